What follows belongs to an exercise in optimizing a design on an open flow for small area; a production flow would make more cautious choices.
Where RTL was checked, it was by simulation tests only, not by an equivalence proof against the original.
Order is by start time. A run may have started before the one above it ended, and the first run may already hold edits.
The series may have gaps, and a smaller design here may also do less where the tests do not look.
Only the layout flow was run in run 10; the RTL was not checked for function there.

===== design/flow/design.v =====
module game_vga(
	clk,
	reset,
	board1,board2,
	p1_win,p2_win,draw,
	end_of_active_frame,
	end_of_frame,divcntr,
	vga_blank,					 
	vga_c_sync,					 
	vga_h_sync,					 
	vga_v_sync,					 
	vga_data_enable,			 
	vga_red,						 
	vga_green,	 				 
	vga_blue	   			 
);
parameter CW								= 7;
parameter H_ACTIVE 						= 640;
parameter H_FRONT_PORCH					=  16;
parameter H_SYNC							=  96;
parameter H_BACK_PORCH 					=  48;
parameter H_TOTAL 						= 800;
parameter V_ACTIVE 						= 480;
parameter V_FRONT_PORCH					=  10;
parameter V_SYNC							=   2;
parameter V_BACK_PORCH 					=  33;
parameter V_TOTAL							= 525;
parameter PW								= 10;			 
parameter PIXEL_COUNTER_INCREMENT	= 10'h001;
parameter LW								= 10;			 
parameter LINE_COUNTER_INCREMENT		= 10'h001;
parameter [2500:0] o_pic = {
{50'b00000000000000000000000000000000000000000000000000},
{50'b00000000000000000000000000000000000000000000000000},
{50'b00000000000000000000000000000000000000000000000000},
{50'b00000000000000000000000000000000000000000000000000},
{50'b00000000000000000000000000000000000000000000000000},
{50'b00000000000000000000000000000000000000000000000000},
{50'b00000000000000000000000000000000000000000000000000},
{50'b00000000000000000001111111111100000000000000000000},
{50'b00000000000000001111111111111111100000000000000000},
{50'b00000000000000011111111111111111110000000000000000},
{50'b00000000000001111110000000000011111100000000000000},
{50'b00000000000011111000000000000000111110000000000000},
{50'b00000000000111100000000000000000001111000000000000},
{50'b00000000001111000000000000000000000111100000000000},
{50'b00000000001110000000000000000000000011100000000000},
{50'b00000000011100000000000000000000000001110000000000},
{50'b00000000111100000000000000000000000001111000000000},
{50'b00000000111000000000000000000000000000111000000000},
{50'b00000000111000000000000000000000000000111000000000},
{50'b00000001110000000000000000000000000000011100000000},
{50'b00000001110000000000000000000000000000011100000000},
{50'b00000001110000000000000000000000000000011100000000},
{50'b00000001110000000000000000000000000000011100000000},
{50'b00000001110000000000000000000000000000011100000000},
{50'b00000001110000000000000000000000000000011100000000},
{50'b00000001110000000000000000000000000000011100000000},
{50'b00000001110000000000000000000000000000011100000000},
{50'b00000001110000000000000000000000000000011100000000},
{50'b00000001110000000000000000000000000000011100000000},
{50'b00000001110000000000000000000000000000011100000000},
{50'b00000000111000000000000000000000000000111000000000},
{50'b00000000111000000000000000000000000000111000000000},
{50'b00000000111100000000000000000000000001111000000000},
{50'b00000000011100000000000000000000000001110000000000},
{50'b00000000001110000000000000000000000011100000000000},
{50'b00000000001111000000000000000000000111100000000000},
{50'b00000000000111100000000000000000001111000000000000},
{50'b00000000000011111000000000000000111110000000000000},
{50'b00000000000001111110000000000011111100000000000000},
{50'b00000000000000011111111111111111110000000000000000},
{50'b00000000000000001111111111111111100000000000000000},
{50'b00000000000000000001111111111100000000000000000000},
{50'b00000000000000000000000000000000000000000000000000},
{50'b00000000000000000000000000000000000000000000000000},
{50'b00000000000000000000000000000000000000000000000000},
{50'b00000000000000000000000000000000000000000000000000},
{50'b00000000000000000000000000000000000000000000000000},
{50'b00000000000000000000000000000000000000000000000000},
{50'b00000000000000000000000000000000000000000000000000},
{50'b00000000000000000000000000000000000000000000000000}
};
parameter [2500:0] x_pic = {
{50'b00000000000000000000000000000000000000000000000000},
{50'b01110000000000000000000000000000000000000000000111},
{50'b00111000000000000000000000000000000000000000001110},
{50'b00011100000000000000000000000000000000000000011100},
{50'b00001110000000000000000000000000000000000000111000},
{50'b00000111000000000000000000000000000000000001110000},
{50'b00000011100000000000000000000000000000000011100000},
{50'b00000001110000000000000000000000000000000111000000},
{50'b00000000111000000000000000000000000000001110000000},
{50'b00000000011100000000000000000000000000011100000000},
{50'b00000000001110000000000000000000000000111000000000},
{50'b00000000000111000000000000000000000001110000000000},
{50'b00000000000011100000000000000000000011100000000000},
{50'b00000000000001110000000000000000000111000000000000},
{50'b00000000000000111000000000000000001110000000000000},
{50'b00000000000000011100000000000000011100000000000000},
{50'b00000000000000001110000000000000111000000000000000},
{50'b00000000000000000111000000000001110000000000000000},
{50'b00000000000000000011100000000011100000000000000000},
{50'b00000000000000000001110000000111000000000000000000},
{50'b00000000000000000000111000001110000000000000000000},
{50'b00000000000000000000011100011100000000000000000000},
{50'b00000000000000000000001110111000000000000000000000},
{50'b00000000000000000000000111110000000000000000000000},
{50'b00000000000000000000000011100000000000000000000000},
{50'b00000000000000000000000111110000000000000000000000},
{50'b00000000000000000000001110111000000000000000000000},
{50'b00000000000000000000011100011100000000000000000000},
{50'b00000000000000000000111000001110000000000000000000},
{50'b00000000000000000001110000000111000000000000000000},
{50'b00000000000000000011100000000011100000000000000000},
{50'b00000000000000000111000000000001110000000000000000},
{50'b00000000000000001110000000000000111000000000000000},
{50'b00000000000000011100000000000000011100000000000000},
{50'b00000000000000111000000000000000001110000000000000},
{50'b00000000000001110000000000000000000111000000000000},
{50'b00000000000011100000000000000000000011100000000000},
{50'b00000000000111000000000000000000000001110000000000},
{50'b00000000001110000000000000000000000000111000000000},
{50'b00000000011100000000000000000000000000011100000000},
{50'b00000000111000000000000000000000000000001110000000},
{50'b00000001110000000000000000000000000000000111000000},
{50'b00000011100000000000000000000000000000000011100000},
{50'b00000111000000000000000000000000000000000001110000},
{50'b00001110000000000000000000000000000000000000111000},
{50'b00011100000000000000000000000000000000000000011100},
{50'b00111000000000000000000000000000000000000000001110},
{50'b01110000000000000000000000000000000000000000000111},
{50'b01100000000000000000000000000000000000000000000011},
{50'b01000000000000000000000000000000000000000000000001}
};
input						clk;
input						reset;
input [9:1]board1,board2;
input p1_win,p2_win,draw;
output reg           divcntr;
output reg				end_of_active_frame;
output reg				end_of_frame;
output reg				vga_blank;			 
output reg				vga_c_sync;			 
output reg				vga_h_sync;			 
output reg				vga_v_sync;			 
output reg				vga_data_enable;	 
output reg	[CW: 0]	vga_red;				 
output reg	[CW: 0]	vga_green;			 
output reg	[CW: 0]	vga_blue;  	 		 
reg			[PW:1]	pixel_counter;
reg			[LW:1]	line_counter;
reg						early_hsync_pulse;
reg						early_vsync_pulse;
reg						hsync_pulse;
reg						vsync_pulse;
reg						csync_pulse;
reg						hblanking_pulse;
reg						vblanking_pulse;
reg						blanking_pulse;
reg [11:0] m11,m12,m13,m14,m15,m16,m17,m18,m19;
reg [11:0] m21,m22,m23,m24,m25,m26,m27,m28,m29;
always @(posedge clk)
begin
if(reset) divcntr <= 1'b0;
 else
 divcntr <= ~divcntr;
 end
always @ (posedge clk)
begin
	if (reset)
	begin
		vga_c_sync			<= 1'b1;
		vga_blank			<= 1'b1;
		vga_h_sync			<= 1'b1;
		vga_v_sync			<= 1'b1;
		vga_red				<= {(CW + 1){1'b0}};
		vga_green			<= {(CW + 1){1'b0}};
		vga_blue				<= {(CW + 1){1'b0}};
		vga_data_enable	<= 1'b0;
		m11<=2500;m12<=2500;m13<=2500;m14<=2500;m15<=2500;m16<=2500;m17<=2500;m18<=2500;m19<=2500;
		m21<=2500;m22<=2500;m23<=2500;m24<=2500;m25<=2500;m26<=2500;m27<=2500;m28<=2500;m29<=2500;
	end
	else if (divcntr)
	begin
		vga_blank			<= ~blanking_pulse;
		vga_c_sync			<= ~csync_pulse;
		vga_h_sync			<= ~hsync_pulse;
		vga_v_sync			<= ~vsync_pulse;
		vga_data_enable	<= ~blanking_pulse;
		if (blanking_pulse)
		begin
			vga_red			<= {(CW + 1){1'b0}};
			vga_green		<= {(CW + 1){1'b0}};
			vga_blue			<= {(CW + 1){1'b0}};
		end
		else
		begin
		if((pixel_counter >= 10'd211 && pixel_counter <= 10'd215) ||
			          (pixel_counter >= 10'd424 && pixel_counter <= 10'd428) ||
						 (line_counter >= 10'd158 && line_counter <= 10'd162) ||
						 (line_counter >= 10'd318 && line_counter <= 10'd322))			
		begin
			vga_red<= 8'd255;
			vga_blue<= 8'd255;
			vga_green<= 8'd255;
		end
		else
		begin
			vga_red<= 8'd0;
			vga_blue<= 8'd0;
			vga_green<= 8'd0;
		end
				if(board1 != 9'h0) begin
				if(board1[1]==1'b1)
				begin
					if((pixel_counter >= 10'd0 && pixel_counter <= 10'd210)  && (line_counter >= 10'd0 && line_counter <= 10'd157)) 
					begin
						if((pixel_counter > 10'd60 && pixel_counter <= 10'd110)  && (line_counter > 10'd40 && line_counter <= 10'd90))
						begin
							if(m11==1)
							begin
							vga_red<= 8'd255;
							vga_blue<= 8'd255;
							vga_green<= 8'd255;
							m11<=2500;
							end
						else if(x_pic[m11])
							begin
							vga_red<= 8'd255;
							vga_blue<= 8'd255;
							vga_green<= 8'd255;
							m11<=m11-1'b1;
							end
						else
							begin
							vga_red<= 8'd25;
							vga_blue<= 8'd25;
							vga_green<= 8'd25;
							m11<=m11-1'b1;
							end
						end
					else
					begin
					vga_red<= 8'd25;
					vga_blue<= 8'd25;
					vga_green<= 8'd25;
					end
					end
				end
			if(board1[2]==1'b1)
				begin
				if((pixel_counter > 10'd216 && pixel_counter <= 10'd423)  && (line_counter >= 10'd0 && line_counter <= 10'd157)) begin
				if((pixel_counter > 10'd300 && pixel_counter <= 10'd350)  && (line_counter > 10'd40 && line_counter <= 10'd90))
					begin
						if(m12==1)
						begin
						vga_red<= 8'd255;
						vga_blue<= 8'd255;
						vga_green<= 8'd255;
						m12<=2500;
						end
					else if(x_pic[m12])
						begin
						vga_red<= 8'd255;
						vga_blue<= 8'd255;
						vga_green<= 8'd255;
						m12<=m12-1'b1;
						end
					else
						begin
						vga_red<= 8'd25;
						vga_blue<= 8'd25;
						vga_green<= 8'd25;
						m12<=m12-1'b1;
					end
					end
					else
					begin
					vga_red<= 8'd25;
					vga_blue<= 8'd25;
					vga_green<= 8'd25;
					end
				end
				end
			if(board1[3]==1'b1)
			begin
				if((pixel_counter > 10'd429 && pixel_counter <= 10'd640)  && (line_counter >= 10'd0 && line_counter <= 10'd157)) begin
				if((pixel_counter > 10'd550 && pixel_counter <= 10'd600)  && (line_counter > 10'd40 && line_counter <= 10'd90))
					begin
						if(m13==1)
						begin
						vga_red<= 8'd255;
						vga_blue<= 8'd255;
						vga_green<= 8'd255;
						m13<=2500;
						end
					else if(x_pic[m13])
						begin
						vga_red<= 8'd255;
						vga_blue<= 8'd255;
						vga_green<= 8'd255;
						m13<=m13-1'b1;
						end
					else
						begin
						vga_red<= 8'd25;
						vga_blue<= 8'd25;
						vga_green<= 8'd25;
						m13<=m13-1'b1;
					end
					end
					else
					begin
					vga_red<= 8'd25;
					vga_blue<= 8'd25;
					vga_green<= 8'd25;
					end
				end
				end
			if(board1[4]==1'b1)
			begin
				if((pixel_counter > 10'd0 && pixel_counter <= 10'd210)  && (line_counter > 10'd163 && line_counter <= 10'd317)) begin
				if((pixel_counter > 10'd60 && pixel_counter <= 10'd110)  && (line_counter > 10'd220 && line_counter <= 10'd270))
					begin
						if(m14==1)
						begin
						vga_red<= 8'd255;
						vga_blue<= 8'd255;
						vga_green<= 8'd255;
						m14<=2500;
						end
					else if(x_pic[m14])
						begin
						vga_red<= 8'd255;
						vga_blue<= 8'd255;
						vga_green<= 8'd255;
						m14<=m14-1'b1;
						end
					else
						begin
						vga_red<= 8'd25;
						vga_blue<= 8'd25;
						vga_green<= 8'd25;
						m14<=m14-1'b1;
					end
					end
					else
					begin
					vga_red<= 8'd25;
					vga_blue<= 8'd25;
					vga_green<= 8'd25;
					end
				end		
				end
			if(board1[5]==1'b1)
			begin
				if((pixel_counter > 10'd216 && pixel_counter <= 10'd423)  && (line_counter > 10'd163 && line_counter <= 10'd317)) begin
				if((pixel_counter > 10'd300 && pixel_counter <= 10'd350)  && (line_counter > 10'd220 && line_counter <= 10'd270))
					begin
						if(m15==1)
						begin
						vga_red<= 8'd255;
						vga_blue<= 8'd255;
						vga_green<= 8'd255;
						m15<=2500;
						end
					else if(x_pic[m15])
						begin
						vga_red<= 8'd255;
						vga_blue<= 8'd255;
						vga_green<= 8'd255;
						m15<=m15-1'b1;
						end
					else
						begin
						vga_red<= 8'd25;
						vga_blue<= 8'd25;
						vga_green<= 8'd25;
						m15<=m15-1'b1;
					end
					end
					else
					begin
					vga_red<= 8'd25;
					vga_blue<= 8'd25;
					vga_green<= 8'd25;
					end
				end
				end	
			if(board1[6]==1'b1)
				begin
				if((pixel_counter > 10'd429 && pixel_counter <= 10'd640)  && (line_counter > 10'd163 && line_counter <= 10'd317)) begin
				if((pixel_counter > 10'd550 && pixel_counter <= 10'd600)  && (line_counter > 10'd220 && line_counter <= 10'd270))
					begin
						if(m16==1)
						begin
						vga_red<= 8'd255;
						vga_blue<= 8'd255;
						vga_green<= 8'd255;
						m16<=2500;
						end
					else if(x_pic[m16])
						begin
						vga_red<= 8'd255;
						vga_blue<= 8'd255;
						vga_green<= 8'd255;
						m16<=m16-1'b1;
						end
					else
						begin
						vga_red<= 8'd25;
						vga_blue<= 8'd25;
						vga_green<= 8'd25;
						m16<=m16-1'b1;
					end
					end
					else
					begin
					vga_red<= 8'd25;
					vga_blue<= 8'd25;
					vga_green<= 8'd25;
					end
				end
				end
			if(board1[7]==1'b1)
				begin
				if((pixel_counter > 10'd0 && pixel_counter <= 10'd210)  && (line_counter > 10'd323 && line_counter <= 10'd480)) begin
				if((pixel_counter > 10'd60 && pixel_counter <= 10'd110)  && (line_counter > 10'd380 && line_counter <= 10'd430))
					begin
						if(m17==1)
						begin
						vga_red<= 8'd255;
						vga_blue<= 8'd255;
						vga_green<= 8'd255;
						m17<=2500;
						end
					else if(x_pic[m17])
						begin
						vga_red<= 8'd255;
						vga_blue<= 8'd255;
						vga_green<= 8'd255;
						m17<=m17-1'b1;
						end
					else
						begin
						vga_red<= 8'd25;
						vga_blue<= 8'd25;
						vga_green<= 8'd25;
						m17<=m17-1'b1;
					end
					end
					else
					begin
					vga_red<= 8'd25;
					vga_blue<= 8'd25;
					vga_green<= 8'd25;
					end
					end
				end	
			if(board1[8]==1'b1)
				begin
				if((pixel_counter > 10'd216 && pixel_counter <= 10'd423)  && (line_counter > 10'd323 && line_counter <= 10'd480)) begin
				if((pixel_counter > 10'd300 && pixel_counter <= 10'd350)  && (line_counter > 10'd380 && line_counter <= 10'd430))
					begin
						if(m18==1)
						begin
						vga_red<= 8'd255;
						vga_blue<= 8'd255;
						vga_green<= 8'd255;
						m18<=2500;
						end
					else if(x_pic[m18])
						begin
						vga_red<= 8'd255;
						vga_blue<= 8'd255;
						vga_green<= 8'd255;
						m18<=m18-1'b1;
						end
					else
						begin
						vga_red<= 8'd25;
						vga_blue<= 8'd25;
						vga_green<= 8'd25;
						m18<=m18-1'b1;
					end
					end
					else
					begin
					vga_red<= 8'd25;
					vga_blue<= 8'd25;
					vga_green<= 8'd25;
					end
					end
				end
			if(board1[9]==1'b1)
				begin
				if((pixel_counter > 10'd429 && pixel_counter <= 10'd640)  && (line_counter > 10'd323 && line_counter <= 10'd480)) begin
				if((pixel_counter > 10'd550 && pixel_counter <= 10'd600)  && (line_counter > 10'd380 && line_counter <= 10'd430))
					begin
						if(m19==1)
						begin
						vga_red<= 8'd255;
						vga_blue<= 8'd255;
						vga_green<= 8'd255;
						m19<=2500;
						end
					else if(x_pic[m19])
						begin
						vga_red<= 8'd255;
						vga_blue<= 8'd255;
						vga_green<= 8'd255;
						m19<=m19-1'b1;
						end
					else
						begin
						vga_red<= 8'd25;
						vga_blue<= 8'd25;
						vga_green<= 8'd25;
						m19<=m19-1'b1;
					end
					end
					else
					begin
					vga_red<= 8'd25;
					vga_blue<= 8'd25;
					vga_green<= 8'd25;
					end
					end
				end
				end
			if(board2 !=9'h0) begin
			if(board2[1]==1'b1)
				begin
				if((pixel_counter >= 10'd0 && pixel_counter <= 10'd210)  && (line_counter > 10'd0 && line_counter <= 10'd157)) begin
					if((pixel_counter > 10'd60 && pixel_counter <= 10'd110)  && (line_counter > 10'd40 && line_counter <= 10'd90))
					begin
						if(m21==1)
						begin
						vga_red<= 8'd255;
						vga_blue<= 8'd255;
						vga_green<= 8'd255;
						m21<=2500;
						end
						else if(o_pic[m21])
							begin
							vga_red<= 8'd255;
							vga_blue<= 8'd255;
							vga_green<= 8'd255;
							m21<=m21-1'b1;
							end
						else
							begin
							vga_red<= 8'd25;
							vga_blue<= 8'd25;
							vga_green<= 8'd25;
							m21<=m21-1'b1;
						end
					end
					else
					begin
					vga_red<= 8'd25;
					vga_blue<= 8'd25;
					vga_green<= 8'd25;
					end
				end
			end	
			if(board2[2]==1'b1)
				begin
				if((pixel_counter > 10'd216 && pixel_counter <= 10'd423)  && (line_counter > 10'd0 && line_counter <= 10'd157)) begin
				if((pixel_counter > 10'd300 && pixel_counter <= 10'd350)  && (line_counter > 10'd40 && line_counter <= 10'd90))
					begin
						if(m22==1)
						begin
						vga_red<= 8'd255;
						vga_blue<= 8'd255;
						vga_green<= 8'd255;
						m22<=2500;
						end
					else if(o_pic[m22])
						begin
						vga_red<= 8'd255;
						vga_blue<= 8'd255;
						vga_green<= 8'd255;
						m22<=m22-1'b1;
						end
					else
						begin
						vga_red<= 8'd25;
						vga_blue<= 8'd25;
						vga_green<= 8'd25;
						m22<=m22-1'b1;
					end
					end
					else
					begin
					vga_red<= 8'd25;
					vga_blue<= 8'd25;
					vga_green<= 8'd25;
					end
				end
				end
			if(board2[3]==1'b1)
				begin
				if((pixel_counter > 10'd429 && pixel_counter <= 10'd640)  && (line_counter > 10'd0 && line_counter <= 10'd157)) begin
				if((pixel_counter > 10'd550 && pixel_counter <= 10'd600)  && (line_counter > 10'd40 && line_counter <= 10'd90))
					begin
						if(m23==1)
						begin
						vga_red<= 8'd255;
						vga_blue<= 8'd255;
						vga_green<= 8'd255;
						m23<=2500;
						end
					else if(o_pic[m23])
						begin
						vga_red<= 8'd255;
						vga_blue<= 8'd255;
						vga_green<= 8'd255;
						m23<=m23-1'b1;
						end
					else
						begin
						vga_red<= 8'd25;
						vga_blue<= 8'd25;
						vga_green<= 8'd25;
						m23<=m23-1'b1;
					end
					end
					else
					begin
					vga_red<= 8'd25;
					vga_blue<= 8'd25;
					vga_green<= 8'd25;
					end
					end
				end
			if(board2[4]==1'b1)
				begin
				if((pixel_counter > 10'd0 && pixel_counter <= 10'd210)  && (line_counter > 10'd163 && line_counter <= 10'd317)) begin
				if((pixel_counter > 10'd60 && pixel_counter <= 10'd110)  && (line_counter > 10'd220 && line_counter <= 10'd270))
					begin
						if(m24==1)
						begin
						vga_red<= 8'd255;
						vga_blue<= 8'd255;
						vga_green<= 8'd255;
						m24<=2500;
						end
					else if(o_pic[m24])
						begin
						vga_red<= 8'd255;
						vga_blue<= 8'd255;
						vga_green<= 8'd255;
						m24<=m24-1'b1;
						end
					else
						begin
						vga_red<= 8'd25;
						vga_blue<= 8'd25;
						vga_green<= 8'd25;
						m24<=m24-1'b1;
					end
					end
					else
					begin
					vga_red<= 8'd25;
					vga_blue<= 8'd25;
					vga_green<= 8'd25;
					end
					end
				end			 
			if(board2[5]==1'b1)
				begin
				if((pixel_counter > 10'd216 && pixel_counter <= 10'd423)  && (line_counter > 10'd163 && line_counter <= 10'd317)) begin
				if((pixel_counter > 10'd300 && pixel_counter <= 10'd350)  && (line_counter > 10'd220 && line_counter <= 10'd270))
					begin
						if(m25==1)
						begin
						vga_red<= 8'd255;
						vga_blue<= 8'd255;
						vga_green<= 8'd255;
						m25<=2500;
						end
					else if(o_pic[m25])
						begin
						vga_red<= 8'd255;
						vga_blue<= 8'd255;
						vga_green<= 8'd255;
						m25<=m25-1'b1;
						end
					else
						begin
						vga_red<= 8'd25;
						vga_blue<= 8'd25;
						vga_green<= 8'd25;
						m25<=m25-1'b1;
					end
					end
					else
					begin
					vga_red<= 8'd25;
					vga_blue<= 8'd25;
					vga_green<= 8'd25;
					end
					end
				end	
			if(board2[6]==1'b1)
				begin
				if((pixel_counter > 10'd429 && pixel_counter <= 10'd640)  && (line_counter > 10'd163 && line_counter <= 10'd317)) begin
				if((pixel_counter > 10'd550 && pixel_counter <= 10'd600)  && (line_counter > 10'd220 && line_counter <= 10'd270))
					begin
						if(m26==1)
						begin
						vga_red<= 8'd255;
						vga_blue<= 8'd255;
						vga_green<= 8'd255;
						m26<=2500;
						end
					else if(o_pic[m26])
						begin
						vga_red<= 8'd255;
						vga_blue<= 8'd255;
						vga_green<= 8'd255;
						m26<=m26-1'b1;
						end
					else
						begin
						vga_red<= 8'd25;
						vga_blue<= 8'd25;
						vga_green<= 8'd25;
						m26<=m26-1'b1;
					end
					end
					else
					begin
					vga_red<= 8'd25;
					vga_blue<= 8'd25;
					vga_green<= 8'd25;
					end
					end
				end	
			if(board2[7]==1'b1)
				begin
				if((pixel_counter > 10'd0 && pixel_counter <= 10'd210)  && (line_counter > 10'd323 && line_counter <= 10'd480)) begin
				if((pixel_counter > 10'd60 && pixel_counter <= 10'd110)  && (line_counter > 10'd380 && line_counter <= 10'd430))
					begin
						if(m27==1)
						begin
						vga_red<= 8'd255;
						vga_blue<= 8'd255;
						vga_green<= 8'd255;
						m27<=2500;
						end
					else if(o_pic[m27])
						begin
						vga_red<= 8'd255;
						vga_blue<= 8'd255;
						vga_green<= 8'd255;
						m27<=m27-1'b1;
						end
					else
						begin
						vga_red<= 8'd25;
						vga_blue<= 8'd25;
						vga_green<= 8'd25;
						m27<=m27-1'b1;
					end
					end
					else
					begin
					vga_red<= 8'd25;
					vga_blue<= 8'd25;
					vga_green<= 8'd25;
					end
					end
				end	
			if(board2[8]==1'b1)
				begin
				if((pixel_counter > 10'd216 && pixel_counter <= 10'd423)  && (line_counter > 10'd323 && line_counter <= 10'd480)) begin
				if((pixel_counter > 10'd300 && pixel_counter <= 10'd350)  && (line_counter > 10'd380 && line_counter <= 10'd430))
					begin
						if(m28==1)
						begin
						vga_red<= 8'd255;
						vga_blue<= 8'd255;
						vga_green<= 8'd255;
						m28<=2500;
						end
					else if(o_pic[m28])
						begin
						vga_red<= 8'd255;
						vga_blue<= 8'd255;
						vga_green<= 8'd255;
						m28<=m28-1'b1;
						end
					else
						begin
						vga_red<= 8'd25;
						vga_blue<= 8'd25;
						vga_green<= 8'd25;
						m28<=m28-1'b1;
					end
					end
					else
					begin
					vga_red<= 8'd25;
					vga_blue<= 8'd25;
					vga_green<= 8'd25;
					end
					end
				end		
			if(board2[9]==1'b1)
				begin
				if((pixel_counter >= 10'd429 && pixel_counter <= 10'd640)  && (line_counter > 10'd323 && line_counter <= 10'd480)) begin
				if((pixel_counter > 10'd550 && pixel_counter <= 10'd600)  && (line_counter > 10'd380 && line_counter <= 10'd430))
					begin
						if(m29==1)
						begin
						vga_red<= 8'd255;
						vga_blue<= 8'd255;
						vga_green<= 8'd255;
						m29<=2500;
						end
					else if(o_pic[m29])
						begin
						vga_red<= 8'd255;
						vga_blue<= 8'd255;
						vga_green<= 8'd255;
						m29<=m29-1'b1;
						end
					else
						begin
						vga_red<= 8'd25;
						vga_blue<= 8'd25;
						vga_green<= 8'd25;
						m29<=m29-1'b1;
					end
					end
					else
					begin
					vga_red<= 8'd25;
					vga_blue<= 8'd25;
					vga_green<= 8'd25;
					end
					end
				end
		if(p1_win==1'b1)
	   begin
			if((pixel_counter > 10'd300 && pixel_counter <= 10'd350)  && (line_counter > 10'd220 && line_counter <= 10'd270))
					begin
						if(m15==1)
						begin
						vga_red<= 8'd255;
						vga_blue<= 8'd255;
						vga_green<= 8'd255;
						m15<=2500;
						end
					else if(x_pic[m15])
						begin
						vga_red<= 8'd255;
						vga_blue<= 8'd255;
						vga_green<= 8'd255;
						m15<=m15-1'b1;
						end
					else
						begin
						vga_red<= 8'd25;
						vga_blue<= 8'd25;
						vga_green<= 8'd25;
						m15<=m15-1'b1;
					end
					end
			 else
			 begin
				vga_red<= 8'd25;
				vga_blue<= 8'd25;
				vga_green<= 8'd25;
			 end
	   end
	   else if(p2_win==1'b1)
	   begin
			if((pixel_counter > 10'd300 && pixel_counter <= 10'd350)  && (line_counter > 10'd220 && line_counter <= 10'd270))
					begin
						if(m25==1)
						begin
						vga_red<= 8'd255;
						vga_blue<= 8'd255;
						vga_green<= 8'd255;
						m25<=2500;
						end
					else if(o_pic[m25])
						begin
						vga_red<= 8'd255;
						vga_blue<= 8'd255;
						vga_green<= 8'd255;
						m25<=m25-1'b1;
						end
					else
						begin
						vga_red<= 8'd25;
						vga_blue<= 8'd25;
						vga_green<= 8'd25;
						m25<=m25-1'b1;
					end
					end
			 else
			 begin
				vga_red<= 8'd25;
				vga_blue<= 8'd25;
				vga_green<= 8'd25;
			 end
	   end
	   else if(draw)
	   begin
			vga_red<= 8'd255;
			vga_blue<= 8'd255;
			vga_green<= 8'd255;
	   end	
		end
	end
end
end
always @ (posedge clk)
begin
	if (reset)
	begin
		pixel_counter	<= H_TOTAL - 20; 
		line_counter	<= V_TOTAL - 1; 
	end
	else if (!divcntr)
	begin
		if (pixel_counter == (H_TOTAL - 1))
		begin
			pixel_counter <= {PW{1'b0}};
			if (line_counter == (V_TOTAL - 1))
				line_counter <= {LW{1'b0}};
			else
				line_counter <= line_counter + LINE_COUNTER_INCREMENT;
		end
		else 
			pixel_counter <= pixel_counter + PIXEL_COUNTER_INCREMENT;  
	end
end
always @ (posedge clk)
begin
	if (reset)
	begin
		end_of_active_frame <= 1'b0;
		end_of_frame		<= 1'b0;
	end
	else if (!divcntr)
	begin
		if ((line_counter == (V_ACTIVE - 1)) &&
			(pixel_counter == (H_ACTIVE - 2)))
			end_of_active_frame <= 1'b1;
		else
			end_of_active_frame <= 1'b0;
		if ((line_counter == (V_TOTAL - 1)) && 
			(pixel_counter == (H_TOTAL - 2)))
			end_of_frame <= 1'b1;
		else
			end_of_frame <= 1'b0;
	end
end
always @ (posedge clk)
begin
	if (reset)
	begin
		early_hsync_pulse <= 1'b0;
		early_vsync_pulse <= 1'b0;
		hsync_pulse <= 1'b0;
		vsync_pulse <= 1'b0;
		csync_pulse	<= 1'b0;
	end
	else if (!divcntr)
	begin
		if (pixel_counter == (H_ACTIVE + H_FRONT_PORCH - 2))
			early_hsync_pulse <= 1'b1;	
		else if (pixel_counter == (H_TOTAL - H_BACK_PORCH - 2))
			early_hsync_pulse <= 1'b0;	
		if ((line_counter == (V_ACTIVE + V_FRONT_PORCH - 1)) && 
				(pixel_counter == (H_TOTAL - 2)))
			early_vsync_pulse <= 1'b1;
		else if ((line_counter == (V_TOTAL - V_BACK_PORCH - 1)) && 
				(pixel_counter == (H_TOTAL - 2)))
			early_vsync_pulse <= 1'b0;
		hsync_pulse <= early_hsync_pulse;
		vsync_pulse <= early_vsync_pulse;
		csync_pulse <= early_hsync_pulse ^ early_vsync_pulse;
	end
end
always @ (posedge clk)
begin
	if (reset)
	begin
		hblanking_pulse	<= 1'b1;
		vblanking_pulse	<= 1'b1;
		blanking_pulse	<= 1'b1;
	end
	else if (!divcntr)
	begin
		if (pixel_counter == (H_ACTIVE - 2))
			hblanking_pulse	<= 1'b1;
		else if (pixel_counter == (H_TOTAL - 2))
			hblanking_pulse	<= 1'b0;
		if ((line_counter == (V_ACTIVE - 1)) &&
				(pixel_counter == (H_TOTAL - 2))) 
			vblanking_pulse	<= 1'b1;
		else if ((line_counter == (V_TOTAL - 1)) &&
				(pixel_counter == (H_TOTAL - 2))) 
			vblanking_pulse	<= 1'b0;
		blanking_pulse		<= hblanking_pulse | vblanking_pulse;
	end
end
endmodule

===== design/flow/run.sh =====
#!/bin/bash
# synth_recipe.tcl (not shown) runs the flow's synth.tcl, then flattens the netlist and writes it again
# the make line also repeats each setting of config.mk as NAME=value (left out here)
make -C /OpenROAD-flow-scripts/flow DESIGN_CONFIG=/design/flow/config.mk WORK_HOME=/design/flow/orfs CLKGATE_MAP_FILE= SYNTH_SCRIPT=/design/flow/synth_recipe.tcl finish

===== design/flow/config.mk =====
export PLATFORM = sky130hd
export DESIGN_NAME = game_vga
export DESIGN_NICKNAME = game_vga
export VERILOG_FILES = /design/flow/design.v
export SDC_FILE = /design/flow/constraint.sdc
export NUM_CORES = 4
export LEC_CHECK = 0
export CAP_MARGIN = 20
export CORE_MARGIN = 2
export CORE_UTILIZATION = 40
export SLEW_MARGIN = 20

===== design/flow/constraint.sdc =====
create_clock -name core_clock -period 10.0 [get_ports {clk}]
set_input_delay 2.0000 -clock core_clock [delete_from_list [all_inputs] [get_ports {clk}]]
set_output_delay 2.0000 -clock core_clock [all_outputs]
set_load 0.01 [all_outputs]

==> impl_results.md, run 1 <==
* Worst flop-to-flop path startpoint: m13[1]
* Clk_skew at 14.4 ps
* Met2 usage at 0.375
* WP data required at roughly 10000 ps
* Syn Std Cell Area at 35700 µm²
* Busiest layer in global routing: met2
* Final setup fails at 0
* Die height at 303 µm
* Worst EP arrival at 5390 ps
* Final Non-Filler Cells at 6129
* Cts bufs inserted at 31
* Worst path bufs/invs at 1
* Post-CTS Setup Inserts at 0
* R2r setup slk at 5030 ps
* Clk root buf: clkbuf_16
* Placed insts at 6068
* Top_reg_cell synth: dfxtp_1
* Number of flops mapped to enable cells by yosys at 0
* Netlist cell types at 108
* Worst Max-Slew Pin Slew at 1300 ps
* Post-synthesis cell count at 5300
* Crit path kind: reg2reg
* CTS H-Tree Depth at 1
* RSZ-0062 raised after global routing: no
* CTS tree: yes
* Fmax at 201 MHz
* IO buf count at 54
* Setup TNS Final at 0 ps
* Worst min path class: reg2reg
* Max-Cap Viols at 0
* Area grow syn2layout at 4.26%
* Slowest-stage cell, CP: nor4_1
* FP Rows at 109
* Worst setup SP type: register
* Met1 Use GR at 0.355
* First-pass GRT wire length at 196000 µm
* Post-route DRC at 0
* Outcome: finished clean
* I/O pins at 55
* Wire per inst at 20.0 µm
* Met3 GRT Util at 0.0574
* Routed vias/inst at 6.65
* Hold_ws at between 400 and 500 ps
* Detailed placer's ending HPWL at between 80000 and 90000 µm
* Syn Area/Cell at between 6 and 7 µm²
* Period utilization at 0.497
* CTS clk-pin slew, worst paths at roughly 60 ps
* Clock buffer depth at 3
* Post-DRT Antenna Nets at 0
* Final hold violation count at 0
* Yosys Warn Count at 1
* CTS hold repair buffers at 0
* Routability Congestion at 1.03
* Worst-case reg-to-reg path depth at 13
* Share of cells above drive strength 1 at 0.0566
* Tmin final at approximately 5000 ps
* Layout Nets at 5102
* Vias in the first global route at 35600
* Initial antenna violation count at 6
* Routed WL at roughly 120000 µm
* Worst min-delay path startpoint: hblanking_pulse
* GRT Residual Overflow at 0
* Worst-Skew Late Latency at 610 ps
* Final worst slack at 5030 ps
* Slew headroom at 0.127
* RR Endpoint: vga_blue[6]
* Max incr delay on CP at 910 ps
* Die width at 303 µm
* Largest net degree at the start of global routing at 68
* Drt pass-1 iters at 9
* Dpl ws at 4730 ps
* CP cell instances: inv_1, ha_1, mux2i_1, o21ai_0, and3_1, nor4b_1, a211oi_1, o2111ai_1, nand4_1, nor4_1, a2111oi_0, nor3_1, o211ai_1
* DR iter-0 viols at between 6000 and 7000
* Via count at 40700
* CP top delay family: simple AND/OR/NAND/NOR gates
* Die area at approximately 90000 µm²
* All-Layer GR Usage at 0.252
* WHS Path Cells at 1
* Flops & latches, synth at 254
* Hold path endpoint: hblanking_pulse
* Sequential fraction of the synthesis area at 0.143
* Critical path endpoint category: register
* Starting Density at 0.404
* Max Slew Vio Count at 0
* Clk sinks at 254
* Number of gates resized after cts at 0
* Core region area at about 88000 µm²
* FFs w/ async S/R, synth at 0
* Crit Path Max Fanout at 22
-- synthesized netlist by cell type (all sizes together), types with 51 or more instances --
| master | count | area (µm²) |
|---|---|---|
| a31oi | 114 | 713 |
| ha | 143 | 1790 |
| dfxtp | 254 | 5080 |
| nor3 | 189 | 978 |
| a211oi | 77 | 588 |
| nor3b | 51 | 388 |
| nand2b | 124 | 776 |
| nor2b | 160 | 1000 |
| xor2 | 65 | 569 |
| and3 | 57 | 362 |
| o31ai | 52 | 390 |
| or2 | 52 | 325 |
| a21oi | 289 | 1450 |
| o211ai | 89 | 668 |
| o22ai | 70 | 438 |
| o21ai | 297 | 1490 |
| clkbuf | 348 | 1310 |
| nor2 | 510 | 1920 |
| inv | 175 | 657 |
| xnor2 | 143 | 1250 |
| nand2 | 497 | 1870 |
| nand3 | 197 | 996 |
| buf | 180 | 896 |
| nand4 | 74 | 463 |
| nor4 | 102 | 666 |
-- worst max-delay path by stage --
stage,start,endpoint,slack (ps),depth (start not counted)
2_1_floorplan,board1[7],m12[11],5950,11
3_3_place_gp,board2[5],m15[11],4830,10
3_5_place_dp,board1[4],m11[11],4730,10
4_1_cts,m13[1],vga_blue[6],5340,13
5_1_grt,m13[1],vga_blue[6],4760,13
6_report,m13[1],vga_blue[6],5030,13
-- cell usage in the layout (no fill, tap or decap), types with 78 or more instances in the layout --
| cell | netlist | routed |
|---|---|---|
| ha_1 | 143 | 143 |
| nor2b_1 | 160 | 160 |
| nor3_1 | 185 | 183 |
| dfxtp_1 | 254 | 254 |
| xnor2_1 | 143 | 143 |
| a21oi_1 | 288 | 288 |
| o211ai_1 | 89 | 89 |
| buf_4 | 26 | 78 |
| o21ai_0 | 297 | 297 |
| nand2b_1 | 124 | 124 |
| nor4_1 | 99 | 99 |
| nand3_1 | 195 | 195 |
| nor2_1 | 508 | 508 |
| inv_1 | 173 | 173 |
| nand2_1 | 496 | 496 |
| a31oi_1 | 114 | 114 |
-- worst reg2reg max path, delay by kind of cell (launching register included) --
kind | cells | cell delay, ps
AO/OA/AOI/OAI | 5 | 830
adder cells (fa/ha/maj) | 1 | 410
AND/OR/NAND/NOR | 5 | 1880
flip-flops | 1 | 810
buffers and inverters | 1 | 290
multiplexers | 1 | 590
-- logic make-up (layout without fill, tap and decap cells) --
| group | Yosys count | after routing | share of synthesized area |
|---|---|---|---|
| adder cells (fa/ha/maj) | 147 | 147 | 0.0513 |
| flip-flops | 254 | 254 | 0.143 |
| AND/OR/NAND/NOR | 2249 | 2249 | 0.326 |
| buffers and inverters | 727 | 388 | 0.0826 |
| AO/OA/AOI/OAI | 1633 | 1633 | 0.320 |
| other | 0 | 3 | 0 |
| XOR/XNOR | 208 | 208 | 0.0511 |
| multiplexers | 82 | 82 | 0.0267 |
-- cell type report --
class	count	area, µm²
fillers	9177	51200
clock inverters	20	278
multi-input cells	4319	27700
diodes	3	7.51
inverters	199	747
well taps	1165	1460
repair buffers	131	1120
clock buffers	38	852
flip-flops and latches	254	5080
-- sequential cells by signal, summed over array words and instances, names as in the netlist, 2 cells and up --
register       count
m11               12
m26               12
m22               12
m19               12
m16               12
m23               12
pixel_counter     10
m29               12
line_counter      10
m12               12
m27               12
m15               12
m17               12
m21               12
m24               12
m14               12
m28               12
m25               12
m13               12
vga_blue           2
m18               12
-- metal layers --
layer | routed length [µm] | part of all wire | up-vias
li1 | - | - | 19100
met1 | 51800 | 0.42 | 18700
met2 | 52400 | 0.43 | 2562
met3 | 14200 | 0.12 | 387
met4 | 4200 | 0.034 | 6
met5 | 145 | 0.0012 | -
-- through the flow --
step,util,area [µm²]
finish,0.421,37200
global route,0.421,37200
CTS,0.421,37200
detailed placement,0.408,36100
global placement,0.408,36100
floorplan,-,35700
Power of run 1 is not shown: the default activity estimate is doubtful for this run.
==> inputs of run 2 (changes only) <==
==> design/flow/design.v (replaced) <==
module game_vga(
	clk,
	reset,
	board1,board2,
	p1_win,p2_win,draw,
	end_of_active_frame,
	end_of_frame,divcntr,
	vga_blank,
	vga_c_sync,
	vga_h_sync,
	vga_v_sync,
	vga_data_enable,
	vga_red,
	vga_green,
	vga_blue
);
input			clk;
input			reset;
input	[9:1]	board1,board2;
input			p1_win,p2_win,draw;
output			divcntr;
output			end_of_active_frame;
output			end_of_frame;
output			vga_blank;
output			vga_c_sync;
output			vga_h_sync;
output			vga_v_sync;
output			vga_data_enable;
output	[7:0]	vga_red;
output	[7:0]	vga_green;
output	[7:0]	vga_blue;
wire [9:0] px, ln;
wire dv;
vga_timing tim(.clk(clk), .reset(reset), .px(px), .ln(ln), .dv(dv),
	.end_of_active_frame(end_of_active_frame), .end_of_frame(end_of_frame),
	.vga_blank(vga_blank), .vga_c_sync(vga_c_sync), .vga_h_sync(vga_h_sync),
	.vga_v_sync(vga_v_sync), .vga_data_enable(vga_data_enable));
assign divcntr = dv;
wire active, in_pic, grid;
wire [9:1] pic, in1, in2;
board_regions reg_i(.px(px), .ln(ln), .active(active), .pic(pic), .in_pic(in_pic),
	.in1(in1), .in2(in2), .grid(grid));
wire b2any = |board2;
wire [9:1] enx = {9{dv}} & pic & (board1 | {4'b0, p1_win & b2any, 4'b0});
wire [9:1] eno = {9{dv}} & pic & (board2 | {4'b0, p2_win & ~p1_win & b2any, 4'b0});
wire bitx, bito;
x_counters xc_i(.clk(clk), .reset(reset), .sel(pic), .en(enx), .bit_out(bitx));
o_counters oc_i(.clk(clk), .reset(reset), .sel(pic), .en(eno), .bit_out(bito));
wire hit1 = |(board1 & in1);
wire hit2 = |(board2 & in2);
reg cw, cg;
always @(posedge clk) begin
	if (reset) begin
		cw <= 1'b0;
		cg <= 1'b0;
	end else if (dv) begin
		if (!active) begin
			cw <= 1'b0;
			cg <= 1'b0;
		end else if (p1_win & b2any) begin
			cw <= pic[5] & bitx;
			cg <= 1'b1;
		end else if (p2_win & b2any) begin
			cw <= pic[5] & bito;
			cg <= 1'b1;
		end else if (draw & b2any) begin
			cw <= 1'b1;
			cg <= 1'b1;
		end else if (hit2) begin
			cw <= in_pic & bito;
			cg <= 1'b1;
		end else if (hit1) begin
			cw <= in_pic & bitx;
			cg <= 1'b1;
		end else begin
			cw <= grid;
			cg <= grid;
		end
	end
end
wire [7:0] col = {cw, cw, cw, cg, cg, cw, cw, cg};
assign vga_red   = col;
assign vga_green = col;
assign vga_blue  = col;
endmodule
module vga_timing(
	input clk, input reset,
	output reg [9:0] px, output reg [9:0] ln, output reg dv,
	output end_of_active_frame, output end_of_frame,
	output vga_blank, output vga_c_sync, output vga_h_sync, output vga_v_sync,
	output vga_data_enable
);
reg pr;		 
wire px_last = px[9] & px[8] & (&px[4:0]);
wire ln_last = ln[9] & ln[3] & ln[2];
always @(posedge clk) begin
	if (reset) begin
		dv <= 1'b0;
		px <= 10'd780;
		ln <= 10'd524;
		pr <= 1'b1;
	end else begin
		dv <= ~dv;
		if (dv) pr <= 1'b0;
		if (!dv) begin
			if (px_last) begin
				px <= 10'd0;
				ln <= ln_last ? 10'd0 : ln + 10'd1;
			end else
				px <= px + 10'd1;
		end
	end
end
assign end_of_frame        = ln_last & px_last;
assign end_of_active_frame = (ln == 10'd479) & (px == 10'd639);
wire hs = (px >= 10'd657 && px <= 10'd751) | (px == 10'd656 && !dv) | (px == 10'd752 && dv);
wire vs = (dv && px == 10'd0) ? (ln >= 10'd491 && ln <= 10'd492) : (ln >= 10'd490 && ln <= 10'd491);
wire den = (ln < 10'd480) & (dv ? (px >= 10'd1 && px <= 10'd640) : (px < 10'd640));
assign vga_h_sync = ~hs;
assign vga_v_sync = ~vs;
assign vga_c_sync = ~(hs ^ vs);
assign vga_data_enable = den;
assign vga_blank = den | pr;
endmodule
module board_regions(
	input [9:0] px, input [9:0] ln,
	output active, output [9:1] pic, output in_pic,
	output [9:1] in1, output [9:1] in2, output grid
);
assign active = (px < 10'd640) & (ln < 10'd480);
wire cA = px >= 10'd61  && px <= 10'd110;
wire cB = px >= 10'd301 && px <= 10'd350;
wire cC = px >= 10'd551 && px <= 10'd600;
wire rA = ln >= 10'd41  && ln <= 10'd90;
wire rB = ln >= 10'd221 && ln <= 10'd270;
wire rC = ln >= 10'd381 && ln <= 10'd430;
assign pic = {rC & cC, rC & cB, rC & cA, rB & cC, rB & cB, rB & cA, rA & cC, rA & cB, rA & cA};
assign in_pic = (cA | cB | cC) & (rA | rB | rC);
wire oc0  = px <= 10'd210;
wire oc0n = px >= 10'd1 && px <= 10'd210;
wire oc1  = px >= 10'd217 && px <= 10'd423;
wire oc2  = px >= 10'd430;
wire oc2b = px >= 10'd429;
wire or0  = ln <= 10'd157;
wire or0n = ln >= 10'd1 && ln <= 10'd157;
wire or1  = ln >= 10'd164 && ln <= 10'd317;
wire or2  = ln >= 10'd324;
assign grid = (px >= 10'd211 && px <= 10'd215) || (px >= 10'd424 && px <= 10'd428) ||
              (ln >= 10'd158 && ln <= 10'd162) || (ln >= 10'd318 && ln <= 10'd322);
assign in1 = {or2 & oc2, or2 & oc1, or2 & oc0n, or1 & oc2, or1 & oc1, or1 & oc0n, or0 & oc2, or0 & oc1, or0 & oc0};
assign in2 = {or2 & oc2b, or2 & oc1, or2 & oc0n, or1 & oc2, or1 & oc1, or1 & oc0n, or0n & oc2, or0n & oc1, or0n & oc0};
endmodule
module x_counters(
	input clk, input reset, input [9:1] sel, input [9:1] en, output bit_out
);
reg [5:0] r [1:9];
reg [5:0] c [1:9];
reg [5:0] sr, sc;
integer i;
always @* begin
	sr = 6'd0; sc = 6'd0;
	for (i = 1; i <= 9; i = i + 1) begin
		sr = sr | (r[i] & {6{sel[i]}});
		sc = sc | (c[i] & {6{sel[i]}});
	end
end
wire rl = sr[5] & sr[4] & sr[0];	 
wire cl = sc[5] & sc[4] & sc[0];
reg [6:0] d, s;
reg b;
always @* begin
	d = {1'b0, sc} - {1'b0, sr};
	s = {1'b0, sc} + {1'b0, sr};
	if (rl)
		b = (sc == 6'd1) | (sc == 6'd48);
	else
		b = (sr != 6'd0) & (sc != 6'd0) & ((d <= 7'd2) | (s >= 7'd48 && s <= 7'd50));
end
assign bit_out = b;
wire [5:0] nc = reset ? 6'd49 : (cl ? 6'd0 : sc + 6'd1);
wire [5:0] nr = reset ? 6'd49 : (cl ? (rl ? 6'd0 : sr + 6'd1) : sr);
genvar k;
generate
for (k = 1; k <= 9; k = k + 1) begin : cnt
	always @(posedge clk)
		if (reset | en[k]) begin
			r[k] <= nr;
			c[k] <= nc;
		end
end
endgenerate
endmodule
module o_counters(
	input clk, input reset, input [9:1] sel, input [9:1] en, output bit_out
);
reg [5:0] r [1:9];
reg [5:0] c [1:9];
reg [5:0] sr, sc;
integer i;
always @* begin
	sr = 6'd0; sc = 6'd0;
	for (i = 1; i <= 9; i = i + 1) begin
		sr = sr | (r[i] & {6{sel[i]}});
		sc = sc | (c[i] & {6{sel[i]}});
	end
end
function oring(input [4:0] a, input [4:0] b);
	begin
		case (a)
		5'd0, 5'd1, 5'd2, 5'd3, 5'd4, 5'd5: oring = b >= 15 && b <= 17;
		5'd6, 5'd7:  oring = b >= 14 && b <= 16;
		5'd8:  oring = b >= 13 && b <= 16;
		5'd9:  oring = b >= 13 && b <= 15;
		5'd10: oring = b >= 12 && b <= 14;
		5'd11: oring = b >= 11 && b <= 14;
		5'd12: oring = b >= 10 && b <= 13;
		5'd13: oring = b >= 8 && b <= 12;
		5'd14: oring = b >= 6 && b <= 11;
		5'd15: oring = b <= 9;
		5'd16: oring = b <= 8;
		5'd17: oring = b <= 5;
		default: oring = 1'b0;
		endcase
	end
endfunction
wire rl = ~sr[5] & sr[4] & sr[3] & sr[0];	 
wire cl = ~sc[5] & sc[4] & sc[3] & sc[0];
assign bit_out = oring(sr[4:0], sc[4:0]) | (rl & ~sc[5] & sc[4] & sc[3] & ~sc[0]);
function [5:0] fstep(input [5:0] v);
	begin
		if (v[5])
			fstep = (v[4:1] == 4'd0) ? 6'd0 : {1'b1, v[4:0] - 5'd1};
		else
			fstep = (v[4] & v[3] & v[0]) ? {1'b1, 5'd24} : {1'b0, v[4:0] + 5'd1};
	end
endfunction
wire [5:0] nc = reset ? 6'd25 : fstep(sc);
wire [5:0] nr = reset ? 6'd25 : (cl ? fstep(sr) : sr);
genvar k;
generate
for (k = 1; k <= 9; k = k + 1) begin : cnt
	always @(posedge clk)
		if (reset | en[k]) begin
			r[k] <= nr;
			c[k] <= nc;
		end
end
endgenerate
endmodule
==> run 2 against run 1 <==
Against the previous run: still clean; via count shrank 76%; utilization is 3.4 points higher; worst setup slack got worse by 1000 ps; largest cell class is now flip-flops and latches; critical path depth rose by 5; cell count shrank 75%; clock-buffer cell count is 9 lower; clock skew up 1.6 ps; wire length decreased by 70%; first-iteration DRC count shrank 80%; sequential cell count down 14; sequential share of layout area is 35 points higher.
==> impl_results.md, run 2 <==
* Share of cells above drive strength 1 at 0.0792 (+0.0225)
* Sequential fraction of the synthesis area at 0.551 (+0.409)
* Hold path endpoint: tim.pr
* Slowest-stage cell, CP: a221o_1
* Syn Std Cell Area at 12600 µm² (-65%)
* Top cells by area, synth: edfxtp_1, dfxtp_1, ha_1
* Crit Path Max Fanout at 37 (+68%)
* Max incr delay on CP at 650 ps (-260 ps)
* Hold_ws at 456 ps (-13.1 ps)
* Worst path bufs/invs at 3 (+2)
* Area grow syn2layout at 12.7%
* CTS tree: yes
* Worst Max-Slew Pin Slew at 1100 ps (-205 ps)
* GRT Residual Overflow at 0 (unchanged)
* RR Endpoint: cw
* Compound-Gate Fraction of Synth Area at 0.191 (-0.129)
* First-pass GRT wire length at 56300 µm (-71%)
* Die area at 33000 µm² (-64%)
* Period utilization at 0.599 (+0.102)
* Via count at 9760 (-76%)
* Fmax at 167 MHz (-17%)
* Mux share of post-synthesis cell area at 0.00574 (-0.0209)
* Starting Density at 0.404 (about the same)
* Worst-Skew Late Latency at 550 ps (-60 ps)
* Metal-1 WL at 15900 µm (-69%)
* Worst setup SP type: register
* Placed insts at 1491 (-75%)
* Max layer used: met4
* Wire per inst at 23.9 µm (+20%)
* CP cell instances: inv_1, ha_1, nand2b_1, a221o_1, and2_2, buf_4, a222oi_1, nor2_1, nor3_2, inv_1, ha_1, nor2_1, nor2_1, o311ai_0, a211oi_1, or4b_1, o41ai_2, o21ai_1
* WP data required at 10420 ps (about the same)
* Synth Area in Adders at 0.0388 (-0.0124)
* Post-CTS Setup Inserts at 0 (unchanged)
* Die width at 182 µm (-40%)
* Core region area at 31300 µm² (-65%)
* Most frequent cell after synthesis: edfxtp_1
* Syn Area/Cell at 11.3 µm² (+68%)
* Post-synth top area cell: edfxtp_1
* Crit path kind: reg2reg
* Clock buffer depth at 3 (unchanged)
* Worst-case reg-to-reg path depth at 18 (+5)
* FP Rows at 65 (-40%)
* CP top delay family: compound AO/OA/AOI/OAI gates
* Routed vias/inst at 6.34 (-4.6%)
* Final hold violation count at 0 (unchanged)
* Inserted Diodes at 0 (-3)
* Final Util at 0.455 (+0.0339)
* DR iter-0 viols at 1256 (-80%)
* Crit path launch: tim.ln[1]
* Initial antenna violation count at 0 (-6)
* Worst EP arrival at 6410 ps (+1020 ps)
* Cts bufs inserted at 26 (-16%)
* IO buf count at 54 (unchanged)
* CTS hold repair buffers at 0 (unchanged)
* CTS H-Tree Depth at 1 (unchanged)
* Die height at 182 µm (-40%)
* Slew headroom at 0.259 (+0.132)
* Yosys top cell area share at 0.513 (+0.371)
* Number of flops mapped to enable cells by yosys at 216 (+216)
* R2r setup slk at 4010 ps (-1020 ps)
* Post-Synth XOR/XNOR Area at 0.0153 (-0.0358)
* Crit path depth at 18 (+5)
* Setup TNS Final at 0 ps (unchanged)
* Drt pass-1 iters at 8 (-1)
* Synth Area in Simple Gates at 0.144 (-0.181)
* Routed WL at 36800 µm (-70%)
* Post-DRT Antenna Nets at 0 (unchanged)
* Post-synthesis cell count at 1120 (-79%)
* Most frequent cells in the layout: edfxtp_1, nor2_1, nand2_1
* Routability Congestion at 0.903 (-12%)
* Met2 routed WL at 17000 µm (-68%)
* Yosys Warn Count at 8 (+7)
* Detailed placer's ending HPWL at 23200 µm (-73%)
* Number of gates resized after cts at 0 (unchanged)
* Clk sinks at 240 (-5.5%)
* Flops & latches, synth at 240 (-5.5%)
* FFs w/ async S/R, synth at 0 (unchanged)
* Post-route DRC at 0 (unchanged)
* I/O pins at 55 (unchanged)
* Tmin final at 5990 ps (+1020 ps)
* WHS Path Cells at 1 (unchanged)
* Max-Cap Viols at 0 (unchanged)
* Largest net degree at the start of global routing at 58 (-15%)
* All-Layer GR Usage at 0.220 (-0.0324)
* Final setup fails at 0 (unchanged)
* Netlist cell types at 79 (-27%)
* Vias in the first global route at 9308 (-74%)
* Max Slew Vio Count at 0 (unchanged)
* Layout Nets at 1178 (-77%)
* Clk root buf: clkbuf_16
* Top_reg_cell synth: edfxtp_1
* Worst min-delay path startpoint: tim.pr
* Cell repeated most along the worst path: nor2_1
* RSZ-0062 raised after global routing: no
* Worst flop-to-flop path startpoint: tim.ln[1]
* Final Non-Filler Cells at 1539 (-75%)
* Worst min path class: reg2reg
* Synth top cells by count: edfxtp_1, nor2_1, nand2_1
* Clk_skew at 16.1 ps (+1.64 ps)
* CTS clk-pin slew, worst paths at 60 ps (about the same)
* Main combinational cell family by area after synthesis: compound AO/OA/AOI/OAI gates
* Outcome: finished clean
* Met3 wire length at 2850 µm (-80%)
* Most common cell after layout, fill and taps aside: edfxtp_1
* Critical path endpoint category: register
==> run 2: how the worst max path moves through the flow <==
stage | to | slack [ps]
3_3_place_gp | cw | 4190
2_1_floorplan | cw | 4730
5_1_grt | cw | 3430
3_5_place_dp | cw | 4120
4_1_cts | cw | 4040
6_report | cw | 4010
==> run 2: through the flow <==
| step | worst slack (ps) | instance area, µm² |
|---|---|---|
| after floorplan | 4730 | 12600 |
| after global placement | 4190 | 13300 |
| after detailed placement | 4120 | 13300 |
| after CTS | 4040 | 14200 |
| after global routing | 3430 | 14200 |
| final | 4010 | 14200 |
==> run 2: layout make-up <==
type / instances / area [µm²]
repair buffers: 75 / 698
clock buffers: 29 / 662
clock inverters: 19 / 279
well taps: 402 / 503
fillers: 2810 / 17100
flip-flops and latches: 240 / 6970
multi-input cells: 744 / 5020
inverters: 30 / 113
==> run 2: logic make-up after synthesis <==
family,after synthesis
AND/OR/NAND/NOR,360
AO/OA/AOI/OAI,317
flip-flops,240
buffers and inverters,136
adder cells (fa/ha/maj),38
XOR/XNOR,22
multiplexers,7
==> run 2: layer usage <==
metal,global-route usage,vias up
li1,-,4395
met1,0.306,4819
met2,0.357,478
met3,0.0277,68
met4,0.0751,0
met5,0,-
==> run 2: worst reg2reg max path, delay by kind of cell, from the launching register on <==
family	cells	cell delay, ps
compound gates	6	2070
simple gates	7	2010
buf+inv	3	640
flops	1	570
fa+ha+maj	2	540
Power of run 2 is not shown: the default activity estimate is doubtful for this run.
==> inputs of run 3 (changes only) <==
--- a/design/flow/config.mk
+++ b/design/flow/config.mk
@@ -7,5 +7,5 @@
 export LEC_CHECK = 0
 export CAP_MARGIN = 20
 export CORE_MARGIN = 2
-export CORE_UTILIZATION = 40
+export CORE_UTILIZATION = 70
 export SLEW_MARGIN = 20
==> run 3 against run 2 <==
Against the previous run: still clean; first-iteration DRC count rose by 27%; non-clock buffer count down 1; clock skew increased by 12 ps; synthesized cell count unchanged; wire length fell by 9.4%; cell count is 12% lower; fmax rose by 1.7%; design area is 3.0% lower; clock-buffer cell count increased by 2; hold slack about the same; via count increased by 1.2%; critical path type unchanged; highest routed layer is now met5.
==> impl_results.md, run 3 <==
* Outcome: finished clean
* Layout Nets at 1175 (-0.25%)
* Worst min path class: reg2reg
* Worst-case reg-to-reg path depth at 21 (+3)
* Synth top cells by count: edfxtp_1, nor2_1, nand2_1
* Vias in the first global route at 9090 (-2.3%)
* Clock buffer depth at 3 (unchanged)
* Cell Area, Placed at 13100 µm² (-1.6%)
* Worst EP arrival at 6290 ps (-120 ps)
* Clk_skew at 27.7 ps (+11.6 ps)
* Number of gates resized after cts at 0 (unchanged)
* Drt pass-1 iters at 6 (-2)
* Clk sinks at 240 (unchanged)
* Post-synthesis cell count at 1120 (unchanged)
* Worst Max-Slew Pin Slew at 1020 ps (-76.0 ps)
* Starting Density at 0.708 (+0.305)
* Initial antenna violation count at 1 (+1)
* Yosys top cell area share at 0.513 (unchanged)
* WHS Path Cells at 1 (unchanged)
* Routed vias/inst at 7.26 (+14%)
* Die area at 19100 µm² (-42%)
* Worst-Skew Late Latency at 540 ps (about the same)
* Routed WL at 33400 µm (-9.4%)
* Die height at 138 µm (-24%)
* Final hold violation count at 0 (unchanged)
* Setup TNS Final at 0 ps (unchanged)
* Fin area at 13800 µm² (-3.0%)
* WP data required at 10400 ps (-20 ps)
* Post-route DRC at 0 (unchanged)
* Max Slew Vio Count at 0 (unchanged)
* RR Endpoint: cw
* Post-CTS Setup Inserts at 0 (unchanged)
* RSZ-0062 raised after global routing: no
* Final setup fails at 0 (unchanged)
* Slew headroom at 0.316 (+0.0569)
* R2r setup slk at 4110 ps (+100 ps)
* CTS H-Tree Depth at 1 (unchanged)
* CTS clk-pin slew, worst paths at 70 ps (about the same)
* Hold path endpoint: tim.pr
* IO buf count at 54 (unchanged)
* Top_reg_cell synth: edfxtp_1
* Most frequent cell after synthesis: edfxtp_1
* All-Layer GR Usage at 0.341 (+0.121)
* Post-DRT Antenna Nets at 0 (unchanged)
* Detailed placer's ending HPWL at 21100 µm (-9.1%)
* Cts bufs inserted at 24 (-7.7%)
* Number of flops mapped to enable cells by yosys at 216 (unchanged)
* Syn Area/Cell at 11.3 µm² (unchanged)
* I/O pins at 55 (unchanged)
* Core region area at 17800 µm² (-43%)
* Worst min-delay path startpoint: tim.pr
* DR iter-0 viols at 1593 (+27%)
* GRT Residual Overflow at 0 (unchanged)
* Fmax at 170 MHz (+1.7%)
* CTS tree: yes
* Top cells by area, synth: edfxtp_1, dfxtp_1, ha_1
* Worst setup SP type: register
* Netlist cell types at 79 (unchanged)
* FFs w/ async S/R, synth at 0 (unchanged)
* Wire per inst at 24.5 µm (+2.5%)
* Worst flop-to-flop path startpoint: tim.ln[1]
* Inserted Diodes at 0 (unchanged)
* Yosys Warn Count at 8 (unchanged)
* Post-synth top area cell: edfxtp_1
* Tmin final at 5890 ps (-102 ps)
* Period utilization at 0.589 (-0.0102)
* Clk root buf: clkbuf_16
* Flops & latches, synth at 240 (unchanged)
* FILL cells at 1131 (-60%)
* Crit Path Max Fanout at 36 (-2.7%)
* Area grow syn2layout at 9.40%
* Via count at 9875 (+1.2%)
* Syn Std Cell Area at 12600 µm² (unchanged)
* Most common cell after layout, fill and taps aside: edfxtp_1
* Die width at 138 µm (-24%)
* Routability Congestion at 0.931 (+3.2%)
* Sequential fraction of the synthesis area at 0.551 (unchanged)
* FP Rows at 49 (-25%)
* Most frequent cells in the layout: edfxtp_1, nor2_1, nand2_1
* Critical path endpoint category: register
* Crit path kind: reg2reg
* First-pass GRT wire length at 51400 µm (-8.8%)
* CTS hold repair buffers at 0 (unchanged)
* Max-Cap Viols at 0 (unchanged)
* Largest net degree at the start of global routing at 69 (+19%)
* Share of cells above drive strength 1 at 0.0725 (-0.00665)
run 3: cell counts after synthesis:
No cell type changed its count.
run 3: worst max-delay path, stage by stage (launching register included):
cell      delay (ps)
dfxtp_1          590
inv_1            120
ha_1             250
nand2b_1         200
a221o_1          590
and2_2           440
buf_4            320
a222oi_1         280
o22ai_1          120
nor2_1           340
inv_1            190
ha_1             330
a21o_1           160
a21oi_1          230
mux2_2           200
o21ai_0           60
and4_1           150
a41oi_1          170
a31oi_1           70
a31o_2           310
a311oi_1         470
o21ai_1          130
run 3: how the worst max path moves through the flow:
stage	startpoint	end	slack (ps)	cells after the start
final	tim.ln[1]	cw	4110	21
after global routing	tim.ln[1]	cw	3720	21
after CTS	tim.ln[1]	cw	4180	21
after detailed placement	tim.ln[2]	cw	4250	19
after global placement	tim.ln[1]	cw	4330	21
after floorplan	tim.ln[0]	cw	4730	28
run 3: metrics by stage:
step | std cells | hold slack (ps) | worst slack [ps] | util
after global routing | 1360 | 488 | 3720 | 0.775
after CTS | 1360 | 452 | 4180 | 0.774
after floorplan | 1120 | 423 | 4730 | -
final | 1360 | 456 | 4110 | 0.775
after detailed placement | 1317 | 438 | 4250 | 0.733
after global placement | 1317 | 431 | 4330 | 0.733
run 3: final cells by class:
type                    count  area (µm²)  share of cell area
flip-flops and latches    240        6970               0.504
multi-input cells         744        5040               0.365
repair buffers             74         691              0.0500
clock buffers              31         627              0.0454
well taps                 229         287              0.0207
inverters                  30         113             0.00815
clock inverters            12         100             0.00724
run 3: logic make-up (layout without fill, tap and decap cells):
logic type,count (synthesis),after routing,synth area share
XOR/XNOR,22,22,0.0153
buffers and inverters,136,147,0.0537
flip-flops,240,240,0.551
multiplexers,7,7,0.00574
adder cells (fa/ha/maj),38,38,0.0388
AND/OR/NAND/NOR,360,360,0.144
AO/OA/AOI/OAI,317,317,0.191
run 3: per-layer routing:
layer  vias up  global-route usage  part of all wire
met2       716               0.512              0.45
met3        93              0.0658              0.12
met5         -                   0           0.00039
met4         2               0.135             0.036
li1       4376                   -                 -
met1      4688               0.499              0.39
Power of run 3 is not shown: the default activity estimate is doubtful for this run.
==> inputs of run 4 (changes only) <==
--- a/design/flow/config.mk
+++ b/design/flow/config.mk
@@ -5,7 +5,9 @@
 export SDC_FILE = /design/flow/constraint.sdc
 export NUM_CORES = 4
 export LEC_CHECK = 0
-export CAP_MARGIN = 20
+export CAP_MARGIN = 0
 export CORE_MARGIN = 2
 export CORE_UTILIZATION = 70
-export SLEW_MARGIN = 20
+export CTS_BUF_LIST = sky130_fd_sc_hd__clkbuf_8
+export CTS_CLUSTER_SIZE = 30
+export SLEW_MARGIN = 0
==> run 4 against run 3 <==
Against the previous run: utilization about the same; synthesized cell count did not move; die area is the same; wire length is 0.46% lower; synthesized area unchanged; critical path depth decreased by 2; via count rose by 0.24%; largest cell class unchanged.
==> impl_results.md, run 4 <==
* RSZ-0062 raised after global routing: no
* Yosys Warn Count at 8 (unchanged)
* Starting Density at 0.708 (unchanged)
* Routed WL at 33200 µm (-0.46%)
* RR Endpoint: cw
* Vias in the first global route at 9096 (+0.066%)
* Worst-Skew Late Latency at 560 ps (+20 ps)
* CTS clk-pin slew, worst paths at 60 ps (about the same)
* Met2 routed WL at 15100 µm (+0.15%)
* Post-Synth XOR/XNOR Area at 0.0153 (unchanged)
* CTS H-Tree Depth at 2 (+1)
* Worst-case reg-to-reg path depth at 19 (-9.5%)
* Post-route DRC at 0 (unchanged)
* Hold path endpoint: tim.pr
* Clock buffer depth at 3 (unchanged)
* Syn Area/Cell at 11.3 µm² (unchanged)
* Share of cells above drive strength 1 at 0.0849 (+0.0124)
* Post-DRT Antenna Nets at 0 (unchanged)
* Top cells by area, synth: edfxtp_1, dfxtp_1, ha_1
* Worst setup SP type: register
* CTS hold repair buffers at 0 (unchanged)
* Routed vias/inst at 7.16 (-1.4%)
* Drt pass-1 iters at 9 (+3)
* Met3 wire length at 3860 µm (-5.2%)
* Final setup fails at 0 (unchanged)
* First-pass GRT wire length at 50900 µm (-0.83%)
* Critical path endpoint category: register
* Fmax at 170 MHz (+0.19%)
* WHS Path Cells at 1 (unchanged)
* Final hold violation count at 0 (unchanged)
* CTS tree: yes
* Top_reg_cell synth: edfxtp_1
* Tmin final at 5880 ps (-11.3 ps)
* Number of gates resized after cts at 0 (unchanged)
* Metal-1 WL at 13200 µm (+1.6%)
* Largest net degree at the start of global routing at 69 (unchanged)
* Layout Nets at 1190 (+1.3%)
* DR iter-0 viols at 1594 (+0.063%)
* All-Layer GR Usage at 0.339 (-0.00212)
* Crit path kind: reg2reg
* Crit Path Max Fanout at 57 (+58%)
* Syn Std Cell Area at 12600 µm² (unchanged)
* Period utilization at 0.588 (-0.00113)
* Worst EP arrival at 6280 ps (about the same)
* Worst Max-Slew Pin Slew at 1220 ps (+192 ps)
* Initial antenna violation count at 0 (-1)
* Clk sinks at 240 (unchanged)
* Post-CTS Setup Inserts at 0 (unchanged)
* Post-synth top area cell: edfxtp_1
* Synth top cells by count: edfxtp_1, nor2_1, nand2_1
* Max layer used: met4
* Most frequent cell after synthesis: edfxtp_1
* Clk_skew at 29.1 ps (+1.41 ps)
* FFs w/ async S/R, synth at 0 (unchanged)
* Setup TNS Final at 0 ps (unchanged)
* FP Rows at 49 (unchanged)
* Die height at 138 µm (unchanged)
* Clk root buf: clkbuf_8
* Area grow syn2layout at 9.45% (about the same)
* Yosys top cell area share at 0.513 (unchanged)
* Flops & latches, synth at 240 (unchanged)
* Netlist cell types at 79 (unchanged)
* Synth Area in Adders at 0.0388 (unchanged)
* Core region area at 17800 µm² (unchanged)
* Worst flop-to-flop path startpoint: tim.ln[2]
* Main combinational cell family by area after synthesis: compound AO/OA/AOI/OAI gates
* Synth Area in Simple Gates at 0.144 (unchanged)
* Worst min-delay path startpoint: tim.pr
* Most frequent cells in the layout: edfxtp_1, nor2_1, nand2_1
* WP data required at 10410 ps (about the same)
* Most common cell after layout, fill and taps aside: edfxtp_1
* Outcome: finished clean
* IO buf count at 54 (unchanged)
* Wire per inst at 24.0 µm (-2.1%)
* Inserted Diodes at 0 (unchanged)
* Max Slew Vio Count at 0 (unchanged)
* Die width at 138 µm (unchanged)
* Compound-Gate Fraction of Synth Area at 0.191 (unchanged)
* Slew headroom at 0.184 (-0.132)
* Routability Congestion at 0.931 (unchanged)
* Mux share of post-synthesis cell area at 0.00574 (unchanged)
* Detailed placer's ending HPWL at 21100 µm (unchanged)
* I/O pins at 55 (unchanged)
* Die area at 19100 µm² (unchanged)
* GRT Residual Overflow at 0 (unchanged)
* Worst min path class: reg2reg
* Number of flops mapped to enable cells by yosys at 216 (unchanged)
* Max-Cap Viols at 0 (unchanged)
* R2r setup slk at 4120 ps (about the same)
* Cts bufs inserted at 39 (+63%)
* Via count at 9899 (+0.24%)
* Post-synthesis cell count at 1120 (unchanged)
* Sequential fraction of the synthesis area at 0.551 (unchanged)
-- run 4: critical path: stages, from the launching register on --
cell      delay, ps
dfxtp_1         620
nand4_1         590
o211ai_1        610
a21oi_4          90
buf_4           340
a222oi_1        370
nor2_1           80
a211oi_1        410
inv_1           280
ha_1            370
a21o_1          160
a21oi_1         230
mux2_2          200
o21ai_0          60
and4_1          150
a41oi_1         170
a31oi_1          70
a31o_2          310
a311oi_1        450
o21ai_1         120
-- run 4: cells by family after synthesis --
logic type	after synthesis
AO/OA/AOI/OAI	317
XOR/XNOR	22
adder cells (fa/ha/maj)	38
AND/OR/NAND/NOR	360
multiplexers	7
flip-flops	240
buffers and inverters	136
-- run 4: cell type report --
cell class | count | area (µm²)
sequential | 240 | 6970
clock buffer | 40 | 551
fill | 1149 | 4010
inverter | 30 | 113
timing repair buffer | 74 | 691
multi-input combinational | 744 | 5030
tap | 229 | 287
clock inverter | 26 | 193
-- run 4: through the flow --
| step | setup slack, ps | util | std cells | area, µm² | hold WS [ps] |
|---|---|---|---|---|---|
| 2_1_floorplan | 4730 | - | 1120 | 12600 | 423 |
| 3_3_place_gp | 4330 | 0.733 | 1317 | 13100 | 431 |
| 3_5_place_dp | 4250 | 0.733 | 1317 | 13100 | 438 |
| 4_1_cts | 4170 | 0.775 | 1383 | 13800 | 452 |
| 5_1_grt | 3700 | 0.775 | 1383 | 13800 | 489 |
| 6_report | 4120 | 0.775 | 1383 | 13800 | 456 |
-- run 4: per-layer routing --
metal  track usage  up-vias
met3        0.0658       77
met5             0        -
li1              -     4415
met1         0.496     4742
met2         0.509      665
met4         0.134        0
-- run 4: worst max path at each step --
stage | start | to
3_5_place_dp | tim.ln[2] | cw
6_report | tim.ln[2] | cw
3_3_place_gp | tim.ln[1] | cw
2_1_floorplan | tim.ln[0] | cw
5_1_grt | tim.ln[1] | cw
4_1_cts | tim.ln[1] | cw
Power of run 4 is not shown: the default activity estimate is doubtful for this run.
==> inputs of run 5 (changes only) <==
--- a/design/flow/config.mk
+++ b/design/flow/config.mk
@@ -8,6 +8,5 @@
 export CAP_MARGIN = 0
 export CORE_MARGIN = 2
 export CORE_UTILIZATION = 70
-export CTS_BUF_LIST = sky130_fd_sc_hd__clkbuf_8
-export CTS_CLUSTER_SIZE = 30
+export CTS_BUF_LIST = sky130_fd_sc_hd__clkbuf_4
 export SLEW_MARGIN = 0
==> run 5 against run 4 <==
Against the previous run: cell count increased by 3.2%; register-to-register slack got worse by 60 ps; non-clock buffer count unchanged; worst setup slack got worse by 64 ps; critical endpoint unchanged; highest routed layer unchanged.
==> impl_results.md, run 5 <==
* Top_reg_cell synth: edfxtp_1
* Most frequent cell after synthesis: edfxtp_1
* Detailed placer's ending HPWL at 21100 µm (unchanged)
* Flops & latches, synth at 240 (unchanged)
* Most frequent cells in the layout: edfxtp_1, nor2_1, clkbuf_4
* Cts bufs inserted at 59 (+51%)
* Post-route DRC at 0 (unchanged)
* Share of cells above drive strength 1 at 0.114 (+0.0295)
* Die area at 19100 µm² (unchanged)
* Worst EP arrival at 6480 ps (+200 ps)
* Final hold violation count at 0 (unchanged)
* WP data required at 10540 ps (+130 ps)
* Clk_skew at 57.3 ps (+28.2 ps)
* Routability Congestion at 0.931 (unchanged)
* Top cells by area, synth: edfxtp_1, dfxtp_1, ha_1
* Syn Std Cell Area at 12600 µm² (unchanged)
* Core region area at 17800 µm² (unchanged)
* Number of flops mapped to enable cells by yosys at 216 (unchanged)
* Area grow syn2layout at 9.69%
* Worst setup SP type: register
* Worst min path class: reg2reg
* Die width at 138 µm (unchanged)
* Slew headroom at 0.101 (-0.0839)
* Crit path kind: reg2reg
* Most common cell after layout, fill and taps aside: edfxtp_1
* All-Layer GR Usage at 0.338 (-0.00119)
* Met3 wire length at 3790 µm (-1.8%)
* Critical path endpoint category: register
* Max Slew Vio Count at 0 (unchanged)
* Worst Max-Slew Pin Slew at 1340 ps (+123 ps)
* Met2 routed WL at 15200 µm (+0.38%)
* Wire per inst at 23.2 µm (-3.5%)
* I/O pins at 55 (unchanged)
* Post-synthesis cell count at 1120 (unchanged)
* Sequential fraction of the synthesis area at 0.551 (unchanged)
* Starting Density at 0.708 (unchanged)
* Clk sinks at 240 (unchanged)
* First-pass GRT wire length at 50900 µm (about the same)
* Clock buffer depth at 3 (unchanged)
* CTS hold repair buffers at 0 (unchanged)
* Tmin final at 5940 ps (+64.5 ps)
* Layout Nets at 1210 (+1.7%)
* Die height at 138 µm (unchanged)
* Yosys top cell area share at 0.513 (unchanged)
* CTS tree: yes
* RSZ-0062 raised after global routing: no
* Fmax at 168 MHz (-1.1%)
* Synth top cells by count: edfxtp_1, nor2_1, nand2_1
* Metal-1 WL at 13200 µm (about the same)
* DR iter-0 viols at 1653 (+3.7%)
* Clk root buf: clkbuf_4
* Netlist cell types at 79 (unchanged)
* Crit Path Max Fanout at 57 (unchanged)
* FFs w/ async S/R, synth at 0 (unchanged)
* Worst-Skew Late Latency at 710 ps (+150 ps)
* Post-DRT Antenna Nets at 0 (unchanged)
* Drt pass-1 iters at 9 (unchanged)
* FP Rows at 49 (unchanged)
* Routed vias/inst at 7.05 (-1.4%)
* Setup TNS Final at 0 ps (unchanged)
* CTS H-Tree Depth at 2 (unchanged)
* Post-synth top area cell: edfxtp_1
* Post-CTS Setup Inserts at 0 (unchanged)
* Vias in the first global route at 9279 (+2.0%)
* GRT Residual Overflow at 0 (unchanged)
* Max-Cap Viols at 0 (unchanged)
* Syn Area/Cell at 11.3 µm² (unchanged)
* Period utilization at 0.594 (+0.00645)
* Via count at 10100 (+1.7%)
* CTS clk-pin slew, worst paths at 70 ps (about the same)
* IO buf count at 54 (unchanged)
* Routed WL at 33100 µm (-0.48%)
* Outcome: finished clean
* Final setup fails at 0 (unchanged)
* Largest net degree at the start of global routing at 69 (unchanged)
* Initial antenna violation count at 1 (+1)
* Yosys Warn Count at 8 (unchanged)
* Number of gates resized after cts at 0 (unchanged)
* Max layer used: met4
-- run 5: worst max-delay path: stages, from the launching register on --
cell      delay, ps
dfxtp_1         630
nand4_1         590
o211ai_1        610
a21oi_4          90
buf_4           340
a222oi_1        360
nor2_1           80
a211oi_1        440
inv_1           290
ha_1            370
a21o_1          160
a21oi_1         230
mux2_2          190
o21ai_0          60
and4_1          150
a41oi_1         180
a31oi_1          70
a31o_2          300
a311oi_1        460
o21ai_1         130
-- run 5: final cells by class --
type / instances / area (µm²)
timing repair buffer: 74 / 691
multi-input combinational: 744 / 5030
antenna: 1 / 2.50
fill: 1161 / 3980
clock buffer: 83 / 623
clock inverter: 26 / 149
tap: 229 / 287
inverter: 30 / 113
sequential: 240 / 6970
-- run 5: per-stage QoR --
| stage | hold slack [ps] | instance area [µm²] | utilization | setup slack, ps | std cells |
|---|---|---|---|---|---|
| floorplan | 423 | 12600 | - | 4730 | 1120 |
| global placement | 431 | 13100 | 0.733 | 4330 | 1317 |
| detailed placement | 438 | 13100 | 0.733 | 4250 | 1317 |
| CTS | 453 | 13900 | 0.777 | 4150 | 1426 |
| global route | 489 | 13900 | 0.777 | 3690 | 1427 |
| finish | 453 | 13900 | 0.777 | 4060 | 1427 |
-- run 5: final timing paths --
path / from / endpoint / slack (ps) / cells after the start
min: tim.pr / tim.pr / 450 / 1
max: tim.ln[2] / cw / 4060 / 19
max reg2reg: tim.ln[2] / cw / 4060 / 19
min reg2reg: tim.pr / tim.pr / 450 / 1
-- run 5: per-layer routing --
layer,GRT usage,up-vias
met3,0.0727,73
met4,0.128,0
met5,0,-
li1,-,4511
met1,0.487,4781
met2,0.513,701
-- run 5: logic make-up after synthesis --
kind of cell             share of synthesized area
AND/OR/NAND/NOR                              0.144
AO/OA/AOI/OAI                                0.191
flip-flops                                   0.551
buffers and inverters                       0.0537
adder cells (fa/ha/maj)                     0.0388
XOR/XNOR                                    0.0153
multiplexers                               0.00574
Power of run 5 is not shown: the default activity estimate is doubtful for this run.
==> inputs of run 6 (changes only) <==
==> design/flow/design.v (replaced) <==
module game_vga(
	clk,
	reset,
	board1,board2,
	p1_win,p2_win,draw,
	end_of_active_frame,
	end_of_frame,divcntr,
	vga_blank,
	vga_c_sync,
	vga_h_sync,
	vga_v_sync,
	vga_data_enable,
	vga_red,
	vga_green,
	vga_blue
);
input			clk;
input			reset;
input	[9:1]	board1,board2;
input			p1_win,p2_win,draw;
output			divcntr;
output			end_of_active_frame;
output			end_of_frame;
output			vga_blank;
output			vga_c_sync;
output			vga_h_sync;
output			vga_v_sync;
output			vga_data_enable;
output	[7:0]	vga_red;
output	[7:0]	vga_green;
output	[7:0]	vga_blue;
wire [9:0] px, ln;
wire dv;
vga_timing tim(.clk(clk), .reset(reset), .px(px), .ln(ln), .dv(dv),
	.end_of_active_frame(end_of_active_frame), .end_of_frame(end_of_frame),
	.vga_blank(vga_blank), .vga_c_sync(vga_c_sync), .vga_h_sync(vga_h_sync),
	.vga_v_sync(vga_v_sync), .vga_data_enable(vga_data_enable));
assign divcntr = dv;
wire act_h = px < 10'd640;
wire act_v = ln < 10'd480;
wire col0 = px < 10'd212;
wire col2 = px >= 10'd429;
wire row0 = ln < 10'd160;
wire row2 = ln >= 10'd320;
wire col1 = ~col0 & ~col2;
wire row1 = ~row0 & ~row2;
wire [9:1] cs = {row2 & col2, row2 & col1, row2 & col0, row1 & col2, row1 & col1, row1 & col0,
                   row0 & col2, row0 & col1, row0 & col0};
wire pic_h = (px >= 10'd61 && px <= 10'd110) | (px >= 10'd301 && px <= 10'd350) | (px >= 10'd551 && px <= 10'd600);
wire pic_v = (ln >= 10'd41 && ln <= 10'd90) | (ln >= 10'd221 && ln <= 10'd270) | (ln >= 10'd381 && ln <= 10'd430);
wire in_pic = pic_h & pic_v;
wire sep_h = (px >= 10'd211 && px <= 10'd216) | (px >= 10'd424 && px <= 10'd429);
wire sep_v = (ln >= 10'd158 && ln <= 10'd163) | (ln >= 10'd318 && ln <= 10'd323);
wire grid = (px >= 10'd211 && px <= 10'd215) | (px >= 10'd424 && px <= 10'd428) |
            (ln >= 10'd158 && ln <= 10'd162) | (ln >= 10'd318 && ln <= 10'd322);
wire px0 = px == 10'd0;
wire ln0 = ln == 10'd0;
wire in1 = ~sep_h & ~sep_v & ~(px0 & ~row0);
wire in2 = ~sep_v & (~sep_h | (px == 10'd429 & row2)) & ~(px0 & ~row0) & ~ln0;
wire b1 = |(board1 & cs);
wire b2 = |(board2 & cs);
wire b2any = |board2;
wire p1 = p1_win & b2any;
wire p2 = p2_win & ~p1_win & b2any;
wire [9:1] enx = {9{dv & in_pic}} & cs & (board1 | {4'b0, p1, 4'b0});
wire [9:1] eno = {9{dv & in_pic}} & cs & (board2 | {4'b0, p2, 4'b0});
wire bitx, bito;
x_counters xc_i(.clk(clk), .reset(reset), .sel(cs), .en(enx), .bit_out(bitx));
o_counters oc_i(.clk(clk), .reset(reset), .sel(cs), .en(eno), .bit_out(bito));
reg cw, cg;
always @(posedge clk) begin
	if (reset) begin
		cw <= 1'b0;
		cg <= 1'b0;
	end else if (dv) begin
		if (!(act_h & act_v)) begin
			cw <= 1'b0;
			cg <= 1'b0;
		end else if (b2any & (p1_win | p2_win | draw)) begin
			cw <= p1_win ? (cs[5] & in_pic & bitx) : p2_win ? (cs[5] & in_pic & bito) : 1'b1;
			cg <= 1'b1;
		end else if (b2 & in2) begin
			cw <= in_pic & bito;
			cg <= 1'b1;
		end else if (b1 & in1) begin
			cw <= in_pic & bitx;
			cg <= 1'b1;
		end else begin
			cw <= grid;
			cg <= grid;
		end
	end
end
wire [7:0] col = {cw, cw, cw, cg, cg, cw, cw, cg};
assign vga_red   = col;
assign vga_green = col;
assign vga_blue  = col;
endmodule
module vga_timing(
	input clk, input reset,
	output [9:0] px, output reg [9:0] ln, output dv,
	output end_of_active_frame, output end_of_frame,
	output vga_blank, output vga_c_sync, output vga_h_sync, output vga_v_sync,
	output vga_data_enable
);
reg [10:0] h;
reg pr;		 
wire h_last  = h[10] & h[9] & (&h[5:0]);
wire ln_last = ln[9] & ln[3] & ln[2];
always @(posedge clk) begin
	if (reset)
		h <= 11'd1561;
	else
		h <= h_last ? 11'd0 : h + 11'd1;
	if (reset | h_last)
		ln <= reset ? 10'd524 : ln_last ? 10'd0 : ln + 10'd1;
	pr <= reset | (pr & h[0]);
end
assign px = h[10:1];
assign dv = ~h[0];
assign end_of_frame        = ln_last & (h[10:1] == 10'd799);
assign end_of_active_frame = (ln == 10'd479) & (h[10:1] == 10'd639);
wire hs = h >= 11'd1313 && h <= 11'd1504;
wire vs = (h == 11'd0) ? (ln >= 10'd491 && ln <= 10'd492) : (ln >= 10'd490 && ln <= 10'd491);
wire den = (ln < 10'd480) & (h >= 11'd1) & (h <= 11'd1280);
assign vga_h_sync = ~hs;
assign vga_v_sync = ~vs;
assign vga_c_sync = ~(hs ^ vs);
assign vga_data_enable = den;
assign vga_blank = den | pr;
endmodule
module x_counters(
	input clk, input reset, input [9:1] sel, input [9:1] en, output bit_out
);
reg [11:0] q [1:9];
reg [11:0] s;
integer i;
always @* begin
	s = 12'd0;
	for (i = 1; i <= 9; i = i + 1)
		s = s | (q[i] & {12{sel[i]}});
end
wire [5:0] sr = s[11:6];
wire [5:0] sc = s[5:0];
wire rl = sr[5] & sr[4] & sr[0];	 
wire cl = sc[5] & sc[4] & sc[0];
wire [6:0] d = {1'b0, sc} - {1'b0, sr};
wire [6:0] t = {1'b0, sc} + {1'b0, sr};
assign bit_out = rl ? ((sc == 6'd1) | (sc == 6'd48)) :
	((sr != 6'd0) & (sc != 6'd0) & ((d <= 7'd2) | (t >= 7'd48 && t <= 7'd50)));
wire [5:0] nc = cl ? 6'd0 : sc + 6'd1;
wire [5:0] nr = cl ? (rl ? 6'd0 : sr + 6'd1) : sr;
wire [11:0] nq = reset ? {6'd49, 6'd49} : {nr, nc};
genvar k;
generate
for (k = 1; k <= 9; k = k + 1) begin : cnt
	always @(posedge clk)
		if (reset | en[k]) q[k] <= nq;
end
endgenerate
endmodule
module o_counters(
	input clk, input reset, input [9:1] sel, input [9:1] en, output bit_out
);
reg [11:0] q [1:9];
reg [11:0] s;
integer i;
always @* begin
	s = 12'd0;
	for (i = 1; i <= 9; i = i + 1)
		s = s | (q[i] & {12{sel[i]}});
end
wire [5:0] sr = s[11:6];
wire [5:0] sc = s[5:0];
function oring(input [4:0] a, input [4:0] b);
	begin
		case (a)
		5'd0, 5'd1, 5'd2, 5'd3, 5'd4, 5'd5: oring = b >= 15 && b <= 17;
		5'd6, 5'd7:  oring = b >= 14 && b <= 16;
		5'd8:  oring = b >= 13 && b <= 16;
		5'd9:  oring = b >= 13 && b <= 15;
		5'd10: oring = b >= 12 && b <= 14;
		5'd11: oring = b >= 11 && b <= 14;
		5'd12: oring = b >= 10 && b <= 13;
		5'd13: oring = b >= 8 && b <= 12;
		5'd14: oring = b >= 6 && b <= 11;
		5'd15: oring = b <= 9;
		5'd16: oring = b <= 8;
		5'd17: oring = b <= 5;
		default: oring = 1'b0;
		endcase
	end
endfunction
wire rl = ~sr[5] & sr[4] & sr[3] & sr[0];	 
wire cl = ~sc[5] & sc[4] & sc[3] & sc[0];
assign bit_out = oring(sr[4:0], sc[4:0]) | (rl & ~sc[5] & sc[4] & sc[3] & ~sc[0]);
function [5:0] fstep(input [5:0] v);
	reg [4:0] y, t;
	integer j;
	begin
		y = v[4:0] ^ {5{v[5]}};
		t[0] = 1'b1;
		for (j = 1; j < 5; j = j + 1) t[j] = t[j-1] & y[j-1];
		if (v[5])
			fstep = (v[4:1] == 4'd0) ? 6'd0 : {1'b1, v[4:0] ^ t};
		else
			fstep = (v[4] & v[3] & v[0]) ? {1'b1, 5'd24} : {1'b0, v[4:0] ^ t};
	end
endfunction
wire [5:0] nc = fstep(sc);
wire [5:0] nr = cl ? fstep(sr) : sr;
wire [11:0] nq = reset ? {6'd25, 6'd25} : {nr, nc};
genvar k;
generate
for (k = 1; k <= 9; k = k + 1) begin : cnt
	always @(posedge clk)
		if (reset | en[k]) q[k] <= nq;
end
endgenerate
endmodule
--- a/design/flow/config.mk
+++ b/design/flow/config.mk
@@ -8,5 +8,7 @@
 export CAP_MARGIN = 0
 export CORE_MARGIN = 2
 export CORE_UTILIZATION = 70
-export CTS_BUF_LIST = sky130_fd_sc_hd__clkbuf_4
+export CTS_BUF_LIST = sky130_fd_sc_hd__clkbuf_16
+export CTS_CLUSTER_DIAMETER = 100
+export CTS_CLUSTER_SIZE = 22
 export SLEW_MARGIN = 0
==> run 6 against run 5 <==
Against the previous run: still clean; global-route usage rose by 0.73 points; design area fell by 7.2%; synthesized cell count fell by 12%; synthesized area fell by 4.9%; critical path depth did not move; die area fell by 4.7%; sequential cell count did not move; sequential share of layout area rose by 4.7 points; critical path type unchanged; critical endpoint is now cw.
==> impl_results.md, run 6 <==
* Outcome: finished clean
* RSZ-0062 raised after global routing: no
* Dpl ws at 4600 ps (+357 ps)
* Slew headroom at 0.336 (+0.235)
* Post-synthesis cell count at 983 (-12%)
* Worst min-delay path startpoint: tim.pr
* Clk sinks at 240 (unchanged)
* Post-DRT Antenna Nets at 0 (unchanged)
* Clk_skew at 20.4 ps (-36.8 ps)
* FP Rows at 47 (-4.1%)
* First-pass GRT wire length at 48600 µm (-4.5%)
* Cts bufs inserted at 15 (-75%)
* Top_reg_cell synth: edfxtp_1
* Fmax at 178 MHz (+5.8%)
* Synth top cells by count: edfxtp_1, o21ai_0, nor2_1
* Biggest regs: oc_i.q: 108 flops, xc_i.q: 108 flops, tim.h: 11 flops
* Most frequent cell after synthesis: edfxtp_1
* Vias in the first global route at 8566 (-7.7%)
* FILL cells at 1039 (-11%)
* Syn Area/Cell at 12.2 µm² (+8.4%)
* Worst-Skew Late Latency at 500 ps (-210 ps)
* Yosys top cell area share at 0.565 (+0.0513)
* Post-CTS Setup Inserts at 0 (unchanged)
* Initial antenna violation count at 0 (-1)
* Post-route DRC at 0 (unchanged)
* CTS tree: yes
* Via count at 8994 (-11%)
* Worst min path class: reg2reg
* WP data required at 10440 ps (-100 ps)
* WHS Path Cells at 1 (unchanged)
* Clk root buf: clkbuf_16
* Routability Congestion at 1.05 (+12%)
* Netlist cell types at 76 (-3.8%)
* DR iter-0 viols at 2036 (+23%)
* Die width at 135 µm (-2.4%)
* Number of gates resized after cts at 0 (unchanged)
* Final setup fails at 0 (unchanged)
* Yosys Warn Count at 6 (-2)
* Wire per inst at 26.0 µm (+12%)
* Hold path endpoint: tim.pr
* GRT Residual Overflow at 0 (unchanged)
* CP top delay family: compound AO/OA/AOI/OAI gates
* Syn Std Cell Area at 12000 µm² (-4.9%)
* IO buf count at 54 (unchanged)
* Cell Area, Placed at 12400 µm² (-5.0%)
* Tmin final at 5610 ps (-325 ps)
* CP cell instances: nor3b_2, a31oi_4, buf_4, nor2_4, buf_4, a222oi_1, o22a_1, o21ai_1, inv_1, ha_1, fa_1, xor2_1, a221oi_1, a41oi_1, a311o_1, mux2_2, o21ai_1, o32ai_1, a21oi_1
* Max Slew Vio Count at 0 (unchanged)
* Layout Nets at 1023 (-15%)
* Share of cells above drive strength 1 at 0.0673 (-0.0471)
* Crit path launch: tim.ln[7]
* CTS clk-pin slew, worst paths at 100 ps (+30 ps)
* Post-synth top area cell: edfxtp_1
* Largest net degree at the start of global routing at 71 (+2.9%)
* Flops & latches, synth at 240 (unchanged)
* Max incr delay on CP at 640 ps (about the same)
* CTS H-Tree Depth at 1 (-1)
* Worst path bufs/invs at 3 (+1)
* Core region area at 16700 µm² (-6.4%)
* Max-Cap Viols at 0 (unchanged)
* Worst EP arrival at 6050 ps (-430 ps)
* Crit path kind: reg2reg
* Clock buffer depth at 3 (unchanged)
* Critical path endpoint category: register
* Top cells by area, synth: edfxtp_1, a222oi_1, o21ai_0
* Sequential fraction of the synthesis area at 0.588 (+0.0366)
* Setup TNS Final at 0 ps (unchanged)
* R2r setup slk at 4390 ps (+330 ps)
* Drt pass-1 iters at 10 (+1)
* Inserted Diodes at 0 (-1)
* Crit Path Max Fanout at 52 (-8.8%)
* Worst setup SP type: register
* Final hold violation count at 0 (unchanged)
* Worst-case reg-to-reg path depth at 19 (unchanged)
* Starting Density at 0.720 (+0.0114)
* Die area at 18200 µm² (-4.7%)
* Slowest-stage cell, CP: edfxtp_1
* All-Layer GR Usage at 0.345 (+0.00726)
* Routed vias/inst at 7.50 (+6.3%)
* Fin area at 12900 µm² (-7.2%)
* Die height at 135 µm (-2.4%)
* Most frequent cells in the layout: edfxtp_1, o21ai_0, nor2_1
* Final worst slack at 4390 ps (+325 ps)
* FFs w/ async S/R, synth at 0 (unchanged)
* Area grow syn2layout at 6.96%
* Worst flop-to-flop path startpoint: tim.ln[7]
* Routed WL at 31200 µm (-5.7%)
* CTS hold repair buffers at 0 (unchanged)
* Most common cell after layout, fill and taps aside: edfxtp_1
* Period utilization at 0.561 (-0.0325)
* Detailed placer's ending HPWL at 19100 µm (-9.5%)
* I/O pins at 55 (unchanged)
* Number of flops mapped to enable cells by yosys at 226 (+4.6%)
* RR Endpoint: cw
* Worst Max-Slew Pin Slew at 986 ps (-353 ps)
run 6: stage by stage:
step,std cells,util,hold WS (ps)
global route,1200,0.770,482
CTS,1200,0.770,467
finish,1200,0.770,467
global placement,1177,0.744,432
detailed placement,1177,0.744,446
floorplan,983,-,423
run 6: layer usage:
layer,global-route usage,up-vias,share of wire
met2,0.539,771,0.47
met4,0.104,0,0.025
met3,0.0522,73,0.13
met5,0,-,0
met1,0.510,4295,0.37
li1,-,3855,-
run 6: cells by family after synthesis:
family / Yosys count / synth area share
buf+inv: 125 / 0.0529
mux: 5 / 0.00458
flops: 240 / 0.588
fa+ha+maj: 27 / 0.0292
simple gates: 267 / 0.119
compound gates: 295 / 0.189
xor+xnor: 24 / 0.0175
run 6: cell type report:
cell class	count	area, µm²	share of cell area
clock buffers	15	375	0.0292
clock inverters	8	52.6	0.00409
inverters	28	105	0.00818
multi-input cells	618	4320	0.336
flip-flops and latches	240	7070	0.550
well taps	220	275	0.0214
repair buffers	71	663	0.0516
run 6: how the worst max path moves through the flow:
| stage | to | slack (ps) | cells past startpoint |
|---|---|---|---|
| final | cw | 4390 | 19 |
| after global placement | cw | 4890 | 17 |
| after global routing | cw | 4080 | 17 |
| after floorplan | cw | 5640 | 21 |
| after detailed placement | cw | 4600 | 19 |
| after CTS | vga_c_sync | 4450 | 8 |
Power of run 6 is not shown: the default activity estimate is doubtful for this run.
==> inputs of run 7 (changes only) <==
--- a/design/flow/config.mk
+++ b/design/flow/config.mk
@@ -10,5 +10,5 @@
 export CORE_UTILIZATION = 70
 export CTS_BUF_LIST = sky130_fd_sc_hd__clkbuf_16
 export CTS_CLUSTER_DIAMETER = 100
-export CTS_CLUSTER_SIZE = 22
+export CTS_CLUSTER_SIZE = 30
 export SLEW_MARGIN = 0
==> run 7 against run 6 <==
Against the previous run: utilization shrank 0.13 points; wire length shrank 2.8%; sequential share of layout area grew 0.096 points; worst setup slack gained 30 ps; still clean; synthesized area is the same; critical path depth shrank 2; design area shrank 0.18%; cell count shrank 0.42%.
==> impl_results.md, run 7 <==
* Yosys top cell area share at 0.565 (unchanged)
* Final hold violation count at 0 (unchanged)
* Die width at 135 µm (unchanged)
* Vias in the first global route at 8456 (-1.3%)
* Syn Std Cell Area at 12000 µm² (unchanged)
* Setup TNS Final at 0 ps (unchanged)
* Outcome: finished clean
* Slowest-stage cell, CP: edfxtp_1
* Number of gates resized after cts at 0 (unchanged)
* IO buf count at 54 (unchanged)
* Flops & latches, synth at 240 (unchanged)
* Cts bufs inserted at 13 (-2)
* Compound-Gate Fraction of Synth Area at 0.189 (unchanged)
* Starting Density at 0.720 (unchanged)
* Initial antenna violation count at 0 (unchanged)
* CP cell instances: o21a_1, or2_2, buf_4, a222oi_1, o22a_1, o21ai_1, inv_1, ha_1, fa_1, xor2_1, a221oi_1, a41oi_1, a311o_1, mux2_2, o21ai_1, o32ai_1, a21oi_1
* Post-route DRC at 0 (unchanged)
* Cell repeated most along the worst path: o21ai_1
* Max-Cap Viols at 0 (unchanged)
* Netlist cell types at 76 (unchanged)
* Most frequent cells in the layout: edfxtp_1, o21ai_0, nor2_1
* CTS hold repair buffers at 0 (unchanged)
* Post-Synth XOR/XNOR Area at 0.0175 (unchanged)
* Final setup fails at 0 (unchanged)
* Number of flops mapped to enable cells by yosys at 226 (unchanged)
* Worst Max-Slew Pin Slew at 1060 ps (+69.3 ps)
* RSZ-0062 raised after global routing: no
* Core region area at 16700 µm² (unchanged)
* Area grow syn2layout at 6.78%
* Top_reg_cell synth: edfxtp_1
* All-Layer GR Usage at 0.337 (-0.00822)
* Critical path endpoint category: register
* First-pass GRT wire length at 47400 µm (-2.5%)
* Post-DRT Antenna Nets at 0 (unchanged)
* Clk_skew at 25.5 ps (+5.06 ps)
* Most frequent cell after synthesis: edfxtp_1
* Yosys Warn Count at 6 (unchanged)
* Fmax at 179 MHz (+0.54%)
* Top cells by area, synth: edfxtp_1, a222oi_1, o21ai_0
* Period utilization at 0.558 (-0.00303)
* Main combinational cell family by area after synthesis: compound AO/OA/AOI/OAI gates
* Syn Area/Cell at 12.2 µm² (unchanged)
* Routed vias/inst at 7.49 (-0.12%)
* Synth Area in Adders at 0.0292 (unchanged)
* CTS H-Tree Depth at 1 (unchanged)
* FP Rows at 47 (unchanged)
* Slew headroom at 0.292 (-0.0435)
* I/O pins at 55 (unchanged)
* Tmin final at 5580 ps (-30.3 ps)
* Die height at 135 µm (unchanged)
* Drt pass-1 iters at 8 (-2)
* Post-synthesis cell count at 983 (unchanged)
* Share of cells above drive strength 1 at 0.0667 (-0.000680)
* Clk sinks at 240 (unchanged)
* Post-CTS Setup Inserts at 0 (unchanged)
* Post-synth top area cell: edfxtp_1
* Worst min path class: reg2reg
* Max Slew Vio Count at 0 (unchanged)
* Via count at 8946 (-0.53%)
* Max incr delay on CP at 720 ps (+80 ps)
* Largest net degree at the start of global routing at 71 (unchanged)
* Biggest regs: oc_i.q: 108 flops, xc_i.q: 108 flops, tim.h: 11 flops
* CTS clk-pin slew, worst paths at 110 ps (about the same)
* GRT Residual Overflow at 0 (unchanged)
* DR iter-0 viols at 1842 (-9.5%)
* Clk root buf: clkbuf_16
* Clock buffer depth at 3 (unchanged)
* Most common cell after layout, fill and taps aside: edfxtp_1
* Die area at 18200 µm² (unchanged)
* Crit Path Max Fanout at 54 (+3.8%)
* Crit path kind: reg2reg
* Mux share of post-synthesis cell area at 0.00458 (unchanged)
* Synth top cells by count: edfxtp_1, o21ai_0, nor2_1
* Inserted Diodes at 0 (unchanged)
* Synth Area in Simple Gates at 0.119 (unchanged)
* Worst EP arrival at 6010 ps (-40 ps)
* FFs w/ async S/R, synth at 0 (unchanged)
* Detailed placer's ending HPWL at 19100 µm (unchanged)
* CTS tree: yes
* Worst-Skew Late Latency at 500 ps (about the same)
* FILL cells at 1040 (+0.096%)
* Wire per inst at 25.4 µm (-2.4%)
* Routability Congestion at 1.05 (unchanged)
* Sequential fraction of the synthesis area at 0.588 (unchanged)
* Layout Nets at 1021 (-0.20%)
* WP data required at 10420 ps (-20 ps)
* Routed WL at 30300 µm (-2.8%)
* Worst setup SP type: register
==> run 7: critical path, delay by kind of cell (launching register included) <==
| family | cells | cell delay [ps] |
|---|---|---|
| AND/OR/NAND/NOR | 1 | 500 |
| XOR/XNOR | 1 | 170 |
| multiplexers | 1 | 290 |
| adder cells (fa/ha/maj) | 2 | 670 |
| AO/OA/AOI/OAI | 10 | 2350 |
| buffers and inverters | 2 | 780 |
| flip-flops | 1 | 720 |
==> run 7: area by class of cell <==
type,instances,area [µm²],share of cell area
clock inverter,5,80.1,0.00624
tap,220,275,0.0215
clock buffer,13,325,0.0254
sequential,240,7070,0.551
inverter,28,105,0.00819
timing repair buffer,71,663,0.0517
multi-input combinational,618,4320,0.336
==> run 7: per-stage QoR <==
step                hold slack (ps)  std cells  setup WS [ps]   util  area [µm²]
finish                          474       1195           4420  0.768       12800
global placement                432       1177           4890  0.744       12400
detailed placement              446       1177           4600  0.744       12400
global route                    488       1195           4080  0.768       12800
floorplan                       423        983           5640      -       12000
CTS                             472       1195           4460  0.768       12800
==> run 7: worst paths after layout <==
| kind | startpoint | cells past startpoint | slack (ps) | to |
|---|---|---|---|---|
| max | tim.ln[7] | 17 | 4420 | cw |
| min | tim.pr | 1 | 470 | tim.pr |
| max reg2reg | tim.ln[7] | 17 | 4420 | cw |
| min reg2reg | tim.pr | 1 | 470 | tim.pr |
==> run 7: routing by layer <==
metal,part of all wire,track usage
met1,0.38,0.504
met2,0.46,0.525
met3,0.14,0.0462
met5,0,0
met4,0.022,0.0995
==> run 7: kinds of logic (layout without fill, tap and decap cells) <==
family,Yosys count,after routing
buf+inv,125,117
compound gates,295,295
xor+xnor,24,24
simple gates,267,267
flops,240,240
mux,5,5
fa+ha+maj,27,27
Power of run 7 is not shown: the default activity estimate is doubtful for this run.
==> inputs of run 8 (changes only) <==
==> design/flow/flow/run.sh (new file) <==
#!/bin/bash
# Standard layout, with two changes: the port buffers are the smallest
# buffer cell, and clock tree synthesis uses larger sink clusters and no
# dummy loads. Each tool's output goes to a log file in this folder.
set -euo pipefail
export BUFFER_PORTS_ARGS="-buffer_cell sky130_fd_sc_hd__buf_1"
export CTS_ARGS="-sink_clustering_enable -repair_clock_nets -sink_clustering_size ${CTS_SIZE:-20} -sink_clustering_max_diameter ${CTS_DIAM:-80} -buf_list sky130_fd_sc_hd__clkbuf_16 -dont_use_dummy_load"
bash standard.sh finish > standard.log 2>&1
==> design/flow/standard.sh (new file) <==
#!/bin/bash
# synth_recipe.tcl (not shown) runs the flow's synth.tcl, then flattens the netlist and writes it again
# the make line also repeats each setting of config.mk as NAME=value (left out here)
make -C /OpenROAD-flow-scripts/flow DESIGN_CONFIG=/design/flow/config.mk WORK_HOME=/design/flow/orfs CLKGATE_MAP_FILE= SYNTH_SCRIPT=/design/flow/synth_recipe.tcl "${@:-finish}"
--- a/design/flow/config.mk
+++ b/design/flow/config.mk
@@ -8,7 +8,4 @@
 export CAP_MARGIN = 0
 export CORE_MARGIN = 2
 export CORE_UTILIZATION = 70
-export CTS_BUF_LIST = sky130_fd_sc_hd__clkbuf_16
-export CTS_CLUSTER_DIAMETER = 100
-export CTS_CLUSTER_SIZE = 30
 export SLEW_MARGIN = 0
removed: design/flow/run.sh
==> run 8 against run 7 <==
Against the previous run: global-route usage shrank 0.56 points; cell count shrank 0.17%; hold slack lost 4.2 ps; synthesized area is the same; first-iteration DRC count shrank 20%; die area is the same; sequential share of layout area grew 1.5 points; worst setup slack lost 200 ps; sequential cell count is the same; utilization shrank 2.0 points; clock-buffer cell count grew 3; non-clock buffer count is the same.
==> impl_results.md, run 8 <==
* Die width at 135 µm (unchanged)
* Most common cell after layout, fill and taps aside: edfxtp_1
* Worst setup SP type: register
* Number of flops mapped to enable cells by yosys at 226 (unchanged)
* Share of cells above drive strength 1 at 0.0647 (-0.00192)
* Post-CTS Setup Inserts at 0 (unchanged)
* Most frequent cell after synthesis: edfxtp_1
* Worst min path class: reg2reg
* Worst min-delay path startpoint: tim.pr
* Post-DRT Antenna Nets at 0 (unchanged)
* Routed vias/inst at 7.37 (-1.6%)
* Most frequent cells in the layout: edfxtp_1, o21ai_0, nor2_1
* DR iter-0 viols at 1470 (-20%)
* Placed insts at 1177 (unchanged)
* Dpl ws at 4410 ps (-195 ps)
* Worst EP arrival at 6190 ps (+180 ps)
* Syn Std Cell Area at 12000 µm² (unchanged)
* Vias in the first global route at 8258 (-2.3%)
* Final Non-Filler Cells at 1193 (-0.17%)
* Max-Cap Viols at 0 (unchanged)
* Final worst slack at 4220 ps (-196 ps)
* Clk sinks at 240 (unchanged)
* I/O pins at 55 (unchanged)
* Top cells by area, synth: edfxtp_1, a222oi_1, o21ai_0
* Crit Path Max Fanout at 34 (-37%)
* CTS clk-pin slew, worst paths at 90 ps (-20 ps)
* RSZ-0062 raised after global routing: no
* Clock buffer depth at 3 (unchanged)
* Die area at 18200 µm² (unchanged)
* Tmin final at 5780 ps (+196 ps)
* Routability Congestion at 0.969 (-7.4%)
* Yosys Warn Count at 6 (unchanged)
* Worst flop-to-flop path startpoint: tim.ln[6]
* Crit path kind: reg2reg
* Worst-case reg-to-reg path depth at 19 (+2)
* Final setup fails at 0 (unchanged)
* Top_reg_cell synth: edfxtp_1
* Netlist cell types at 76 (unchanged)
* Max Slew Vio Count at 0 (unchanged)
* Die height at 135 µm (unchanged)
* Setup TNS Final at 0 ps (unchanged)
* Outcome: finished clean
* Worst-Skew Late Latency at 490 ps (about the same)
* Worst Max-Slew Pin Slew at 1170 ps (+114 ps)
* All-Layer GR Usage at 0.331 (-0.00563)
* WHS Path Cells at 1 (unchanged)
* Period utilization at 0.578 (+0.0196)
* R2r setup slk at 4220 ps (-200 ps)
* Inserted Diodes at 0 (unchanged)
* Layout Nets at 1024 (+0.29%)
* Post-synth top area cell: edfxtp_1
* Cell Area, Placed at 12100 µm² (-2.7%)
* Number of gates resized after cts at 0 (unchanged)
* Via count at 8788 (-1.8%)
* Flops & latches, synth at 240 (unchanged)
* Post-synthesis cell count at 983 (unchanged)
* Critical path endpoint category: register
* Wire per inst at 25.3 µm (-0.35%)
* CTS H-Tree Depth at 1 (unchanged)
* Area grow syn2layout at 3.98%
* Detailed placer's ending HPWL at 18500 µm (-3.3%)
* FP Rows at 47 (unchanged)
* Largest net degree at the start of global routing at 83 (+17%)
* Biggest regs: oc_i.q: 108 flops, xc_i.q: 108 flops, tim.h: 11 flops
* Post-route DRC at 0 (unchanged)
* CTS tree: yes
* Core region area at 16700 µm² (unchanged)
* Drt pass-1 iters at 7 (-1)
* First-pass GRT wire length at 46300 µm (-2.3%)
* Initial antenna violation count at 0 (unchanged)
* Fin area at 12500 µm² (-2.6%)
* Slew headroom at 0.212 (-0.0799)
* Clk root buf: clkbuf_16
* Syn Area/Cell at 12.2 µm² (unchanged)
* WP data required at 10410 ps (about the same)
* Routed WL at 30200 µm (-0.52%)
* Clk_skew at 37.4 ps (+11.8 ps)
* Cts bufs inserted at 16 (+3)
* Synth top cells by count: edfxtp_1, o21ai_0, nor2_1
* CTS hold repair buffers at 0 (unchanged)
* Yosys top cell area share at 0.565 (unchanged)
* Sequential fraction of the synthesis area at 0.588 (unchanged)
* Final hold violation count at 0 (unchanged)
* FFs w/ async S/R, synth at 0 (unchanged)
* Starting Density at 0.720 (unchanged)
* GRT Residual Overflow at 0 (unchanged)
* IO buf count at 54 (unchanged)
* Crit path launch: tim.ln[6]
* Fmax at 173 MHz (-3.4%)
-- run 8: cell counts after synthesis --
Identical to the previous run, type by type.
-- run 8: routing by layer --
metal	part of all wire	vias to the layer above	global-route usage
met5	0	-	0
met4	0.030	0	0.109
met3	0.12	89	0.0559
met2	0.45	637	0.508
met1	0.40	4213	0.490
li1	-	3849	-
-- run 8: final cells by class --
| class | instances | area [µm²] |
|---|---|---|
| repair buffers | 71 | 332 |
| inverters | 28 | 105 |
| clock buffers | 16 | 400 |
| multi-input cells | 618 | 4320 |
| fillers | 1083 | 4210 |
| flip-flops and latches | 240 | 7070 |
| well taps | 220 | 275 |
-- run 8: logic make-up (layout without fill, tap and decap cells) --
group | after synthesis | count (layout) | synth area share
simple gates | 267 | 267 | 0.119
fa+ha+maj | 27 | 27 | 0.0292
mux | 5 | 5 | 0.00458
buf+inv | 125 | 115 | 0.0529
flops | 240 | 240 | 0.588
compound gates | 295 | 295 | 0.189
xor+xnor | 24 | 24 | 0.0175
-- run 8: critical path, stage by stage, from the launching register on --
cell	delay, ps
edfxtp_1	690
or2_4	240
a31oi_4	80
buf_4	280
nor2_4	480
buf_4	480
a222oi_1	190
o22a_1	260
o21ai_1	380
inv_1	170
ha_1	280
fa_1	390
xor2_1	170
a221oi_1	230
a41oi_1	190
a311o_1	350
mux2_2	310
o21ai_1	200
o32ai_1	120
a21oi_1	180
-- run 8: worst paths after layout --
check,to
max reg2reg,cw
min,tim.pr
min reg2reg,tim.pr
max,cw
-- run 8: stage by stage --
step	hold slack [ps]	util
after global placement	430	0.724
final	470	0.748
after global routing	491	0.748
after floorplan	423	-
after detailed placement	453	0.724
after CTS	471	0.748
Power of run 8 is not shown: the default activity estimate is doubtful for this run.
==> inputs of run 9 (changes only) <==
==> design/flow/flow/run.sh (replaced) <==
#!/bin/bash
# Standard layout, with two changes: the port buffers are the smallest
# buffer cell, and clock tree synthesis uses larger sink clusters and no
# dummy loads. Each tool's output goes to a log file in this folder.
set -euo pipefail
export BUFFER_PORTS_ARGS="-buffer_cell sky130_fd_sc_hd__buf_1"
export CTS_ARGS="-sink_clustering_enable -repair_clock_nets -sink_clustering_size 30 -sink_clustering_max_diameter 100 -buf_list sky130_fd_sc_hd__clkbuf_16 -dont_use_dummy_load"
bash standard.sh finish > standard.log 2>&1
==> run 9 against run 8 <==
Against the previous run: still clean on timing, DRC and antenna; first-iteration DRC count is 11% lower; clock-buffer cell count down 4; wire length decreased by 1.8%; critical endpoint unchanged.
==> impl_results.md, run 9 <==
* Outcome: finished clean
* Synth top cells by count: edfxtp_1, o21ai_0, nor2_1
* Routability Congestion at 0.969 (unchanged)
* FFs w/ async S/R, synth at 0 (unchanged)
* Final hold violation count at 0 (unchanged)
* Post-CTS Setup Inserts at 0 (unchanged)
* Starting Density at 0.720 (unchanged)
* Multi-input gate area at 4320 µm² (unchanged)
* CTS H-Tree Depth at 1 (unchanged)
* Netlist cell types at 76 (unchanged)
* Post-synth top area cell: edfxtp_1
* IO buf count at 54 (unchanged)
* Core region area at 16700 µm² (unchanged)
* Largest net degree at the start of global routing at 83 (unchanged)
* Worst min-delay path startpoint: tim.pr
* Inserted Diodes at 0 (unchanged)
* Final setup fails at 0 (unchanged)
* Yosys top cell area share at 0.565 (unchanged)
* Syn Std Cell Area at 12000 µm² (unchanged)
* Setup TNS Final at 0 ps (unchanged)
* Max-Cap Viols at 0 (unchanged)
* Drt pass-1 iters at 8 (+1)
* Slew headroom at 0.268 (+0.0558)
* Flops & latches, synth at 240 (unchanged)
* Die height at 135 µm (unchanged)
* Critical path endpoint category: register
* Sequential fraction of the synthesis area at 0.588 (unchanged)
* Most frequent cells in the layout: edfxtp_1, o21ai_0, nor2_1
* Vias in the first global route at 8252 (-0.073%)
* Wire per inst at 24.9 µm (-1.4%)
* Register Area at 7070 µm² (unchanged)
* Worst min path class: reg2reg
* FP Rows at 47 (unchanged)
* Most frequent cell after synthesis: edfxtp_1
* Post-DRT Antenna Nets at 0 (unchanged)
* Initial antenna violation count at 0 (unchanged)
* Via count at 8770 (-0.20%)
* Clk_skew at 43.6 ps (+6.25 ps)
* Routed WL at 29600 µm (-1.8%)
* RSZ-0062 raised after global routing: no
* Worst-Skew Late Latency at 490 ps (about the same)
* Hold_ws at 482 ps (+12.5 ps)
* Max Slew Vio Count at 0 (unchanged)
* Area grow syn2layout at 3.14%
* Layout Nets at 1020 (-0.39%)
* DR iter-0 viols at 1308 (-11%)
* Worst Max-Slew Pin Slew at 1090 ps (-82.8 ps)
* Number of flops mapped to enable cells by yosys at 226 (unchanged)
* Detailed placer's ending HPWL at 18500 µm (unchanged)
* All-Layer GR Usage at 0.327 (-0.00426)
* Most common cell after layout, fill and taps aside: edfxtp_1
* Routed vias/inst at 7.38 (+0.13%)
* First-pass GRT wire length at 45800 µm (-1.1%)
* Die area at 18200 µm² (unchanged)
* Yosys Warn Count at 6 (unchanged)
* Crit Path Max Fanout at 34 (unchanged)
* CTS hold repair buffers at 0 (unchanged)
* Clock buffer depth at 3 (unchanged)
* I/O pins at 55 (unchanged)
* Worst EP arrival at 6170 ps (-20 ps)
* Worst setup SP type: register
* Crit path kind: reg2reg
* Fmax at 173 MHz (-0.22%)
* Post-synthesis cell count at 983 (unchanged)
* Post-route DRC at 0 (unchanged)
* Top cells by area, synth: edfxtp_1, a222oi_1, o21ai_0
* Biggest regs: oc_i.q: 108 flops, xc_i.q: 108 flops, tim.h: 11 flops
* Clk root buf: clkbuf_16
* Cts bufs inserted at 12 (-4)
* Clk sinks at 240 (unchanged)
* Worst flop-to-flop path startpoint: tim.ln[7]
* Die width at 135 µm (unchanged)
* Period utilization at 0.579 (+0.00131)
* Tmin final at 5790 ps (+13.1 ps)
* Number of gates resized after cts at 0 (unchanged)
* Share of cells above drive strength 1 at 0.0609 (-0.00386)
* GRT Residual Overflow at 0 (unchanged)
* CTS tree: yes
* Syn Area/Cell at 12.2 µm² (unchanged)
* Top_reg_cell synth: edfxtp_1
* WP data required at 10380 ps (-30 ps)
* CTS clk-pin slew, worst paths at 110 ps (+20 ps)
* FILL cells at 1100 (+1.6%)
* Crit path launch: tim.ln[7]
## run 9: cell counts after synthesis
Identical to the previous run, type by type.
## run 9: critical path: stages, from the launching register on
cell      delay [ps]
edfxtp_1         630
nor3b_2          330
a31oi_4           40
buf_4            290
nor2_4           490
buf_4            490
a222oi_1         180
o22a_1           250
o21ai_1          390
inv_1            170
ha_1             280
fa_1             390
xor2_1           170
a221oi_1         230
a41oi_1          180
a311o_1          340
mux2_2           310
o21ai_1          210
o32ai_1          120
a21oi_1          180
## run 9: through the flow
step           instance area (µm²)  cells  utilization  setup WS [ps]
6_report                     12400   1189        0.742           4210
5_1_grt                      12400   1189        0.742           3970
4_1_cts                      12400   1189        0.742           4370
3_5_place_dp                 12100   1177        0.724           4410
3_3_place_gp                 12100   1177        0.724           4660
2_1_floorplan                12000    983            -           5640
## run 9: cell type report
cell class,count,area share
sequential,240,0.570
multi-input combinational,618,0.348
timing repair buffer,71,0.0267
clock buffer,12,0.0242
tap,220,0.0222
inverter,28,0.00848
## run 9: logic make-up after synthesis
| group | count (synthesis) | share of synthesized area |
|---|---|---|
| AOI/OAI and AO/OA | 295 | 0.189 |
| and+or+nand+nor | 267 | 0.119 |
| adders and majority gates | 27 | 0.0292 |
| muxes | 5 | 0.00458 |
| xor gates and xnor gates | 24 | 0.0175 |
| DFF | 240 | 0.588 |
| buffers and inverters | 125 | 0.0529 |
## run 9: per-layer routing
| metal | wire length (µm) | up-vias | share of wire | global-route usage |
|---|---|---|---|---|
| met5 | 0 | - | 0 | 0 |
| met2 | 13500 | 634 | 0.45 | 0.502 |
| li1 | - | 3835 | - | - |
| met3 | 3550 | 65 | 0.12 | 0.0511 |
| met1 | 12000 | 4236 | 0.40 | 0.486 |
| met4 | 671 | 0 | 0.023 | 0.109 |
## run 9: final timing paths
check / end / slack [ps] / cells past startpoint
hold / removal: tim.pr / 480 / 1
setup reg to reg: cw / 4210 / 19
hold reg to reg: tim.pr / 480 / 1
setup / recovery: cw / 4210 / 19
Power of run 9 is not shown: the default activity estimate is doubtful for this run.
==> inputs of run 10 (changes only) <==
--- a/design/flow/design.v
+++ b/design/flow/design.v
@@ -174,19 +174,61 @@
 wire [5:0] sc = s[5:0];
 function oring(input [4:0] a, input [4:0] b);
 	begin
-		case (a)
-		5'd0, 5'd1, 5'd2, 5'd3, 5'd4, 5'd5: oring = b >= 15 && b <= 17;
-		5'd6, 5'd7:  oring = b >= 14 && b <= 16;
-		5'd8:  oring = b >= 13 && b <= 16;
-		5'd9:  oring = b >= 13 && b <= 15;
-		5'd10: oring = b >= 12 && b <= 14;
-		5'd11: oring = b >= 11 && b <= 14;
-		5'd12: oring = b >= 10 && b <= 13;
-		5'd13: oring = b >= 8 && b <= 12;
-		5'd14: oring = b >= 6 && b <= 11;
-		5'd15: oring = b <= 9;
-		5'd16: oring = b <= 8;
-		5'd17: oring = b <= 5;
+		case ({a, b})
+		10'd15, 10'd16, 10'd17, 10'd47, 10'd48, 10'd49, 10'd79, 10'd80,
+		10'd81, 10'd111, 10'd112, 10'd113, 10'd143, 10'd144, 10'd145, 10'd175,
+		10'd176, 10'd177, 10'd206, 10'd207, 10'd208, 10'd238, 10'd239, 10'd240,
+		10'd269, 10'd270, 10'd271, 10'd272, 10'd301, 10'd302, 10'd303, 10'd332,
+		10'd333, 10'd334, 10'd363, 10'd364, 10'd365, 10'd366, 10'd394, 10'd395,
+		10'd396, 10'd397, 10'd424, 10'd425, 10'd426, 10'd427, 10'd428, 10'd454,
+		10'd455, 10'd456, 10'd457, 10'd458, 10'd459, 10'd480, 10'd481, 10'd482,
+		10'd483, 10'd484, 10'd485, 10'd486, 10'd487, 10'd488, 10'd489, 10'd512,
+		10'd513, 10'd514, 10'd515, 10'd516, 10'd517, 10'd518, 10'd519, 10'd520,
+		10'd544, 10'd545, 10'd546, 10'd547, 10'd548, 10'd549: oring = 1'b1;
+		10'd26, 10'd27, 10'd28, 10'd29, 10'd30, 10'd31, 10'd58, 10'd59,
+		10'd60, 10'd61, 10'd62, 10'd63, 10'd90, 10'd91, 10'd92, 10'd93,
+		10'd94, 10'd95, 10'd122, 10'd123, 10'd124, 10'd125, 10'd126, 10'd127,
+		10'd154, 10'd155, 10'd156, 10'd157, 10'd158, 10'd159, 10'd186, 10'd187,
+		10'd188, 10'd189, 10'd190, 10'd191, 10'd218, 10'd219, 10'd220, 10'd221,
+		10'd222, 10'd223, 10'd250, 10'd251, 10'd252, 10'd253, 10'd254, 10'd255,
+		10'd282, 10'd283, 10'd284, 10'd285, 10'd286, 10'd287, 10'd314, 10'd315,
+		10'd316, 10'd317, 10'd318, 10'd319, 10'd346, 10'd347, 10'd348, 10'd349,
+		10'd350, 10'd351, 10'd378, 10'd379, 10'd380, 10'd381, 10'd382, 10'd383,
+		10'd410, 10'd411, 10'd412, 10'd413, 10'd414, 10'd415, 10'd442, 10'd443,
+		10'd444, 10'd445, 10'd446, 10'd447, 10'd474, 10'd475, 10'd476, 10'd477,
+		10'd478, 10'd479, 10'd506, 10'd507, 10'd508, 10'd509, 10'd510, 10'd511,
+		10'd538, 10'd539, 10'd540, 10'd541, 10'd542, 10'd543, 10'd570, 10'd571,
+		10'd572, 10'd573, 10'd574, 10'd575, 10'd602, 10'd603, 10'd604, 10'd605,
+		10'd606, 10'd607, 10'd634, 10'd635, 10'd636, 10'd637, 10'd638, 10'd639,
+		10'd666, 10'd667, 10'd668, 10'd669, 10'd670, 10'd671, 10'd698, 10'd699,
+		10'd700, 10'd701, 10'd702, 10'd703, 10'd730, 10'd731, 10'd732, 10'd733,
+		10'd734, 10'd735, 10'd762, 10'd763, 10'd764, 10'd765, 10'd766, 10'd767,
+		10'd794, 10'd795, 10'd796, 10'd797, 10'd798, 10'd799, 10'd826, 10'd827,
+		10'd828, 10'd829, 10'd830, 10'd831, 10'd832, 10'd833, 10'd834, 10'd835,
+		10'd836, 10'd837, 10'd838, 10'd839, 10'd840, 10'd841, 10'd842, 10'd843,
+		10'd844, 10'd845, 10'd846, 10'd847, 10'd848, 10'd849, 10'd850, 10'd851,
+		10'd852, 10'd853, 10'd854, 10'd855, 10'd856, 10'd857, 10'd858, 10'd859,
+		10'd860, 10'd861, 10'd862, 10'd863, 10'd864, 10'd865, 10'd866, 10'd867,
+		10'd868, 10'd869, 10'd870, 10'd871, 10'd872, 10'd873, 10'd874, 10'd875,
+		10'd876, 10'd877, 10'd878, 10'd879, 10'd880, 10'd881, 10'd882, 10'd883,
+		10'd884, 10'd885, 10'd886, 10'd887, 10'd888, 10'd889, 10'd890, 10'd891,
+		10'd892, 10'd893, 10'd894, 10'd895, 10'd896, 10'd897, 10'd898, 10'd899,
+		10'd900, 10'd901, 10'd902, 10'd903, 10'd904, 10'd905, 10'd906, 10'd907,
+		10'd908, 10'd909, 10'd910, 10'd911, 10'd912, 10'd913, 10'd914, 10'd915,
+		10'd916, 10'd917, 10'd918, 10'd919, 10'd920, 10'd921, 10'd922, 10'd923,
+		10'd924, 10'd925, 10'd926, 10'd927, 10'd928, 10'd929, 10'd930, 10'd931,
+		10'd932, 10'd933, 10'd934, 10'd935, 10'd936, 10'd937, 10'd938, 10'd939,
+		10'd940, 10'd941, 10'd942, 10'd943, 10'd944, 10'd945, 10'd946, 10'd947,
+		10'd948, 10'd949, 10'd950, 10'd951, 10'd952, 10'd953, 10'd954, 10'd955,
+		10'd956, 10'd957, 10'd958, 10'd959, 10'd960, 10'd961, 10'd962, 10'd963,
+		10'd964, 10'd965, 10'd966, 10'd967, 10'd968, 10'd969, 10'd970, 10'd971,
+		10'd972, 10'd973, 10'd974, 10'd975, 10'd976, 10'd977, 10'd978, 10'd979,
+		10'd980, 10'd981, 10'd982, 10'd983, 10'd984, 10'd985, 10'd986, 10'd987,
+		10'd988, 10'd989, 10'd990, 10'd991, 10'd992, 10'd993, 10'd994, 10'd995,
+		10'd996, 10'd997, 10'd998, 10'd999, 10'd1000, 10'd1001, 10'd1002, 10'd1003,
+		10'd1004, 10'd1005, 10'd1006, 10'd1007, 10'd1008, 10'd1009, 10'd1010, 10'd1011,
+		10'd1012, 10'd1013, 10'd1014, 10'd1015, 10'd1016, 10'd1017, 10'd1018, 10'd1019,
+		10'd1020, 10'd1021, 10'd1022, 10'd1023: oring = 1'bx;
 		default: oring = 1'b0;
 		endcase
 	end
==> design/flow/flow/run.sh (replaced) <==
#!/bin/bash
# The standard layout with these changes:
#  - synthesis maps logic with an area-oriented ABC script (flow/area.abc);
#  - every port still gets a buffer, but the smallest buffer cell;
#  - clock tree synthesis uses larger sink clusters and no dummy loads.
# The make output goes to standard.log here; each ORFS step keeps its own
# log under orfs/logs.
set -euo pipefail
W=$PWD
export AREA_ABC_SCRIPT=$W/flow/area.abc
export FLOW_SYNTH_TCL=$W/synth_recipe.tcl
export BUFFER_PORTS_ARGS="-buffer_cell sky130_fd_sc_hd__buf_1"
export CTS_ARGS="-sink_clustering_enable -repair_clock_nets -sink_clustering_size 20 -sink_clustering_max_diameter 80 -buf_list sky130_fd_sc_hd__clkbuf_16 -dont_use_dummy_load"
sed "s#SYNTH_SCRIPT=[^ ]*#SYNTH_SCRIPT=$W/flow/synth_area.tcl#" standard.sh > std_area.sh
grep -q "SYNTH_SCRIPT=$W/flow/synth_area.tcl" std_area.sh
bash std_area.sh finish > standard.log 2>&1
==> design/flow/flow/area.abc (new file) <==
strash
dch -f
amap -m
&get -n
&st
&dch -f
&nf -R 1000
&put
topo
stime -c
==> design/flow/flow/synth_area.tcl (new file) <==
# The standard flow's synthesis script, with ABC's technology mapping run on an
# area-oriented script (flow/area.abc) in place of ORFS's speed script.
# Registers are mapped before ABC runs, so they are the same as the standard flow's.
proc abc {args} {
  set i [lsearch -exact $args -script]
  if { $i >= 0 } { lset args [expr {$i + 1}] $::env(AREA_ABC_SCRIPT) }
  yosys abc {*}$args
}
source $::env(FLOW_SYNTH_TCL)
==> run 10 against run 9 <==
Against the previous run: still clean; synthesized area down 7.6%; fmax down 4.2%; clock skew down 18 ps; hold slack about the same; via count down 2.3%; design area down 3.9%; critical path depth up 4; non-clock buffer count down 4; critical path type unchanged.
==> impl_results.md, run 10 <==
* Outcome: finished clean
* Yosys top cell area share at 0.611 (+0.0466)
* Worst-Skew Late Latency at 480 ps (about the same)
* Post-synth top area cell: edfxtp_1
* Final setup fails at 0 (unchanged)
* Biggest regs: oc_i.q: 108 flops, xc_i.q: 108 flops, tim.h: 11 flops
* Hold_ws at 482 ps (-0.440 ps)
* IO buf count at 54 (unchanged)
* CTS clk-pin slew, worst paths at 80 ps (-30 ps)
* Tmin final at 6040 ps (+252 ps)
* Max layer used: met4
* Clock buffer depth at 3 (unchanged)
* Post-DRT Antenna Nets at 0 (unchanged)
* Top_reg_cell synth: edfxtp_1
* Max-Cap Viols at 0 (unchanged)
* Routed vias/inst at 7.34 (-0.47%)
* Crit path kind: reg2reg
* Layout Nets at 1005 (-1.5%)
* Via count at 8567 (-2.3%)
* Critical path endpoint category: register
* Post-route DRC at 0 (unchanged)
* FILL cells at 979 (-11%)
* Syn Area/Cell at 12.4 µm² (+1.8%)
* Flops & latches, synth at 240 (unchanged)
* CTS tree: yes
* Worst setup SP type: register
* Final Util at 0.758 (+0.0161)
* Number of gates resized after cts at 0 (unchanged)
* I/O pins at 55 (unchanged)
* Cts bufs inserted at 16 (+4)
* Detailed placer's ending HPWL at 18500 µm (about the same)
* Most frequent cells in the layout: edfxtp_1, nand2_1, nor2_1
* Clk sinks at 240 (unchanged)
* All-Layer GR Usage at 0.363 (+0.0358)
* Clk_skew at 26.1 ps (-17.5 ps)
* Metal-1 WL at 10400 µm (-13%)
* Most frequent cell after synthesis: edfxtp_1
* RSZ-0062 raised after global routing: no
* Final Non-Filler Cells at 1167 (-1.9%)
* Inserted Diodes at 0 (unchanged)
* First-pass GRT wire length at 46000 µm (+0.33%)
* Top cells by area, synth: edfxtp_1, a222oi_1, nand2_1
* Sequential fraction of the synthesis area at 0.637 (+0.0485)
* Met2 routed WL at 14200 µm (+5.8%)
* Met3 wire length at 4070 µm (+15%)
* Routed WL at 30100 µm (+1.4%)
* Most common cell after layout, fill and taps aside: edfxtp_1
* Worst EP arrival at 6440 ps (+270 ps)
* FP Rows at 46 (-2.1%)
* Synth top cells by count: edfxtp_1, nand2_1, nor2_1
* GRT Residual Overflow at 0 (unchanged)
* Post-synthesis cell count at 892 (-9.3%)
* Core region area at 15700 µm² (-5.9%)
* Worst min path class: reg2reg
* Final hold violation count at 0 (unchanged)
* Clk root buf: clkbuf_16
* Period utilization at 0.604 (+0.0252)
* Area grow syn2layout at 7.33%
* WP data required at 10400 ps (+20 ps)
* Routability Congestion at 0.982 (+1.3%)
* Share of cells above drive strength 1 at 0.0400 (-0.0209)
* Max Slew Vio Count at 0 (unchanged)
* Number of flops mapped to enable cells by yosys at 226 (unchanged)
* DR iter-0 viols at 1580 (+21%)
* Initial antenna violation count at 0 (unchanged)
* Worst Max-Slew Pin Slew at 1160 ps (+75.2 ps)
* Die height at 130 µm (-3.8%)
* Drt pass-1 iters at 9 (+1)
* Setup TNS Final at 0 ps (unchanged)
* Syn Std Cell Area at 11100 µm² (-7.6%)
* Netlist cell types at 54 (-29%)
* FFs w/ async S/R, synth at 0 (unchanged)
* Wire per inst at 25.8 µm (+3.3%)
* Fmax at 165 MHz (-4.2%)
* Die area at 16900 µm² (-7.4%)
* Slew headroom at 0.224 (-0.0442)
* Post-CTS Setup Inserts at 0 (unchanged)
* Placed insts at 1151 (-2.2%)
* Starting Density at 0.707 (-0.0130)
* Crit Path Max Fanout at 16 (-53%)
* Die width at 130 µm (-3.8%)
* CTS hold repair buffers at 0 (unchanged)
* Largest net degree at the start of global routing at 37 (-55%)
* Yosys Warn Count at 6 (unchanged)
* Vias in the first global route at 8246 (-0.073%)
* CTS H-Tree Depth at 1 (unchanged)
## run 10: changes by cell type after synthesis, sizes merged, moves of 10 or more
cell	before	now
clkbuf	35	0
o221ai	18	1
o21ai	65	44
nand3	40	58
buf	62	24
clkinv	0	23
nor3b	30	3
inv	28	0
a21oi	33	43
o21bai	13	3
nand2	45	94
a22o	26	6
a41o	14	0
nor2	63	81
## run 10: worst max-delay path, stage by stage, from the launching register on
cell       delay, ps
dfxtp_1          640
nor3_1           160
o31ai_1          680
nand2_1          260
nor2_2           740
a222oi_1         280
nand3_1          140
a221o_1          340
ha_1             240
clkinv_1          80
fa_1             410
a2111oi_0        360
o21ai_0          160
a211oi_1         220
a31oi_1           80
a31oi_1          150
o31ai_1           90
a22o_1           270
o21ai_0          150
nand2_1           70
nor2_1            80
a311o_1          130
a32oi_1           90
nor2_1           110
## run 10: per-layer routing
metal / vias to the layer above / track usage
met2: 802 / 0.586
li1: 3670 / -
met1: 3970 / 0.482
met4: 0 / 0.161
met5: - / 0
met3: 125 / 0.0767
## run 10: kinds of logic (layout without fill, tap and decap cells)
kind of cell / Yosys count / count (layout) / share of synthesized area
buf+inv: 47 / 106 / 0.0240
fa+ha+maj: 29 / 29 / 0.0340
simple gates: 324 / 324 / 0.136
compound gates: 228 / 228 / 0.150
mux: 3 / 3 / 0.00270
xor+xnor: 21 / 21 / 0.0166
flops: 240 / 240 / 0.637
## run 10: cell type report
| cell class | instances | area [µm²] | share of cell area |
|---|---|---|---|
| Inverter | 23 | 86.3 | 0.00725 |
| Multi-Input combinational cell | 605 | 3790 | 0.318 |
| Clock buffer | 16 | 400 | 0.0336 |
| Timing Repair Buffer | 67 | 300 | 0.0252 |
| Sequential cell | 240 | 7070 | 0.593 |
| Tap cell | 216 | 270 | 0.0227 |
## run 10: path summary, 6_finish.rpt
path	from	end	depth (start not counted)	slack (ps)
min reg2reg	tim.pr	tim.pr	2	480
max	tim.h[6]	cw	23	3960
max reg2reg	tim.h[6]	cw	23	3960
min	tim.pr	tim.pr	2	480
## run 10: through the flow
step           setup slack (ps)  area [µm²]
2_1_floorplan              4890       11100
3_3_place_gp               4420       11500
3_5_place_dp               4210       11500
4_1_cts                    4130       11900
5_1_grt                    3380       11900
6_report                   3960       11900
Power of run 10 is not shown: the default activity estimate is doubtful for this run.
==> inputs of run 11 (changes only) <==
==> design/flow/design.v: back to that of run 6 <==
--- a/design/flow/flow/run.sh
+++ b/design/flow/flow/run.sh
@@ -10,7 +10,7 @@
 export AREA_ABC_SCRIPT=$W/flow/area.abc
 export FLOW_SYNTH_TCL=$W/synth_recipe.tcl
 export BUFFER_PORTS_ARGS="-buffer_cell sky130_fd_sc_hd__buf_1"
-export CTS_ARGS="-sink_clustering_enable -repair_clock_nets -sink_clustering_size 20 -sink_clustering_max_diameter 80 -buf_list sky130_fd_sc_hd__clkbuf_16 -dont_use_dummy_load"
+export CTS_ARGS="-sink_clustering_enable -repair_clock_nets -sink_clustering_size 30 -sink_clustering_max_diameter 100 -buf_list sky130_fd_sc_hd__clkbuf_16 -dont_use_dummy_load"
 sed "s#SYNTH_SCRIPT=[^ ]*#SYNTH_SCRIPT=$W/flow/synth_area.tcl#" standard.sh > std_area.sh
 grep -q "SYNTH_SCRIPT=$W/flow/synth_area.tcl" std_area.sh
 bash std_area.sh finish > standard.log 2>&1
==> run 11 against run 10 <==
Against the previous run: design area is 1.7% lower; fmax grew 3.5%; utilization up 0.65 points; clock skew shrank 2.6 ps; synthesized area fell by 0.66%; sequential share of layout area is 1.0 points higher; hold slack lost 4.8 ps; first-iteration DRC count down 7.7%; synthesized cell count fell by 1.5%; sequential cell count did not move; critical endpoint unchanged; largest cell class unchanged.
==> impl_results.md, run 11 <==
* Outcome: finished clean
* CTS hold repair buffers at 0 (unchanged)
* Largest net degree at the start of global routing at 34 (-8.1%)
* Worst min path class: reg2reg
* Placed insts at 1133 (-1.6%)
* Final Util at 0.765 (+0.00655)
* Most frequent cells in the layout: edfxtp_1, nand2_1, nor2_1, a222oi_1, buf_1
* Number of flops mapped to enable cells by yosys at 226 (unchanged)
* Worst-Skew Late Latency at 470 ps (about the same)
* Top cells by area, synth: edfxtp_1, a222oi_1, nand2_1
* Worst EP arrival at 6250 ps (-190 ps)
* Yosys Warn Count at 6 (unchanged)
* Die area at 16800 µm² (-0.65%)
* Clk sinks at 240 (unchanged)
* CTS tree: yes
* Crit Path Max Fanout at 23 (+7)
* FFs w/ async S/R, synth at 0 (unchanged)
* Final setup fails at 0 (unchanged)
* Netlist cell types at 55 (+1.9%)
* Starting Density at 0.720 (+0.0135)
* Core region area at 15300 µm² (-2.5%)
* Routed vias/inst at 7.19 (-2.0%)
* Final Non-Filler Cells at 1144 (-2.0%)
* DR iter-0 viols at 1458 (-7.7%)
* IO buf count at 54 (unchanged)
* Die height at 130 µm (-0.32%)
* Max Slew Vio Count at 0 (unchanged)
* Sequential fraction of the synthesis area at 0.641 (+0.00426)
* I/O pins at 55 (unchanged)
* Area grow syn2layout at 6.22%
* Post-CTS Setup Inserts at 0 (unchanged)
* Setup TNS Final at 0 ps (unchanged)
* First-pass GRT wire length at 43900 µm (-4.5%)
* Cts bufs inserted at 11 (-5)
* Clock buffer depth at 3 (unchanged)
* All-Layer GR Usage at 0.348 (-0.0150)
* Die width at 130 µm (-0.32%)
* Slowest-stage cell, CP: dfxtp_1
* Most common cell after layout, fill and taps aside: edfxtp_1
* WP data required at 10410 ps (about the same)
* RSZ-0062 raised after global routing: no
* Number of gates resized after cts at 0 (unchanged)
* Biggest regs: oc_i.q: 108 flops, xc_i.q: 108 flops, tim.h: 11 flops
* Yosys top cell area share at 0.615 (+0.00409)
* Worst setup SP type: register
* Via count at 8228 (-4.0%)
* Post-synthesis cell count at 879 (-1.5%)
* FP Rows at 45 (-2.2%)
* Routed WL at 28600 µm (-4.8%)
* Drt pass-1 iters at 6 (-3)
* CTS H-Tree Depth at 1 (unchanged)
* Crit path kind: reg2reg
* Final hold violation count at 0 (unchanged)
* Layout Nets at 984 (-2.1%)
* Wire per inst at 25.0 µm (-2.9%)
* Share of cells above drive strength 1 at 0.0364 (-0.00352)
* Detailed placer's ending HPWL at 18400 µm (-0.18%)
* Inserted Diodes at 0 (unchanged)
* GRT Residual Overflow at 0 (unchanged)
* Syn Area/Cell at 12.5 µm² (+0.80%)
* CTS clk-pin slew, worst paths at 120 ps (+40 ps)
* Syn Std Cell Area at 11000 µm² (-0.66%)
* Flops & latches, synth at 240 (unchanged)
* Register Area at 7070 µm² (unchanged)
* Vias in the first global route at 8015 (-2.8%)
* FILL cells at 980 (+0.10%)
* Most frequent cell after synthesis: edfxtp_1
* Fmax at 171 MHz (+3.5%)
* Tmin final at 5840 ps (-204 ps)
* Clk_skew at 23.4 ps (-2.63 ps)
* Worst Max-Slew Pin Slew at 1370 ps (+210 ps)
* Slew headroom at 0.0781 (-0.146)
* Max incr delay on CP at 710 ps (-30 ps)
* Post-DRT Antenna Nets at 0 (unchanged)
* Post-synth top area cell: edfxtp_1
* Period utilization at 0.584 (-0.0204)
* Top_reg_cell synth: edfxtp_1
* Routability Congestion at 1.07 (+9.1%)
* Clk root buf: clkbuf_16
* Initial antenna violation count at 0 (unchanged)
* Max-Cap Viols at 0 (unchanged)
* Multi-input gate area at 3710 µm² (-2.1%)
* Synth top cells by count: edfxtp_1, nand2_1, nor2_1
* Cell repeated most along the worst path: a21oi_1
* Critical path endpoint category: register
* Post-route DRC at 0 (unchanged)
run 11: cell count changes in the layout (fill, tap and decap cells not counted), moves of 4 or more:
cell | previous run | this run
and2_0 | 4 | 9
nand2_1 | 94 | 105
nor4_1 | 4 | 8
a21oi_1 | 43 | 36
a222oi_1 | 56 | 62
o21ai_0 | 42 | 38
nand3_1 | 58 | 36
a22oi_1 | 6 | 13
or3_1 | 5 | 1
clkbuf_16 | 16 | 11
a21boi_0 | 4 | 0
nor3_1 | 22 | 33
a221o_1 | 8 | 2
nor2_1 | 72 | 62
run 11: kinds of logic (layout without fill, tap and decap cells):
kind of cell | after synthesis | count (layout) | synth area share
and+or+nand+nor | 319 | 319 | 0.135
adders and majority gates | 27 | 27 | 0.0318
DFF | 240 | 240 | 0.641
xor gates and xnor gates | 24 | 24 | 0.0191
buffers and inverters | 50 | 104 | 0.0252
AOI/OAI and AO/OA | 218 | 218 | 0.147
muxes | 1 | 1 | 0.000908
run 11: through the flow:
step	setup WS (ps)	hold WS (ps)	cell area [µm²]
global placement	4550	449	11400
detailed placement	4340	461	11400
finish	4160	477	11700
CTS	4300	479	11700
global route	3690	529	11700
floorplan	4630	420	11000
run 11: layout make-up:
class | count | share of cell area
inverters | 26 | 0.00833
well taps | 211 | 0.0225
repair buffers | 67 | 0.0256
flip-flops and latches | 240 | 0.603
clock buffers | 11 | 0.0235
multi-input cells | 589 | 0.317
run 11: worst max-delay path: cells and delay by family, from the launching register on:
| family | cells | cell delay [ps] |
|---|---|---|
| AOI/OAI and AO/OA | 15 | 2700 |
| and+or+nand+nor | 6 | 1010 |
| DFF | 1 | 710 |
| adders and majority gates | 2 | 640 |
| buffers and inverters | 2 | 550 |
| xor gates and xnor gates | 1 | 170 |
run 11: final timing paths:
path | startpoint | end | slack [ps] | depth (start not counted)
worst max-delay path | tim.h[5] | cw | 4160 | 26
worst max register to register | tim.h[5] | cw | 4160 | 26
worst min-delay path | tim.pr | tim.pr | 480 | 2
worst min register to register | tim.pr | tim.pr | 480 | 2
run 11: layer usage:
metal / vias to the layer above / track usage / routed length [µm]
li1: 3602 / - / -
met1: 3916 / 0.465 / 10500
met2: 615 / 0.589 / 14000
met3: 95 / 0.0429 / 2900
met4: 0 / 0.140 / 1180
met5: - / 0 / 0
Power of run 11 is not shown: the default activity estimate is doubtful for this run.
==> inputs of run 12 (changes only) <==
--- a/design/flow/flow/run.sh
+++ b/design/flow/flow/run.sh
@@ -9,8 +9,9 @@
 W=$PWD
 export AREA_ABC_SCRIPT=$W/flow/area.abc
 export FLOW_SYNTH_TCL=$W/synth_recipe.tcl
+export REMOVE_ABC_BUFFERS=1
 export BUFFER_PORTS_ARGS="-buffer_cell sky130_fd_sc_hd__buf_1"
-export CTS_ARGS="-sink_clustering_enable -repair_clock_nets -sink_clustering_size 30 -sink_clustering_max_diameter 100 -buf_list sky130_fd_sc_hd__clkbuf_16 -dont_use_dummy_load"
+export CTS_ARGS="-sink_clustering_enable -repair_clock_nets -sink_clustering_size 26 -sink_clustering_max_diameter 90 -buf_list sky130_fd_sc_hd__clkbuf_16 -dont_use_dummy_load"
 sed "s#SYNTH_SCRIPT=[^ ]*#SYNTH_SCRIPT=$W/flow/synth_area.tcl#" standard.sh > std_area.sh
 grep -q "SYNTH_SCRIPT=$W/flow/synth_area.tcl" std_area.sh
 bash std_area.sh finish > standard.log 2>&1
--- a/design/flow/config.mk
+++ b/design/flow/config.mk
@@ -8,4 +8,5 @@
 export CAP_MARGIN = 0
 export CORE_MARGIN = 2
 export CORE_UTILIZATION = 70
+export GPL_TIMING_DRIVEN = 0
 export SLEW_MARGIN = 0
==> run 12 against run 11 <==
Against the previous run: via count is 0.98% lower; global-route usage fell by 1.8 points; design area grew 0.22%; non-clock buffer count decreased by 10; worst setup slack got worse by 760 ps; clock skew up 42 ps; synthesized cell count unchanged; register-to-register slack worse by 760 ps; critical path depth is 1 lower; still clean.
==> impl_results.md, run 12 <==
* Worst path bufs/invs at 1 (-1)
* Slowest-stage cell, CP: nor2_4
* Worst min path class: reg2reg
* All-Layer GR Usage at 0.330 (-0.0175)
* Sequential fraction of the synthesis area at 0.641 (unchanged)
* I/O pins at 55 (unchanged)
* Clk root buf: clkbuf_16
* Largest net degree at the start of global routing at 39 (+15%)
* Placed insts at 1122 (-0.97%)
* FFs w/ async S/R, synth at 0 (unchanged)
* Post-route DRC at 0 (unchanged)
* Syn Std Cell Area at 11000 µm² (unchanged)
* RSZ-0062 raised after global routing: no
* CP top delay family: compound AO/OA/AOI/OAI gates
* Post-synth top area cell: edfxtp_1
* WP data required at 10410 ps (about the same)
* Netlist cell types at 55 (unchanged)
* CTS tree: yes
* Detailed placer's ending HPWL at 17400 µm (-5.4%)
* Layout Nets at 976 (-0.81%)
* Starting Density at 0.720 (unchanged)
* Worst Max-Slew Pin Slew at 1270 ps (-97.1 ps)
* Share of cells above drive strength 1 at 0.0292 (-0.00725)
* Drt pass-1 iters at 7 (+1)
* Most frequent cell after synthesis: edfxtp_1
* Fmax at 151 MHz (-12%)
* Wire per inst at 24.3 µm (-2.8%)
* CTS clk-pin slew, worst paths at 100 ps (-20 ps)
* Post-CTS Setup Inserts at 0 (unchanged)
* CTS hold repair buffers at 0 (unchanged)
* Via count at 8147 (-0.98%)
* Worst-Skew Late Latency at 490 ps (+20 ps)
* Routed WL at 27600 µm (-3.5%)
* FILL cells at 999 (+1.9%)
* Clock buffer depth at 3 (unchanged)
* IO buf count at 54 (unchanged)
* Crit Path Max Fanout at 26 (+13%)
* Multi-input gate area at 3750 µm² (+1.0%)
* Post-DRT Antenna Nets at 0 (unchanged)
* Synth top cells by count: edfxtp_1, nand2_1, nor2_1
* Setup TNS Final at 0 ps (unchanged)
* Max Slew Vio Count at 0 (unchanged)
* Final Non-Filler Cells at 1136 (-0.70%)
* Crit path kind: reg2reg
* Slew headroom at 0.145 (+0.0673)
* Outcome: finished clean
* Flops & latches, synth at 240 (unchanged)
* Core region area at 15300 µm² (unchanged)
* Critical path endpoint category: register
* Top_reg_cell synth: edfxtp_1
* Routability Congestion at 0.965 (-9.9%)
* Most frequent cells in the layout: edfxtp_1, nand2_1, nor2_1, a222oi_1, buf_1
* Syn Area/Cell at 12.5 µm² (unchanged)
* Final hold violation count at 0 (unchanged)
* Number of flops mapped to enable cells by yosys at 226 (unchanged)
* Clk_skew at 65.4 ps (+42.0 ps)
* Vias in the first global route at 7646 (-4.6%)
* Inserted Diodes at 0 (unchanged)
* DR iter-0 viols at 1464 (+0.41%)
* Die width at 130 µm (unchanged)
* Cell repeated most along the worst path: a21oi_1
* Area grow syn2layout at 6.46%
* Routed vias/inst at 7.17 (-0.29%)
* CTS H-Tree Depth at 1 (unchanged)
* Final setup fails at 0 (unchanged)
* Max-Cap Viols at 0 (unchanged)
* Worst setup SP type: register
* FP Rows at 45 (unchanged)
* Die height at 130 µm (unchanged)
* Post-synthesis cell count at 879 (unchanged)
* Biggest regs: oc_i.q: 108 flops, xc_i.q: 108 flops, tim.h: 11 flops
* Cts bufs inserted at 13 (+2)
* Number of gates resized after cts at 0 (unchanged)
* Worst EP arrival at 7020 ps (+770 ps)
* Tmin final at 6600 ps (+763 ps)
* Period utilization at 0.660 (+0.0763)
* Die area at 16800 µm² (unchanged)
* First-pass GRT wire length at 41700 µm (-5.0%)
* Yosys Warn Count at 6 (unchanged)
* Most common cell after layout, fill and taps aside: edfxtp_1
* Top cells by area, synth: edfxtp_1, a222oi_1, nand2_1
* GRT Residual Overflow at 0 (unchanged)
* Max incr delay on CP at 780 ps (+70 ps)
* Yosys top cell area share at 0.615 (unchanged)
* Clk sinks at 240 (unchanged)
* Initial antenna violation count at 0 (unchanged)
* Register Area at 7070 µm² (unchanged)
-- run 12: changes by cell type in the layout (fill, tap and decap cells not counted), sizes merged --
cell,change
buf,-11
clkbuf,+3
-- run 12: through the flow --
stage,setup WS (ps),cell area [µm²],hold slack [ps],utilization
after floorplan,4630,10800,420,-
after global placement,2580,11300,431,0.739
after detailed placement,3610,11400,439,0.745
after CTS,3640,11700,457,0.766
after global routing,3150,11700,491,0.767
final,3400,11700,462,0.767
-- run 12: path summary, 6_finish.rpt --
check / start / end / slack, ps / cells after the start
max: tim.h[7] / cw / 3400 / 25
max reg2reg: tim.h[7] / cw / 3400 / 25
min: tim.pr / tim.pr / 460 / 2
min reg2reg: tim.pr / tim.pr / 460 / 2
-- run 12: layout make-up --
type	instances	area share
Timing Repair Buffer	57	0.0202
Inverter	26	0.00831
Clock buffer	13	0.0277
Sequential cell	240	0.602
Tap cell	211	0.0225
Multi-Input combinational cell	589	0.319
-- run 12: cell families after synthesis --
family	synth area share
flops	0.641
xor+xnor	0.0191
fa+ha+maj	0.0318
mux	0.000908
compound gates	0.147
buf+inv	0.0252
simple gates	0.135
-- run 12: worst reg2reg max path: cells and delay by family (launching register included) --
family          cells  cell delay [ps]
buf+inv             1              220
simple gates        8             2080
xor+xnor            1              170
fa+ha+maj           2              650
compound gates     13             2820
flops               1              640
-- run 12: per-layer routing --
metal	wire length, µm	GRT usage	share of wire
met1	10400	0.462	0.38
met3	2930	0.0380	0.11
met2	13500	0.552	0.49
met4	772	0.108	0.028
met5	0	0	0
Power of run 12 is not shown: the default activity estimate is doubtful for this run.
==> inputs of run 13 (changes only) <==
--- a/design/flow/flow/run.sh
+++ b/design/flow/flow/run.sh
@@ -9,7 +9,6 @@
 W=$PWD
 export AREA_ABC_SCRIPT=$W/flow/area.abc
 export FLOW_SYNTH_TCL=$W/synth_recipe.tcl
-export REMOVE_ABC_BUFFERS=1
 export BUFFER_PORTS_ARGS="-buffer_cell sky130_fd_sc_hd__buf_1"
 export CTS_ARGS="-sink_clustering_enable -repair_clock_nets -sink_clustering_size 26 -sink_clustering_max_diameter 90 -buf_list sky130_fd_sc_hd__clkbuf_16 -dont_use_dummy_load"
 sed "s#SYNTH_SCRIPT=[^ ]*#SYNTH_SCRIPT=$W/flow/synth_area.tcl#" standard.sh > std_area.sh
--- a/design/flow/config.mk
+++ b/design/flow/config.mk
@@ -7,6 +7,5 @@
 export LEC_CHECK = 0
 export CAP_MARGIN = 0
 export CORE_MARGIN = 2
-export CORE_UTILIZATION = 70
-export GPL_TIMING_DRIVEN = 0
+export CORE_UTILIZATION = 60
 export SLEW_MARGIN = 0
==> run 13 against run 12 <==
Against the previous run: global-route usage fell by 3.5 points; first-iteration DRC count decreased by 9.2%; utilization is 11 points lower; register-to-register slack improved by 560 ps; critical path depth is the same; wire length grew 5.5%; synthesized cell count did not move; fmax is 9.3% higher; synthesized area did not move; cell count grew 2.5%; via count fell by 0.95%; hold slack improved by 5.4 ps; critical endpoint unchanged.
==> impl_results.md, run 13 <==
* Setup TNS Final at 0 ps (unchanged)
* Layout Nets at 986 (+1.0%)
* Routability Congestion at 0.948 (-1.8%)
* Post-route DRC at 0 (unchanged)
* Yosys Warn Count at 6 (unchanged)
* Clk sinks at 240 (unchanged)
* Post-synthesis cell count at 879 (unchanged)
* Post-CTS Setup Inserts at 0 (unchanged)
* Flops & latches, synth at 240 (unchanged)
* Most frequent cells in the layout: edfxtp_1, nand2_1, nor2_1, a222oi_1, buf_1
* I/O pins at 55 (unchanged)
* Routed vias/inst at 6.93 (-3.3%)
* IO buf count at 54 (unchanged)
* Biggest regs: oc_i.q: 108 flops, xc_i.q: 108 flops, tim.h: 11 flops
* Die area at 19500 µm² (+16%)
* Starting Density at 0.612 (-0.108)
* Core region area at 18000 µm² (+18%)
* Top_reg_cell synth: edfxtp_1
* CTS hold repair buffers at 0 (unchanged)
* RSZ-0062 raised after global routing: no
* Share of cells above drive strength 1 at 0.0385 (+0.00931)
* CTS clk-pin slew, worst paths at 100 ps (about the same)
* Clock buffer depth at 3 (unchanged)
* All-Layer GR Usage at 0.295 (-0.0351)
* Initial antenna violation count at 0 (unchanged)
* Area grow syn2layout at 6.88%
* Most frequent cell after synthesis: edfxtp_1
* Number of gates resized after cts at 0 (unchanged)
* WP data required at 10420 ps (about the same)
* Fin area at 11800 µm² (+0.39%)
* FP Rows at 49 (+8.9%)
* Syn Std Cell Area at 11000 µm² (unchanged)
* Max-Cap Viols at 0 (unchanged)
* Via count at 8070 (-0.95%)
* Top cells by area, synth: edfxtp_1, a222oi_1, nand2_1
* GRT Residual Overflow at 0 (unchanged)
* Synth top cells by count: edfxtp_1, nand2_1, nor2_1
* Wire per inst at 25.0 µm (+3.0%)
* FFs w/ async S/R, synth at 0 (unchanged)
* Number of flops mapped to enable cells by yosys at 226 (unchanged)
* Clk root buf: clkbuf_16
* Worst-Skew Late Latency at 490 ps (about the same)
* Post-synth top area cell: edfxtp_1
* Yosys top cell area share at 0.615 (unchanged)
* Fmax at 166 MHz (+9.3%)
* Die width at 140 µm (+7.8%)
* Drt pass-1 iters at 10 (+3)
* CTS H-Tree Depth at 1 (unchanged)
* Final setup fails at 0 (unchanged)
* Sequential fraction of the synthesis area at 0.641 (unchanged)
* Critical path endpoint category: register
* Largest net degree at the start of global routing at 34 (-13%)
* Detailed placer's ending HPWL at 19100 µm (+9.6%)
* Syn Area/Cell at 12.5 µm² (unchanged)
* Final hold violation count at 0 (unchanged)
* CTS tree: yes
* First-pass GRT wire length at 44300 µm (+6.2%)
* Worst Max-Slew Pin Slew at 1270 ps (-7.82 ps)
* Outcome: finished clean
* Routed WL at 29100 µm (+5.5%)
* Worst min path class: reg2reg
* Worst setup SP type: register
* Most common cell after layout, fill and taps aside: edfxtp_1
* Cell Area, Placed at 11500 µm² (+0.45%)
* Slew headroom at 0.151 (+0.00537)
* Post-DRT Antenna Nets at 0 (unchanged)
* Crit path kind: reg2reg
* Vias in the first global route at 7764 (+1.5%)
* Crit Path Max Fanout at 13 (-50%)
* Die height at 140 µm (+7.8%)
* Inserted Diodes at 0 (unchanged)
* Netlist cell types at 55 (unchanged)
* Worst EP arrival at 6460 ps (-560 ps)
* DR iter-0 viols at 1329 (-9.2%)
* Clk_skew at 61.0 ps (-4.47 ps)
* Cts bufs inserted at 13 (unchanged)
* Max Slew Vio Count at 0 (unchanged)
* Period utilization at 0.604 (-0.0564)
* Tmin final at 6040 ps (-564 ps)
==> run 13: cell counts after synthesis <==
Identical to the previous run, type by type.
==> run 13: kinds of logic after synthesis <==
kind of cell / count (synthesis) / share of synthesized area
simple gates: 319 / 0.135
flops: 240 / 0.641
compound gates: 218 / 0.147
buf+inv: 50 / 0.0252
fa+ha+maj: 27 / 0.0318
xor+xnor: 24 / 0.0191
mux: 1 / 0.000908
==> run 13: per-stage QoR <==
step	hold WS, ps	worst slack [ps]	util	cells
final	468	3960	0.654	1164
after global routing	492	3700	0.654	1164
after CTS	472	4130	0.654	1164
after detailed placement	457	4090	0.636	1151
after global placement	442	4300	0.636	1151
after floorplan	420	4630	-	879
==> run 13: worst paths after layout <==
check | cells after the start | slack [ps] | end | start
min | 2 | 470 | tim.pr | tim.pr
max reg2reg | 25 | 3960 | cw | tim.h[9]
min reg2reg | 2 | 470 | tim.pr | tim.pr
max | 25 | 3960 | cw | tim.h[9]
==> run 13: layout make-up <==
cell class              instances  area [µm²]
inverters                      26        97.6
clock buffers                  13         325
flip-flops and latches        240        7070
multi-input cells             589        3710
fillers                      1373        6240
well taps                     229         287
repair buffers                 67         300
==> run 13: layer usage <==
metal | GRT usage | vias to the layer above | part of all wire
li1 | - | 3613 | -
met1 | 0.405 | 3910 | 0.38
met2 | 0.498 | 485 | 0.50
met3 | 0.0440 | 62 | 0.10
met4 | 0.0842 | 0 | 0.024
met5 | 0 | - | 0
==> run 13: critical path, cell delays in order (launching register included) <==
cell	delay [ps]
dfxtp_1	470
nor2b_1	220
nand3b_1	130
or4b_1	560
o221a_1	400
nor2_2	680
a222oi_1	150
nand3_1	150
a221o_1	350
clkinv_1	180
ha_1	260
fa_1	380
xor2_1	170
a21oi_1	120
o21ai_0	100
a2111oi_0	420
nor2_1	100
a31oi_1	150
a21oi_1	80
a31oi_1	240
a21oi_1	110
nor3_1	200
a31oi_1	60
nand2_1	110
o211ai_1	80
a21oi_1	150
Power of run 13 is not shown: the default activity estimate is doubtful for this run.
==> inputs of run 14 (changes only) <==
--- a/design/flow/config.mk
+++ b/design/flow/config.mk
@@ -7,5 +7,5 @@
 export LEC_CHECK = 0
 export CAP_MARGIN = 0
 export CORE_MARGIN = 2
-export CORE_UTILIZATION = 60
+export CORE_UTILIZATION = 80
 export SLEW_MARGIN = 0
==> run 14 against run 13 <==
Against the previous run: hold slack lost 12 ps; first-iteration DRC count grew 76%; design area shrank 0.55%; critical path type unchanged; synthesized area is the same; clock-buffer cell count is the same; fmax shrank 13%; worst setup slack lost 870 ps; wire length grew 14%; register-to-register slack lost 870 ps; sequential cell count is the same; via count grew 13%; highest routed layer unchanged.
==> impl_results.md, run 14 <==
* Hold path endpoint: tim.pr
* Number of flops mapped to enable cells by yosys at 226 (unchanged)
* Starting Density at 0.826 (+0.214)
* Worst-Skew Late Latency at 480 ps (about the same)
* Top cells by area, synth: edfxtp_1, a222oi_1, nand2_1
* Multi-input gate area at 3710 µm² (-0.10%)
* CTS hold repair buffers at 0 (unchanged)
* Post-synthesis cell count at 879 (unchanged)
* Die area at 14700 µm² (-24%)
* Die width at 121 µm (-13%)
* Register Area at 7070 µm² (unchanged)
* Sequential fraction of the synthesis area at 0.641 (unchanged)
* Die height at 121 µm (-13%)
* Met3 GRT Util at 0.135 (+0.0908)
* Post-route DRC at 0 (unchanged)
* Worst Max-Slew Pin Slew at 1050 ps (-213 ps)
* Fmax at 145 MHz (-13%)
* Yosys Warn Count at 6 (unchanged)
* Wire per inst at 29.7 µm (+19%)
* IO buf count at 54 (unchanged)
* Crit Path Max Fanout at 15 (+2)
* WHS Path Cells at 2 (unchanged)
* Vias in the first global route at 8730 (+12%)
* Routed WL at 33100 µm (+14%)
* Max-Cap Viols at 0 (unchanged)
* Worst setup SP type: register
* Most frequent cell after synthesis: edfxtp_1
* Syn Area/Cell at 12.5 µm² (unchanged)
* RSZ-0062 raised after global routing: no
* Final setup fails at 0 (unchanged)
* Netlist cell types at 55 (unchanged)
* I/O pins at 55 (unchanged)
* WP data required at 10420 ps (about the same)
* Worst EP arrival at 7330 ps (+870 ps)
* Final hold violation count at 0 (unchanged)
* Inserted Diodes at 0 (unchanged)
* Clk sinks at 240 (unchanged)
* Drt pass-1 iters at 19 (+9)
* Cts bufs inserted at 13 (unchanged)
* Synth top cells by count: edfxtp_1, nand2_1, nor2_1
* Clock buffer depth at 3 (unchanged)
* FFs w/ async S/R, synth at 0 (unchanged)
* First-pass GRT wire length at 50200 µm (+13%)
* CTS tree: yes
* Clk root buf: clkbuf_16
* Yosys top cell area share at 0.615 (unchanged)
* Area grow syn2layout at 6.29%
* Top_reg_cell synth: edfxtp_1
* Worst min-delay path startpoint: tim.pr
* Largest net degree at the start of global routing at 39 (+15%)
* CP top delay family: compound AO/OA/AOI/OAI gates
* Routed vias/inst at 8.19 (+18%)
* CTS H-Tree Depth at 1 (unchanged)
* Max incr delay on CP at 680 ps (about the same)
* Worst flop-to-flop path startpoint: tim.h[9]
* CTS clk-pin slew, worst paths at 110 ps (about the same)
* Routability Congestion at 0.993 (+4.7%)
* Most common cell after layout, fill and taps aside: edfxtp_1
* Busiest layer in global routing: met2
* Worst min path class: reg2reg
* Syn Std Cell Area at 11000 µm² (unchanged)
* Period utilization at 0.690 (+0.0865)
* Max Slew Vio Count at 0 (unchanged)
* Met1 Use GR at 0.585 (+0.179)
* R2r setup slk at 3100 ps (-870 ps)
* DR iter-0 viols at 2340 (+76%)
* Number of gates resized after cts at 0 (unchanged)
* Slew headroom at 0.291 (+0.140)
* Post-synth top area cell: edfxtp_1
* GRT Residual Overflow at 0 (unchanged)
* Critical path endpoint category: register
* Crit path kind: reg2reg
* RR Endpoint: cw
* Via count at 9107 (+13%)
* Most frequent cells in the layout: edfxtp_1, nand2_1, nor2_1, a222oi_1, buf_1
* Setup TNS Final at 0 ps (unchanged)
* Tmin final at 6900 ps (+865 ps)
* Core region area at 13300 µm² (-26%)
* Share of cells above drive strength 1 at 0.0385 (-0.0000411)
* Post-CTS Setup Inserts at 0 (unchanged)
* Flops & latches, synth at 240 (unchanged)
* Post-DRT Antenna Nets at 0 (unchanged)
* FILL cells at 569 (-59%)
* All-Layer GR Usage at 0.466 (+0.170)
* Detailed placer's ending HPWL at 20300 µm (+6.3%)
* Layout Nets at 987 (+0.10%)
* Cell repeated most along the worst path: a21oi_1
* Slowest-stage cell, CP: nor2_2
* Worst-case reg-to-reg path depth at 26 (+4.0%)
* Outcome: finished clean
* Biggest regs: oc_i.q: 108 flops, xc_i.q: 108 flops, tim.h: 11 flops
* FP Rows at 42 (-14%)
* Met2 usage at 0.714 (+0.217)
* Initial antenna violation count at 0 (unchanged)
* Worst path bufs/invs at 2 (+1)
* Clk_skew at 50.8 ps (-10.1 ps)
-- run 14: cell counts after synthesis --
No cell type changed its count.
-- run 14: layer usage --
metal  vias up  wire [µm]
met4         0       2980
met5         -          0
met3       296       5520
met2      1106      14800
li1       3611          -
met1      4094       9800
-- run 14: final cells by class --
type                    count  area share
well taps                 176      0.0188
flip-flops and latches    240       0.603
inverters                  26     0.00833
clock buffers              13      0.0278
repair buffers             68      0.0260
multi-input cells         589       0.316
-- run 14: worst max-delay path by stage --
stage / start / endpoint / slack (ps) / cells after the start
after floorplan: tim.h[9] / cw / 4630 / 25
after global placement: tim.h[9] / cw / 4260 / 26
after detailed placement: tim.h[9] / cw / 3690 / 26
after CTS: tim.h[9] / cw / 3470 / 26
after global routing: tim.h[9] / cw / 3000 / 26
final: tim.h[9] / cw / 3100 / 26
-- run 14: kinds of logic after synthesis --
| group | count (synthesis) | synth area share |
|---|---|---|
| AND/OR/NAND/NOR | 319 | 0.135 |
| flip-flops | 240 | 0.641 |
| AO/OA/AOI/OAI | 218 | 0.147 |
| buffers and inverters | 50 | 0.0252 |
| adder cells (fa/ha/maj) | 27 | 0.0318 |
| XOR/XNOR | 24 | 0.0191 |
| multiplexers | 1 | 0.000908 |
-- run 14: tightest hold or removal path: cells and delay by family (launching register included) --
| kind | cells | cell delay [ps] |
|---|---|---|
| simple gates | 2 | 110 |
| flops | 1 | 320 |
-- run 14: metrics by stage --
| step | setup slack (ps) | hold slack [ps] | instances | utilization | instance area, µm² |
|---|---|---|---|---|---|
| after floorplan | 4630 | 420 | 879 | - | 11000 |
| after global placement | 4260 | 432 | 1098 | 0.853 | 11400 |
| after detailed placement | 3690 | 440 | 1098 | 0.853 | 11400 |
| after CTS | 3470 | 457 | 1111 | 0.878 | 11700 |
| after global routing | 3000 | 510 | 1112 | 0.878 | 11700 |
| final | 3100 | 456 | 1112 | 0.878 | 11700 |
Power of run 14 is not shown: the default activity estimate is doubtful for this run.
==> inputs of run 15 (changes only) <==
--- a/design/flow/flow/run.sh
+++ b/design/flow/flow/run.sh
@@ -9,8 +9,9 @@
 W=$PWD
 export AREA_ABC_SCRIPT=$W/flow/area.abc
 export FLOW_SYNTH_TCL=$W/synth_recipe.tcl
+export REMOVE_ABC_BUFFERS=1
 export BUFFER_PORTS_ARGS="-buffer_cell sky130_fd_sc_hd__buf_1"
-export CTS_ARGS="-sink_clustering_enable -repair_clock_nets -sink_clustering_size 26 -sink_clustering_max_diameter 90 -buf_list sky130_fd_sc_hd__clkbuf_16 -dont_use_dummy_load"
+export CTS_ARGS="-sink_clustering_enable -repair_clock_nets -sink_clustering_size 28 -sink_clustering_max_diameter 95 -buf_list sky130_fd_sc_hd__clkbuf_16 -root_buf sky130_fd_sc_hd__clkbuf_8 -tree_buf sky130_fd_sc_hd__clkbuf_8 -sink_clustering_buffer sky130_fd_sc_hd__clkbuf_16 -dont_use_dummy_load"
 sed "s#SYNTH_SCRIPT=[^ ]*#SYNTH_SCRIPT=$W/flow/synth_area.tcl#" standard.sh > std_area.sh
 grep -q "SYNTH_SCRIPT=$W/flow/synth_area.tcl" std_area.sh
 bash std_area.sh finish > standard.log 2>&1
--- a/design/flow/config.mk
+++ b/design/flow/config.mk
@@ -7,5 +7,6 @@
 export LEC_CHECK = 0
 export CAP_MARGIN = 0
 export CORE_MARGIN = 2
-export CORE_UTILIZATION = 80
+export CORE_UTILIZATION = 70
+export GPL_TIMING_DRIVEN = 0
 export SLEW_MARGIN = 0
==> run 15 against run 14 <==
Against the previous run: still clean; cell count rose by 2.1%; synthesized cell count did not move; via count fell by 10%; synthesized area did not move; first-iteration DRC count fell by 37%; sequential share of layout area rose by 0.21 points; non-clock buffer count fell by 11; critical path type unchanged; critical endpoint unchanged.
==> impl_results.md, run 15 <==
* WP data required at 10450 ps (+30 ps)
* Clk sinks at 240 (unchanged)
* Max incr delay on CP at 790 ps (+110 ps)
* FP Rows at 45 (+7.1%)
* FFs w/ async S/R, synth at 0 (unchanged)
* Die height at 130 µm (+6.7%)
* Worst path bufs/invs at 1 (-1)
* Max Slew Vio Count at 0 (unchanged)
* Placed insts at 1122 (+2.2%)
* Worst flop-to-flop path startpoint: tim.h[7]
* Crit Path Max Fanout at 26 (+11)
* Die width at 130 µm (+6.7%)
* Synth top cells by count: edfxtp_1, nand2_1, nor2_1
* Max layer used: met4
* Fmax at 153 MHz (+5.3%)
* Max-Cap Viols at 0 (unchanged)
* Outcome: finished clean
* Share of cells above drive strength 1 at 0.0281 (-0.0103)
* Area grow syn2layout at 5.92%
* Initial antenna violation count at 0 (unchanged)
* Post-route DRC at 0 (unchanged)
* CTS H-Tree Depth at 1 (unchanged)
* Syn Std Cell Area at 11000 µm² (unchanged)
* Syn Area/Cell at 12.5 µm² (unchanged)
* Worst Max-Slew Pin Slew at 1270 ps (+217 ps)
* Crit path depth at 25 (-3.8%)
* Number of flops mapped to enable cells by yosys at 226 (unchanged)
* RR Endpoint: cw
* CTS hold repair buffers at 0 (unchanged)
* Post-DRT Antenna Nets at 0 (unchanged)
* Flops & latches, synth at 240 (unchanged)
* Vias in the first global route at 7629 (-13%)
* Clk root buf: clkbuf_8
* Cell repeated most along the worst path: a21oi_1
* Largest net degree at the start of global routing at 39 (unchanged)
* Number of gates resized after cts at 0 (unchanged)
* I/O pins at 55 (unchanged)
* Top cells by area, synth: edfxtp_1, a222oi_1, nand2_1
* Most frequent cell after synthesis: edfxtp_1
* GRT Residual Overflow at 0 (unchanged)
* Top_reg_cell synth: edfxtp_1
* Post-synth top area cell: edfxtp_1
* Clock buffer depth at 3 (unchanged)
* Final Util at 0.763 (-0.115)
* Period utilization at 0.655 (-0.0350)
* Layout Nets at 975 (-1.2%)
* Setup crit end: cw
* CTS clk-pin slew, worst paths at 100 ps (about the same)
* Most frequent cells in the layout: edfxtp_1, nand2_1, nor2_1, a222oi_1, buf_1
* Starting Density at 0.720 (-0.106)
* Worst-Skew Late Latency at 530 ps (+50 ps)
* Yosys top cell area share at 0.615 (unchanged)
* Via count at 8157 (-10%)
* Final hold violation count at 0 (unchanged)
* Crit path kind: reg2reg
* R2r setup slk at 3450 ps (+350 ps)
* Drt pass-1 iters at 7 (-12)
* Most common cell after layout, fill and taps aside: edfxtp_1
* Slew headroom at 0.148 (-0.142)
* Inserted Diodes at 0 (unchanged)
* Yosys Warn Count at 6 (unchanged)
* Metal-1 WL at 10300 µm (+5.2%)
* Worst setup SP type: register
* FILL cells at 1003 (+76%)
* Routed vias/inst at 7.19 (-12%)
* Cell Area, Placed at 11400 µm² (+0.17%)
* Routability Congestion at 0.965 (-2.8%)
* Detailed placer's ending HPWL at 17400 µm (-14%)
* Die area at 16800 µm² (+14%)
* CP top delay family: compound AO/OA/AOI/OAI gates
* Setup TNS Final at 0 ps (unchanged)
* Tmin final at 6550 ps (-350 ps)
* Final setup fails at 0 (unchanged)
* Routed WL at 27500 µm (-17%)
* Crit path launch: tim.h[7]
* Worst min path class: reg2reg
* Cts bufs inserted at 12 (-1)
* Sequential fraction of the synthesis area at 0.641 (unchanged)
* Met2 routed WL at 13400 µm (-9.3%)
* Wire per inst at 24.2 µm (-19%)
* IO buf count at 54 (unchanged)
* Slowest-stage cell, CP: nor2_4
* RSZ-0062 raised after global routing: no
* DR iter-0 viols at 1471 (-37%)
* Critical path endpoint category: register
* Post-CTS Setup Inserts at 0 (unchanged)
* Post-synthesis cell count at 879 (unchanged)
* Met3 wire length at 2870 µm (-48%)
* Biggest regs: oc_i.q: 108 flops, xc_i.q: 108 flops, tim.h: 11 flops
* All-Layer GR Usage at 0.330 (-0.135)
* First-pass GRT wire length at 41800 µm (-17%)
* Final Non-Filler Cells at 1135 (+2.1%)
* Netlist cell types at 55 (unchanged)
* Worst-case reg-to-reg path depth at 25 (-3.8%)
* CTS tree: yes
* Core region area at 15300 µm² (+15%)
* Clk_skew at 56.6 ps (+5.74 ps)
* Worst EP arrival at 7010 ps (-320 ps)
* Fin area at 11700 µm² (-0.34%)
-- run 15: routing by layer --
metal  track usage  vias up
met4         0.111        0
met3        0.0359      109
met5             0        -
li1              -     3587
met1         0.461     3884
met2         0.552      577
-- run 15: worst register-to-register path: cells and delay by family (launching register included) --
family | cells | cell delay [ps]
adder cells (fa/ha/maj) | 2 | 650
XOR/XNOR | 1 | 170
flip-flops | 1 | 650
buffers and inverters | 1 | 220
AND/OR/NAND/NOR | 8 | 2060
AO/OA/AOI/OAI | 13 | 2780
-- run 15: how the worst min path moves through the flow --
| stage | start | endpoint | cells after the start |
|---|---|---|---|
| detailed placement | tim.pr | tim.pr | 2 |
| floorplan | tim.pr | tim.pr | 2 |
| global placement | tim.pr | tim.pr | 2 |
| CTS | tim.pr | tim.pr | 2 |
| finish | tim.pr | tim.pr | 2 |
| global route | tim.pr | tim.pr | 2 |
-- run 15: cell families (layout without fill, tap and decap cells) --
group	Yosys count	in the layout	synth area share
flops	240	240	0.641
simple gates	319	319	0.135
buf+inv	50	95	0.0252
xor+xnor	24	24	0.0191
mux	1	1	0.000908
compound gates	218	218	0.147
fa+ha+maj	27	27	0.0318
-- run 15: area by class of cell --
type | instances | area (µm²) | share of cell area
Sequential cell | 240 | 7070 | 0.605
Tap cell | 211 | 264 | 0.0226
Clock buffer | 12 | 267 | 0.0228
Inverter | 26 | 97.6 | 0.00835
Timing Repair Buffer | 57 | 238 | 0.0204
Multi-Input combinational cell | 589 | 3750 | 0.321
-- run 15: per-stage QoR --
step           worst slack [ps]  hold slack [ps]
2_1_floorplan              4630              420
3_5_place_dp               3610              439
6_report                   3450              455
5_1_grt                    3130              487
4_1_cts                    3650              454
3_3_place_gp               2580              431
Power of run 15 is not shown: the default activity estimate is doubtful for this run.
==> inputs of run 16 (changes only) <==
--- a/design/flow/flow/run.sh
+++ b/design/flow/flow/run.sh
@@ -11,7 +11,7 @@
 export FLOW_SYNTH_TCL=$W/synth_recipe.tcl
 export REMOVE_ABC_BUFFERS=1
 export BUFFER_PORTS_ARGS="-buffer_cell sky130_fd_sc_hd__buf_1"
-export CTS_ARGS="-sink_clustering_enable -repair_clock_nets -sink_clustering_size 28 -sink_clustering_max_diameter 95 -buf_list sky130_fd_sc_hd__clkbuf_16 -root_buf sky130_fd_sc_hd__clkbuf_8 -tree_buf sky130_fd_sc_hd__clkbuf_8 -sink_clustering_buffer sky130_fd_sc_hd__clkbuf_16 -dont_use_dummy_load"
+export CTS_ARGS="-sink_clustering_enable -repair_clock_nets -sink_clustering_size 28 -sink_clustering_max_diameter 95 -buf_list sky130_fd_sc_hd__clkbuf_16 -root_buf sky130_fd_sc_hd__clkbuf_4 -tree_buf sky130_fd_sc_hd__clkbuf_4 -sink_clustering_buffer sky130_fd_sc_hd__clkbuf_16 -dont_use_dummy_load"
 sed "s#SYNTH_SCRIPT=[^ ]*#SYNTH_SCRIPT=$W/flow/synth_area.tcl#" standard.sh > std_area.sh
 grep -q "SYNTH_SCRIPT=$W/flow/synth_area.tcl" std_area.sh
 bash std_area.sh finish > standard.log 2>&1
==> run 16 against run 15 <==
Against the previous run: still clean; cell count hardly changed; wire length is 0.67% higher; global-route usage about the same; die area unchanged; synthesized area is the same; fmax shrank 0.60%; non-clock buffer count is the same; utilization down 0.11 points; register-to-register slack got worse by 40 ps; design area fell by 0.14%; highest routed layer unchanged.
==> impl_results.md, run 16 <==
* Clock buffer depth at 3 (unchanged)
* Die width at 130 µm (unchanged)
* Compound-Gate Fraction of Synth Area at 0.147 (unchanged)
* Starting Density at 0.720 (unchanged)
* Yosys top cell area share at 0.615 (unchanged)
* Post-CTS Setup Inserts at 0 (unchanged)
* Largest net degree at the start of global routing at 39 (unchanged)
* Slew headroom at 0.152 (+0.00359)
* Detailed placer's ending HPWL at 17400 µm (unchanged)
* FP Rows at 45 (unchanged)
* WHS Path Cells at 2 (unchanged)
* Most frequent cells in the layout: edfxtp_1, nand2_1, nor2_1, a222oi_1, buf_1
* Post-Synth XOR/XNOR Area at 0.0191 (unchanged)
* Worst Max-Slew Pin Slew at 1260 ps (-5.35 ps)
* Critical path endpoint category: register
* DR iter-0 viols at 1457 (-0.95%)
* Worst min path class: reg2reg
* Via count at 8195 (+0.47%)
* Final setup fails at 0 (unchanged)
* Wire per inst at 24.3 µm (+0.58%)
* Fmax at 152 MHz (-0.60%)
* Post-route DRC at 0 (unchanged)
* Max Slew Vio Count at 0 (unchanged)
* Top cells by area, synth: edfxtp_1, a222oi_1, nand2_1
* Post-synth top area cell: edfxtp_1
* Routed WL at 27600 µm (+0.67%)
* Netlist cell types at 55 (unchanged)
* Die height at 130 µm (unchanged)
* Clk sinks at 240 (unchanged)
* IO buf count at 54 (unchanged)
* GRT Residual Overflow at 0 (unchanged)
* Biggest regs: oc_i.q: 108 flops, xc_i.q: 108 flops, tim.h: 11 flops
* RSZ-0062 raised after global routing: no
* Drt pass-1 iters at 9 (+2)
* Dpl ws at 3610 ps (unchanged)
* Yosys Warn Count at 6 (unchanged)
* Share of cells above drive strength 1 at 0.0281 (unchanged)
* Final Util at 0.762 (-0.00106)
* Routed vias/inst at 7.21 (+0.38%)
* Initial antenna violation count at 1 (+1)
* First-pass GRT wire length at 41800 µm (unchanged)
* Synth top cells by count: edfxtp_1, nand2_1, nor2_1
* CTS tree: yes
* Period utilization at 0.659 (+0.00392)
* CTS clk-pin slew, worst paths at 100 ps (about the same)
* Most frequent cell after synthesis: edfxtp_1
* Worst EP arrival at 7150 ps (+140 ps)
* Vias in the first global route at 7628 (-0.013%)
* Post-DRT Antenna Nets at 0 (unchanged)
* Final worst slack at 3410 ps (-39.3 ps)
* I/O pins at 55 (unchanged)
* Crit path kind: reg2reg
* Crit Path Max Fanout at 26 (unchanged)
* Most common cell after layout, fill and taps aside: edfxtp_1
* Flops & latches, synth at 240 (unchanged)
* Syn Std Cell Area at 11000 µm² (unchanged)
* Area grow syn2layout at 5.77%
* Mux share of post-synthesis cell area at 0.000908 (unchanged)
* FFs w/ async S/R, synth at 0 (unchanged)
* Top_reg_cell synth: edfxtp_1
* Clk root buf: clkbuf_4
* Sequential fraction of the synthesis area at 0.641 (unchanged)
* Outcome: finished clean
* Worst-case reg-to-reg path depth at 25 (unchanged)
* Number of flops mapped to enable cells by yosys at 226 (unchanged)
* All-Layer GR Usage at 0.330 (about the same)
* Setup TNS Final at 0 ps (unchanged)
* Synth Area in Simple Gates at 0.135 (unchanged)
* Layout Nets at 975 (unchanged)
* WP data required at 10560 ps (+110 ps)
* Clk_skew at 74.2 ps (+17.6 ps)
* Synth Area in Adders at 0.0318 (unchanged)
* Worst setup SP type: register
* Routability Congestion at 0.965 (unchanged)
* Core region area at 15300 µm² (unchanged)
* CTS H-Tree Depth at 1 (unchanged)
* Worst-Skew Late Latency at 640 ps (+110 ps)
* Max-Cap Viols at 0 (unchanged)
* CTS hold repair buffers at 0 (unchanged)
* Die area at 16800 µm² (unchanged)
* Post-synthesis cell count at 879 (unchanged)
* Final hold violation count at 0 (unchanged)
* Cts bufs inserted at 12 (unchanged)
* Number of gates resized after cts at 0 (unchanged)
* Syn Area/Cell at 12.5 µm² (unchanged)
* Main combinational cell family by area after synthesis: compound AO/OA/AOI/OAI gates
* Tmin final at 6590 ps (+39.2 ps)
## run 16: per-stage QoR
stage                     cell area, µm²  std cells  hold slack, ps
final                              11700       1136             456
after global routing               11700       1136             487
after CTS                          11700       1134             454
after detailed placement           11400       1122             439
after global placement             11300       1120             431
after floorplan                    10800        855             420
## run 16: worst paths after layout
path | startpoint | endpoint | slack (ps)
max | tim.h[7] | cw | 3410
min reg2reg | tim.pr | tim.pr | 460
min | tim.pr | tim.pr | 460
max reg2reg | tim.h[7] | cw | 3410
## run 16: cell families after synthesis
kind of cell	count (synthesis)
compound gates	218
xor+xnor	24
fa+ha+maj	27
buf+inv	50
flops	240
mux	1
simple gates	319
## run 16: per-layer routing
layer  track usage  share of wire  vias up
li1              -              -     3590
met1         0.461           0.37     3871
met4         0.117          0.032        0
met5             0              0        -
met3        0.0367           0.11       95
met2         0.550           0.49      639
## run 16: layout make-up
type	count	area, µm²
clock buffers	12	248
diodes	1	2.50
fillers	1004	3650
well taps	211	264
multi-input cells	589	3750
inverters	26	97.6
repair buffers	57	238
flip-flops and latches	240	7070
## run 16: critical path: stages (launching register included)
cell and delay (ps):
dfxtp_1 650, nand3b_1 220, or4b_1 160, o221a_1 580
nand2_1 360, nor2_4 800, a222oi_1 260, nand3_1 140
a221o_1 410, clkinv_1 220, ha_1 280, fa_1 380
xor2_1 170, a21oi_1 110, o21ai_0 90, a2111oi_0 320
nor2_1 110, a31oi_1 190, a21oi_1 100, a31oi_1 330
a21oi_1 130, nor3_1 190, a31oi_1 60, nand2_1 100
o211ai_1 80, a21oi_1 140
Power of run 16 is not shown: the default activity estimate is doubtful for this run.
==> inputs of run 17 (changes only) <==
--- a/design/flow/flow/run.sh
+++ b/design/flow/flow/run.sh
@@ -1,10 +1,15 @@
 #!/bin/bash
-# The standard layout with these changes:
-#  - synthesis maps logic with an area-oriented ABC script (flow/area.abc);
+# The standard layout (standard.sh) with these changes:
+#  - synthesis is the standard flow's script, but ABC maps the logic with an
+#    area-oriented script (flow/area.abc) instead of ORFS's speed script;
+#    registers are mapped before ABC, so they are the standard ones;
+#  - the buffers synthesis leaves are removed at floorplan, and global
+#    placement is not timing-driven (the 10 ns clock has ample slack);
 #  - every port still gets a buffer, but the smallest buffer cell;
-#  - clock tree synthesis uses larger sink clusters and no dummy loads.
+#  - clock tree synthesis clusters up to 28 flip-flops per leaf buffer,
+#    uses small buffers above the leaves, and adds no dummy loads.
 # The make output goes to standard.log here; each ORFS step keeps its own
-# log under orfs/logs.
+# full log under orfs/logs.
 set -euo pipefail
 W=$PWD
 export AREA_ABC_SCRIPT=$W/flow/area.abc
==> design/flow/flow/area.abc (replaced) <==
strash
&get -n
&deepsyn -J 50
&dch -f
&nf -R 1000
&put
topo
stime -c
==> run 17 against run 16 <==
Against the previous run: wire length fell by 4.9%; register-to-register slack improved by 720 ps; clock-buffer cell count did not move; fmax rose by 12%; critical path type unchanged; critical endpoint is now oc_i.q[4][10]; largest cell class unchanged.
==> impl_results.md, run 17 <==
* Met2 usage at 0.507 (-0.0434)
* WHS Path Cells at 2 (unchanged)
* CTS tree: yes
* Post-Synth XOR/XNOR Area at 0.0146 (-0.00445)
* Most frequent cell after synthesis: edfxtp_1
* Outcome: finished clean
* Final hold violation count at 0 (unchanged)
* Largest net degree at the start of global routing at 38 (-2.6%)
* Setup TNS Final at 0 ps (unchanged)
* All-Layer GR Usage at 0.323 (-0.00698)
* Via count at 7842 (-4.3%)
* Layout Nets at 943 (-3.3%)
* Critical path endpoint category: register
* Yosys top cell area share at 0.629 (+0.0136)
* WP data required at 10380 ps (-180 ps)
* Initial antenna violation count at 1 (unchanged)
* Area grow syn2layout at 6.66%
* Worst-case reg-to-reg path depth at 17 (-32%)
* Max-Cap Viols at 0 (unchanged)
* Core region area at 15100 µm² (-1.1%)
* Die height at 128 µm (-1.1%)
* First-pass GRT wire length at 40300 µm (-3.6%)
* Most common cell after layout, fill and taps aside: edfxtp_1
* Busiest layer in global routing: met2
* Worst-Skew Late Latency at 640 ps (about the same)
* CTS clk-pin slew, worst paths at 110 ps (about the same)
* Flops & latches, synth at 240 (unchanged)
* Number of flops mapped to enable cells by yosys at 226 (unchanged)
* Yosys Warn Count at 6 (unchanged)
* CTS hold repair buffers at 0 (unchanged)
* RSZ-0062 raised after global routing: no
* Routed WL at 26300 µm (-4.9%)
* Crit path kind: reg2reg
* Post-route DRC at 0 (unchanged)
* Drt pass-1 iters at 9 (unchanged)
* Worst setup SP type: register
* Biggest regs: oc_i.q: 108 flops, xc_i.q: 108 flops, tim.h: 11 flops
* Die width at 128 µm (-1.1%)
* Vias in the first global route at 7300 (-4.3%)
* Hold path endpoint: tim.pr
* Top cells by area, synth: edfxtp_1, a222oi_1, nand2_1
* Number of gates resized after cts at 0 (unchanged)
* CTS H-Tree Depth at 1 (unchanged)
* Worst min path class: reg2reg
* R2r setup slk at 4120 ps (+720 ps)
* Clk root buf: clkbuf_4
* Post-synthesis cell count at 841 (-4.3%)
* Main combinational cell family by area after synthesis: compound AO/OA/AOI/OAI gates
* Clock buffer depth at 3 (unchanged)
* Period utilization at 0.588 (-0.0716)
* Share of cells above drive strength 1 at 0.0359 (+0.00774)
* Post-synth top area cell: edfxtp_1
* Die area at 16400 µm² (-2.1%)
* Clk_skew at 84.6 ps (+10.4 ps)
* Syn Std Cell Area at 10800 µm² (-2.2%)
* Clk sinks at 240 (unchanged)
* Worst flop-to-flop path startpoint: tim.ln[7]
* Synth top cells by count: edfxtp_1, nand2_1, nor2_1
* Slew headroom at 0.116 (-0.0356)
* Sequential fraction of the synthesis area at 0.655 (+0.0142)
* Cts bufs inserted at 12 (unchanged)
* Synth Area in Adders at 0.0315 (-0.000224)
* FFs w/ async S/R, synth at 0 (unchanged)
* FP Rows at 45 (unchanged)
* Worst min-delay path startpoint: tim.pr
* Met1 Use GR at 0.477 (+0.0169)
* Top_reg_cell synth: edfxtp_1
* Starting Density at 0.712 (-0.00775)
* Max Slew Vio Count at 0 (unchanged)
* I/O pins at 55 (unchanged)
* Netlist cell types at 51 (-7.3%)
* Worst EP arrival at 6260 ps (-890 ps)
* RR Endpoint: oc_i.q[4][10]
* Detailed placer's ending HPWL at 16600 µm (-5.0%)
* Syn Area/Cell at 12.8 µm² (+2.3%)
* Post-CTS Setup Inserts at 0 (unchanged)
* Synth Area in Simple Gates at 0.134 (-0.00129)
* Worst Max-Slew Pin Slew at 1320 ps (+53.1 ps)
* GRT Residual Overflow at 0 (unchanged)
* Final setup fails at 0 (unchanged)
* Mux share of post-synthesis cell area at 0.000928 (+0.0000201)
* Wire per inst at 24.3 µm (about the same)
* IO buf count at 54 (unchanged)
* Most frequent cells in the layout: edfxtp_1, nand2_1, nor2_1
* Fmax at 170 MHz (+12%)
* Routability Congestion at 1.02 (+5.3%)
* DR iter-0 viols at 1388 (-4.7%)
* Crit Path Max Fanout at 28 (+7.7%)
* Met3 GRT Util at 0.0555 (+0.0188)
* Routed vias/inst at 7.25 (+0.56%)
* Tmin final at 5880 ps (-716 ps)
* Compound-Gate Fraction of Synth Area at 0.137 (-0.0102)
* Post-DRT Antenna Nets at 0 (unchanged)
run 17: cell count changes after synthesis, moves of 6 or more:
cell	previous run	this run
a21oi_1	36	28
a221oi_1	4	10
a222oi_1	62	51
a22oi_1	13	20
nand4_1	8	23
nor3_1	33	19
o21ai_0	40	27
run 17: area by class of cell:
| cell class | count | area [µm²] |
|---|---|---|
| Multi-Input combinational cell | 547 | 3510 |
| Sequential cell | 240 | 7070 |
| Clock buffer | 12 | 248 |
| Fill cell | 958 | 3640 |
| Tap cell | 188 | 235 |
| Timing Repair Buffer | 63 | 329 |
| Inverter | 30 | 113 |
| Antenna cell | 1 | 2.50 |
run 17: layer usage:
metal / up-vias / part of all wire
met3: 67 / 0.12
met1: 3778 / 0.40
met2: 543 / 0.45
li1: 3454 / -
met5: - / 0
met4: 0 / 0.026
run 17: cells by family (layout without fill, tap and decap cells):
group,count (synthesis),in the layout
AO/OA/AOI/OAI,194,194
XOR/XNOR,18,18
adder cells (fa/ha/maj),26,26
buffers and inverters,54,105
flip-flops,240,240
multiplexers,1,1
other,0,1
AND/OR/NAND/NOR,308,308
run 17: worst max-delay path, cell delays in order (launching register included):
cell and delay, ps:
edfxtp_1 530, and2_0 280, a211oi_1 940, nand2_1 400, nor2_4 770, a222oi_1 250, nand2_1 120, a221oi_1 50
nand2_1 320, and3_1 220, nor2b_1 430, o21ai_0 280, nor2_1 240, o21ai_0 140, nand2b_1 180, o21ai_0 170
o31ai_1 110, nand2_1 230
run 17: stage by stage:
| stage | utilization | hold WS (ps) | cells | worst slack, ps | instance area (µm²) |
|---|---|---|---|---|---|
| 2_1_floorplan | - | 420 | 817 | 4730 | 10600 |
| 3_3_place_gp | 0.729 | 453 | 1059 | 2250 | 11000 |
| 3_5_place_dp | 0.743 | 452 | 1068 | 4160 | 11300 |
| 4_1_cts | 0.760 | 470 | 1080 | 4210 | 11500 |
| 5_1_grt | 0.760 | 528 | 1081 | 3630 | 11500 |
| 6_report | 0.760 | 465 | 1081 | 4120 | 11500 |
run 17: worst max-delay path by stage:
stage | from | to | cells after the start
4_1_cts | tim.ln[7] | oc_i.q[4][10] | 17
2_1_floorplan | tim.h[1] | cw | 19
5_1_grt | tim.ln[7] | oc_i.q[4][10] | 17
6_report | tim.ln[7] | oc_i.q[4][10] | 17
3_5_place_dp | tim.ln[7] | cw | 17
3_3_place_gp | tim.h[5] | cw | 19
Power of run 17 is not shown: the default activity estimate is doubtful for this run.
==> inputs of run 18 (changes only) <==
--- a/design/flow/design.v
+++ b/design/flow/design.v
@@ -107,13 +107,21 @@
 reg pr;		 
 wire h_last  = h[10] & h[9] & (&h[5:0]);
 wire ln_last = ln[9] & ln[3] & ln[2];
+reg [9:0] lt;		 
+integer i;
+always @* begin
+	lt[0] = h_last;
+	for (i = 1; i < 10; i = i + 1) lt[i] = lt[i-1] & ln[i-1];
+end
 always @(posedge clk) begin
 	if (reset)
 		h <= 11'd1561;
 	else
 		h <= h_last ? 11'd0 : h + 11'd1;
-	if (reset | h_last)
-		ln <= reset ? 10'd524 : ln_last ? 10'd0 : ln + 10'd1;
+	if (reset)
+		ln <= 10'd524;
+	else
+		ln <= (ln ^ lt) & ~{10{h_last & ln_last}};
 	pr <= reset | (pr & h[0]);
 end
 assign px = h[10:1];
==> run 18 against run 17 <==
Against the previous run: largest cell class unchanged; critical path type unchanged; first-iteration DRC count fell by 11%; critical path depth is 6 higher; global-route usage fell by 0.11 points; fmax fell by 7.7%; clock-buffer cell count up 1; register-to-register slack lost 490 ps; non-clock buffer count fell by 1; wire length down 0.61%; synthesized area shrank 0.96%; cell count fell by 0.19%; still clean on timing, DRC and antenna; clock skew is 49 ps higher; sequential cell count unchanged.
==> impl_results.md, run 18 <==
* Worst path bufs/invs at 4 (+4)
* Setup TNS Final at 0 ps (unchanged)
* Post-synth top area cell: edfxtp_1
* Sequential fraction of the synthesis area at 0.652 (-0.00300)
* Crit path kind: reg2reg
* WP data required at 10570 ps (+190 ps)
* CP cell instances: nor2_1, o31ai_1, a21oi_1, nand2_1, nor3_2, buf_6, a221oi_1, and3_1, clkinv_1, ha_1, clkinv_1, fa_1, clkinv_1, a2111oi_0, a22oi_1, a311o_1, a31oi_1, o21ai_0, o31ai_1, nand2_1, a21oi_1, a311oi_1, o21ai_0
* CTS tree: yes
* Max Slew Vio Count at 0 (unchanged)
* Synth top cells by count: edfxtp_1, nand2_1, nor2_1
* CTS H-Tree Depth at 1 (unchanged)
* CTS clk-pin slew, worst paths at 80 ps (-30 ps)
* Worst EP arrival at 6940 ps (+680 ps)
* Biggest regs: oc_i.q: 108 flops, xc_i.q: 108 flops, tim.h: 11 flops
* Core region area at 15000 µm² (-0.74%)
* Top_reg_cell synth: edfxtp_1
* First-pass GRT wire length at 39700 µm (-1.4%)
* Max-Cap Viols at 0 (unchanged)
* Die width at 128 µm (-0.47%)
* Most frequent cell after synthesis: edfxtp_1
* Post-DRT Antenna Nets at 0 (unchanged)
* Die area at 16300 µm² (-0.93%)
* Worst Max-Slew Pin Slew at 1350 ps (+37.4 ps)
* Worst min path class: reg2reg
* Post-route DRC at 0 (unchanged)
* Yosys top cell area share at 0.607 (-0.0220)
* Flops & latches, synth at 240 (unchanged)
* RSZ-0062 raised after global routing: no
* Period utilization at 0.637 (+0.0493)
* Starting Density at 0.711 (-0.00157)
* GRT Residual Overflow at 0 (unchanged)
* Cell repeated most along the worst path: clkinv_1
* CP top delay family: compound AO/OA/AOI/OAI gates
* Die height at 128 µm (-0.47%)
* Number of flops mapped to enable cells by yosys at 216 (-4.4%)
* Worst-Skew Late Latency at 670 ps (+30 ps)
* IO buf count at 54 (unchanged)
* Detailed placer's ending HPWL at 16300 µm (-1.4%)
* Most frequent cells in the layout: edfxtp_1, nand2_1, nor2_1
* Fmax at 157 MHz (-7.7%)
* I/O pins at 55 (unchanged)
* All-Layer GR Usage at 0.322 (-0.00111)
* Routed WL at 26100 µm (-0.61%)
* Yosys Warn Count at 6 (unchanged)
* Routed vias/inst at 7.23 (-0.30%)
* Drt pass-1 iters at 10 (+1)
* Final setup fails at 0 (unchanged)
* Outcome: finished clean
* Clk_skew at 134 ps (+49.1 ps)
* Cts bufs inserted at 13 (+1)
* Initial antenna violation count at 1 (unchanged)
* Worst setup SP type: register
* DR iter-0 viols at 1238 (-11%)
* Max incr delay on CP at 760 ps (-180 ps)
* Area grow syn2layout at 6.53%
* Final hold violation count at 0 (unchanged)
* Netlist cell types at 55 (+7.8%)
* Slew headroom at 0.0969 (-0.0195)
* Post-synthesis cell count at 836 (-0.59%)
* FP Rows at 45 (unchanged)
* Syn Std Cell Area at 10700 µm² (-0.96%)
* Share of cells above drive strength 1 at 0.0361 (+0.000202)
* Syn Area/Cell at 12.8 µm² (-0.37%)
* Clk root buf: clkbuf_4
* Most common cell after layout, fill and taps aside: edfxtp_1
* Layout Nets at 943 (unchanged)
* Routability Congestion at 1.02 (-0.13%)
* Number of gates resized after cts at 0 (unchanged)
* FFs w/ async S/R, synth at 0 (unchanged)
* Slowest-stage cell, CP: nor3_2
* Post-CTS Setup Inserts at 0 (unchanged)
* Tmin final at 6370 ps (+493 ps)
* CTS hold repair buffers at 0 (unchanged)
* Via count at 7804 (-0.48%)
* Top cells by area, synth: edfxtp_1, dfxtp_1, a222oi_1
* Clock buffer depth at 3 (unchanged)
* Critical path endpoint category: register
* Largest net degree at the start of global routing at 34 (-11%)
* Vias in the first global route at 7256 (-0.60%)
* Clk sinks at 240 (unchanged)
* Wire per inst at 24.2 µm (-0.43%)
* Crit Path Max Fanout at 17 (-39%)
run 18: cell count changes in the layout (fill, tap and decap cells not counted), moves of 8 or more:
cell	delta
a21oi_1	+8
a22o_1	+10
dfxtp_1	+10
edfxtp_1	-10
nand2_1	-12
nand4_1	-11
run 18: per-stage QoR:
step	utilization	hold slack, ps	setup slack (ps)	instances	instance area [µm²]
2_1_floorplan	-	420	4300	812	10500
6_report	0.757	474	3630	1079	11400
4_1_cts	0.757	480	3770	1075	11400
3_5_place_dp	0.738	467	3780	1062	11100
3_3_place_gp	0.728	434	1340	1054	10900
5_1_grt	0.757	509	3330	1079	11400
run 18: layout make-up:
class | count | area (µm²)
inverters | 25 | 93.8
clock buffers | 13 | 273
well taps | 188 | 235
fillers | 934 | 3650
diodes | 4 | 10.0
multi-input cells | 547 | 3520
flip-flops and latches | 240 | 6970
repair buffers | 62 | 285
run 18: layer usage:
metal  part of all wire  track usage
met5                  0            0
met3               0.13       0.0523
met4              0.030        0.117
met1               0.39        0.482
met2               0.46        0.489
run 18: tightest hold or removal path: cells and delay by family, from the launching register on:
family	cells	cell delay, ps
AND/OR/NAND/NOR	2	110
flip-flops	1	320
run 18: cell families (layout without fill, tap and decap cells):
group	Yosys count	after routing	synth area share
simple gates	309	309	0.136
flops	240	240	0.652
compound gates	188	188	0.132
buf+inv	49	100	0.0256
fa+ha+maj	31	31	0.0377
xor+xnor	16	16	0.0131
mux	3	3	0.00281
other cells	0	4	0
run 18: path summary, 6_finish.rpt:
kind,start,to,slack (ps),cells past startpoint
worst max-delay path,tim.h[5],cw,3630,23
worst min-delay path,tim.pr,tim.pr,470,2
worst max register to register,tim.h[5],cw,3630,23
worst min register to register,tim.pr,tim.pr,470,2
Power of run 18 is not shown: the default activity estimate is doubtful for this run.
==> inputs of run 19 (changes only) <==
--- a/design/flow/flow/run.sh
+++ b/design/flow/flow/run.sh
@@ -3,6 +3,8 @@
 #  - synthesis is the standard flow's script, but ABC maps the logic with an
 #    area-oriented script (flow/area.abc) instead of ORFS's speed script;
 #    registers are mapped before ABC, so they are the standard ones;
+#    adders are left to ABC as plain logic (no ADDER_MAP_FILE half/full
+#    adder cells), so it can merge them with the logic around them;
 #  - the buffers synthesis leaves are removed at floorplan, and global
 #    placement is not timing-driven (the 10 ns clock has ample slack);
 #  - every port still gets a buffer, but the smallest buffer cell;
@@ -15,6 +17,7 @@
 export AREA_ABC_SCRIPT=$W/flow/area.abc
 export FLOW_SYNTH_TCL=$W/synth_recipe.tcl
 export REMOVE_ABC_BUFFERS=1
+export ADDER_MAP_FILE=
 export BUFFER_PORTS_ARGS="-buffer_cell sky130_fd_sc_hd__buf_1"
 export CTS_ARGS="-sink_clustering_enable -repair_clock_nets -sink_clustering_size 28 -sink_clustering_max_diameter 95 -buf_list sky130_fd_sc_hd__clkbuf_16 -root_buf sky130_fd_sc_hd__clkbuf_4 -tree_buf sky130_fd_sc_hd__clkbuf_4 -sink_clustering_buffer sky130_fd_sc_hd__clkbuf_16 -dont_use_dummy_load"
 sed "s#SYNTH_SCRIPT=[^ ]*#SYNTH_SCRIPT=$W/flow/synth_area.tcl#" standard.sh > std_area.sh
==> run 19 against run 18 <==
Against the previous run: clock-buffer cell count shrank 1; via count shrank 3.4%; cell count shrank 2.3%; fmax grew 9.9%; worst setup slack gained 570 ps; sequential cell count is the same; non-clock buffer count grew 2; wire length shrank 3.6%.
==> impl_results.md, run 19 <==
* Outcome: finished clean
* Post-DRT Antenna Nets at 0 (unchanged)
* Detailed placer's ending HPWL at 16300 µm (about the same)
* Post-CTS Setup Inserts at 0 (unchanged)
* Sequential fraction of the synthesis area at 0.675 (+0.0232)
* Initial antenna violation count at 0 (-1)
* Starting Density at 0.713 (+0.00180)
* Fmax at 172 MHz (+9.9%)
* Vias in the first global route at 7272 (+0.22%)
* Max-Cap Viols at 0 (unchanged)
* CTS H-Tree Depth at 1 (unchanged)
* Most common cell after layout, fill and taps aside: edfxtp_1
* CTS hold repair buffers at 0 (unchanged)
* Clock buffer depth at 3 (unchanged)
* Slew headroom at 0.213 (+0.117)
* Routed WL at 25200 µm (-3.6%)
* GRT Residual Overflow at 0 (unchanged)
* Post-route DRC at 0 (unchanged)
* Via count at 7538 (-3.4%)
* Worst min path class: reg2reg
* Clk sinks at 240 (unchanged)
* Worst-Skew Late Latency at 630 ps (-40 ps)
* Max Slew Vio Count at 0 (unchanged)
* Post-synth top area cell: edfxtp_1
* Top_reg_cell synth: edfxtp_1
* Most frequent cell after synthesis: edfxtp_1
* Layout Nets at 895 (-5.1%)
* Crit path launch: tim.h[9]
* Cts bufs inserted at 12 (-1)
* Crit Path Max Fanout at 14 (-3)
* Core region area at 14500 µm² (-3.7%)
* Worst Max-Slew Pin Slew at 1170 ps (-182 ps)
* FP Rows at 44 (-2.2%)
* Routability Congestion at 0.900 (-11%)
* Synth top cells by count: edfxtp_1, nand2_1, nor2_1
* Share of cells above drive strength 1 at 0.0356 (-0.000444)
* Yosys Warn Count at 6 (unchanged)
* Setup TNS Final at 0 ps (unchanged)
* Slowest-stage cell, CP: o21ai_0
* Syn Area/Cell at 12.6 µm² (-1.3%)
* Flops & latches, synth at 240 (unchanged)
* Area grow syn2layout at 6.44% (about the same)
* Die width at 125 µm (-1.7%)
* RSZ-0062 raised after global routing: no
* CTS tree: yes
* Post-synthesis cell count at 818 (-2.2%)
* Period utilization at 0.580 (-0.0571)
* Final worst slack at 4200 ps (+571 ps)
* Setup crit end: oc_i.q[2][9]
* Clk_skew at 73.5 ps (-60.2 ps)
* Clk root buf: clkbuf_4
* Biggest regs: oc_i.q: 108 flops, xc_i.q: 108 flops, tim.h: 11 flops
* All-Layer GR Usage at 0.323 (+0.00111)
* Final hold violation count at 0 (unchanged)
* WP data required at 10280 ps (-290 ps)
* Yosys top cell area share at 0.629 (+0.0216)
* Number of gates resized after cts at 0 (unchanged)
* Tmin final at 5800 ps (-571 ps)
* CP cell instances: o21ai_0, a21oi_1, nor2_1, clkinv_1, a31oi_1, nand2_1, nor3_2, buf_6, buf_4, a222oi_1, nand4_1, nand2b_1, nor2_1, nand2_1, nor2_1, nand2_1, xor2_1, o21ai_0
* Worst setup SP type: register
* Die height at 125 µm (-1.7%)
* R2r setup slk at 4200 ps (+570 ps)
* Number of flops mapped to enable cells by yosys at 216 (unchanged)
* Worst-case reg-to-reg path depth at 18 (-22%)
* Dpl ws at 4370 ps (+592 ps)
* Top cells by area, synth: edfxtp_1, nand2_1, a222oi_1
* Syn Std Cell Area at 10300 µm² (-3.4%)
* Die area at 15700 µm² (-3.3%)
* DR iter-0 viols at 1383 (+12%)
* Most frequent cells in the layout: edfxtp_1, nand2_1, nor2_1
* Worst flop-to-flop path startpoint: tim.h[9]
* FFs w/ async S/R, synth at 0 (unchanged)
* Worst EP arrival at 6080 ps (-860 ps)
* Crit path kind: reg2reg
* Critical path endpoint category: register
* Drt pass-1 iters at 8 (-2)
* Wire per inst at 23.9 µm (-1.3%)
* Worst min-delay path startpoint: tim.pr
* Largest net degree at the start of global routing at 36 (+5.9%)
* Inserted Diodes at 0 (-4)
* I/O pins at 55 (unchanged)
* CTS clk-pin slew, worst paths at 100 ps (+20 ps)
* Final setup fails at 0 (unchanged)
* Netlist cell types at 51 (-7.3%)
* First-pass GRT wire length at 39600 µm (-0.23%)
* Max incr delay on CP at 800 ps (+40 ps)
* Routed vias/inst at 7.15 (-1.1%)
* IO buf count at 54 (unchanged)
* RR Endpoint: oc_i.q[2][9]
[run 19: metal layers]
| metal | up-vias | part of all wire | GRT usage |
|---|---|---|---|
| met2 | 477 | 0.50 | 0.544 |
| met4 | 0 | 0.033 | 0.110 |
| met1 | 3642 | 0.37 | 0.441 |
| met5 | - | 0 | 0 |
| met3 | 76 | 0.099 | 0.0479 |
| li1 | 3343 | - | - |
[run 19: worst min-delay path by stage]
stage,end,slack (ps),cells past startpoint
2_1_floorplan,tim.pr,420,2
3_3_place_gp,tim.pr,430,2
3_5_place_dp,tim.pr,440,2
4_1_cts,tim.pr,460,2
5_1_grt,tim.pr,500,2
6_report,tim.pr,460,2
[run 19: cell type report]
type,count,area [µm²]
inverter,13,48.8
clock buffer,12,248
multi-input combinational,541,3180
timing repair buffer,64,312
tap,184,230
fill,923,3500
sequential,240,6970
[run 19: cells by family after synthesis]
kind of cell | count (synthesis) | share of synthesized area
AOI/OAI and AO/OA | 199 | 0.140
buffers and inverters | 37 | 0.0222
and+or+nand+nor | 321 | 0.144
muxes | 3 | 0.00303
adders and majority gates | 1 | 0.000970
DFF | 240 | 0.675
xor gates and xnor gates | 17 | 0.0144
[run 19: critical path: cells and delay by family, from the launching register on]
kind / cells / cell delay (ps)
DFF: 1 / 460
xor gates and xnor gates: 1 / 150
AOI/OAI and AO/OA: 5 / 1820
and+or+nand+nor: 9 / 2520
buffers and inverters: 3 / 580
[run 19: through the flow]
| step | std cells | hold WS (ps) | util | instance area [µm²] |
|---|---|---|---|---|
| 2_1_floorplan | 794 | 420 | - | 10100 |
| 3_3_place_gp | 1032 | 431 | 0.730 | 10600 |
| 3_5_place_dp | 1042 | 438 | 0.741 | 10700 |
| 4_1_cts | 1054 | 458 | 0.758 | 11000 |
| 5_1_grt | 1054 | 497 | 0.758 | 11000 |
| 6_report | 1054 | 461 | 0.758 | 11000 |
Power of run 19 is not shown: the default activity estimate is doubtful for this run.

[re-timing with driven ports]
The results above use ideal ports. As a check the final layouts listed here were re-extracted and re-timed, cells and wires unchanged. Step 1: set_driving_cell puts a clkbuf_16 on clk and a buf_2 on each other input, an assumption about the parent block. Step 2 moves the port delays by t, midway between the first and last clock arrival at a register: inputs arrive t later, outputs are due t later. That takes back most of the time a late clock gives input paths. Slacks: ideal / step 1 / step 2; pairs: ideal / step 1.
run | t (ns) | setup slack, ns | worst hold slack (ns) | pins driven straight from the clock port
run 1 | 0.661 | 5.028 / 5.028 / 4.654 | 0.469 / 0.469 / 0.469 | 1
run 2 | 0.598 | 4.011 / 4.011 / 4.011 | 0.456 / 0.456 / 0.456 | 1
run 3 | 0.577 | 4.113 / 4.113 / 4.113 | 0.456 / 0.456 / 0.456 | 1
run 4 | 0.589 | 4.125 / 4.125 / 4.125 | 0.456 / 0.456 / 0.456 | 1
run 5 | 0.728 | 4.060 / 4.060 / 4.060 | 0.453 / 0.453 / 0.453 | 1
run 6 | 0.531 | 4.386 / 4.386 / 4.386 | 0.467 / 0.467 / 0.467 | 1
run 7 | 0.534 | 4.416 / 4.416 / 4.416 | 0.474 / 0.474 / 0.474 | 1
run 8 | 0.516 | 4.220 / 4.220 / 4.220 | 0.470 / 0.470 / 0.470 | 1
run 9 | 0.510 | 4.207 / 4.207 / 4.207 | 0.482 / 0.482 / 0.482 | 1
run 10 | 0.512 | 3.956 / 3.956 / 3.956 | 0.482 / 0.482 / 0.482 | 1
run 11 | 0.498 | 4.160 / 4.160 / 4.160 | 0.477 / 0.477 / 0.477 | 1
run 12 | 0.497 | 3.397 / 3.397 / 3.397 | 0.462 / 0.462 / 0.462 | 1
run 13 | 0.502 | 3.961 / 3.961 / 3.961 | 0.468 / 0.468 / 0.468 | 1
run 14 | 0.502 | 3.096 / 3.096 / 3.096 | 0.456 / 0.456 / 0.456 | 1
run 15 | 0.535 | 3.446 / 3.446 / 3.446 | 0.455 / 0.455 / 0.455 | 1
run 16 | 0.636 | 3.406 / 3.406 / 3.406 | 0.456 / 0.456 / 0.456 | 1
run 17 | 0.636 | 4.122 / 4.122 / 4.122 | 0.465 / 0.465 / 0.465 | 1
run 18 | 0.641 | 3.629 / 3.629 / 3.629 | 0.474 / 0.474 / 0.474 | 1
run 19 | 0.625 | 4.201 / 4.201 / 4.201 | 0.461 / 0.461 / 0.461 | 1
After both steps every run listed still meets setup and hold. For run 1, which loses most, drivers alone change the setup slack by 0.000 ns; drivers and shift together by -0.374 ns.
